Context: an optimization exercise on an open-source flow, tuned for small area. The choices shown serve that exercise and are no tape-out recipe.
RTL that was checked went through simulation tests only; none was proved equivalent to the original.
Order is by start time. A run may have started before the one above it ended, and the first run may already hold edits.
Some runs may be left out. An edit can pass the tests and still lose a function that they never use.
Function not checked in runs 3 to 7 and 20: the RTL went through the layout flow alone.

==> flow/design.v <==
`timescale 1ns / 1ps
module iic_driver #
	(
		parameter	CLKIN_MHz = 100,  	 
		parameter 	IIC_KHz = 1000,  	 
		parameter	TIMEOUT_us = 1,		 
		parameter	RESTART_DELAY_us = 0  
	)
	(
	input 				clk_in,
	input 				rst_n,
	input 				sda_in,
	output	reg			sda_out,
	output	reg			sda_en,  	 
	output	reg			scl,	 	 
	input				cmd_en,  	 
	input	[7:0]		addr, 	 	 
	input	[31:0]		cmd,	 	 
	input	[2:0]		cmd_len,	 
	input				wdata_vld, 	 
	input	[7:0]		wdata,		 
	input	[7:0]		rd_len,  	 
	output	reg [7:0]	rdata, 		 
	output	reg			rdata_vld,	 
	output	reg			cmd_done,	 
	output	reg 		opt_err		 
    );
localparam  DATA_POS 	= CLKIN_MHz*1000 / (4*IIC_KHz) - 1,
    		CLK_POS 	= CLKIN_MHz*1000 / (2*IIC_KHz) - 1,
    		DATA_NEG 	= 3*CLKIN_MHz*1000 / (4*IIC_KHz) - 1,
			CLK_NEG 	= CLKIN_MHz*1000 / (IIC_KHz) - 1;
localparam  TIMEOUT = CLKIN_MHz * TIMEOUT_us + CLK_POS;
localparam	RESTART_DELAY = CLKIN_MHz * RESTART_DELAY_us;			
localparam  MAX_WR_LEN = 32;
localparam	IDLE 		= 4'd0,
			START 		= 4'd1,
			WRITE 		= 4'd2,
			WAIT_ASK	= 4'd3,
			DELAY		= 4'd4,
			READ		= 4'd5,
			ASK			= 4'd6,
			STOP		= 4'd7,
			FINISH		= 4'd8,
			ERR			= 4'd9;
localparam  DIR_READ	= 1'b1,
			DIR_WRITE	= 1'b0;
localparam 	OPT_IDLE	= 3'd0,
			ADDR1_DONE 	= 3'd1,
			CMD_DONE	= 3'd2,
			ADDR2_DONE	= 3'd3,
			WDATA_DONE	= 3'd4,
			RDATA_DONE	= 3'd5;
reg			cnt_flag;
reg 		dir_flag;
reg 		cmd_en_z; 
reg [2:0] 	opt_sta;
reg [2:0] 	opt_sta_z;		
reg [3:0] 	cur_sta,nxt_sta;
reg [31:0] 	timeout_cnt;
reg [31:0] 	delay_cnt;
reg [3:0] 	bit_cnt;       
reg [31:0] 	clk_cnt;
reg [7:0] 	byte_cnt;
reg [7:0]	byte_len;
reg [31:0]	dly_cnt;
reg [7:0]	wr_len;
reg [7:0] 	wdata_z;
reg [7:0]   wr_mem[MAX_WR_LEN - 1:0];
always@(posedge clk_in or negedge rst_n)
begin
	if(~rst_n)
		clk_cnt <= 0;
	else if(cur_sta == IDLE || clk_cnt == CLK_NEG)
		clk_cnt <= 0;
	else
	begin
		if(cnt_flag)
			clk_cnt <= clk_cnt + 1'b1;
		else
			clk_cnt <= clk_cnt;
	end
end
always@(posedge clk_in or negedge rst_n)
begin
	if(~rst_n)
		timeout_cnt <= 0;
	else
	begin
		if(nxt_sta == WAIT_ASK) 
			timeout_cnt <= timeout_cnt + 1'b1;
		else
			timeout_cnt <= 0;
	end
end
always@(posedge clk_in or negedge rst_n)
begin
	if(~rst_n)
		delay_cnt <= 0;
	else
	begin
		if(nxt_sta == DELAY) 
			delay_cnt <= delay_cnt + 1'b1;
		else
			delay_cnt <= 0;
	end
end
always@(posedge clk_in or negedge rst_n)
begin
	if(~rst_n)
		cnt_flag <= 1'b1;
	else if((nxt_sta == WAIT_ASK) && (clk_cnt >= DATA_NEG))
	begin
		if(timeout_cnt >= TIMEOUT)
			cnt_flag <= 1'b1;
		else if(sda_in == 1'b1)
			cnt_flag <= 1'b0;
		else
			cnt_flag <= 1'b1;
	end
	else if(nxt_sta == DELAY)
	begin
		if(delay_cnt > RESTART_DELAY)
			cnt_flag <= 1'b1;
		else
			cnt_flag <= 1'b0;
	end
	else
	begin
		cnt_flag <= 1'b1;
	end
end
always@(posedge clk_in or negedge rst_n)
begin
	if(~rst_n)
		cmd_en_z <= 8'h0;
	else
		cmd_en_z <= cmd_en;
end
always@(posedge clk_in or negedge rst_n)
begin
	if(~rst_n)
		dir_flag <= 1'h0;
	else if(cmd_en && ~cmd_en_z) 
		dir_flag <= addr[0];
	else
		dir_flag <= dir_flag;
end
always@(posedge clk_in or negedge rst_n)
begin
	if(~rst_n)
		wr_len <= 8'h0;
	else if(wdata_vld && wr_len < MAX_WR_LEN) 
		wr_len <= wr_len + 1'b1;
	else if(nxt_sta == IDLE)
		wr_len <= 8'h0;
	else
		wr_len <= wr_len;
end
integer i;
always@(posedge clk_in or negedge rst_n)
begin
	if(~rst_n)
	begin
		for(i = 0; i < MAX_WR_LEN; i = i+1)
			wr_mem[i] <= 8'h0;
	end
	else if(wdata_vld) 
		wr_mem[wr_len] <= wdata;
	else
		wr_mem[wr_len] <= wr_mem[wr_len];
end
always@(posedge clk_in or negedge rst_n)
begin
	if(~rst_n)
		bit_cnt <= 4'b0;
	else
	begin
		if(nxt_sta == WRITE || nxt_sta == READ)
		begin
			if(clk_cnt == DATA_POS)
				bit_cnt <= bit_cnt + 1'b1;
			else
				bit_cnt <= bit_cnt;
		end
		else
			bit_cnt <= 4'b0;
	end
end
always@(posedge clk_in or negedge rst_n)
begin
	if(~rst_n)
		opt_sta <= OPT_IDLE;
	else if(cur_sta == IDLE)
		opt_sta <= OPT_IDLE;
	else if(opt_sta == OPT_IDLE && cur_sta == WRITE && nxt_sta == WAIT_ASK)  
	begin
		if(cmd_len == 0)  
			opt_sta <= (dir_flag == DIR_READ)?ADDR2_DONE:CMD_DONE;
		else
			opt_sta <= ADDR1_DONE;
	end
	else if(opt_sta == ADDR1_DONE && cur_sta == WRITE && nxt_sta == WAIT_ASK && byte_len == byte_cnt) 
	begin
		if(dir_flag == DIR_WRITE && wr_len == 0)
			opt_sta <= WDATA_DONE;
		else
			opt_sta <= CMD_DONE;
	end
	else if(opt_sta == CMD_DONE && cur_sta == WRITE && nxt_sta == WAIT_ASK && dir_flag == DIR_READ)
		opt_sta <= ADDR2_DONE;
	else if(opt_sta == CMD_DONE && cur_sta == WRITE && nxt_sta == WAIT_ASK && byte_len == byte_cnt)
		opt_sta <= WDATA_DONE;
	else if(opt_sta == ADDR2_DONE && cur_sta == READ && nxt_sta == ASK && byte_len == byte_cnt)
		opt_sta <= RDATA_DONE;
	else
		opt_sta <= opt_sta;
end
always@(posedge clk_in or negedge rst_n)
begin
	if(~rst_n)
		opt_sta_z <= 3'b0;
	else
		opt_sta_z <= opt_sta;
end
always@(posedge clk_in or negedge rst_n)
begin
	if(~rst_n)
		byte_cnt <= 8'b0;
	else if(opt_sta_z != opt_sta)
		byte_cnt <= 8'b0;
	else
	begin
		if((nxt_sta == WRITE || nxt_sta == READ ) && (clk_cnt == CLK_POS) && (bit_cnt == 8))
			byte_cnt <= byte_cnt + 1'b1;
		else
			byte_cnt <= byte_cnt;
	end
end
always@(posedge clk_in or negedge rst_n)
begin
	if(~rst_n)
		byte_len <= 8'b0;
	else if(nxt_sta == START || nxt_sta == STOP)
		byte_len <= 8'd0;
	else if(cur_sta == START && nxt_sta == WRITE)  
		byte_len <= 8'd1;
	else if(opt_sta == ADDR1_DONE && nxt_sta == WAIT_ASK )
		byte_len <= cmd_len;
	else if(opt_sta == CMD_DONE && nxt_sta == WAIT_ASK)
		byte_len <= wr_len;
	else if(opt_sta == ADDR2_DONE && nxt_sta == WAIT_ASK )
		byte_len <= rd_len;
	else
		byte_len <= byte_len;
end
always@(posedge clk_in or negedge rst_n)
begin
	if(~rst_n)
		wdata_z <= 8'b0;
	else if(opt_sta == IDLE)
		wdata_z <= {addr[7:1],(cmd_len == 0) ? dir_flag : DIR_WRITE};
	else if(cur_sta == DELAY && nxt_sta == START)
		wdata_z <= {addr[7:1],DIR_READ};
	else if(opt_sta == ADDR1_DONE) 
	begin
		case(byte_cnt)
		0:wdata_z <= cmd[7:0];
		1:wdata_z <= cmd[15:8];
		2:wdata_z <= cmd[23:16];
		default:wdata_z <= cmd[31:24];
		endcase
	end
	else if(opt_sta == CMD_DONE && dir_flag == DIR_WRITE)
		wdata_z <= wr_mem[byte_cnt];
	else
		wdata_z <= wdata_z;
end
always@(posedge clk_in or negedge rst_n)
begin
	if(~rst_n)
		scl <= 1'b1;
	else if(nxt_sta == IDLE || (cur_sta == WAIT_ASK && nxt_sta == START))
		scl <= 1'b1;
	else if(nxt_sta == STOP || nxt_sta == DELAY)
	begin
		if(clk_cnt == CLK_POS)
			scl <= 1'b1;
		else
			scl <= scl;
	end
	else
	begin
		if(clk_cnt == CLK_POS)
			scl <= 1'b1;
		else if(clk_cnt == CLK_NEG)
			scl <= 1'b0;
	end
end
always@(posedge clk_in or negedge rst_n)
begin
	if(~rst_n)
	begin
		sda_out <= 1'b1;
	end
	else
	begin
		if(nxt_sta == IDLE)
		begin
			sda_out <= 1'b1;
		end
		else if(nxt_sta == START) 	
		begin
			if(clk_cnt == CLK_POS)
				sda_out <= 1'b0;
			else
				sda_out <= sda_out;
		end
		else if(nxt_sta == WRITE)
		begin
			if(clk_cnt == DATA_POS)
				sda_out <= wdata_z[7- bit_cnt];
			else
				sda_out <= sda_out;
		end
		else if(nxt_sta == DELAY)
		begin
			sda_out <= 1'b1;
		end
		else if(nxt_sta == ASK)
		begin
			if(clk_cnt == DATA_POS)
			begin
				if(byte_len == byte_cnt)
					sda_out <= 1'b1;
				else
					sda_out <= 1'b0;
			end
		end
		else if(nxt_sta == READ || nxt_sta == WAIT_ASK)
		begin
			sda_out <= 1'b1;
		end
		else if(nxt_sta == STOP)
		begin
			if(clk_cnt == DATA_POS)
				sda_out <= 1'b0;
			else if(clk_cnt == CLK_NEG)
				sda_out <= 1'b1;
		end
		else
		begin
			sda_out <= sda_out;
		end
	end
end
always@(posedge clk_in or negedge rst_n)
begin
	if(~rst_n)
	begin
		sda_en <= 1'b1;
	end
	else
	begin
		if(nxt_sta == READ || nxt_sta == WAIT_ASK)
			sda_en <= 1'b0;
		else
			sda_en <= 1'b1;
	end
end
always@(posedge clk_in or negedge rst_n)
begin
	if(~rst_n)
		rdata <= 8'b0;
	else if(nxt_sta == READ)
	begin
		if(clk_cnt == CLK_NEG)
			rdata <= {rdata[6:0],sda_in};
		else
			rdata <= rdata;
	end
	else if(nxt_sta != ASK)
		rdata <= 8'b0;
end
always@(posedge clk_in or negedge rst_n)
begin
	if(~rst_n)
		rdata_vld <= 1'b0;
	else if((cur_sta == READ) && (nxt_sta == ASK))
		rdata_vld <= 1'b1;
	else
		rdata_vld <= 1'b0;
end
always@(posedge clk_in or negedge rst_n)
begin
	if(~rst_n)
		cmd_done <= 1'b0;
	else if(cmd_en && !cmd_en_z)
		cmd_done <= 1'b0;
	else if(nxt_sta == FINISH)
		cmd_done <= 1'b1;
	else
		cmd_done <= cmd_done;
end
always@(posedge clk_in or negedge rst_n)
begin
	if(~rst_n)
		opt_err <= 1'b0;
	else if(cmd_en && !cmd_en_z)
		opt_err <= 1'b0;
	else if(timeout_cnt >= TIMEOUT)  
		opt_err <= 1'b1;
	else
		opt_err <= opt_err;
end
always@(posedge clk_in or negedge rst_n)
begin
	if(~rst_n)
		cur_sta <= IDLE;
	else
		cur_sta <= nxt_sta;
end
always@(*)
begin
	nxt_sta = cur_sta;
	case(cur_sta)
		IDLE:
			begin
				if(cmd_en && !cmd_en_z)    
					nxt_sta = START;
			end			
		START: 	if(clk_cnt == CLK_NEG) 	 
					nxt_sta = WRITE;	
		WRITE:	if((clk_cnt == DATA_POS) && (bit_cnt == 8))  
					nxt_sta = WAIT_ASK;
		WAIT_ASK:
			begin
				if(clk_cnt == DATA_POS)  
				begin
					if(timeout_cnt < TIMEOUT)
					begin
						if(opt_sta == CMD_DONE && dir_flag == DIR_READ)
							nxt_sta = DELAY;
						else if(opt_sta == ADDR2_DONE)
							nxt_sta = READ;
						else if(opt_sta == WDATA_DONE)
							nxt_sta = STOP;
						else
							nxt_sta = WRITE;
					end
					else
					nxt_sta = STOP; 
				end
			end
		DELAY:	if(clk_cnt == DATA_POS)  
					nxt_sta = START;
		READ:	if( (clk_cnt == DATA_POS) && (bit_cnt == 8))  
					nxt_sta = ASK;
		ASK:
			begin
				if(clk_cnt == DATA_POS)	 
				begin
					if(opt_sta == RDATA_DONE)
						nxt_sta = STOP;
					else
						nxt_sta = READ;
				end
			end
		STOP:	if(clk_cnt == DATA_POS)  
					nxt_sta = FINISH;	
		FINISH: nxt_sta = IDLE;
		default:nxt_sta = IDLE;
		endcase
end    
endmodule
==> flow/run.sh <==
#!/bin/bash
# synth_recipe.tcl (not shown) runs the flow's synth.tcl, then flattens the netlist and writes it again
# the make line also repeats each setting of config.mk as NAME=value (left out here)
make -C /OpenROAD-flow-scripts/flow DESIGN_CONFIG=/design/flow/config.mk WORK_HOME=/design/flow/orfs CLKGATE_MAP_FILE= SYNTH_SCRIPT=/design/flow/synth_recipe.tcl finish
==> flow/config.mk <==
export PLATFORM = sky130hd
export DESIGN_NAME = iic_driver
export DESIGN_NICKNAME = iic_driver
export VERILOG_FILES = /design/flow/design.v
export SDC_FILE = /design/flow/constraint.sdc
export NUM_CORES = 4
export LEC_CHECK = 0
export CAP_MARGIN = 20
export CORE_MARGIN = 2
export CORE_UTILIZATION = 40
export SLEW_MARGIN = 20
==> flow/constraint.sdc <==
create_clock -name core_clock -period 10.0 [get_ports {clk_in}]
set_input_delay 2.0000 -clock core_clock [delete_from_list [all_inputs] [get_ports {clk_in}]]
set_output_delay 2.0000 -clock core_clock [all_outputs]
set_load 0.01 [all_outputs]
==> reports/metrics.yaml, run 1 <==
global_route:
  grt_pass1_wl_um: 116300
  grt_pass1_vias: 18250
  grt_antenna_before_repair: 3
  grt_start_max_net_pins: 157
  global_route.overflow_total: 0
  grt_usage: 0.2763
worst_setup_path:
  worst_setup_path_end_kind: "flip-flop"
  crit_slowest_cell: "sky130_fd_sc_hd__nor3b_2"
  kind_of_critical_path: "primary input to flip-flop"
  worst_path_most_repeated_cell: "sky130_fd_sc_hd__nand3_1"
  timing.critical_path.fanout_max: 41
  cp_data_required_time_ns: 10.46
  slowest_delay_ns: 0.93
  element_type_at_the_critical_path_start: "primary input"
  worstPathCellList: "clkdlybuf4s50_1 > nor2b_1 > nand2_1 > o221a_2 > nand3_1 > nand3_2 > nor3b_2 > nand3_1 > a32o_1"
  worst_ep_arrival_time_ns: 5.53
status:
  status: "no timing/DRC/antenna violations"
floorplanning:
  floorplan.die_area_um2: 55090
  initial_core_util: 0.4052
  die_h_um: 234.7
  chipWidth_um: 234.7
  design.core.area_um2: 52550
  rows: 84
  design.portCount: 78
timing:
  worst_clock_skew_ns: 0.03596
  worst_pin_slew_ns: 1.310
  final-setup-viol-count: 0
  final.period_utilization: 0.5071
  finalWorstPathRequiredPeriod_ns: 5.071
  worst_hold_slack_ns: 0.4885
  final_hold_violation_count: 0
  unrepaired_setup_endpoints_after_global_routing: "false"
  worst_slew_margin_rel: 0.1237
  fmaxAchievable_ghz: 0.1972
  slew_viol_final: 0
  setup_total_negative_slack_ns: 0
clocking:
  clockRootBuffer: "sky130_fd_sc_hd__clkbuf_16"
  clock_sink_count: 415
  worstSkewPairLatency_ns: 0.60
  post_cts_buffers: 0
  cts_tree: "done"
  cts-hold-fix-buffers: 0
  cts_buffer_depth: 3
  cts-buffers-inserted: 45
  cts.htree.levels: 2
  cts-resized-gates: 0
  path_clk_slew_ns: 0.06
synthesis:
  ys_seq_area_frac: 0.4880
  post_synth_main_area_contributors: "sky130_fd_sc_hd__dfrtp_1 48%, sky130_fd_sc_hd__nor2_1 6.0%, sky130_fd_sc_hd__nand2_1 4.2%"
  synth_edf_count: 0
  leading_cell_types_by_count_after_synthesis: "411 x sky130_fd_sc_hd__dfrtp_1, 340 x sky130_fd_sc_hd__nor2_1, 240 x sky130_fd_sc_hd__nand2_1"
  yosys.area.top_type_share: 0.4830
  yosys_register_bits: 415
  dominantRegCellSynth: "sky130_fd_sc_hd__dfrtp_1"
  synth.net_count: 2403
  post_synth_instance_area_um2: 21290
  postSynthAreaPerCell_um2: 9.194
  yosys.cell_types.count: 74
  synthesis.yosys.warnings: 2
  synth_async_sr_flop_share: 1.000
  yosys.cell_count.top_type: "sky130_fd_sc_hd__dfrtp_1"
  synthesis.instances: 2316
  yosys.area.top_type: "sky130_fd_sc_hd__dfrtp_1"
placement:
  dp_cells: 2980
  finalWeightedCongestion: 1.020
  buffer_ports.inserted: 77
  dp.final_hpwl_um: 50600
route:
  vias_after_detailed_routing: 19400
  drt_wl_total_um: 78040
  dr.pass1.iters: 9
  route.antenna.remaining_nets: 0
  detail_route.iter0.violations: 2725
  detail_route.wl_per_cell_um: 25.49
  drcViolationCount: 0
  post_drt_via_cell_ratio: 6.335
worst_hold_path:
  holdCritPathClass: "flip-flop to flip-flop"
finish:
  nFillCells: 4988
  final_cell_count_no_fill: 3062
  diodes: 0
  final_layout_size_suffix_gt1_frac: 0.09688
  layout.nets: 2428
  final_core_util: 0.4662
  area_growth_pct: 15.05
job:
  timing.max_cap.violations: 0
-- path summary, 6_finish.rpt --
check / slack, ns / depth (start not counted) / to / startpoint
max in group asynchronous: 6.70 / 3 / wr_mem[3][3] / rst_n
worst max register to register: 5.57 / 10 / byte_len[1] / clk_cnt[20]
worst min-delay path: 0.49 / 1 / delay_cnt[0] / delay_cnt[0]
min in group asynchronous: 1.30 / 1 / clk_cnt[29] / rst_n
worst max-delay path: 4.93 / 9 / byte_len[1] / cmd_en
worst min register to register: 0.49 / 1 / delay_cnt[0] / delay_cnt[0]
-- metrics by stage --
| stage | instance area (um2) | setup WS, ns |
|---|---|---|
| 2_1_floorplan | 21290 | 6.391 |
| 3_3_place_gp | 22890 | 4.441 |
| 3_5_place_dp | 22890 | 4.377 |
| 4_1_cts | 24450 | 4.961 |
| 5_1_grt | 24500 | 4.654 |
| 6_report | 24500 | 4.929 |
-- logic make-up after synthesis --
group,share of synthesized area
flops,0.4880
mux,0.02039
simple gates,0.2023
buf+inv,0.03485
fa+ha+maj,0.01352
xor+xnor,0.04113
compound gates,0.1999
-- layer usage --
| layer | GRT usage | wire [um] |
|---|---|---|
| met5 | 0 | 39 |
| met3 | 0.08635 | 9105 |
| met2 | 0.4121 | 33620 |
| met4 | 0.1398 | 4557 |
| met1 | 0.3620 | 30720 |
-- flip-flops by register name (all words and copies together) (netlist names), 4 cells and up --
signal / count
byte_cnt: 8
wdata_z: 8
rdata: 8
bit_cnt: 4
timeout_cnt: 32
clk_cnt: 32
cur_sta: 4
delay_cnt: 32
wr_len: 8
byte_len: 8
wr_mem: 256
-- area by class of cell --
class,instances,area [um2],area share
flip-flops and latches,415,10390,0.4241
multi-input cells,1712,10340,0.4221
clock buffers,61,1316,0.05373
repair buffers,134,1227,0.05010
well taps,688,860.8,0.03514
clock inverters,19,239.0,0.009755
inverters,33,123.9,0.005056
-- critical path: cells and delay by family --
family	cells	cell delay, ns
buf+inv	1	0.47
compound gates	2	0.42
simple gates	6	2.64
-- placed cells by master, fill, tap and decap left out, types with 7 or more instances in the layout --
master / instances
sky130_fd_sc_hd__and3_1: 26
sky130_fd_sc_hd__nand2_1: 240
sky130_fd_sc_hd__nor2_1: 326
sky130_fd_sc_hd__and2_1: 9
sky130_fd_sc_hd__a22oi_1: 101
sky130_fd_sc_hd__nor4b_1: 8
sky130_fd_sc_hd__nand4_1: 36
sky130_fd_sc_hd__a221oi_1: 52
sky130_fd_sc_hd__xnor2_1: 45
sky130_fd_sc_hd__or4_1: 8
sky130_fd_sc_hd__nor2_2: 13
sky130_fd_sc_hd__and4_1: 11
sky130_fd_sc_hd__mux2i_1: 11
sky130_fd_sc_hd__clkbuf_8: 13
sky130_fd_sc_hd__dfrtp_1: 411
sky130_fd_sc_hd__nand2b_1: 9
sky130_fd_sc_hd__clkinv_2: 8
sky130_fd_sc_hd__nor3_1: 22
sky130_fd_sc_hd__a22o_1: 60
sky130_fd_sc_hd__or3_1: 13
sky130_fd_sc_hd__a211oi_1: 7
sky130_fd_sc_hd__or2_2: 7
sky130_fd_sc_hd__o21ai_0: 159
sky130_fd_sc_hd__nor2b_1: 13
sky130_fd_sc_hd__clkdlybuf4s50_1: 76
sky130_fd_sc_hd__ha_1: 23
sky130_fd_sc_hd__inv_1: 31
sky130_fd_sc_hd__buf_4: 54
sky130_fd_sc_hd__a21oi_1: 172
sky130_fd_sc_hd__mux2_2: 23
sky130_fd_sc_hd__o31a_2: 7
sky130_fd_sc_hd__o2111ai_1: 10
sky130_fd_sc_hd__clkbuf_16: 45
sky130_fd_sc_hd__xor2_1: 55
sky130_fd_sc_hd__a222oi_1: 30
sky130_fd_sc_hd__nand3_1: 95
sky130_fd_sc_hd__nor4_1: 25
sky130_fd_sc_hd__and4b_1: 7
Power of run 1 is not shown: the default activity estimate is doubtful for this run.
==> inputs of run 2 (changes only) <==
==> flow/design.v (replaced) <==
`timescale 1ns / 1ps
module iic_driver #
	(
		parameter	CLKIN_MHz = 100,
		parameter 	IIC_KHz = 1000,
		parameter	TIMEOUT_us = 1,
		parameter	RESTART_DELAY_us = 0
	)
	(
	input 				clk_in,
	input 				rst_n,
	input 				sda_in,
	output				sda_out,
	output				sda_en,
	output				scl,
	input				cmd_en,
	input	[7:0]		addr,
	input	[31:0]		cmd,
	input	[2:0]		cmd_len,
	input				wdata_vld,
	input	[7:0]		wdata,
	input	[7:0]		rd_len,
	output	reg [7:0]	rdata,
	output				rdata_vld,
	output				cmd_done,
	output	reg 		opt_err
    );
localparam	S_IDLE0   = 4'b0000,	 
			S_IDLE1   = 4'b0001,	 
			S_STARTA  = 4'b0010,	 
			S_STARTR  = 4'b0011,	 
			S_W_ADDR  = 4'b0100,
			S_W_CMD   = 4'b0101,
			S_W_WR    = 4'b0110,
			S_W_RADDR = 4'b0111,
			S_A_ADDR  = 4'b1000,
			S_A_CMD   = 4'b1001,
			S_A_WR    = 4'b1010,
			S_A_RADDR = 4'b1011,
			S_DELAY   = 4'b1100,
			S_READ    = 4'b1101,
			S_ASK     = 4'b1110,
			S_STOP    = 4'b1111;
reg [3:0]	st, nst;
reg [6:0]	clk_cnt;	 
reg			cnt_flag;
reg [7:0]	tcnt;		 
reg [7:0]	bc;			 
reg [5:0]	wn;			 
reg			cmd_en_z;
reg [7:0]	fifo [0:31];
wire rise   = cmd_en & ~cmd_en_z;
wire c24    = (clk_cnt == 7'd24);
wire c99    = (clk_cnt == 7'd99);
wire ge74   = (clk_cnt >= 7'd74);
wire ge50   = (clk_cnt >= 7'd50);
wire lt25   = (clk_cnt < 7'd25);
wire is_idle  = (st[3:1] == 3'b000);
wire is_start = (st[3:1] == 3'b001);
wire is_w     = (st[3:2] == 2'b01);
wire is_a     = (st[3:2] == 2'b10);
wire tmo      = tcnt >= 8'd156;
wire last_bit = (tcnt[3:0] == 4'd7);
wire last_cmd = (bc[1:0] == cmd_len[1:0]);
wire last_wr  = (bc[5:0] == wn);
wire last_rd  = (bc == rd_len);
wire wn_zero  = (wn == 6'd0);
wire align    = (st == S_W_ADDR) & ~bc[5];
wire consume  = (st == S_W_WR) & c24 & last_bit;
wire shift    = wdata_vld | align | consume;
always @(*) begin
	nst = st;
	case (st)
	S_IDLE0, S_IDLE1:
		if (rise) nst = S_STARTA;
	S_STARTA:
		if (c99) nst = S_W_ADDR;
	S_STARTR:
		if (c99) nst = S_W_RADDR;
	S_W_ADDR, S_W_CMD, S_W_WR, S_W_RADDR:
		if (c24 & last_bit) nst = {2'b10, st[1:0]};
	S_A_ADDR:
		if (c24) begin
			if (tmo) nst = S_STOP;
			else if (cmd_len != 3'd0) nst = S_W_CMD;
			else if (addr[0]) nst = S_READ;
			else nst = S_W_WR;
		end
	S_A_CMD:
		if (c24) begin
			if (tmo) nst = S_STOP;
			else if (!last_cmd) nst = S_W_CMD;
			else if (addr[0]) nst = S_DELAY;
			else if (wn_zero) nst = S_STOP;
			else nst = S_W_WR;
		end
	S_A_WR:
		if (c24) begin
			if (tmo | last_wr) nst = S_STOP;
			else nst = S_W_WR;
		end
	S_A_RADDR:
		if (c24) nst = tmo ? S_STOP : S_READ;
	S_DELAY:
		if (c24) nst = S_STARTR;
	S_READ:
		if (c24 & last_bit) nst = S_ASK;
	S_ASK:
		if (c24) nst = last_rd ? S_STOP : S_READ;
	S_STOP:
		if (c24) nst = S_IDLE1;
	endcase
end
always @(posedge clk_in or negedge rst_n)
	if (~rst_n) st <= S_IDLE0;
	else st <= nst;
always @(posedge clk_in) begin
	cmd_en_z <= cmd_en;
	if (is_idle | c99) clk_cnt <= 7'd0;
	else if (cnt_flag) clk_cnt <= clk_cnt + 7'd1;
	cnt_flag <= ~((is_a & ge74 & ~tmo & sda_in) | ((nst == S_DELAY) & (st != S_DELAY)));
	if (is_a) tcnt <= c24 ? 8'd0 : tcnt + 8'd1;
	else if (is_w | (st == S_READ)) begin
		if (c24) tcnt <= tcnt + 8'd1;
	end
	else if (st == S_ASK) tcnt <= 8'd0;
	else tcnt <= 8'hff;
	if (is_idle) bc <= {7'd0, wdata_vld};
	else if (st == S_STARTA) begin
		if (wdata_vld) bc <= bc + 8'd1;
		if (c99) wn <= bc[5:0];
	end
	else if (align) bc <= bc + 8'd1;
	else if ((st == S_A_ADDR) | (st == S_A_RADDR) | (st == S_DELAY) | ((st == S_A_CMD) & c24 & last_cmd))
		bc <= 8'd0;
	else if (((st == S_W_CMD) | (st == S_W_WR) | (st == S_READ)) & c24 & last_bit)
		bc <= bc + 8'd1;
	if (c99) rdata <= {rdata[6:0], sda_in};
end
integer i;
always @(posedge clk_in)
	if (shift) begin
		fifo[0] <= wdata;
		for (i = 1; i < 32; i = i + 1)
			fifo[i] <= fifo[i-1];
	end
always @(posedge clk_in or negedge rst_n)
	if (~rst_n) opt_err <= 1'b0;
	else if (rise) opt_err <= 1'b0;
	else if (is_a & tmo) opt_err <= 1'b1;
reg [7:0] txb;
always @(*) begin
	case (st[1:0])
	2'b00: txb = {addr[7:1], (cmd_len == 3'd0) ? addr[0] : 1'b0};
	2'b01: case (bc[1:0])
			2'd0: txb = cmd[7:0];
			2'd1: txb = cmd[15:8];
			2'd2: txb = cmd[23:16];
			default: txb = cmd[31:24];
			endcase
	2'b10: txb = fifo[31];
	default: txb = {addr[7:1], 1'b1};
	endcase
end
reg sda_o;
always @(*) begin
	case (st)
	S_STARTA, S_STARTR: sda_o = ~ge50;
	S_W_ADDR, S_W_CMD, S_W_WR, S_W_RADDR: sda_o = tcnt[3] ? 1'b0 : txb[~tcnt[2:0]];
	S_ASK:  sda_o = last_rd;
	S_STOP: sda_o = lt25;
	default: sda_o = 1'b1;
	endcase
end
assign sda_out = sda_o;
assign sda_en = ~(is_a | (st == S_READ));
assign scl = is_idle | is_start | ge50 | (((st == S_DELAY) | (st == S_STOP)) & lt25);
assign rdata_vld = (st == S_ASK) & (clk_cnt == 7'd25);
assign cmd_done  = (st == S_IDLE1);
endmodule
==> reports/metrics.yaml, run 2 <==
status:
  status: "no timing/DRC/antenna violations"
worst_hold_path:
  worst_hold_startpoint: "fifo[21][2]"
  holdCritPathClass: "flip-flop to flip-flop"
floorplanning:
  chipWidth_um: 169.5
  initial_core_util: 0.4064
  die_h_um: 169.5
  design.core.area_um2: 26950
  rows: 60
  design.portCount: 78
  floorplan.die_area_um2: 28720
timing:
  final-setup-viol-count: 0
  unrepaired_setup_endpoints_after_global_routing: "false"
  setup_total_negative_slack_ns: 0
  worst_slew_margin_rel: 0.3098
  final.period_utilization: 0.6316
  worst_clock_skew_ns: 0.02799
  final_hold_violation_count: 0
  slew_viol_final: 0
  finalWorstPathRequiredPeriod_ns: 6.316
  fmaxAchievable_ghz: 0.1583
  worst_pin_slew_ns: 1.035
worst_setup_path:
  cp_data_required_time_ns: 8.00
  element_type_at_the_critical_path_start: "primary input"
  worstPathCellList: "clkdlybuf4s50_1 > nor3_1 > nand3b_1 > o2111ai_1 > a21oi_1 > a2111oi_0 > a2111o_1 > clkdlybuf4s50_1"
  slowest_delay_ns: 0.53
  cpLargestDelayFamily: "buffers and inverters"
  crit_path_start: "cmd_len[1]"
  critical_path_buf_inv_count: 2
  worst_ep_arrival_time_ns: 4.32
  timing.critical_path.fanout_max: 3
  kind_of_critical_path: "primary input to output port"
  worst_path_most_repeated_cell: "sky130_fd_sc_hd__clkdlybuf4s50_1"
  crit-reg2reg-launch: "clk_cnt[1]"
  crit_slowest_cell: "sky130_fd_sc_hd__clkdlybuf4s50_1"
  worst_setup_path_end_kind: "output port"
synthesis:
  yosys.area.top_type_share: 0.7649
  postSynthAreaPerCell_um2: 17.61
  post_synth_instance_area_um2: 10950
  yosys.cell_count.top_type: "sky130_fd_sc_hd__edfxtp_1"
  yosys.area.top_type: "sky130_fd_sc_hd__edfxtp_1"
  ys_seq_area_frac: 0.8056
  post_synth_main_area_contributors: "sky130_fd_sc_hd__edfxtp_1 76%, sky130_fd_sc_hd__dfxtp_1 2.9%, sky130_fd_sc_hd__xor2_1 1.7%"
  synth_edf_count: 279
  yosys.cell_types.count: 66
  synthesis.yosys.warnings: 2
  leading_cell_types_by_count_after_synthesis: "279 x sky130_fd_sc_hd__edfxtp_1, 33 x sky130_fd_sc_hd__nand2_1, 25 x sky130_fd_sc_hd__nor2_1, 25 x sky130_fd_sc_hd__o21ai_0, 21 x sky130_fd_sc_hd__xor2_1"
  synthesis.instances: 622
  synth.net_count: 696
  yosys_register_bits: 300
  synth_async_sr_flop_share: 0.01667
  dominantRegCellSynth: "sky130_fd_sc_hd__edfxtp_1"
finish:
  area_growth_pct: 20.00
  final_layout_size_suffix_gt1_frac: 0.09128
  diodes: 0
  layout.nets: 784
  nFillCells: 2216
  most-common-layout-cells: "279 x sky130_fd_sc_hd__edfxtp_1, 77 x sky130_fd_sc_hd__clkdlybuf4s50_1, 33 x sky130_fd_sc_hd__nand2_1"
  largest_register_ffs: 256
  layout.cells.most_common: "sky130_fd_sc_hd__edfxtp_1"
  largest_register: "fifo"
  layout.area.seq_um2: 8823
  multi_input_combinational_cell_area_um2: 1958
route:
  detail_route.iter0.violations: 506
  vias_after_detailed_routing: 5631
  detail_route.wl_per_cell_um: 17.53
  route.antenna.remaining_nets: 0
  drt_wl_total_um: 18850
  drcViolationCount: 0
  post_drt_via_cell_ratio: 5.238
  dr.pass1.iters: 5
global_route:
  grt_pass1_wl_um: 29780
  grt_antenna_before_repair: 0
  grt_usage: 0.1306
  grt_start_max_net_pins: 90
  global_route.overflow_total: 0
  grt_pass1_vias: 5597
placement:
  buffer_ports.inserted: 77
  dp.final_hpwl_um: 11480
  finalWeightedCongestion: 0.9003
clocking:
  cts-buffers-inserted: 30
  path_clk_slew_ns: 0.07
  worstSkewPairLatency_ns: 0.57
  clock_sink_count: 300
  cts_buffer_depth: 3
  cts-resized-gates: 0
  cts-hold-fix-buffers: 0
  cts_tree: "done"
  cts.htree.levels: 1
  post_cts_buffers: 0
  clockRootBuffer: "sky130_fd_sc_hd__clkbuf_16"
job:
  timing.max_cap.violations: 0
[run 2: changes by cell type after synthesis, sizes merged, moves of 34 or more]
cell    previous run  this run
xor2              55        21
nand3             97        15
o21ai            162        26
clkbuf           105         8
nor2             341        25
a22oi            101         1
xnor2             45         9
a221oi            52         0
a22o              60         0
dfrtp            411         5
edfxtp             0       279
a21oi            174        13
nand2            240        33
[run 2: cells by family (layout without fill, tap and decap cells)]
family | count (synthesis) | after routing | synth area share
DFF | 300 | 300 | 0.8056
muxes | 7 | 7 | 0.007539
and+or+nand+nor | 132 | 132 | 0.06351
xor gates and xnor gates | 30 | 30 | 0.02399
AOI/OAI and AO/OA | 105 | 105 | 0.07026
buffers and inverters | 38 | 150 | 0.01771
adders and majority gates | 10 | 10 | 0.01142
[run 2: worst paths after layout]
check | slack [ns] | endpoint | depth (start not counted)
max in group asynchronous | 8.12 | st[0] | 1
min reg2reg | 0.40 | fifo[22][2] | 0
min | 0.40 | fifo[22][2] | 0
max | 3.68 | sda_out | 8
max reg2reg | 5.85 | fifo[26][2] | 9
min in group asynchronous | 1.68 | st[3] | 1
[run 2: metal layers]
| layer | global-route usage | share of wire | wire length [um] | up-vias |
|---|---|---|---|---|
| met1 | 0.1826 | 0.46 | 8638 | 2763 |
| met4 | 0.04831 | 0.027 | 504 | 0 |
| li1 | - | - | - | 2611 |
| met2 | 0.2020 | 0.44 | 8342 | 211 |
| met3 | 0.02892 | 0.072 | 1362 | 46 |
| met5 | 0 | 0 | 0 | - |
[run 2: area by class of cell]
| cell class | instances | share of cell area |
|---|---|---|
| Sequential cell | 300 | 0.6713 |
| Clock inverter | 26 | 0.02523 |
| Inverter | 12 | 0.003427 |
| Multi-Input combinational cell | 284 | 0.1490 |
| Tap cell | 341 | 0.03246 |
| Clock buffer | 30 | 0.05712 |
| Timing Repair Buffer | 82 | 0.06149 |
[run 2: per-stage QoR]
| step | cell area [um2] | util | setup WS (ns) | std cells | hold WS [ns] |
|---|---|---|---|---|---|
| 2_1_floorplan | 10950 | - | 2.252 | 622 | 0.4003 |
| 3_3_place_gp | 12050 | 0.4472 | 3.811 | 1019 | 0.4003 |
| 3_5_place_dp | 12050 | 0.4472 | 3.766 | 1019 | 0.4045 |
| 4_1_cts | 13140 | 0.4874 | 3.739 | 1075 | 0.4020 |
| 5_1_grt | 13140 | 0.4877 | 3.511 | 1075 | 0.4024 |
| 6_report | 13140 | 0.4877 | 3.684 | 1075 | 0.4048 |
[run 2: worst register-to-register path: cells and delay by family, from the launching register on]
kind,cells,cell delay [ns]
buffers and inverters,3,1.50
AND/OR/NAND/NOR,3,0.89
AO/OA/AOI/OAI,1,0.63
flip-flops,1,0.38
multiplexers,1,0.20
adder cells (fa/ha/maj),1,0.16
Power of run 2 is not shown: the default activity estimate is doubtful for this run.
==> inputs of run 3 (changes only) <==
--- a/flow/design.v
+++ b/flow/design.v
@@ -20,7 +20,7 @@
 	input				wdata_vld,
 	input	[7:0]		wdata,
 	input	[7:0]		rd_len,
-	output	reg [7:0]	rdata,
+	output	[7:0]	rdata,
 	output				rdata_vld,
 	output				cmd_done,
 	output	reg 		opt_err
@@ -46,7 +46,6 @@
 reg			cnt_flag;
 reg [7:0]	tcnt;		 
 reg [7:0]	bc;			 
-reg [5:0]	wn;			 
 reg			cmd_en_z;
 reg [7:0]	fifo [0:31];
 wire rise   = cmd_en & ~cmd_en_z;
@@ -61,13 +60,13 @@
 wire is_a     = (st[3:2] == 2'b10);
 wire tmo      = tcnt >= 8'd156;
 wire last_bit = (tcnt[3:0] == 4'd7);
-wire last_cmd = (bc[1:0] == cmd_len[1:0]);
-wire last_wr  = (bc[5:0] == wn);
+wire last_cmd = (bc[7:6] == cmd_len[1:0]);
+wire last_wr  = bc[5];
 wire last_rd  = (bc == rd_len);
-wire wn_zero  = (wn == 6'd0);
-wire align    = (st == S_W_ADDR) & ~bc[5];
+wire align    = (st == S_STARTA) & clk_cnt[6] & ~tcnt[5];
 wire consume  = (st == S_W_WR) & c24 & last_bit;
-wire shift    = wdata_vld | align | consume;
+wire rd_shift = (st == S_READ) & c99;
+wire shift    = wdata_vld | align | consume | rd_shift;
 always @(*) begin
 	nst = st;
 	case (st)
@@ -91,7 +90,7 @@
 			if (tmo) nst = S_STOP;
 			else if (!last_cmd) nst = S_W_CMD;
 			else if (addr[0]) nst = S_DELAY;
-			else if (wn_zero) nst = S_STOP;
+			else if (last_wr) nst = S_STOP;
 			else nst = S_W_WR;
 		end
 	S_A_WR:
@@ -124,23 +123,21 @@
 		if (c24) tcnt <= tcnt + 8'd1;
 	end
 	else if (st == S_ASK) tcnt <= 8'd0;
+	else if (is_idle) tcnt <= {7'd0, wdata_vld};
+	else if ((st == S_STARTA) & ~c99) begin
+		if (wdata_vld | align) tcnt <= tcnt + 8'd1;
+	end
 	else tcnt <= 8'hff;
-	if (is_idle) bc <= {7'd0, wdata_vld};
-	else if (st == S_STARTA) begin
-		if (wdata_vld) bc <= bc + 8'd1;
-		if (c99) wn <= bc[5:0];
-	end
-	else if (align) bc <= bc + 8'd1;
-	else if ((st == S_A_ADDR) | (st == S_A_RADDR) | (st == S_DELAY) | ((st == S_A_CMD) & c24 & last_cmd))
+	if (is_idle) bc <= 8'd0;
+	else if (align | consume | (((st == S_W_CMD) | (st == S_READ)) & c24 & last_bit))
+		bc <= bc + ((st == S_W_CMD) ? 8'd64 : 8'd1);
+	else if ((st == S_A_RADDR) | ((st == S_A_ADDR) & addr[0]))
 		bc <= 8'd0;
-	else if (((st == S_W_CMD) | (st == S_W_WR) | (st == S_READ)) & c24 & last_bit)
-		bc <= bc + 8'd1;
-	if (c99) rdata <= {rdata[6:0], sda_in};
 end
 integer i;
 always @(posedge clk_in)
 	if (shift) begin
-		fifo[0] <= wdata;
+		fifo[0] <= st[3] ? {fifo[0][6:0], sda_in} : wdata;
 		for (i = 1; i < 32; i = i + 1)
 			fifo[i] <= fifo[i-1];
 	end
@@ -152,7 +149,7 @@
 always @(*) begin
 	case (st[1:0])
 	2'b00: txb = {addr[7:1], (cmd_len == 3'd0) ? addr[0] : 1'b0};
-	2'b01: case (bc[1:0])
+	2'b01: case (bc[7:6])
 			2'd0: txb = cmd[7:0];
 			2'd1: txb = cmd[15:8];
 			2'd2: txb = cmd[23:16];
@@ -175,6 +172,7 @@
 assign sda_out = sda_o;
 assign sda_en = ~(is_a | (st == S_READ));
 assign scl = is_idle | is_start | ge50 | (((st == S_DELAY) | (st == S_STOP)) & lt25);
+assign rdata     = fifo[0];
 assign rdata_vld = (st == S_ASK) & (clk_cnt == 7'd25);
 assign cmd_done  = (st == S_IDLE1);
 endmodule
==> flow/flow/run.sh (new file) <==
#!/bin/bash
set -euo pipefail
export BUFFER_PORTS_ARGS="-buffer_cell sky130_fd_sc_hd__buf_1"
export CTS_ARGS="-sink_clustering_enable -repair_clock_nets -dont_use_dummy_load"
bash standard.sh > flow_make.log 2>&1
==> flow/standard.sh (new file) <==
#!/bin/bash
# synth_recipe.tcl (not shown) runs the flow's synth.tcl, then flattens the netlist and writes it again
# the make line also repeats each setting of config.mk as NAME=value (left out here)
make -C /OpenROAD-flow-scripts/flow DESIGN_CONFIG=/design/flow/config.mk WORK_HOME=/design/flow/orfs CLKGATE_MAP_FILE= SYNTH_SCRIPT=/design/flow/synth_recipe.tcl "${@:-finish}"
removed: flow/run.sh
==> reports/metrics.yaml, run 3 <==
floorplanning:
  design.portCount: 78
  initial_core_util: 0.4060
  design.core.area_um2: 25910
  floorplan.die_area_um2: 27610
  chipWidth_um: 166.2
  die_h_um: 166.2
  rows: 59
clocking:
  cts-buffers-inserted: 28
  worstSkewPairLatency_ns: 0.54
  cts.htree.levels: 1
  cts-resized-gates: 0
  cts_tree: "done"
  post_cts_buffers: 0
  cts_buffer_depth: 3
  cts-hold-fix-buffers: 0
  clockRootBuffer: "sky130_fd_sc_hd__clkbuf_16"
  clock_sink_count: 286
  path_clk_slew_ns: 0.06
finish:
  reg.largest.list: "fifo x256, bc x8, tcnt x8"
  layout.nets: 766
  most-common-layout-cells: "264 x sky130_fd_sc_hd__edfxtp_1, 77 x sky130_fd_sc_hd__buf_1, 35 x sky130_fd_sc_hd__nor2_1"
  layout.area.seq_um2: 8393
  nFillCells: 2208
  area_growth_pct: 13.18
  largest_register: "fifo"
  diodes: 0
  largest_register_ffs: 256
  multi_input_combinational_cell_area_um2: 1967
  final_core_util: 0.4595
  final_layout_size_suffix_gt1_frac: 0.07959
  layout.cells.most_common: "sky130_fd_sc_hd__edfxtp_1"
worst_setup_path:
  critical_path_buf_inv_count: 2
  crit_slowest_cell: "sky130_fd_sc_hd__o41ai_1"
  slowest_delay_ns: 0.38
  cpLargestDelayFamily: "compound AO/OA/AOI/OAI gates"
  kind_of_critical_path: "primary input to output port"
  cp_data_required_time_ns: 8.00
  timing.critical_path.fanout_max: 3
  element_type_at_the_critical_path_start: "primary input"
  worst_setup_path_end_kind: "output port"
  worst_ep_arrival_time_ns: 3.60
  worstPathCellList: "buf_1 > nor3_1 > a311oi_1 > o41ai_1 > a211oi_1 > o41ai_1 > buf_1"
timing:
  worst_clock_skew_ns: 0.06188
  fmaxAchievable_ghz: 0.1787
  final-setup-viol-count: 0
  final.period_utilization: 0.5595
  worst_slew_margin_rel: 0.3237
  worst_pin_slew_ns: 1.007
  final_hold_violation_count: 0
  slew_viol_final: 0
  setup_total_negative_slack_ns: 0
  finalWorstPathRequiredPeriod_ns: 5.595
  unrepaired_setup_endpoints_after_global_routing: "false"
placement:
  finalWeightedCongestion: 0.9233
  dp.final_hpwl_um: 10730
  buffer_ports.inserted: 77
route:
  drcViolationCount: 0
  dr.pass1.iters: 5
  vias_after_detailed_routing: 5405
  detail_route.wl_per_cell_um: 17.15
  drt_wl_total_um: 17590
  detail_route.iter0.violations: 447
  route.antenna.remaining_nets: 0
  post_drt_via_cell_ratio: 5.268
synthesis:
  yosys.cell_count.top_type: "sky130_fd_sc_hd__edfxtp_1"
  post_synth_main_area_contributors: "sky130_fd_sc_hd__edfxtp_1 75%, sky130_fd_sc_hd__dfxtp_1 3.2%, sky130_fd_sc_hd__nor2_1 1.2%"
  postSynthAreaPerCell_um2: 17.42
  post_synth_instance_area_um2: 10520
  yosys.area.top_type_share: 0.7536
  synthesis.yosys.warnings: 2
  dominantRegCellSynth: "sky130_fd_sc_hd__edfxtp_1"
  synth_edf_count: 264
  synthesis.instances: 604
  synth.net_count: 677
  ys_seq_area_frac: 0.7978
  synth_async_sr_flop_share: 0.01748
  yosys.cell_types.count: 62
  yosys.area.top_type: "sky130_fd_sc_hd__edfxtp_1"
  leading_cell_types_by_count_after_synthesis: "264 x sky130_fd_sc_hd__edfxtp_1, 35 x sky130_fd_sc_hd__nor2_1, 25 x sky130_fd_sc_hd__a21oi_1"
  yosys_register_bits: 286
global_route:
  global_route.overflow_total: 0
  grt_pass1_wl_um: 28800
  grt_antenna_before_repair: 0
  grt_pass1_vias: 5525
  grt_usage: 0.1267
  grt_start_max_net_pins: 232
worst_hold_path:
  holdCritPathClass: "flip-flop to flip-flop"
job:
  timing.max_cap.violations: 0
status:
  status: "no timing/DRC/antenna violations"
==> run 3: layer usage <==
metal,vias up,track usage,part of all wire,routed length [um]
met3,36,0.02669,0.062,1090
met5,-,0,0,0
met1,2674,0.1764,0.45,7948
met2,185,0.2001,0.46,8047
li1,2510,-,-,-
met4,0,0.04197,0.029,506
==> run 3: cells by family after synthesis <==
| kind of cell | after synthesis | synth area share |
|---|---|---|
| adders and majority gates | 9 | 0.01070 |
| AOI/OAI and AO/OA | 97 | 0.06137 |
| muxes | 24 | 0.02973 |
| xor gates and xnor gates | 25 | 0.02081 |
| and+or+nand+nor | 124 | 0.06304 |
| buffers and inverters | 39 | 0.01653 |
| DFF | 286 | 0.7978 |
==> run 3: path summary, 6_finish.rpt <==
check / from / depth (start not counted) / slack [ns] / endpoint
worst max-delay path: cmd_len[0] / 7 / 4.40 / sda_out
worst min-delay path: fifo[22][1] / 0 / 0.39 / fifo[23][1]
worst max register to register: clk_cnt[1] / 8 / 6.03 / fifo[26][1]
worst min register to register: fifo[22][1] / 0 / 0.39 / fifo[23][1]
max in group asynchronous: rst_n / 1 / 8.42 / st[3]
min in group asynchronous: rst_n / 1 / 1.36 / opt_err
==> run 3: final cells by class <==
type / instances / share of cell area
Multi-Input combinational cell: 279 / 0.1652
Inverter: 14 / 0.004414
Timing Repair Buffer: 84 / 0.03142
Sequential cell: 286 / 0.7049
Tap cell: 335 / 0.03520
Clock buffer: 28 / 0.05885
==> run 3: per-stage QoR <==
step / hold slack [ns] / std cells / area (um2) / setup WS [ns]
6_report: 0.3898 / 1026 / 11910 / 4.405
3_5_place_dp: 0.4045 / 997 / 11180 / 4.424
4_1_cts: 0.3894 / 1025 / 11880 / 4.407
3_3_place_gp: 0.4042 / 997 / 11180 / 4.499
2_1_floorplan: 0.4003 / 604 / 10530 / 1.409
5_1_grt: 0.3983 / 1026 / 11910 / 4.241
Power of run 3 is not shown: the default activity estimate is doubtful for this run.
==> inputs of run 4 (changes only) <==
==> flow/run.sh (new file) <==
#!/bin/bash
# synth_recipe.tcl (not shown) runs the flow's synth.tcl, then flattens the netlist and writes it again
# the make line also repeats each setting of config.mk as NAME=value (left out here)
make -C /OpenROAD-flow-scripts/flow DESIGN_CONFIG=/design/flow/config.mk WORK_HOME=/design/flow/orfs CLKGATE_MAP_FILE= SYNTH_SCRIPT=/design/flow/synth_recipe.tcl finish
--- a/flow/config.mk
+++ b/flow/config.mk
@@ -8,4 +8,5 @@
 export CAP_MARGIN = 20
 export CORE_MARGIN = 2
 export CORE_UTILIZATION = 40
+export CTS_BUF_LIST = sky130_fd_sc_hd__clkbuf_8
 export SLEW_MARGIN = 20
removed: flow/flow/run.sh
removed: flow/standard.sh
==> reports/metrics.yaml, run 4 <==
clocking:
  worstSkewPairLatency_ns: 0.56
  cts_buffer_depth: 3
  cts-buffers-inserted: 46
  path_clk_slew_ns: 0.06
  clock_sink_count: 286
  cts_tree: "done"
  clockRootBuffer: "sky130_fd_sc_hd__clkbuf_8"
  post_cts_buffers: 0
  cts-hold-fix-buffers: 0
  cts-resized-gates: 0
  cts.htree.levels: 2
placement:
  finalWeightedCongestion: 0.8894
  dp.final_hpwl_um: 10990
  dp_cells: 998
  buffer_ports.inserted: 77
synthesis:
  yosys_register_bits: 286
  leading_cell_types_by_count_after_synthesis: "264 x sky130_fd_sc_hd__edfxtp_1, 35 x sky130_fd_sc_hd__nor2_1, 25 x sky130_fd_sc_hd__a21oi_1"
  synthesis.instances: 604
  yosys.area.top_type_share: 0.7536
  post_synth_main_area_contributors: "sky130_fd_sc_hd__edfxtp_1 75%, sky130_fd_sc_hd__dfxtp_1 3.2%, sky130_fd_sc_hd__nor2_1 1.2%"
  yosys.area.top_type: "sky130_fd_sc_hd__edfxtp_1"
  yosys.cell_count.top_type: "sky130_fd_sc_hd__edfxtp_1"
  synth_edf_count: 264
  synthesis.yosys.warnings: 2
  post_synth_instance_area_um2: 10520
  yosys.cell_types.count: 62
  ys_seq_area_frac: 0.7978
  postSynthAreaPerCell_um2: 17.42
  synth.net_count: 677
  dominantRegCellSynth: "sky130_fd_sc_hd__edfxtp_1"
  synth_async_sr_flop_share: 0.01748
worst_setup_path:
  worst_ep_arrival_time_ns: 4.39
  timing.critical_path.fanout_max: 3
  cp_data_required_time_ns: 8.00
  kind_of_critical_path: "primary input to output port"
  element_type_at_the_critical_path_start: "primary input"
  worst_setup_path_end_kind: "output port"
timing:
  final-setup-viol-count: 0
  worst_clock_skew_ns: 0.03185
  worst_slew_margin_rel: 0.3860
  final.period_utilization: 0.6393
  unrepaired_setup_endpoints_after_global_routing: "false"
  finalWorstPathRequiredPeriod_ns: 6.393
  worst_pin_slew_ns: 0.9210
  final_hold_violation_count: 0
  setup_total_negative_slack_ns: 0
  fmaxAchievable_ghz: 0.1564
  slew_viol_final: 0
route:
  detail_route.wl_per_cell_um: 17.37
  drcViolationCount: 0
  drt_wl_total_um: 18710
  dr.pass1.iters: 4
  route.antenna.remaining_nets: 0
  post_drt_via_cell_ratio: 5.136
  detail_route.iter0.violations: 506
  vias_after_detailed_routing: 5532
floorplanning:
  floorplan.die_area_um2: 27610
  initial_core_util: 0.4060
  design.core.area_um2: 25910
  rows: 59
  die_h_um: 166.2
  design.portCount: 78
  chipWidth_um: 166.2
global_route:
  grt_pass1_vias: 5678
  grt_antenna_before_repair: 0
  grt_usage: 0.1362
  grt_pass1_wl_um: 30360
  global_route.overflow_total: 0
  grt_start_max_net_pins: 96
finish:
  diodes: 0
  most-common-layout-cells: "264 x sky130_fd_sc_hd__edfxtp_1, 77 x sky130_fd_sc_hd__clkdlybuf4s50_1, 47 x sky130_fd_sc_hd__clkbuf_8"
  largest_register: "fifo"
  final_layout_size_suffix_gt1_frac: 0.1078
  largest_register_ffs: 256
  layout.nets: 784
  reg.largest.list: "fifo x256, bc x8, tcnt x8"
  layout.cells.most_common: "sky130_fd_sc_hd__edfxtp_1"
  final_cell_count_no_fill: 1077
  area_growth_pct: 18.86
job:
  timing.max_cap.violations: 0
worst_hold_path:
  holdCritPathClass: "flip-flop to flip-flop"
status:
  status: "no timing/DRC/antenna violations"
==> run 4: cell counts after synthesis <==
Identical to the previous run, type by type.
==> run 4: through the flow <==
| step | utilization | hold slack [ns] | worst slack (ns) | instance area [um2] |
|---|---|---|---|---|
| after CTS | 0.4823 | 0.3928 | 3.620 | 12500 |
| after global routing | 0.4826 | 0.4085 | 3.393 | 12500 |
| final | 0.4826 | 0.3954 | 3.607 | 12500 |
| after detailed placement | 0.4498 | 0.4045 | 3.652 | 11650 |
| after floorplan | - | 0.4003 | 1.409 | 10530 |
| after global placement | 0.4498 | 0.4008 | 3.713 | 11650 |
==> run 4: layout make-up <==
type | count | area [um2]
tap | 335 | 419.2
clock inverter | 32 | 195.2
clock buffer | 47 | 646.9
inverter | 14 | 52.55
multi-input combinational | 279 | 1967
timing repair buffer | 84 | 830.8
fill | 2221 | 13410
sequential | 286 | 8393
==> run 4: worst paths after layout <==
check | start | endpoint | slack, ns | cells past startpoint
worst max-delay path | cmd_len[0] | sda_out | 3.61 | 7
worst min-delay path | fifo[26][1] | fifo[27][1] | 0.40 | 0
worst max register to register | clk_cnt[1] | fifo[22][7] | 5.91 | 7
worst min register to register | fifo[26][1] | fifo[27][1] | 0.40 | 0
max in group asynchronous | rst_n | st[1] | 8.13 | 1
min in group asynchronous | rst_n | st[0] | 1.67 | 1
==> run 4: per-layer routing <==
| metal | GRT usage | up-vias | share of wire |
|---|---|---|---|
| met5 | 0 | - | 0 |
| met4 | 0.04877 | 0 | 0.021 |
| met3 | 0.03932 | 32 | 0.064 |
| met2 | 0.2084 | 174 | 0.45 |
| met1 | 0.1869 | 2748 | 0.46 |
| li1 | - | 2578 | - |
==> run 4: kinds of logic (layout without fill, tap and decap cells) <==
logic type                 count (synthesis)  after routing  synth area share
DFF                                      286            286            0.7978
and+or+nand+nor                          124            124           0.06304
AOI/OAI and AO/OA                         97             97           0.06137
buffers and inverters                     39            177           0.01653
xor gates and xnor gates                  25             25           0.02081
muxes                                     24             24           0.02973
adders and majority gates                  9              9           0.01070
==> run 4: critical path: stages <==
cell,delay (ns)
sky130_fd_sc_hd__clkdlybuf4s50_1,0.45
sky130_fd_sc_hd__nor3_1,0.35
sky130_fd_sc_hd__a311oi_1,0.15
sky130_fd_sc_hd__o41ai_1,0.36
sky130_fd_sc_hd__a211oi_1,0.09
sky130_fd_sc_hd__o41ai_1,0.39
sky130_fd_sc_hd__clkdlybuf4s50_1,0.61
Power of run 4 is not shown: the default activity estimate is doubtful for this run.
==> inputs of run 5 (changes only) <==
==> flow/flow/run.sh (new file) <==
#!/bin/bash
set -euo pipefail
export BUFFER_PORTS_ARGS="-buffer_cell sky130_fd_sc_hd__buf_1"
export CTS_ARGS="-sink_clustering_enable -repair_clock_nets -dont_use_dummy_load -buf_list sky130_fd_sc_hd__clkbuf_8 -sink_clustering_size 16 -sink_clustering_max_diameter 80"
bash standard.sh > flow_make.log 2>&1
==> flow/standard.sh (new file) <==
#!/bin/bash
# synth_recipe.tcl (not shown) runs the flow's synth.tcl, then flattens the netlist and writes it again
# the make line also repeats each setting of config.mk as NAME=value (left out here)
make -C /OpenROAD-flow-scripts/flow DESIGN_CONFIG=/design/flow/config.mk WORK_HOME=/design/flow/orfs CLKGATE_MAP_FILE= SYNTH_SCRIPT=/design/flow/synth_recipe.tcl "${@:-finish}"
--- a/flow/config.mk
+++ b/flow/config.mk
@@ -8,5 +8,4 @@
 export CAP_MARGIN = 20
 export CORE_MARGIN = 2
 export CORE_UTILIZATION = 40
-export CTS_BUF_LIST = sky130_fd_sc_hd__clkbuf_8
 export SLEW_MARGIN = 20
removed: flow/run.sh
==> reports/metrics.yaml, run 5 <==
synthesis:
  synthesis.instances: 604
  yosys.area.top_type_share: 0.7536
  leading_cell_types_by_count_after_synthesis: "264 x sky130_fd_sc_hd__edfxtp_1, 35 x sky130_fd_sc_hd__nor2_1, 25 x sky130_fd_sc_hd__a21oi_1"
  synth.net_count: 677
  post_synth_main_area_contributors: "sky130_fd_sc_hd__edfxtp_1 75%, sky130_fd_sc_hd__dfxtp_1 3.2%, sky130_fd_sc_hd__nor2_1 1.2%"
  dominantRegCellSynth: "sky130_fd_sc_hd__edfxtp_1"
  synth_edf_count: 264
  yosys_register_bits: 286
  synth_async_sr_flop_share: 0.01748
  yosys.area.top_type: "sky130_fd_sc_hd__edfxtp_1"
  yosys.cell_types.count: 62
  postSynthAreaPerCell_um2: 17.42
  post_synth_instance_area_um2: 10520
  yosys.cell_count.top_type: "sky130_fd_sc_hd__edfxtp_1"
  synthesis.yosys.warnings: 2
  ys_seq_area_frac: 0.7978
clocking:
  clock_sink_count: 286
  cts_buffer_depth: 3
  clockRootBuffer: "sky130_fd_sc_hd__clkbuf_8"
  cts-hold-fix-buffers: 0
  cts-resized-gates: 0
  path_clk_slew_ns: 0.09
  cts.htree.levels: 1
  cts-buffers-inserted: 22
  worstSkewPairLatency_ns: 0.53
  post_cts_buffers: 0
  cts_tree: "done"
timing:
  worst_clock_skew_ns: 0.07698
  fmaxAchievable_ghz: 0.1764
  final-setup-viol-count: 0
  final.period_utilization: 0.5669
  final_hold_violation_count: 0
  final_critical_path_setup_slack_ns: 4.331
  unrepaired_setup_endpoints_after_global_routing: "false"
  setup_total_negative_slack_ns: 0
  finalWorstPathRequiredPeriod_ns: 5.669
  slew_viol_final: 0
  worst_pin_slew_ns: 1.015
  worst_slew_margin_rel: 0.3181
finish:
  reg.largest.list: "fifo x256, bc x8, tcnt x8"
  most-common-layout-cells: "264 x sky130_fd_sc_hd__edfxtp_1, 77 x sky130_fd_sc_hd__buf_1, 35 x sky130_fd_sc_hd__nor2_1"
  largest_register_ffs: 256
  largest_register: "fifo"
  nFillCells: 2253
  layout.area.seq_um2: 8393
  layout.cells.most_common: "sky130_fd_sc_hd__edfxtp_1"
  area_growth_pct: 9.395
  final_layout_size_suffix_gt1_frac: 0.07153
  diodes: 0
  layout.nets: 760
  multi_input_combinational_cell_area_um2: 1967
floorplanning:
  design.portCount: 78
  chipWidth_um: 166.2
  initial_core_util: 0.4060
  die_h_um: 166.2
  rows: 59
  floorplan.die_area_um2: 27610
  design.core.area_um2: 25910
route:
  route.antenna.remaining_nets: 0
  drcViolationCount: 0
  dr.pass1.iters: 5
  met2_length_um: 7852
  vias_after_detailed_routing: 5345
  detail_route.wl_per_cell_um: 17.08
  post_drt_via_cell_ratio: 5.240
  wl_met3_um: 896
  detail_route.iter0.violations: 412
  drt_wl_total_um: 17420
  drt-met1-wl_um: 8239
  dr.max_layer_used: "met4"
worst_setup_path:
  kind_of_critical_path: "primary input to output port"
  element_type_at_the_critical_path_start: "primary input"
  critical_path_buf_inv_count: 2
  slowest_delay_ns: 0.43
  timing.critical_path.fanout_max: 3
  worst_setup_path_end_kind: "output port"
  cp.depth: 7
  worstPathCellList: "buf_1 > nor3_1 > a311oi_1 > o41ai_1 > a211oi_1 > o41ai_1 > buf_1"
  worst_ep_arrival_time_ns: 3.67
  crit_slowest_cell: "sky130_fd_sc_hd__o41ai_1"
  reg2reg_depth: 8
  cp_data_required_time_ns: 8.00
  cpLargestDelayFamily: "compound AO/OA/AOI/OAI gates"
global_route:
  grt_usage: 0.1252
  grt_antenna_before_repair: 0
  grt_pass1_vias: 5442
  grt_pass1_wl_um: 28500
  global_route.overflow_total: 0
  grt_start_max_net_pins: 232
placement:
  dp.final_hpwl_um: 10730
  place_ws_ns: 4.424
  buffer_ports.inserted: 77
  finalWeightedCongestion: 0.9233
worst_hold_path:
  worstHoldPathCells: 0
  holdCritPathClass: "flip-flop to flip-flop"
status:
  status: "no timing/DRC/antenna violations"
job:
  timing.max_cap.violations: 0
run 5: cell types whose count changed in the layout (fill, tap and decap cells not counted), moves of 9 or more:
cell	previous run	this run
sky130_fd_sc_hd__clkinv_1	10	1
sky130_fd_sc_hd__clkdlybuf4s50_1	77	0
sky130_fd_sc_hd__inv_1	30	13
sky130_fd_sc_hd__buf_1	0	77
sky130_fd_sc_hd__clkbuf_8	47	22
run 5: through the flow:
stage / utilization / area [um2] / instances / hold slack (ns)
final: 0.4442 / 11510 / 1020 / 0.3964
after global routing: 0.4442 / 11510 / 1020 / 0.3822
after CTS: 0.4431 / 11480 / 1019 / 0.3907
after detailed placement: 0.4314 / 11180 / 997 / 0.4045
after global placement: 0.4314 / 11180 / 997 / 0.4042
after floorplan: - / 10530 / 604 / 0.4003
run 5: per-layer routing:
metal | vias to the layer above | global-route usage
li1 | 2484 | -
met1 | 2663 | 0.1791
met2 | 168 | 0.1983
met3 | 30 | 0.02288
met4 | 0 | 0.03478
met5 | - | 0
run 5: area by class of cell:
class                           count  area share
Inverter                           14    0.004566
Tap cell                          335     0.03642
Clock buffer                       22     0.02631
Sequential cell                   286      0.7293
Timing Repair Buffer               84     0.03251
Multi-Input combinational cell    279      0.1709
run 5: cell families after synthesis:
family / count (synthesis) / synth area share
adder cells (fa/ha/maj): 9 / 0.01070
flip-flops: 286 / 0.7978
AO/OA/AOI/OAI: 97 / 0.06137
buffers and inverters: 39 / 0.01653
XOR/XNOR: 25 / 0.02081
multiplexers: 24 / 0.02973
AND/OR/NAND/NOR: 124 / 0.06304
run 5: path summary, 6_finish.rpt:
kind | startpoint | end | slack (ns)
max in group asynchronous | rst_n | st[2] | 8.44
worst min-delay path | fifo[21][3] | fifo[22][3] | 0.40
min in group asynchronous | rst_n | st[3] | 1.30
worst max-delay path | cmd_len[0] | sda_out | 4.33
worst min register to register | fifo[21][3] | fifo[22][3] | 0.40
worst max register to register | clk_cnt[1] | fifo[4][7] | 6.01
Power of run 5 is not shown: the default activity estimate is doubtful for this run.
==> inputs of run 6 (changes only) <==
==> flow/flow/run.sh (replaced) <==
#!/bin/bash
set -euo pipefail
export BUFFER_PORTS_ARGS="-buffer_cell sky130_fd_sc_hd__buf_1"
export CTS_ARGS="-sink_clustering_enable -repair_clock_nets -dont_use_dummy_load -buf_list sky130_fd_sc_hd__clkbuf_16 -sink_clustering_size 30 -sink_clustering_max_diameter 100"
bash standard.sh > flow_make.log 2>&1
==> reports/metrics.yaml, run 6 <==
global_route:
  grt_usage: 0.1237
  grt_antenna_before_repair: 0
  grt_start_max_net_pins: 232
  global_route.overflow_total: 0
  grt_pass1_vias: 5358
  grt_pass1_wl_um: 28280
timing:
  unrepaired_setup_endpoints_after_global_routing: "false"
  worst_clock_skew_ns: 0.04541
  final-setup-viol-count: 0
  slew_viol_final: 0
  worst_pin_slew_ns: 1.005
  final.period_utilization: 0.5655
  fmaxAchievable_ghz: 0.1768
  setup_total_negative_slack_ns: 0
  worst_hold_slack_ns: 0.3810
  final_hold_violation_count: 0
  worst_slew_margin_rel: 0.3250
  finalWorstPathRequiredPeriod_ns: 5.655
worst_setup_path:
  kind_of_critical_path: "primary input to output port"
  cp_data_required_time_ns: 8.00
  worst_ep_arrival_time_ns: 3.66
  element_type_at_the_critical_path_start: "primary input"
  worst_setup_path_end_kind: "output port"
  timing.critical_path.fanout_max: 3
  r2r_slack_ns: 5.97
synthesis:
  yosys.area.top_type_share: 0.7536
  synth_async_sr_flop_share: 0.01748
  dominantRegCellSynth: "sky130_fd_sc_hd__edfxtp_1"
  yosys_register_bits: 286
  post_synth_main_area_contributors: "sky130_fd_sc_hd__edfxtp_1 75%, sky130_fd_sc_hd__dfxtp_1 3.2%, sky130_fd_sc_hd__nor2_1 1.2%"
  yosys.area.top_type: "sky130_fd_sc_hd__edfxtp_1"
  ys_seq_area_frac: 0.7978
  post_synth_instance_area_um2: 10520
  synthesis.yosys.warnings: 2
  yosys.cell_count.top_type: "sky130_fd_sc_hd__edfxtp_1"
  leading_cell_types_by_count_after_synthesis: "264 x sky130_fd_sc_hd__edfxtp_1, 35 x sky130_fd_sc_hd__nor2_1, 25 x sky130_fd_sc_hd__a21oi_1"
  yosys.cell_types.count: 62
  synthesis.instances: 604
  synth_edf_count: 264
  postSynthAreaPerCell_um2: 17.42
  synth.net_count: 677
finish:
  diodes: 0
  layout.nets: 752
  reg.largest.list: "fifo x256, bc x8, tcnt x8"
  nFillCells: 2246
  largest_register: "fifo"
  largest_register_ffs: 256
  most-common-layout-cells: "264 x sky130_fd_sc_hd__edfxtp_1, 77 x sky130_fd_sc_hd__buf_1, 35 x sky130_fd_sc_hd__nor2_1"
  final_cell_count_no_fill: 1012
  layout.cells.most_common: "sky130_fd_sc_hd__edfxtp_1"
  area_growth_pct: 9.848
  final_core_util: 0.4460
  final_layout_size_suffix_gt1_frac: 0.06056
route:
  post_drt_via_cell_ratio: 5.237
  dr.pass1.iters: 5
  drt_wl_total_um: 17270
  detail_route.wl_per_cell_um: 17.06
  met2_length_um: 7858
  wl_met3_um: 832
  dr.max_layer_used: "met4"
  detail_route.iter0.violations: 478
  drcViolationCount: 0
  route.antenna.remaining_nets: 0
  drt-met1-wl_um: 8162
  vias_after_detailed_routing: 5300
floorplanning:
  initial_core_util: 0.4060
  design.core.area_um2: 25910
  chipWidth_um: 166.2
  rows: 59
  design.portCount: 78
  die_h_um: 166.2
  floorplan.die_area_um2: 27610
clocking:
  worstSkewPairLatency_ns: 0.48
  clockRootBuffer: "sky130_fd_sc_hd__clkbuf_16"
  cts.htree.levels: 1
  clock_sink_count: 286
  path_clk_slew_ns: 0.10
  cts-resized-gates: 0
  cts-hold-fix-buffers: 0
  post_cts_buffers: 0
  cts-buffers-inserted: 14
  cts_tree: "done"
  cts_buffer_depth: 3
placement:
  dp.final_hpwl_um: 10730
  finalWeightedCongestion: 0.9233
  buffer_ports.inserted: 77
  dp_cells: 997
status:
  status: "no timing/DRC/antenna violations"
worst_hold_path:
  holdCritPathClass: "flip-flop to flip-flop"
job:
  timing.max_cap.violations: 0
## run 6: final cells by class
cell class	count	area, um2	share of cell area
repair buffers	84	374.1	0.03237
clock buffers	14	350.3	0.03032
flip-flops and latches	286	8393	0.7263
inverters	14	52.55	0.004547
well taps	335	419.2	0.03627
multi-input cells	279	1967	0.1702
## run 6: path summary, 6_finish.rpt
kind | start | to | cells after the start
max | cmd_len[0] | sda_out | 7
min | fifo[29][3] | fifo[30][3] | 0
max reg2reg | clk_cnt[1] | fifo[13][0] | 8
min reg2reg | fifo[29][3] | fifo[30][3] | 0
max in group asynchronous | rst_n | st[2] | 1
min in group asynchronous | rst_n | opt_err | 1
## run 6: metal layers
layer	global-route usage	up-vias
met5	0	-
met4	0.03214	0
li1	-	2472
met1	0.1752	2643
met3	0.02169	31
met2	0.1995	154
## run 6: logic make-up (layout without fill, tap and decap cells)
group	Yosys count	after routing	share of synthesized area
flip-flops	286	286	0.7978
buffers and inverters	39	112	0.01653
XOR/XNOR	25	25	0.02081
AO/OA/AOI/OAI	97	97	0.06137
multiplexers	24	24	0.02973
AND/OR/NAND/NOR	124	124	0.06304
adder cells (fa/ha/maj)	9	9	0.01070
## run 6: metrics by stage
stage                     worst slack, ns  instance area [um2]
after floorplan                     1.409                10530
after global placement              4.499                11180
after detailed placement            4.424                11180
after CTS                           4.407                11530
after global routing                4.241                11560
final                               4.345                11560
## run 6: worst max-delay path, cell delays in order
cell and delay (ns):
sky130_fd_sc_hd__buf_1 0.11, sky130_fd_sc_hd__nor3_1 0.33, sky130_fd_sc_hd__a311oi_1 0.15, sky130_fd_sc_hd__o41ai_1 0.42
sky130_fd_sc_hd__a211oi_1 0.09, sky130_fd_sc_hd__o41ai_1 0.36, sky130_fd_sc_hd__buf_1 0.20
Power of run 6 is not shown: the default activity estimate is doubtful for this run.
==> inputs of run 7 (changes only) <==
--- a/flow/design.v
+++ b/flow/design.v
@@ -145,25 +145,16 @@
 	if (~rst_n) opt_err <= 1'b0;
 	else if (rise) opt_err <= 1'b0;
 	else if (is_a & tmo) opt_err <= 1'b1;
-reg [7:0] txb;
-always @(*) begin
-	case (st[1:0])
-	2'b00: txb = {addr[7:1], (cmd_len == 3'd0) ? addr[0] : 1'b0};
-	2'b01: case (bc[7:6])
-			2'd0: txb = cmd[7:0];
-			2'd1: txb = cmd[15:8];
-			2'd2: txb = cmd[23:16];
-			default: txb = cmd[31:24];
-			endcase
-	2'b10: txb = fifo[31];
-	default: txb = {addr[7:1], 1'b1};
-	endcase
-end
+wire [2:0] bidx = ~tcnt[2:0];
+wire cmd_bit  = cmd[{bc[7:6], bidx}];
+wire addr_bit = (bidx == 3'd0) ? (st[0] | ((cmd_len == 3'd0) & addr[0])) : addr[bidx];
+wire wr_bit   = fifo[31][bidx];
+wire txbit    = (st[1:0] == 2'b01) ? cmd_bit : (st[1:0] == 2'b10) ? wr_bit : addr_bit;
 reg sda_o;
 always @(*) begin
 	case (st)
 	S_STARTA, S_STARTR: sda_o = ~ge50;
-	S_W_ADDR, S_W_CMD, S_W_WR, S_W_RADDR: sda_o = tcnt[3] ? 1'b0 : txb[~tcnt[2:0]];
+	S_W_ADDR, S_W_CMD, S_W_WR, S_W_RADDR: sda_o = ~tcnt[3] & txbit;
 	S_ASK:  sda_o = last_rd;
 	S_STOP: sda_o = lt25;
 	default: sda_o = 1'b1;
==> flow/flow/run.sh (replaced) <==
#!/bin/bash
set -euo pipefail
export BUFFER_PORTS_ARGS="-buffer_cell sky130_fd_sc_hd__buf_1"
export CTS_ARGS="-sink_clustering_enable -repair_clock_nets -dont_use_dummy_load -buf_list sky130_fd_sc_hd__clkbuf_8 -sink_clustering_size 16 -sink_clustering_max_diameter 80"
bash standard.sh > flow_make.log 2>&1
==> reports/metrics.yaml, run 7 <==
status:
  status: "no timing/DRC/antenna violations"
finish:
  diodes: 0
  area_growth_pct: 9.651
  final_layout_size_suffix_gt1_frac: 0.08882
  largest_register: "fifo"
  final_core_util: 0.4429
  nFillCells: 2270
  largest_register_ffs: 256
  layout.area.seq_um2: 8393
  layout.cells.most_common: "sky130_fd_sc_hd__edfxtp_1"
  reg.largest.list: "fifo x256, bc x8, tcnt x8"
  most-common-layout-cells: "264 x sky130_fd_sc_hd__edfxtp_1, 77 x sky130_fd_sc_hd__buf_1, 28 x sky130_fd_sc_hd__nor2_1"
  layout.nets: 729
  multi_input_combinational_cell_area_um2: 1901
clocking:
  cts-resized-gates: 0
  cts-buffers-inserted: 22
  clock_sink_count: 286
  clockRootBuffer: "sky130_fd_sc_hd__clkbuf_8"
  cts.htree.levels: 1
  cts_buffer_depth: 3
  path_clk_slew_ns: 0.10
  worstSkewPairLatency_ns: 0.51
  post_cts_buffers: 0
  cts-hold-fix-buffers: 0
  cts_tree: "done"
floorplanning:
  initial_core_util: 0.4039
  die_h_um: 165.5
  design.core.area_um2: 25840
  floorplan.die_area_um2: 27400
  chipWidth_um: 165.5
  design.portCount: 78
  rows: 59
route:
  dr.pass1.iters: 5
  detail_route.iter0.violations: 431
  drcViolationCount: 0
  vias_after_detailed_routing: 5051
  dr.max_layer_used: "met4"
  route.antenna.remaining_nets: 0
  wl_met3_um: 955
  drt_wl_total_um: 15600
  post_drt_via_cell_ratio: 5.112
  met2_length_um: 7061
  drt-met1-wl_um: 7284
  detail_route.wl_per_cell_um: 15.79
worst_setup_path:
  cpLargestDelayFamily: "multiplexers"
  worst_setup_path_end_kind: "output port"
  worstPathCellList: "buf_1 > mux4_2 > mux4_2 > mux2i_1 > nand2_1 > o311ai_1 > o311ai_1 > buf_1"
  slowest_delay_ns: 0.48
  crit_slowest_cell: "sky130_fd_sc_hd__mux4_2"
  kind_of_critical_path: "primary input to output port"
  worst_ep_arrival_time_ns: 3.79
  critical_path_buf_inv_count: 2
  cp_data_required_time_ns: 8.00
  element_type_at_the_critical_path_start: "primary input"
  timing.critical_path.fanout_max: 1
synthesis:
  postSynthAreaPerCell_um2: 18.34
  leading_cell_types_by_count_after_synthesis: "264 x sky130_fd_sc_hd__edfxtp_1, 28 x sky130_fd_sc_hd__nor2_1, 24 x sky130_fd_sc_hd__a21oi_1"
  synth_edf_count: 264
  yosys.cell_count.top_type: "sky130_fd_sc_hd__edfxtp_1"
  synth.net_count: 643
  dominantRegCellSynth: "sky130_fd_sc_hd__edfxtp_1"
  yosys.area.top_type: "sky130_fd_sc_hd__edfxtp_1"
  synth_async_sr_flop_share: 0.01748
  yosys_register_bits: 286
  yosys.cell_types.count: 60
  post_synth_main_area_contributors: "sky130_fd_sc_hd__edfxtp_1 76%, sky130_fd_sc_hd__dfxtp_1 3.3%, sky130_fd_sc_hd__mux4_2 3.0%"
  post_synth_instance_area_um2: 10440
  synthesis.yosys.warnings: 2
  yosys.area.top_type_share: 0.7596
  ys_seq_area_frac: 0.8042
  synthesis.instances: 569
timing:
  worst_pin_slew_ns: 0.7996
  slew_viol_final: 0
  finalWorstPathRequiredPeriod_ns: 5.789
  final_hold_violation_count: 0
  unrepaired_setup_endpoints_after_global_routing: "false"
  worst_clock_skew_ns: 0.06466
  final.period_utilization: 0.5789
  worst_slew_margin_rel: 0.4650
  final-setup-viol-count: 0
  final_critical_path_setup_slack_ns: 4.211
  setup_total_negative_slack_ns: 0
  fmaxAchievable_ghz: 0.1728
global_route:
  grt_antenna_before_repair: 0
  grt_usage: 0.1104
  global_route.overflow_total: 0
  grt_pass1_wl_um: 24150
  grt_start_max_net_pins: 240
  grt_pass1_vias: 4721
placement:
  buffer_ports.inserted: 77
  finalWeightedCongestion: 0.8137
  dp.final_hpwl_um: 9475
  place_ws_ns: 4.215
worst_hold_path:
  holdCritPathClass: "flip-flop to flip-flop"
job:
  timing.max_cap.violations: 0
## run 7: logic make-up after synthesis
logic type	synth area share
buffers and inverters	0.01535
adders and majority gates	0.01199
DFF	0.8042
xor gates and xnor gates	0.01846
muxes	0.04256
and+or+nand+nor	0.05647
AOI/OAI and AO/OA	0.05096
## run 7: layout make-up
type,instances,share of cell area
multi-input cells,246,0.1661
repair buffers,82,0.03182
flip-flops and latches,286,0.7334
clock buffers,22,0.02646
well taps,335,0.03663
inverters,17,0.005576
## run 7: routing by layer
metal,track usage,vias to the layer above
li1,-,2367
met1,0.1619,2511
met2,0.1682,149
met3,0.02298,24
met4,0.03017,0
met5,0,-
## run 7: path summary, 6_finish.rpt
path / end / cells past startpoint / slack [ns] / from
min in group asynchronous: st[0] / 1 / 1.31 / rst_n
worst max register to register: fifo[21][2] / 6 / 5.97 / st[1]
worst max-delay path: sda_out / 8 / 4.21 / cmd[24]
worst min register to register: fifo[22][6] / 0 / 0.37 / fifo[21][6]
worst min-delay path: fifo[22][6] / 0 / 0.37 / fifo[21][6]
max in group asynchronous: st[2] / 1 / 8.49 / rst_n
## run 7: through the flow
stage	instances	hold WS (ns)	instance area, um2
6_report	988	0.3720	11440
5_1_grt	988	0.3799	11440
4_1_cts	986	0.3754	11390
3_5_place_dp	964	0.4045	11090
3_3_place_gp	963	0.4014	11090
2_1_floorplan	569	0.4003	10440
Power of run 7 is not shown: the default activity estimate is doubtful for this run.
==> inputs of run 8 (changes only) <==
--- a/flow/design.v
+++ b/flow/design.v
@@ -59,10 +59,11 @@
 wire is_w     = (st[3:2] == 2'b01);
 wire is_a     = (st[3:2] == 2'b10);
 wire tmo      = tcnt >= 8'd156;
-wire last_bit = (tcnt[3:0] == 4'd7);
+wire last_bit = &tcnt[2:0];
+wire post     = lt25 & tcnt[5];	 
 wire last_cmd = (bc[7:6] == cmd_len[1:0]);
 wire last_wr  = bc[5];
-wire last_rd  = (bc == rd_len);
+wire last_rd  = &bc;	 
 wire align    = (st == S_STARTA) & clk_cnt[6] & ~tcnt[5];
 wire consume  = (st == S_W_WR) & c24 & last_bit;
 wire rd_shift = (st == S_READ) & c99;
@@ -72,10 +73,8 @@
 	case (st)
 	S_IDLE0, S_IDLE1:
 		if (rise) nst = S_STARTA;
-	S_STARTA:
-		if (c99) nst = S_W_ADDR;
-	S_STARTR:
-		if (c99) nst = S_W_RADDR;
+	S_STARTA, S_STARTR:
+		if (c24 & tcnt[5]) nst = {2'b01, st[0], st[0]};
 	S_W_ADDR, S_W_CMD, S_W_WR, S_W_RADDR:
 		if (c24 & last_bit) nst = {2'b10, st[1:0]};
 	S_A_ADDR:
@@ -119,20 +118,19 @@
 	else if (cnt_flag) clk_cnt <= clk_cnt + 7'd1;
 	cnt_flag <= ~((is_a & ge74 & ~tmo & sda_in) | ((nst == S_DELAY) & (st != S_DELAY)));
 	if (is_a) tcnt <= c24 ? 8'd0 : tcnt + 8'd1;
-	else if (is_w | (st == S_READ)) begin
-		if (c24) tcnt <= tcnt + 8'd1;
+	else if (st == S_DELAY) tcnt <= tcnt + 8'd1;
+	else if (st == S_ASK) tcnt <= 8'd0;
+	else if (is_idle) tcnt <= wdata_vld ? tcnt + 8'd1 : 8'd0;
+	else if (is_start) begin
+		if (c24 & tcnt[5]) tcnt <= 8'd0;
+		else if (wdata_vld | align) tcnt <= tcnt + 8'd1;
 	end
-	else if (st == S_ASK) tcnt <= 8'd0;
-	else if (is_idle) tcnt <= {7'd0, wdata_vld};
-	else if ((st == S_STARTA) & ~c99) begin
-		if (wdata_vld | align) tcnt <= tcnt + 8'd1;
-	end
-	else tcnt <= 8'hff;
+	else if (c24) tcnt <= tcnt + 8'd1;
 	if (is_idle) bc <= 8'd0;
 	else if (align | consume | (((st == S_W_CMD) | (st == S_READ)) & c24 & last_bit))
 		bc <= bc + ((st == S_W_CMD) ? 8'd64 : 8'd1);
-	else if ((st == S_A_RADDR) | ((st == S_A_ADDR) & addr[0]))
-		bc <= 8'd0;
+	else if ((st == S_A_RADDR) | ((st == S_A_ADDR) & addr[0] & (cmd_len == 3'd0)))
+		bc <= ~rd_len;
 end
 integer i;
 always @(posedge clk_in)
@@ -153,8 +151,8 @@
 reg sda_o;
 always @(*) begin
 	case (st)
-	S_STARTA, S_STARTR: sda_o = ~ge50;
-	S_W_ADDR, S_W_CMD, S_W_WR, S_W_RADDR: sda_o = ~tcnt[3] & txbit;
+	S_STARTA, S_STARTR: sda_o = ~ge50 & ~post;
+	S_W_ADDR, S_W_CMD, S_W_WR, S_W_RADDR: sda_o = txbit;
 	S_ASK:  sda_o = last_rd;
 	S_STOP: sda_o = lt25;
 	default: sda_o = 1'b1;
@@ -162,7 +160,7 @@
 end
 assign sda_out = sda_o;
 assign sda_en = ~(is_a | (st == S_READ));
-assign scl = is_idle | is_start | ge50 | (((st == S_DELAY) | (st == S_STOP)) & lt25);
+assign scl = is_idle | ge50 | (is_start & ~post) | (((st == S_DELAY) | (st == S_STOP)) & lt25);
 assign rdata     = fifo[0];
 assign rdata_vld = (st == S_ASK) & (clk_cnt == 7'd25);
 assign cmd_done  = (st == S_IDLE1);
==> reports/metrics.yaml, run 8 <==
status:
  status: "no timing/DRC/antenna violations"
synthesis:
  yosys.cell_types.count: 62
  yosys.cell_count.top_type: "sky130_fd_sc_hd__edfxtp_1"
  dominantRegCellSynth: "sky130_fd_sc_hd__edfxtp_1"
  synth_edf_count: 264
  synth.net_count: 654
  ys_seq_area_frac: 0.8089
  leading_cell_types_by_count_after_synthesis: "264 x sky130_fd_sc_hd__edfxtp_1, 38 x sky130_fd_sc_hd__nor2_1, 24 x sky130_fd_sc_hd__nand2_1"
  synthesis.instances: 580
  yosys.area.top_type_share: 0.7640
  yosys.area.top_type: "sky130_fd_sc_hd__edfxtp_1"
  yosys_register_bits: 286
  post_synth_instance_area_um2: 10380
  postSynthAreaPerCell_um2: 17.89
  synthesis.yosys.warnings: 2
  post_synth_main_area_contributors: "sky130_fd_sc_hd__edfxtp_1 76%, sky130_fd_sc_hd__dfxtp_1 3.3%, sky130_fd_sc_hd__mux4_2 2.4%"
  synth_async_sr_flop_share: 0.01748
route:
  drcViolationCount: 0
  route.antenna.remaining_nets: 0
  detail_route.iter0.violations: 481
  detail_route.wl_per_cell_um: 16.54
  post_drt_via_cell_ratio: 5.119
  drt_wl_total_um: 16360
  dr.pass1.iters: 4
  vias_after_detailed_routing: 5063
clocking:
  cts-hold-fix-buffers: 0
  post_cts_buffers: 0
  cts_tree: "done"
  clockRootBuffer: "sky130_fd_sc_hd__clkbuf_8"
  cts-resized-gates: 0
  cts-buffers-inserted: 22
  cts.htree.levels: 1
  cts_buffer_depth: 3
  worstSkewPairLatency_ns: 0.54
  path_clk_slew_ns: 0.10
  clock_sink_count: 286
finish:
  most-common-layout-cells: "264 x sky130_fd_sc_hd__edfxtp_1, 77 x sky130_fd_sc_hd__buf_1, 38 x sky130_fd_sc_hd__nor2_1"
  layout.area.seq_um2: 8393
  layout.nets: 735
  multi_input_combinational_cell_area_um2: 1844
  largest_register_ffs: 256
  diodes: 0
  area_growth_pct: 9.333
  layout.cells.most_common: "sky130_fd_sc_hd__edfxtp_1"
  reg.largest.list: "fifo x256, bc x8, tcnt x8"
  nFillCells: 2198
  largest_register: "fifo"
  final_layout_size_suffix_gt1_frac: 0.08498
global_route:
  grt_antenna_before_repair: 0
  grt_start_max_net_pins: 157
  global_route.overflow_total: 0
  grt_pass1_vias: 4979
  grt_pass1_wl_um: 25810
  grt_usage: 0.1193
worst_setup_path:
  worstPathCellList: "buf_1 > mux2_2 > o311ai_0 > a311oi_1 > or4_1 > nand3_1 > nand4_1 > buf_1"
  cp.depth: 8
  worst_path_most_repeated_cell: "sky130_fd_sc_hd__buf_1"
  cp-endpoint: "sda_out"
  kind_of_critical_path: "primary input to output port"
  crit-reg2reg-launch: "tcnt[0]"
  worst_ep_arrival_time_ns: 3.76
  r2r_slack_ns: 5.63
  reg2reg_depth: 8
  crit_path_start: "cmd[12]"
  crit_slowest_cell: "sky130_fd_sc_hd__or4_1"
  element_type_at_the_critical_path_start: "primary input"
  cp_data_required_time_ns: 8.00
  r2r_end: "fifo[2][3]"
  worst_setup_path_end_kind: "output port"
  slowest_delay_ns: 0.55
  critical_path_buf_inv_count: 2
  cpLargestDelayFamily: "simple AND/OR/NAND/NOR gates"
  timing.critical_path.fanout_max: 1
timing:
  worst_clock_skew_ns: 0.05216
  worst_pin_slew_ns: 0.9167
  setup_total_negative_slack_ns: 0
  fmaxAchievable_ghz: 0.1737
  final.period_utilization: 0.5756
  finalWorstPathRequiredPeriod_ns: 5.756
  final-setup-viol-count: 0
  worst_slew_margin_rel: 0.3889
  slew_viol_final: 0
  unrepaired_setup_endpoints_after_global_routing: "false"
  final_hold_violation_count: 0
floorplanning:
  die_h_um: 165.1
  floorplan.die_area_um2: 27240
  chipWidth_um: 165.1
  design.portCount: 78
  design.core.area_um2: 25330
  initial_core_util: 0.4097
  rows: 58
job:
  timing.max_cap.violations: 0
worst_hold_path:
  holdCritPathClass: "flip-flop to flip-flop"
placement:
  finalWeightedCongestion: 0.7673
  buffer_ports.inserted: 77
  dp.final_hpwl_um: 10110
[run 8: kinds of logic (layout without fill, tap and decap cells)]
kind of cell               Yosys count  after routing  share of synthesized area
adders and majority gates           10             10                    0.01206
buffers and inverters               39            118                    0.01507
muxes                               27             27                    0.04040
AOI/OAI and AO/OA                   80             80                    0.05234
DFF                                286            286                     0.8089
and+or+nand+nor                    126            126                    0.06114
xor gates and xnor gates            12             12                    0.01013
[run 8: cell type report]
cell class / count / share of cell area
Inverter: 15 / 0.004963
Tap cell: 330 / 0.03640
Timing Repair Buffer: 81 / 0.02956
Multi-Input combinational cell: 255 / 0.1626
Sequential cell: 286 / 0.7398
Clock buffer: 22 / 0.02669
[run 8: how the worst min path moves through the flow]
stage | start | end | slack [ns] | cells past startpoint
detailed placement | fifo[11][2] | fifo[12][2] | 0.40 | 0
floorplan | fifo[9][0] | fifo[10][0] | 0.40 | 0
global placement | fifo[30][0] | fifo[31][0] | 0.40 | 0
CTS | fifo[25][7] | fifo[26][7] | 0.40 | 0
global route | fifo[25][7] | fifo[26][7] | 0.41 | 0
finish | fifo[6][2] | fifo[7][2] | 0.40 | 0
[run 8: stage by stage]
| stage | util | setup slack (ns) | instance area [um2] | hold WS, ns | cells |
|---|---|---|---|---|---|
| CTS | 0.4476 | 4.255 | 11340 | 0.3960 | 989 |
| floorplan | - | 1.796 | 10390 | 0.4003 | 580 |
| finish | 0.4479 | 4.244 | 11340 | 0.3965 | 989 |
| global placement | 0.4357 | 4.319 | 11030 | 0.4009 | 967 |
| detailed placement | 0.4357 | 4.276 | 11030 | 0.4045 | 967 |
| global route | 0.4479 | 4.086 | 11340 | 0.4099 | 989 |
[run 8: layer usage]
| layer | global-route usage | part of all wire | up-vias | wire [um] |
|---|---|---|---|---|
| li1 | - | - | 2398 | - |
| met5 | 0 | 0 | - | 0 |
| met4 | 0.03676 | 0.027 | 0 | 442 |
| met2 | 0.1828 | 0.45 | 125 | 7365 |
| met3 | 0.02098 | 0.044 | 30 | 714 |
| met1 | 0.1752 | 0.48 | 2510 | 7837 |
Power of run 8 is not shown: the default activity estimate is doubtful for this run.
==> inputs of run 9 (changes only) <==
--- a/flow/design.v
+++ b/flow/design.v
@@ -59,8 +59,7 @@
 wire is_w     = (st[3:2] == 2'b01);
 wire is_a     = (st[3:2] == 2'b10);
 wire tmo      = tcnt >= 8'd156;
-wire last_bit = &tcnt[2:0];
-wire post     = lt25 & tcnt[5];	 
+wire last_bit = (tcnt[3:0] == 4'd7);
 wire last_cmd = (bc[7:6] == cmd_len[1:0]);
 wire last_wr  = bc[5];
 wire last_rd  = &bc;	 
@@ -73,8 +72,10 @@
 	case (st)
 	S_IDLE0, S_IDLE1:
 		if (rise) nst = S_STARTA;
-	S_STARTA, S_STARTR:
-		if (c24 & tcnt[5]) nst = {2'b01, st[0], st[0]};
+	S_STARTA:
+		if (c99) nst = S_W_ADDR;
+	S_STARTR:
+		if (c99) nst = S_W_RADDR;
 	S_W_ADDR, S_W_CMD, S_W_WR, S_W_RADDR:
 		if (c24 & last_bit) nst = {2'b10, st[1:0]};
 	S_A_ADDR:
@@ -118,14 +119,15 @@
 	else if (cnt_flag) clk_cnt <= clk_cnt + 7'd1;
 	cnt_flag <= ~((is_a & ge74 & ~tmo & sda_in) | ((nst == S_DELAY) & (st != S_DELAY)));
 	if (is_a) tcnt <= c24 ? 8'd0 : tcnt + 8'd1;
-	else if (st == S_DELAY) tcnt <= tcnt + 8'd1;
+	else if (is_w | (st == S_READ)) begin
+		if (c24) tcnt <= tcnt + 8'd1;
+	end
 	else if (st == S_ASK) tcnt <= 8'd0;
-	else if (is_idle) tcnt <= wdata_vld ? tcnt + 8'd1 : 8'd0;
-	else if (is_start) begin
-		if (c24 & tcnt[5]) tcnt <= 8'd0;
-		else if (wdata_vld | align) tcnt <= tcnt + 8'd1;
+	else if (is_idle) tcnt <= {7'd0, wdata_vld};
+	else if ((st == S_STARTA) & ~c99) begin
+		if (wdata_vld | align) tcnt <= tcnt + 8'd1;
 	end
-	else if (c24) tcnt <= tcnt + 8'd1;
+	else tcnt <= 8'hff;
 	if (is_idle) bc <= 8'd0;
 	else if (align | consume | (((st == S_W_CMD) | (st == S_READ)) & c24 & last_bit))
 		bc <= bc + ((st == S_W_CMD) ? 8'd64 : 8'd1);
@@ -151,8 +153,8 @@
 reg sda_o;
 always @(*) begin
 	case (st)
-	S_STARTA, S_STARTR: sda_o = ~ge50 & ~post;
-	S_W_ADDR, S_W_CMD, S_W_WR, S_W_RADDR: sda_o = txbit;
+	S_STARTA, S_STARTR: sda_o = ~ge50;
+	S_W_ADDR, S_W_CMD, S_W_WR, S_W_RADDR: sda_o = ~tcnt[3] & txbit;
 	S_ASK:  sda_o = last_rd;
 	S_STOP: sda_o = lt25;
 	default: sda_o = 1'b1;
@@ -160,7 +162,7 @@
 end
 assign sda_out = sda_o;
 assign sda_en = ~(is_a | (st == S_READ));
-assign scl = is_idle | ge50 | (is_start & ~post) | (((st == S_DELAY) | (st == S_STOP)) & lt25);
+assign scl = is_idle | is_start | ge50 | (((st == S_DELAY) | (st == S_STOP)) & lt25);
 assign rdata     = fifo[0];
 assign rdata_vld = (st == S_ASK) & (clk_cnt == 7'd25);
 assign cmd_done  = (st == S_IDLE1);
==> reports/metrics.yaml, run 9 <==
placement:
  buffer_ports.inserted: 77
  dp_cells: 985
  dp.final_hpwl_um: 10180
  finalWeightedCongestion: 0.8372
timing:
  fmaxAchievable_ghz: 0.1753
  final-setup-viol-count: 0
  worst_pin_slew_ns: 1.017
  worst_clock_skew_ns: 0.04534
  slew_viol_final: 0
  finalWorstPathRequiredPeriod_ns: 5.705
  setup_total_negative_slack_ns: 0
  unrepaired_setup_endpoints_after_global_routing: "false"
  final_hold_violation_count: 0
  final.period_utilization: 0.5705
  worst_slew_margin_rel: 0.3222
floorplanning:
  die_h_um: 166.0
  design.portCount: 78
  chipWidth_um: 166.0
  floorplan.die_area_um2: 27560
  design.core.area_um2: 25910
  initial_core_util: 0.4052
  rows: 59
synthesis:
  yosys.cell_types.count: 61
  synth-compound-area-share: 0.05995
  yosys_register_bits: 286
  yosys.cell_count.top_type: "sky130_fd_sc_hd__edfxtp_1"
  synth_simple_gate_area_frac: 0.06245
  synth_async_sr_flop_share: 0.01748
  synth_edf_count: 264
  postSynthAreaPerCell_um2: 17.70
  synth_top_family_by_area: "simple AND/OR/NAND/NOR gates"
  post_synth_instance_area_um2: 10500
  dominantRegCellSynth: "sky130_fd_sc_hd__edfxtp_1"
  arithmetic_cell_share_of_the_synthesized_area_counting_full_adders_half_adders_and_majority_gates: 0.01192
  ys_seq_area_frac: 0.7994
  post_synth_mux_area_share: 0.03814
  yosys.area.top_type_share: 0.7551
  synthesis.instances: 593
  synth-xor-area-share: 0.01251
  post_synth_main_area_contributors: "sky130_fd_sc_hd__edfxtp_1 76%, sky130_fd_sc_hd__dfxtp_1 3.2%, sky130_fd_sc_hd__mux4_2 2.6%"
  synth.net_count: 667
  leading_cell_types_by_count_after_synthesis: "264 x sky130_fd_sc_hd__edfxtp_1, 32 x sky130_fd_sc_hd__nor2_1, 26 x sky130_fd_sc_hd__a21oi_1"
  yosys.area.top_type: "sky130_fd_sc_hd__edfxtp_1"
  synthesis.yosys.warnings: 2
finish:
  layout.nets: 748
  layout.area.seq_um2: 8393
  nFillCells: 2218
  final_layout_size_suffix_gt1_frac: 0.07887
  multi_input_combinational_cell_area_um2: 1954
  largest_register: "fifo"
  reg.largest.list: "fifo x256, bc x8, tcnt x8"
  area_growth_pct: 9.046
  layout.cells.most_common: "sky130_fd_sc_hd__edfxtp_1"
  final_cell_count_no_fill: 1007
  diodes: 0
  most-common-layout-cells: "264 x sky130_fd_sc_hd__edfxtp_1, 77 x sky130_fd_sc_hd__buf_1, 32 x sky130_fd_sc_hd__nor2_1"
  largest_register_ffs: 256
worst_setup_path:
  element_type_at_the_critical_path_start: "primary input"
  worst_ep_arrival_time_ns: 3.71
  timing.critical_path.fanout_max: 1
  worst_setup_path_end_kind: "output port"
  kind_of_critical_path: "primary input to output port"
  cp_data_required_time_ns: 8.00
route:
  detail_route.iter0.violations: 483
  drcViolationCount: 0
  route.antenna.remaining_nets: 0
  vias_after_detailed_routing: 5269
  detail_route.wl_per_cell_um: 16.51
  drt_wl_total_um: 16630
  dr.pass1.iters: 5
  post_drt_via_cell_ratio: 5.232
clocking:
  path_clk_slew_ns: 0.09
  clockRootBuffer: "sky130_fd_sc_hd__clkbuf_8"
  cts-hold-fix-buffers: 0
  cts-resized-gates: 0
  worstSkewPairLatency_ns: 0.53
  cts-buffers-inserted: 22
  cts_tree: "done"
  post_cts_buffers: 0
  cts_buffer_depth: 3
  clock_sink_count: 286
  cts.htree.levels: 1
global_route:
  grt_pass1_wl_um: 26810
  grt_pass1_vias: 5183
  grt_antenna_before_repair: 0
  global_route.overflow_total: 0
  grt_start_max_net_pins: 87
  grt_usage: 0.1175
status:
  status: "no timing/DRC/antenna violations"
worst_hold_path:
  holdCritPathClass: "flip-flop to flip-flop"
job:
  timing.max_cap.violations: 0
==> run 9: through the flow <==
step | hold WS, ns | util | cell area (um2) | worst slack (ns)
3_5_place_dp | 0.4045 | 0.4302 | 11150 | 4.301
4_1_cts | 0.4019 | 0.4418 | 11450 | 4.272
3_3_place_gp | 0.4018 | 0.4302 | 11150 | 4.335
6_report | 0.4015 | 0.4418 | 11450 | 4.295
5_1_grt | 0.3920 | 0.4418 | 11450 | 4.079
2_1_floorplan | 0.4003 | - | 10500 | 2.935
==> run 9: final timing paths <==
path,end,slack (ns),startpoint,depth (start not counted)
setup / recovery,sda_out,4.29,cmd[4],8
hold / removal,fifo[21][6],0.40,fifo[20][6],0
setup reg to reg,fifo[26][1],5.43,tcnt[0],7
hold reg to reg,fifo[21][6],0.40,fifo[20][6],0
max in group asynchronous,st[1],8.44,rst_n,1
min in group asynchronous,st[3],1.31,rst_n,1
==> run 9: area by class of cell <==
type / instances / area share
clock buffer: 22 / 0.02645
inverter: 14 / 0.004590
multi-input combinational: 268 / 0.1707
sequential: 286 / 0.7331
tap: 335 / 0.03661
timing repair buffer: 82 / 0.02852
==> run 9: logic make-up after synthesis <==
group | after synthesis
multiplexers | 24
adder cells (fa/ha/maj) | 10
buffers and inverters | 39
XOR/XNOR | 15
AO/OA/AOI/OAI | 92
AND/OR/NAND/NOR | 127
flip-flops | 286
==> run 9: metal layers <==
metal	up-vias	global-route usage	share of wire
met5	-	0	0
met4	0	0.03214	0.023
met3	35	0.02479	0.053
met2	159	0.1822	0.45
met1	2624	0.1700	0.48
li1	2451	-	-
==> run 9: critical path: stages <==
cell and delay, ns:
sky130_fd_sc_hd__buf_1 0.08, sky130_fd_sc_hd__mux4_2 0.45, sky130_fd_sc_hd__nor2b_1 0.14, sky130_fd_sc_hd__a2111oi_0 0.45, sky130_fd_sc_hd__a31oi_1 0.08, sky130_fd_sc_hd__a31oi_1 0.19
sky130_fd_sc_hd__o311ai_0 0.14, sky130_fd_sc_hd__buf_1 0.17
Power of run 9 is not shown: the default activity estimate is doubtful for this run.
==> inputs of run 10 (changes only) <==
--- a/flow/design.v
+++ b/flow/design.v
@@ -59,7 +59,8 @@
 wire is_w     = (st[3:2] == 2'b01);
 wire is_a     = (st[3:2] == 2'b10);
 wire tmo      = tcnt >= 8'd156;
-wire last_bit = (tcnt[3:0] == 4'd7);
+wire last_bit = &tcnt[2:0];
+wire post     = lt25 & tcnt[5];	 
 wire last_cmd = (bc[7:6] == cmd_len[1:0]);
 wire last_wr  = bc[5];
 wire last_rd  = &bc;	 
@@ -72,10 +73,8 @@
 	case (st)
 	S_IDLE0, S_IDLE1:
 		if (rise) nst = S_STARTA;
-	S_STARTA:
-		if (c99) nst = S_W_ADDR;
-	S_STARTR:
-		if (c99) nst = S_W_RADDR;
+	S_STARTA, S_STARTR:
+		if (c24 & tcnt[5]) nst = {2'b01, st[0], st[0]};
 	S_W_ADDR, S_W_CMD, S_W_WR, S_W_RADDR:
 		if (c24 & last_bit) nst = {2'b10, st[1:0]};
 	S_A_ADDR:
@@ -119,15 +118,14 @@
 	else if (cnt_flag) clk_cnt <= clk_cnt + 7'd1;
 	cnt_flag <= ~((is_a & ge74 & ~tmo & sda_in) | ((nst == S_DELAY) & (st != S_DELAY)));
 	if (is_a) tcnt <= c24 ? 8'd0 : tcnt + 8'd1;
-	else if (is_w | (st == S_READ)) begin
-		if (c24) tcnt <= tcnt + 8'd1;
+	else if (st == S_DELAY) tcnt <= tcnt + 8'd1;
+	else if (st == S_ASK) tcnt <= 8'd0;
+	else if (is_idle) tcnt <= wdata_vld ? tcnt + 8'd1 : 8'd0;
+	else if (is_start) begin
+		if (c24 & tcnt[5]) tcnt <= 8'd0;
+		else if (wdata_vld | align) tcnt <= tcnt + 8'd1;
 	end
-	else if (st == S_ASK) tcnt <= 8'd0;
-	else if (is_idle) tcnt <= {7'd0, wdata_vld};
-	else if ((st == S_STARTA) & ~c99) begin
-		if (wdata_vld | align) tcnt <= tcnt + 8'd1;
-	end
-	else tcnt <= 8'hff;
+	else if (c24) tcnt <= tcnt + 8'd1;
 	if (is_idle) bc <= 8'd0;
 	else if (align | consume | (((st == S_W_CMD) | (st == S_READ)) & c24 & last_bit))
 		bc <= bc + ((st == S_W_CMD) ? 8'd64 : 8'd1);
@@ -153,8 +151,8 @@
 reg sda_o;
 always @(*) begin
 	case (st)
-	S_STARTA, S_STARTR: sda_o = ~ge50;
-	S_W_ADDR, S_W_CMD, S_W_WR, S_W_RADDR: sda_o = ~tcnt[3] & txbit;
+	S_STARTA, S_STARTR: sda_o = ~ge50 & ~post;
+	S_W_ADDR, S_W_CMD, S_W_WR, S_W_RADDR: sda_o = txbit;
 	S_ASK:  sda_o = last_rd;
 	S_STOP: sda_o = lt25;
 	default: sda_o = 1'b1;
@@ -162,7 +160,7 @@
 end
 assign sda_out = sda_o;
 assign sda_en = ~(is_a | (st == S_READ));
-assign scl = is_idle | is_start | ge50 | (((st == S_DELAY) | (st == S_STOP)) & lt25);
+assign scl = is_idle | ge50 | (is_start & ~post) | (((st == S_DELAY) | (st == S_STOP)) & lt25);
 assign rdata     = fifo[0];
 assign rdata_vld = (st == S_ASK) & (clk_cnt == 7'd25);
 assign cmd_done  = (st == S_IDLE1);
==> flow/flow/run.sh (replaced) <==
#!/bin/bash
# The standard layout with these changes:
# - synthesis maps the logic with an area-oriented ABC script (flow/synth.tcl)
# - ports are buffered with the smallest buffer
# - CTS uses clkbuf_8 in clusters of at most 16 sinks and inserts no dummy loads
set -euo pipefail
here=$(pwd)
export FLOW_WORK=$here
export MY_ABC_SCRIPT=$here/flow/abc_area.script
export BUFFER_PORTS_ARGS="-buffer_cell sky130_fd_sc_hd__buf_1"
export CTS_ARGS="-sink_clustering_enable -repair_clock_nets -dont_use_dummy_load -buf_list sky130_fd_sc_hd__clkbuf_8 -sink_clustering_size 16 -sink_clustering_max_diameter 80"
sed "s|SYNTH_SCRIPT=[^ ]*|SYNTH_SCRIPT=$here/flow/synth.tcl|" standard.sh > synth_area.sh
bash synth_area.sh synth > synth_make.log 2>&1
bash standard.sh > flow_make.log 2>&1
==> flow/flow/abc_area.script (new file) <==
strash
dc2
dch -f
amap
strash
dc2
dch -f
amap
topo
==> flow/flow/synth.tcl (new file) <==
# The standard synthesis (synth_recipe.tcl), with one change: the final
# technology mapping uses the area-oriented ABC script in MY_ABC_SCRIPT
# instead of ORFS's speed script. Registers are mapped before ABC runs, so
# they are the same as in the standard synthesis.
proc abc {args} {
  set i [lsearch -exact $args -script]
  if {$i >= 0} { lset args [expr {$i + 1}] $::env(MY_ABC_SCRIPT) }
  yosys abc {*}$args
}
source $::env(FLOW_WORK)/synth_recipe.tcl
==> reports/metrics.yaml, run 10 <==
synthesis:
  yosys.area.top_type: "sky130_fd_sc_hd__edfxtp_1"
  synth_async_sr_flop_share: 0.01748
  synthesis.instances: 596
  synth.net_count: 670
  arithmetic_cell_share_of_the_synthesized_area_counting_full_adders_half_adders_and_majority_gates: 0.01244
  synthesis.yosys.warnings: 2
  ys_seq_area_frac: 0.8347
  yosys.cell_count.top_type: "sky130_fd_sc_hd__edfxtp_1"
  post_synth_mux_area_share: 0
  leading_cell_types_by_count_after_synthesis: "264 x sky130_fd_sc_hd__edfxtp_1, 83 x sky130_fd_sc_hd__nor2_1, 43 x sky130_fd_sc_hd__clkinv_1"
  yosys.area.top_type_share: 0.7885
  post_synth_main_area_contributors: "sky130_fd_sc_hd__edfxtp_1 79%, sky130_fd_sc_hd__dfxtp_1 3.4%, sky130_fd_sc_hd__nor2_1 3.1%"
  yosys.cell_types.count: 36
  post_synth_instance_area_um2: 10050
  synth_edf_count: 264
  synth_simple_gate_area_frac: 0.06894
  yosys_register_bits: 286
  dominantRegCellSynth: "sky130_fd_sc_hd__edfxtp_1"
  postSynthAreaPerCell_um2: 16.87
  synth-xor-area-share: 0
  synth-compound-area-share: 0.06782
  synth_top_family_by_area: "simple AND/OR/NAND/NOR gates"
floorplanning:
  design.core.area_um2: 24960
  rows: 58
  floorplan.die_area_um2: 26420
  design.portCount: 78
  die_h_um: 162.5
  initial_core_util: 0.4028
  chipWidth_um: 162.5
worst_setup_path:
  reg2reg_depth: 9
  kind_of_critical_path: "flip-flop to output port"
  cpLargestDelayFamily: "compound AO/OA/AOI/OAI gates"
  worstPathCellList: "clkinv_1 > nand2_1 > nor2_1 > a2111oi_0 > nor3_1 > o31ai_1 > a21oi_1 > o41ai_1 > buf_1"
  timing.critical_path.fanout_max: 18
  crit-reg2reg-launch: "st[1]"
  crit_slowest_cell: "sky130_fd_sc_hd__edfxtp_1"
  cp_data_required_time_ns: 8.00
  worst_ep_arrival_time_ns: 3.52
  r2r_slack_ns: 5.61
  worst_setup_path_end_kind: "output port"
  slowest_delay_ns: 0.76
  critical_path_buf_inv_count: 2
  r2r_end: "fifo[20][7]"
  element_type_at_the_critical_path_start: "flip-flop"
worst_hold_path:
  hold-path-endpoint: "fifo[28][0]"
  worst_hold_startpoint: "fifo[27][0]"
  holdCritPathClass: "flip-flop to flip-flop"
  worstHoldPathCells: 0
route:
  detail_route.iter0.violations: 550
  dr.pass1.iters: 4
  route.antenna.remaining_nets: 0
  detail_route.wl_per_cell_um: 16.32
  drt_wl_total_um: 16760
  drcViolationCount: 0
  post_drt_via_cell_ratio: 5.175
  vias_after_detailed_routing: 5315
placement:
  placedInstanceArea_um2: 10800
  dp_cells: 1005
  buffer_ports.inserted: 77
  finalWeightedCongestion: 0.8927
  dp.final_hpwl_um: 10510
finish:
  most-common-layout-cells: "264 x sky130_fd_sc_hd__edfxtp_1, 83 x sky130_fd_sc_hd__nor2_1, 77 x sky130_fd_sc_hd__buf_1"
  layout.nets: 773
  final_cell_count_no_fill: 1027
  largest_register: "fifo"
  layout.area.seq_um2: 8393
  diodes: 0
  reg.largest.list: "fifo x256, bc x8, tcnt x8"
  multi_input_combinational_cell_area_um2: 1511
  layout.cells.most_common: "sky130_fd_sc_hd__edfxtp_1"
  finalInstanceArea_um2: 11100
  final_layout_size_suffix_gt1_frac: 0.03587
  largest_register_ffs: 256
  nFillCells: 2198
  area_growth_pct: 10.38
timing:
  worst_slew_margin_rel: 0.3315
  final-setup-viol-count: 0
  final.period_utilization: 0.5522
  slew_viol_final: 0
  unrepaired_setup_endpoints_after_global_routing: "false"
  final_hold_violation_count: 0
  worst_pin_slew_ns: 1.003
  setup_total_negative_slack_ns: 0
  worst_clock_skew_ns: 0.07382
  finalWorstPathRequiredPeriod_ns: 5.522
  fmaxAchievable_ghz: 0.1811
clocking:
  post_cts_buffers: 0
  cts-hold-fix-buffers: 0
  cts_buffer_depth: 3
  path_clk_slew_ns: 0.09
  worstSkewPairLatency_ns: 0.54
  cts-buffers-inserted: 22
  cts.htree.levels: 1
  cts_tree: "done"
  clockRootBuffer: "sky130_fd_sc_hd__clkbuf_8"
  cts-resized-gates: 0
  clock_sink_count: 286
global_route:
  grt_usage: 0.1262
  grt_start_max_net_pins: 190
  grt_antenna_before_repair: 0
  global_route.overflow_total: 0
  grt_pass1_vias: 5195
  grt_pass1_wl_um: 26710
job:
  timing.max_cap.violations: 0
status:
  status: "no timing/DRC/antenna violations"
## run 10: cell families after synthesis
kind of cell,after synthesis
flops,286
buf+inv,43
fa+ha+maj,10
simple gates,159
compound gates,98
## run 10: routing by layer
layer | part of all wire | global-route usage | vias to the layer above
met1 | 0.48 | 0.1777 | 2619
met5 | 0 | 0 | -
li1 | - | - | 2489
met4 | 0.025 | 0.03781 | 0
met2 | 0.44 | 0.1994 | 171
met3 | 0.059 | 0.02648 | 36
## run 10: how the worst max path moves through the flow
| stage | startpoint | slack, ns | cells after the start | to |
|---|---|---|---|---|
| final | tcnt[2] | 4.48 | 9 | sda_out |
| after global placement | cmd_len[0] | 4.57 | 8 | sda_out |
| after global routing | tcnt[2] | 4.16 | 9 | sda_out |
| after floorplan | st[0] | 1.59 | 6 | fifo[0][0] |
| after CTS | cmd_len[0] | 4.49 | 8 | sda_out |
| after detailed placement | cmd_len[0] | 4.51 | 8 | sda_out |
## run 10: through the flow
stage            util  setup WS, ns  hold slack, ns
6_report       0.4446         4.478          0.3921
5_1_grt        0.4446         4.158          0.4026
3_5_place_dp   0.4324         4.512          0.4045
4_1_cts        0.4446         4.495          0.3932
3_3_place_gp   0.4324         4.570          0.4015
2_1_floorplan       -         1.587          0.4003
## run 10: area by class of cell
cell class	count	share of cell area
Clock buffer	22	0.02728
Inverter	43	0.01454
Multi-Input combinational cell	267	0.1362
Sequential cell	286	0.7563
Tap cell	330	0.03720
Timing Repair Buffer	79	0.02852
Power of run 10 is not shown: the default activity estimate is doubtful for this run.
==> inputs of run 11 (changes only) <==
--- a/flow/flow/run.sh
+++ b/flow/flow/run.sh
@@ -8,7 +8,7 @@
 export FLOW_WORK=$here
 export MY_ABC_SCRIPT=$here/flow/abc_area.script
 export BUFFER_PORTS_ARGS="-buffer_cell sky130_fd_sc_hd__buf_1"
-export CTS_ARGS="-sink_clustering_enable -repair_clock_nets -dont_use_dummy_load -buf_list sky130_fd_sc_hd__clkbuf_8 -sink_clustering_size 16 -sink_clustering_max_diameter 80"
+export CTS_ARGS='-sink_clustering_enable -repair_clock_nets -dont_use_dummy_load -buf_list {sky130_fd_sc_hd__clkbuf_4 sky130_fd_sc_hd__clkbuf_8} -root_buf sky130_fd_sc_hd__clkbuf_4 -tree_buf sky130_fd_sc_hd__clkbuf_4 -sink_clustering_buffer sky130_fd_sc_hd__clkbuf_8 -sink_clustering_size 16 -sink_clustering_max_diameter 80'
 sed "s|SYNTH_SCRIPT=[^ ]*|SYNTH_SCRIPT=$here/flow/synth.tcl|" standard.sh > synth_area.sh
 bash synth_area.sh synth > synth_make.log 2>&1
 bash standard.sh > flow_make.log 2>&1
==> reports/metrics.yaml, run 11 <==
status:
  status: "no timing/DRC/antenna violations"
floorplanning:
  die_h_um: 162.5
  design.core.area_um2: 24960
  initial_core_util: 0.4028
  floorplan.die_area_um2: 26420
  design.portCount: 78
  rows: 58
  chipWidth_um: 162.5
route:
  drt_wl_total_um: 16790
  drcViolationCount: 0
  detail_route.iter0.violations: 498
  route.antenna.remaining_nets: 0
  post_drt_via_cell_ratio: 5.152
  dr.pass1.iters: 4
  vias_after_detailed_routing: 5296
  detail_route.wl_per_cell_um: 16.33
synthesis:
  yosys.area.top_type_share: 0.7885
  synthesis.yosys.warnings: 2
  post_synth_instance_area_um2: 10050
  synth_edf_count: 264
  synthesis.instances: 596
  yosys_register_bits: 286
  leading_cell_types_by_count_after_synthesis: "264 x sky130_fd_sc_hd__edfxtp_1, 83 x sky130_fd_sc_hd__nor2_1, 43 x sky130_fd_sc_hd__clkinv_1"
  ys_seq_area_frac: 0.8347
  post_synth_main_area_contributors: "sky130_fd_sc_hd__edfxtp_1 79%, sky130_fd_sc_hd__dfxtp_1 3.4%, sky130_fd_sc_hd__nor2_1 3.1%"
  yosys.cell_count.top_type: "sky130_fd_sc_hd__edfxtp_1"
  dominantRegCellSynth: "sky130_fd_sc_hd__edfxtp_1"
  synth_async_sr_flop_share: 0.01748
  yosys.area.top_type: "sky130_fd_sc_hd__edfxtp_1"
  synth.net_count: 670
  postSynthAreaPerCell_um2: 16.87
  yosys.cell_types.count: 36
timing:
  slew_viol_final: 0
  worst_pin_slew_ns: 1.024
  finalWorstPathRequiredPeriod_ns: 5.599
  final_hold_violation_count: 0
  fmaxAchievable_ghz: 0.1786
  worst_slew_margin_rel: 0.3172
  final-setup-viol-count: 0
  final.period_utilization: 0.5599
  setup_total_negative_slack_ns: 0
  worst_clock_skew_ns: 0.1097
  unrepaired_setup_endpoints_after_global_routing: "false"
worst_setup_path:
  r2r_slack_ns: 5.52
  cp-endpoint: "sda_out"
  cpLargestDelayFamily: "compound AO/OA/AOI/OAI gates"
  timing.critical_path.fanout_max: 18
  worst_ep_arrival_time_ns: 3.60
  worst_setup_path_end_kind: "output port"
  cp.depth: 9
  reg2reg_depth: 9
  crit_path_start: "tcnt[2]"
  critical_path_buf_inv_count: 2
  kind_of_critical_path: "flip-flop to output port"
  r2r_end: "fifo[20][7]"
  element_type_at_the_critical_path_start: "flip-flop"
  cp_data_required_time_ns: 8.00
  crit-reg2reg-launch: "st[1]"
  slowest_delay_ns: 0.75
  worstPathCellList: "clkinv_1 > nand2_1 > nor2_1 > a2111oi_0 > nor3_1 > o31ai_1 > a21oi_1 > o41ai_1 > buf_1"
  crit_slowest_cell: "sky130_fd_sc_hd__edfxtp_1"
placement:
  dp.final_hpwl_um: 10510
  buffer_ports.inserted: 77
  finalWeightedCongestion: 0.8927
finish:
  nFillCells: 2204
  multi_input_combinational_cell_area_um2: 1511
  reg.largest.list: "fifo x256, bc x8, tcnt x8"
  layout.cells.most_common: "sky130_fd_sc_hd__edfxtp_1"
  layout.area.seq_um2: 8393
  layout.nets: 773
  most-common-layout-cells: "264 x sky130_fd_sc_hd__edfxtp_1, 83 x sky130_fd_sc_hd__nor2_1, 77 x sky130_fd_sc_hd__buf_1"
  final_layout_size_suffix_gt1_frac: 0.03587
  area_growth_pct: 10.22
  largest_register_ffs: 256
  largest_register: "fifo"
global_route:
  groute.layer.met1.usage: 0.1777
  grt_antenna_before_repair: 1
  grt_pass1_vias: 5205
  grt_pass1_wl_um: 26710
  global_route.overflow_total: 0
  globalRoute.busiestLayer: "met2"
  grt.met3_usage: 0.02597
  globalRouteMet2Util: 0.1994
  grt_start_max_net_pins: 190
  grt_usage: 0.1261
clocking:
  cts-buffers-inserted: 22
  path_clk_slew_ns: 0.10
  cts_tree: "done"
  cts-hold-fix-buffers: 0
  clock_sink_count: 286
  cts_buffer_depth: 3
  clockRootBuffer: "sky130_fd_sc_hd__clkbuf_4"
  post_cts_buffers: 0
  worstSkewPairLatency_ns: 0.68
  cts.htree.levels: 1
  cts-resized-gates: 0
job:
  timing.max_cap.violations: 0
worst_hold_path:
  holdCritPathClass: "flip-flop to flip-flop"
-- run 11: cell type report --
class | instances | area share
diodes | 1 | 0.0002258
clock buffers | 22 | 0.02563
inverters | 43 | 0.01456
multi-input cells | 267 | 0.1364
flip-flops and latches | 286 | 0.7574
well taps | 330 | 0.03726
repair buffers | 79 | 0.02856
-- run 11: cell families after synthesis --
logic type / after synthesis / synth area share
DFF: 286 / 0.8347
and+or+nand+nor: 159 / 0.06894
AOI/OAI and AO/OA: 98 / 0.06782
buffers and inverters: 43 / 0.01605
adders and majority gates: 10 / 0.01244
-- run 11: metal layers --
layer	vias up	share of wire
li1	2492	-
met1	2615	0.47
met2	156	0.45
met3	33	0.055
met4	0	0.026
met5	-	0
-- run 11: how the worst min path moves through the flow --
| stage | end | startpoint | slack (ns) | depth (start not counted) |
|---|---|---|---|---|
| after floorplan | fifo[10][0] | fifo[9][0] | 0.40 | 0 |
| after CTS | fifo[22][3] | fifo[21][3] | 0.38 | 0 |
| after global placement | fifo[31][0] | fifo[30][0] | 0.40 | 0 |
| after global routing | fifo[18][4] | fifo[17][4] | 0.39 | 0 |
| after detailed placement | fifo[13][5] | fifo[12][5] | 0.40 | 0 |
| final | fifo[19][2] | fifo[18][2] | 0.37 | 0 |
-- run 11: through the flow --
stage	utilization	instances	instance area, um2	hold WS, ns	setup WS, ns
after floorplan	-	596	10060	0.4003	1.587
after global placement	0.4324	1005	10800	0.4015	4.570
after detailed placement	0.4324	1005	10800	0.4045	4.512
after CTS	0.4438	1027	11080	0.3753	4.374
after global routing	0.4439	1028	11080	0.3917	4.035
final	0.4439	1028	11080	0.3665	4.401
Power of run 11 is not shown: the default activity estimate is doubtful for this run.
==> inputs of run 12 (changes only) <==
==> flow/flow/run.sh (replaced) <==
#!/bin/bash
# The standard layout with these changes:
# - synthesis maps the logic with an area-oriented ABC script (flow/synth.tcl)
# - ports are buffered with the smallest buffer
# - CTS uses clkbuf_8 in clusters of at most 16 sinks and inserts no dummy loads
set -euo pipefail
here=$(pwd)
export FLOW_WORK=$here
export MY_ABC_SCRIPT=$here/flow/abc_area.script
export BUFFER_PORTS_ARGS="-buffer_cell sky130_fd_sc_hd__buf_1"
export CTS_ARGS='-sink_clustering_enable -repair_clock_nets -dont_use_dummy_load -buf_list {sky130_fd_sc_hd__clkbuf_4 sky130_fd_sc_hd__clkbuf_16} -root_buf sky130_fd_sc_hd__clkbuf_4 -tree_buf sky130_fd_sc_hd__clkbuf_4 -sink_clustering_buffer sky130_fd_sc_hd__clkbuf_16 -sink_clustering_size 34 -sink_clustering_max_diameter 100'
sed "s|SYNTH_SCRIPT=[^ ]*|SYNTH_SCRIPT=$here/flow/synth.tcl|" standard.sh > synth_area.sh
bash synth_area.sh synth > synth_make.log 2>&1
bash standard.sh > flow_make.log 2>&1
==> reports/metrics.yaml, run 12 <==
status:
  status: "no timing/DRC/antenna violations"
worst_hold_path:
  holdCritPathClass: "flip-flop to flip-flop"
floorplanning:
  design.portCount: 78
  floorplan.die_area_um2: 26420
  rows: 58
  design.core.area_um2: 24960
  chipWidth_um: 162.5
  die_h_um: 162.5
  initial_core_util: 0.4028
synthesis:
  yosys.cell_count.top_type: "sky130_fd_sc_hd__edfxtp_1"
  post_synth_main_area_contributors: "sky130_fd_sc_hd__edfxtp_1 79%, sky130_fd_sc_hd__dfxtp_1 3.4%, sky130_fd_sc_hd__nor2_1 3.1%"
  synth.net_count: 670
  dominantRegCellSynth: "sky130_fd_sc_hd__edfxtp_1"
  postSynthAreaPerCell_um2: 16.87
  yosys.area.top_type_share: 0.7885
  synth_async_sr_flop_share: 0.01748
  yosys.area.top_type: "sky130_fd_sc_hd__edfxtp_1"
  synthesis.instances: 596
  leading_cell_types_by_count_after_synthesis: "264 x sky130_fd_sc_hd__edfxtp_1, 83 x sky130_fd_sc_hd__nor2_1, 43 x sky130_fd_sc_hd__clkinv_1"
  ys_seq_area_frac: 0.8347
  post_synth_instance_area_um2: 10050
  yosys.cell_types.count: 36
  synthesis.yosys.warnings: 2
  yosys_register_bits: 286
  synth_edf_count: 264
clocking:
  clockRootBuffer: "sky130_fd_sc_hd__clkbuf_4"
  post_cts_buffers: 0
  cts.htree.levels: 1
  path_clk_slew_ns: 0.12
  cts_tree: "done"
  cts-hold-fix-buffers: 0
  worstSkewPairLatency_ns: 0.66
  cts_buffer_depth: 3
  clock_sink_count: 286
  cts-buffers-inserted: 13
  cts-resized-gates: 0
worst_setup_path:
  crit-reg2reg-launch: "st[1]"
  timing.critical_path.fanout_max: 18
  reg2reg_depth: 9
  cp_data_required_time_ns: 8.00
  kind_of_critical_path: "flip-flop to output port"
  r2r_end: "fifo[29][3]"
  worst_ep_arrival_time_ns: 3.67
  r2r_slack_ns: 5.77
  cp-endpoint: "sda_out"
  worst_setup_path_end_kind: "output port"
  element_type_at_the_critical_path_start: "flip-flop"
  crit_path_start: "tcnt[2]"
global_route:
  grt_usage: 0.1245
  grt_pass1_vias: 5143
  global_route.overflow_total: 0
  grt_start_max_net_pins: 190
  grt_pass1_wl_um: 26430
  grt_antenna_before_repair: 1
placement:
  place_ws_ns: 4.512
  finalWeightedCongestion: 0.8927
  dp.final_hpwl_um: 10510
  buffer_ports.inserted: 77
finish:
  reg.largest.list: "fifo x256, bc x8, tcnt x8"
  layout.cells.most_common: "sky130_fd_sc_hd__edfxtp_1"
  final_layout_size_suffix_gt1_frac: 0.02326
  largest_register: "fifo"
  layout.nets: 764
  most-common-layout-cells: "264 x sky130_fd_sc_hd__edfxtp_1, 83 x sky130_fd_sc_hd__nor2_1, 77 x sky130_fd_sc_hd__buf_1"
  area_growth_pct: 10.10
  nFillCells: 2200
  largest_register_ffs: 256
timing:
  final_critical_path_setup_slack_ns: 4.332
  setup_total_negative_slack_ns: 0
  final.period_utilization: 0.5668
  final_hold_violation_count: 0
  slew_viol_final: 0
  fmaxAchievable_ghz: 0.1764
  final-setup-viol-count: 0
  worst_slew_margin_rel: 0.2849
  unrepaired_setup_endpoints_after_global_routing: "false"
  worst_pin_slew_ns: 1.073
  worst_clock_skew_ns: 0.1076
  finalWorstPathRequiredPeriod_ns: 5.668
route:
  route.antenna.remaining_nets: 0
  dr.pass1.iters: 5
  detail_route.wl_per_cell_um: 16.22
  vias_after_detailed_routing: 5223
  post_drt_via_cell_ratio: 5.126
  drt_wl_total_um: 16530
  detail_route.iter0.violations: 516
  drcViolationCount: 0
job:
  timing.max_cap.violations: 0
## run 12: cell counts after synthesis
Identical to the previous run, type by type.
## run 12: cells by family after synthesis
| logic type | Yosys count | share of synthesized area |
|---|---|---|
| adders and majority gates | 10 | 0.01244 |
| and+or+nand+nor | 159 | 0.06894 |
| AOI/OAI and AO/OA | 98 | 0.06782 |
| buffers and inverters | 43 | 0.01605 |
| DFF | 286 | 0.8347 |
## run 12: area by class of cell
class | instances | area [um2] | area share
timing repair buffer | 79 | 316.6 | 0.02859
inverter | 43 | 161.4 | 0.01458
sequential | 286 | 8393 | 0.7581
tap | 330 | 412.9 | 0.03730
antenna | 1 | 2.502 | 0.0002260
clock buffer | 13 | 272.8 | 0.02464
multi-input combinational | 267 | 1511 | 0.1365
## run 12: how the worst min path moves through the flow
stage / from / to / slack, ns / cells after the start
2_1_floorplan: fifo[9][0] / fifo[10][0] / 0.40 / 0
3_3_place_gp: fifo[30][0] / fifo[31][0] / 0.40 / 0
3_5_place_dp: fifo[12][5] / fifo[13][5] / 0.40 / 0
4_1_cts: fifo[21][1] / fifo[22][1] / 0.32 / 0
5_1_grt: fifo[21][1] / fifo[22][1] / 0.33 / 0
6_report: fifo[21][1] / fifo[22][1] / 0.33 / 0
## run 12: metrics by stage
stage	cell area, um2	instances	hold slack, ns	util
floorplan	10060	596	0.4003	-
global placement	10800	1005	0.4015	0.4324
detailed placement	10800	1005	0.4045	0.4324
CTS	11070	1018	0.3217	0.4434
global route	11070	1019	0.3330	0.4435
finish	11070	1019	0.3320	0.4435
## run 12: worst max-delay path, cell delays in order (launching register included)
cell	delay, ns
sky130_fd_sc_hd__edfxtp_1	0.77
sky130_fd_sc_hd__clkinv_1	0.55
sky130_fd_sc_hd__nand2_1	0.43
sky130_fd_sc_hd__nor2_1	0.07
sky130_fd_sc_hd__a2111oi_0	0.38
sky130_fd_sc_hd__nor3_1	0.12
sky130_fd_sc_hd__o31ai_1	0.23
sky130_fd_sc_hd__a21oi_1	0.06
sky130_fd_sc_hd__o41ai_1	0.24
sky130_fd_sc_hd__buf_1	0.20
## run 12: layer usage
metal | vias to the layer above | wire length [um] | GRT usage
met3 | 25 | 1010 | 0.02496
li1 | 2473 | - | -
met1 | 2564 | 7746 | 0.1772
met5 | - | 0 | 0
met2 | 161 | 7497 | 0.1979
met4 | 0 | 278 | 0.03258
Power of run 12 is not shown: the default activity estimate is doubtful for this run.
==> inputs of run 13 (changes only) <==
==> flow/flow/run.sh (replaced) <==
#!/bin/bash
# The standard layout with these changes:
# - synthesis maps the logic with an area-oriented ABC script (flow/synth.tcl,
#   flow/abc_area.script)
# - ports are buffered with the smallest buffer
# - CTS uses clkbuf_8 leaf buffers for clusters of at most 16 sinks, clkbuf_4
#   above them, and inserts no dummy loads
set -euo pipefail
here=$(pwd)
export FLOW_WORK=$here
export MY_ABC_SCRIPT=$here/flow/abc_area.script
export BUFFER_PORTS_ARGS="-buffer_cell sky130_fd_sc_hd__buf_1"
export CTS_ARGS='-sink_clustering_enable -repair_clock_nets -dont_use_dummy_load -buf_list {sky130_fd_sc_hd__clkbuf_4 sky130_fd_sc_hd__clkbuf_8} -root_buf sky130_fd_sc_hd__clkbuf_4 -tree_buf sky130_fd_sc_hd__clkbuf_4 -sink_clustering_buffer sky130_fd_sc_hd__clkbuf_8 -sink_clustering_size 16 -sink_clustering_max_diameter 80'
sed "s|SYNTH_SCRIPT=[^ ]*|SYNTH_SCRIPT=$here/flow/synth.tcl|" standard.sh > synth_area.sh
bash synth_area.sh synth > synth_make.log 2>&1
bash standard.sh > flow_make.log 2>&1
==> flow/flow/abc_area.script (replaced) <==
strash
&get -n
&deepsyn -J 50 -T 100
&put
dc2
dch -f
amap
strash
dc2
dch -f
amap
topo
==> reports/metrics.yaml, run 13 <==
synthesis:
  synth.net_count: 646
  yosys.area.top_type_share: 0.7945
  leading_cell_types_by_count_after_synthesis: "264 x sky130_fd_sc_hd__edfxtp_1, 72 x sky130_fd_sc_hd__nor2_1, 49 x sky130_fd_sc_hd__clkinv_1"
  dominantRegCellSynth: "sky130_fd_sc_hd__edfxtp_1"
  synth_async_sr_flop_share: 0.01748
  synthesis.yosys.warnings: 2
  synth_edf_count: 264
  post_synth_instance_area_um2: 9978
  synthesis.instances: 572
  postSynthAreaPerCell_um2: 17.44
  ys_seq_area_frac: 0.8411
  yosys_register_bits: 286
  yosys.area.top_type: "sky130_fd_sc_hd__edfxtp_1"
  yosys.cell_count.top_type: "sky130_fd_sc_hd__edfxtp_1"
  post_synth_main_area_contributors: "sky130_fd_sc_hd__edfxtp_1 79%, sky130_fd_sc_hd__dfxtp_1 3.4%, sky130_fd_sc_hd__nor2_1 2.7%"
  yosys.cell_types.count: 41
floorplanning:
  chipWidth_um: 161.9
  design.portCount: 78
  rows: 57
  initial_core_util: 0.4091
  floorplan.die_area_um2: 26220
  design.core.area_um2: 24390
  die_h_um: 161.9
timing:
  fmaxAchievable_ghz: 0.1818
  final_hold_violation_count: 0
  setup_total_negative_slack_ns: 0
  final.period_utilization: 0.5501
  worst_pin_slew_ns: 0.9388
  final-setup-viol-count: 0
  worst_clock_skew_ns: 0.02587
  unrepaired_setup_endpoints_after_global_routing: "false"
  finalWorstPathRequiredPeriod_ns: 5.501
  worst_slew_margin_rel: 0.3741
  slew_viol_final: 0
worst_setup_path:
  timing.critical_path.fanout_max: 1
  crit_slowest_cell: "sky130_fd_sc_hd__a221oi_1"
  slowest_delay_ns: 0.26
  kind_of_critical_path: "primary input to output port"
  worst_setup_path_end_kind: "output port"
  element_type_at_the_critical_path_start: "primary input"
  cpLargestDelayFamily: "compound AO/OA/AOI/OAI gates"
  worstPathCellList: "buf_1 > and3_1 > a21oi_1 > clkinv_1 > a221oi_1 > o221ai_1 > and3_1 > a311oi_1 > o41ai_1 > buf_1"
  worst_ep_arrival_time_ns: 3.50
  cp_data_required_time_ns: 8.00
  critical_path_buf_inv_count: 3
global_route:
  globalRouteMet2Util: 0.1859
  grt_pass1_wl_um: 25450
  globalRoute.busiestLayer: "met2"
  groute.layer.met1.usage: 0.1732
  grt_pass1_vias: 4905
  grt.met3_usage: 0.02349
  global_route.overflow_total: 0
  grt_start_max_net_pins: 83
  grt_antenna_before_repair: 0
  grt_usage: 0.1203
clocking:
  path_clk_slew_ns: 0.09
  clock_sink_count: 286
  cts-resized-gates: 0
  cts-buffers-inserted: 21
  cts-hold-fix-buffers: 0
  cts_tree: "done"
  clockRootBuffer: "sky130_fd_sc_hd__clkbuf_4"
  post_cts_buffers: 0
  cts.htree.levels: 1
  worstSkewPairLatency_ns: 0.63
  cts_buffer_depth: 3
route:
  dr.pass1.iters: 5
  post_drt_via_cell_ratio: 5.035
  drcViolationCount: 0
  vias_after_detailed_routing: 5020
  drt_wl_total_um: 15860
  detail_route.iter0.violations: 477
  route.antenna.remaining_nets: 0
  detail_route.wl_per_cell_um: 15.91
finish:
  area_growth_pct: 9.981
  final_layout_size_suffix_gt1_frac: 0.03715
  largest_register_ffs: 256
  largest_register: "fifo"
  reg.largest.list: "fifo x256, bc x8, tcnt x8"
  layout.nets: 749
  layout.cells.most_common: "sky130_fd_sc_hd__edfxtp_1"
  nFillCells: 2192
  most-common-layout-cells: "264 x sky130_fd_sc_hd__edfxtp_1, 77 x sky130_fd_sc_hd__buf_1, 72 x sky130_fd_sc_hd__nor2_1"
  diodes: 0
worst_hold_path:
  holdCritPathClass: "flip-flop to flip-flop"
job:
  timing.max_cap.violations: 0
placement:
  dp.final_hpwl_um: 10220
  buffer_ports.inserted: 77
  finalWeightedCongestion: 0.9745
status:
  status: "no timing/DRC/antenna violations"
-- run 13: cell count changes after synthesis, moves of 5 or more --
cell,previous run,this run
sky130_fd_sc_hd__a221oi_1,9,4
sky130_fd_sc_hd__a222oi_1,0,6
sky130_fd_sc_hd__clkinv_1,43,49
sky130_fd_sc_hd__nor2_1,83,72
sky130_fd_sc_hd__nor3_1,19,11
sky130_fd_sc_hd__o21ai_0,24,10
sky130_fd_sc_hd__o22a_1,1,8
-- run 13: path summary, 6_finish.rpt --
path | start | endpoint | slack (ns) | cells after the start
max | cmd[18] | sda_out | 4.50 | 10
min | fifo[4][5] | fifo[5][5] | 0.42 | 0
max reg2reg | st[3] | fifo[6][6] | 5.39 | 7
min reg2reg | fifo[4][5] | fifo[5][5] | 0.42 | 0
max in group asynchronous | rst_n | st[1] | 8.58 | 1
min in group asynchronous | rst_n | opt_err | 1.21 | 1
-- run 13: layer usage --
layer,part of all wire,vias to the layer above
met2,0.44,160
met1,0.47,2422
met3,0.062,35
li1,-,2403
met4,0.028,0
met5,0,-
-- run 13: cells by family after synthesis --
logic type                 count (synthesis)  share of synthesized area
adders and majority gates                 10                    0.01254
and+or+nand+nor                          132                    0.05680
AOI/OAI and AO/OA                         95                    0.07110
buffers and inverters                     49                    0.01843
DFF                                      286                     0.8411
-- run 13: worst register-to-register path, stage by stage, from the launching register on --
cell and delay (ns):
sky130_fd_sc_hd__dfrtp_1 0.73, sky130_fd_sc_hd__clkinv_1 0.63, sky130_fd_sc_hd__nor2_1 0.37, sky130_fd_sc_hd__clkinv_1 0.20, sky130_fd_sc_hd__nor2_1 0.26, sky130_fd_sc_hd__a211o_4 0.55, sky130_fd_sc_hd__buf_4 0.67, sky130_fd_sc_hd__buf_4 0.81
-- run 13: layout make-up --
type / instances / area, um2 / share of cell area
clock buffers: 21 / 270.3 / 0.02463
inverters: 49 / 183.9 / 0.01676
multi-input cells: 237 / 1410 / 0.1285
flip-flops and latches: 286 / 8393 / 0.7648
well taps: 324 / 405.4 / 0.03694
repair buffers: 80 / 311.5 / 0.02839
-- run 13: metrics by stage --
| step | cell area, um2 | util | hold slack (ns) | std cells | worst slack (ns) |
|---|---|---|---|---|---|
| 2_1_floorplan | 9978 | - | 0.4003 | 572 | 2.122 |
| 3_3_place_gp | 10700 | 0.4389 | 0.4017 | 976 | 4.561 |
| 3_5_place_dp | 10700 | 0.4389 | 0.4045 | 976 | 4.515 |
| 4_1_cts | 10970 | 0.4499 | 0.4161 | 997 | 4.505 |
| 5_1_grt | 10970 | 0.4499 | 0.4214 | 997 | 4.392 |
| 6_report | 10970 | 0.4499 | 0.4172 | 997 | 4.499 |
Power of run 13 is not shown: the default activity estimate is doubtful for this run.
==> inputs of run 14 (changes only) <==
--- a/flow/design.v
+++ b/flow/design.v
@@ -58,13 +58,17 @@
 wire is_start = (st[3:1] == 3'b001);
 wire is_w     = (st[3:2] == 2'b01);
 wire is_a     = (st[3:2] == 2'b10);
-wire tmo      = tcnt >= 8'd156;
-wire last_bit = &tcnt[2:0];
-wire post     = lt25 & tcnt[5];	 
+localparam [7:0] T_S0 = 8'h97;
+wire [7:0] tnext  = {tcnt[6:0], ~(tcnt[7] ^ tcnt[6] ^ tcnt[1] ^ tcnt[0])};
+wire last_bit = ~tcnt[2] & tcnt[1];
+wire t32      = tcnt[6] & tcnt[2] & tcnt[0];
+wire tmo      = (tcnt[7] & ~tcnt[6] & tcnt[5] & ~tcnt[3] & ~tcnt[2] & tcnt[1]) | opt_err;
+wire sec      = t32 | st[0];	 
+wire post     = lt25 & sec;		 
 wire last_cmd = (bc[7:6] == cmd_len[1:0]);
 wire last_wr  = bc[5];
 wire last_rd  = &bc;	 
-wire align    = (st == S_STARTA) & clk_cnt[6] & ~tcnt[5];
+wire align    = (st == S_STARTA) & clk_cnt[6] & ~t32;
 wire consume  = (st == S_W_WR) & c24 & last_bit;
 wire rd_shift = (st == S_READ) & c99;
 wire shift    = wdata_vld | align | consume | rd_shift;
@@ -74,7 +78,7 @@
 	S_IDLE0, S_IDLE1:
 		if (rise) nst = S_STARTA;
 	S_STARTA, S_STARTR:
-		if (c24 & tcnt[5]) nst = {2'b01, st[0], st[0]};
+		if (c24 & sec) nst = {2'b01, st[0], st[0]};
 	S_W_ADDR, S_W_CMD, S_W_WR, S_W_RADDR:
 		if (c24 & last_bit) nst = {2'b10, st[1:0]};
 	S_A_ADDR:
@@ -117,15 +121,13 @@
 	if (is_idle | c99) clk_cnt <= 7'd0;
 	else if (cnt_flag) clk_cnt <= clk_cnt + 7'd1;
 	cnt_flag <= ~((is_a & ge74 & ~tmo & sda_in) | ((nst == S_DELAY) & (st != S_DELAY)));
-	if (is_a) tcnt <= c24 ? 8'd0 : tcnt + 8'd1;
-	else if (st == S_DELAY) tcnt <= tcnt + 8'd1;
-	else if (st == S_ASK) tcnt <= 8'd0;
-	else if (is_idle) tcnt <= wdata_vld ? tcnt + 8'd1 : 8'd0;
+	if (st[3] & (st != S_READ)) tcnt <= c24 ? T_S0 : tnext;
+	else if (is_idle) tcnt <= wdata_vld ? tnext : T_S0;
 	else if (is_start) begin
-		if (c24 & tcnt[5]) tcnt <= 8'd0;
-		else if (wdata_vld | align) tcnt <= tcnt + 8'd1;
+		if (c24 & sec) tcnt <= T_S0;
+		else if (wdata_vld | align) tcnt <= tnext;
 	end
-	else if (c24) tcnt <= tcnt + 8'd1;
+	else if (c24) tcnt <= tnext;
 	if (is_idle) bc <= 8'd0;
 	else if (align | consume | (((st == S_W_CMD) | (st == S_READ)) & c24 & last_bit))
 		bc <= bc + ((st == S_W_CMD) ? 8'd64 : 8'd1);
@@ -143,7 +145,18 @@
 	if (~rst_n) opt_err <= 1'b0;
 	else if (rise) opt_err <= 1'b0;
 	else if (is_a & tmo) opt_err <= 1'b1;
-wire [2:0] bidx = ~tcnt[2:0];
+reg [2:0] bidx;
+always @(*)
+	case (tcnt[6:4])
+	3'd1: bidx = 3'd7;
+	3'd2: bidx = 3'd6;
+	3'd5: bidx = 3'd5;
+	3'd3: bidx = 3'd4;
+	3'd7: bidx = 3'd3;
+	3'd6: bidx = 3'd2;
+	3'd4: bidx = 3'd1;
+	default: bidx = 3'd0;
+	endcase
 wire cmd_bit  = cmd[{bc[7:6], bidx}];
 wire addr_bit = (bidx == 3'd0) ? (st[0] | ((cmd_len == 3'd0) & addr[0])) : addr[bidx];
 wire wr_bit   = fifo[31][bidx];
==> reports/metrics.yaml, run 14 <==
finish:
  finalInstanceArea_um2: 10850
  final_layout_size_suffix_gt1_frac: 0.04128
  diodes: 0
  layout.nets: 728
  largest_register_ffs: 256
  nFillCells: 2146
  multi_input_combinational_cell_area_um2: 1318
  final_cell_count_no_fill: 978
  most-common-layout-cells: "264 x sky130_fd_sc_hd__edfxtp_1, 77 x sky130_fd_sc_hd__buf_1, 76 x sky130_fd_sc_hd__nor2_1"
  layout.cells.most_common: "sky130_fd_sc_hd__edfxtp_1"
  area_growth_pct: 10.38
  layout.area.seq_um2: 8393
  largest_register: "fifo"
  reg.largest.list: "fifo x256, bc x8, tcnt x8"
synthesis:
  yosys.area.top_type_share: 0.8062
  postSynthAreaPerCell_um2: 17.81
  synthesis.instances: 552
  synthesis.yosys.warnings: 2
  synth_async_sr_flop_share: 0.01748
  yosys.area.top_type: "sky130_fd_sc_hd__edfxtp_1"
  synth.net_count: 624
  yosys.cell_count.top_type: "sky130_fd_sc_hd__edfxtp_1"
  yosys_register_bits: 286
  ys_seq_area_frac: 0.8535
  yosys.cell_types.count: 40
  post_synth_main_area_contributors: "sky130_fd_sc_hd__edfxtp_1 81%, sky130_fd_sc_hd__dfxtp_1 3.5%, sky130_fd_sc_hd__nor2_1 2.9%"
  post_synth_instance_area_um2: 9833
  synth_edf_count: 264
  leading_cell_types_by_count_after_synthesis: "264 x sky130_fd_sc_hd__edfxtp_1, 76 x sky130_fd_sc_hd__nor2_1, 37 x sky130_fd_sc_hd__clkinv_1"
  dominantRegCellSynth: "sky130_fd_sc_hd__edfxtp_1"
timing:
  final_hold_violation_count: 0
  slew_viol_final: 0
  worst_clock_skew_ns: 0.1379
  fmaxAchievable_ghz: 0.1805
  final-setup-viol-count: 0
  final.period_utilization: 0.5541
  unrepaired_setup_endpoints_after_global_routing: "false"
  worst_slew_margin_rel: 0.4397
  finalWorstPathRequiredPeriod_ns: 5.541
  worst_pin_slew_ns: 0.8405
  setup_total_negative_slack_ns: 0
worst_setup_path:
  timing.critical_path.fanout_max: 3
  element_type_at_the_critical_path_start: "primary input"
  worst_setup_path_end_kind: "output port"
  crit-reg2reg-launch: "clk_cnt[6]"
  crit_path_start: "cmd_len[0]"
  worst_path_most_repeated_cell: "sky130_fd_sc_hd__buf_1"
  crit_slowest_cell: "sky130_fd_sc_hd__nor4_1"
  kind_of_critical_path: "primary input to output port"
  r2r_end: "fifo[30][6]"
  worstPathCellList: "buf_1 > nor4_1 > a21oi_1 > o32a_1 > o2111ai_1 > o311ai_0 > o211ai_1 > buf_1"
  slowest_delay_ns: 0.39
  r2r_slack_ns: 5.90
  reg2reg_depth: 7
  worst_ep_arrival_time_ns: 3.54
  cp_data_required_time_ns: 8.00
global_route:
  grt_antenna_before_repair: 0
  globalRouteMet2Util: 0.1818
  grt_pass1_wl_um: 25300
  grt_pass1_vias: 4706
  grt_start_max_net_pins: 94
  grt.met3_usage: 0.02454
  globalRoute.busiestLayer: "met1"
  grt_usage: 0.1217
  global_route.overflow_total: 0
  groute.layer.met1.usage: 0.1828
clocking:
  cts-hold-fix-buffers: 0
  post_cts_buffers: 0
  clockRootBuffer: "sky130_fd_sc_hd__clkbuf_4"
  path_clk_slew_ns: 0.09
  clock_sink_count: 286
  cts_buffer_depth: 3
  cts_tree: "done"
  worstSkewPairLatency_ns: 0.69
  cts.htree.levels: 1
  cts-resized-gates: 0
  cts-buffers-inserted: 22
placement:
  dp.final_hpwl_um: 9998
  buffer_ports.inserted: 77
  placedInstanceArea_um2: 10560
  finalWeightedCongestion: 0.8029
  dp_cells: 956
route:
  post_drt_via_cell_ratio: 4.956
  vias_after_detailed_routing: 4847
  detail_route.wl_per_cell_um: 16.13
  drt_wl_total_um: 15770
  route.antenna.remaining_nets: 0
  dr.pass1.iters: 5
  drcViolationCount: 0
  detail_route.iter0.violations: 495
worst_hold_path:
  worstHoldPathCells: 0
  hold-path-endpoint: "fifo[25][7]"
  holdCritPathClass: "flip-flop to flip-flop"
  worst_hold_startpoint: "fifo[24][7]"
status:
  status: "no timing/DRC/antenna violations"
floorplanning:
  design.portCount: 78
  chipWidth_um: 160.8
  design.core.area_um2: 24250
  die_h_um: 160.8
  floorplan.die_area_um2: 25850
  initial_core_util: 0.4055
  rows: 57
job:
  timing.max_cap.violations: 0
## run 14: how the worst max path moves through the flow
| stage | end | cells past startpoint |
|---|---|---|
| global route | sda_out | 8 |
| global placement | sda_out | 8 |
| floorplan | fifo[0][0] | 1 |
| CTS | sda_out | 8 |
| detailed placement | sda_out | 8 |
| finish | sda_out | 8 |
## run 14: worst max-delay path, delay by kind of cell
kind,cells,cell delay [ns]
AND/OR/NAND/NOR,1,0.39
AO/OA/AOI/OAI,5,0.87
buffers and inverters,2,0.28
## run 14: cells by family (layout without fill, tap and decap cells)
logic type,after synthesis,count (layout),synth area share
AO/OA/AOI/OAI,81,81,0.05879
buffers and inverters,37,139,0.01412
flip-flops,286,286,0.8535
AND/OR/NAND/NOR,139,139,0.06248
XOR/XNOR,1,1,0.0008909
adder cells (fa/ha/maj),8,8,0.01018
## run 14: layout make-up
cell class,instances,share of cell area
clock buffer,22,0.02617
inverter,37,0.01280
multi-input combinational,229,0.1214
sequential,286,0.7733
tap,324,0.03735
timing repair buffer,80,0.02905
## run 14: stage by stage
step,hold slack (ns),setup WS [ns],util
after CTS,0.3247,4.430,0.4473
final,0.3398,4.459,0.4476
after global routing,0.3419,4.338,0.4476
after floorplan,0.4003,1.507,-
after global placement,0.4039,4.531,0.4356
after detailed placement,0.4045,4.438,0.4356
## run 14: per-layer routing
layer / wire length, um / part of all wire
met4: 390 / 0.025
met1: 7644 / 0.48
met5: 0 / 0
met3: 831 / 0.053
met2: 6906 / 0.44
Power of run 14 is not shown: the default activity estimate is doubtful for this run.
==> inputs of run 15 (changes only) <==
--- a/flow/design.v
+++ b/flow/design.v
@@ -72,6 +72,8 @@
 wire consume  = (st == S_W_WR) & c24 & last_bit;
 wire rd_shift = (st == S_READ) & c99;
 wire shift    = wdata_vld | align | consume | rd_shift;
+wire lo_inc   = align | consume | ((st == S_READ) & c24 & last_bit);
+wire hi_inc   = ((st == S_W_CMD) & c24 & last_bit) | (lo_inc & (&bc[5:0]));
 always @(*) begin
 	nst = st;
 	case (st)
@@ -129,10 +131,12 @@
 	end
 	else if (c24) tcnt <= tnext;
 	if (is_idle) bc <= 8'd0;
-	else if (align | consume | (((st == S_W_CMD) | (st == S_READ)) & c24 & last_bit))
-		bc <= bc + ((st == S_W_CMD) ? 8'd64 : 8'd1);
 	else if ((st == S_A_RADDR) | ((st == S_A_ADDR) & addr[0] & (cmd_len == 3'd0)))
 		bc <= ~rd_len;
+	else begin
+		if (lo_inc) bc[5:0] <= bc[5:0] + 6'd1;
+		if (hi_inc) bc[7:6] <= bc[7:6] + 2'd1;
+	end
 end
 integer i;
 always @(posedge clk_in)
==> reports/metrics.yaml, run 15 <==
status:
  status: "no timing/DRC/antenna violations"
global_route:
  global_route.overflow_total: 0
  grt_antenna_before_repair: 0
  grt_pass1_vias: 4876
  grt_usage: 0.1254
  grt_pass1_wl_um: 26040
  grt_start_max_net_pins: 208
worst_setup_path:
  crit-reg2reg-launch: "st[0]"
  cpLargestDelayFamily: "compound AO/OA/AOI/OAI gates"
  slowest_delay_ns: 0.25
  cp.depth: 13
  reg2reg_depth: 10
  element_type_at_the_critical_path_start: "primary input"
  crit_slowest_cell: "sky130_fd_sc_hd__o2111a_1"
  cp_data_required_time_ns: 8.00
  timing.critical_path.fanout_max: 1
  worst_setup_path_end_kind: "output port"
  worstPathCellList: "buf_1 > nor2_1 > nor3_1 > o221ai_1 > o221ai_1 > clkinv_1 > o41ai_1 > a32oi_1 > o2111a_1 > a31oi_1 > a21oi_1 > o21ai_0 > buf_1"
  critical_path_buf_inv_count: 3
  r2r_end: "fifo[29][6]"
  worst_ep_arrival_time_ns: 3.63
  crit_path_start: "cmd[3]"
  cp-endpoint: "sda_out"
  r2r_slack_ns: 5.58
  kind_of_critical_path: "primary input to output port"
floorplanning:
  design.core.area_um2: 24250
  initial_core_util: 0.4051
  design.portCount: 78
  floorplan.die_area_um2: 25820
  rows: 57
  die_h_um: 160.7
  chipWidth_um: 160.7
synthesis:
  yosys.area.top_type_share: 0.8071
  synthesis.yosys.warnings: 2
  yosys.area.top_type: "sky130_fd_sc_hd__edfxtp_1"
  synth_async_sr_flop_share: 0.01748
  yosys.cell_types.count: 43
  synthesis.instances: 543
  synth_edf_count: 264
  dominantRegCellSynth: "sky130_fd_sc_hd__edfxtp_1"
  post_synth_main_area_contributors: "sky130_fd_sc_hd__edfxtp_1 81%, sky130_fd_sc_hd__dfxtp_1 3.5%, sky130_fd_sc_hd__nor2_1 2.4%"
  leading_cell_types_by_count_after_synthesis: "264 x sky130_fd_sc_hd__edfxtp_1, 62 x sky130_fd_sc_hd__nor2_1, 48 x sky130_fd_sc_hd__clkinv_1"
  yosys.cell_count.top_type: "sky130_fd_sc_hd__edfxtp_1"
  synth.net_count: 614
  ys_seq_area_frac: 0.8545
  postSynthAreaPerCell_um2: 18.09
  post_synth_instance_area_um2: 9822
  yosys_register_bits: 286
timing:
  unrepaired_setup_endpoints_after_global_routing: "false"
  slew_viol_final: 0
  final.period_utilization: 0.5628
  worst_pin_slew_ns: 1.017
  worst_slew_margin_rel: 0.3218
  final-setup-viol-count: 0
  fmaxAchievable_ghz: 0.1777
  worst_clock_skew_ns: 0.1121
  finalWorstPathRequiredPeriod_ns: 5.628
  setup_total_negative_slack_ns: 0
  final_hold_violation_count: 0
placement:
  placedInstanceArea_um2: 10570
  dp_cells: 947
  dp.final_hpwl_um: 10250
  finalWeightedCongestion: 0.8309
  buffer_ports.inserted: 77
clocking:
  clock_sink_count: 286
  cts-buffers-inserted: 22
  cts-resized-gates: 0
  post_cts_buffers: 0
  cts-hold-fix-buffers: 0
  cts.htree.levels: 1
  clockRootBuffer: "sky130_fd_sc_hd__clkbuf_4"
  path_clk_slew_ns: 0.09
  cts_tree: "done"
  worstSkewPairLatency_ns: 0.68
  cts_buffer_depth: 3
finish:
  diodes: 0
  layout.cells.most_common: "sky130_fd_sc_hd__edfxtp_1"
  final_core_util: 0.4476
  most-common-layout-cells: "264 x sky130_fd_sc_hd__edfxtp_1, 77 x sky130_fd_sc_hd__buf_1, 62 x sky130_fd_sc_hd__nor2_1"
  reg.largest.list: "fifo x256, bc x8, tcnt x8"
  area_growth_pct: 10.50
  layout.nets: 718
  final_layout_size_suffix_gt1_frac: 0.04031
  largest_register: "fifo"
  final_cell_count_no_fill: 969
  largest_register_ffs: 256
  finalInstanceArea_um2: 10850
route:
  dr.pass1.iters: 5
  detail_route.iter0.violations: 557
  vias_after_detailed_routing: 4905
  drt_wl_total_um: 16360
  post_drt_via_cell_ratio: 5.062
  detail_route.wl_per_cell_um: 16.88
  drcViolationCount: 0
  route.antenna.remaining_nets: 0
worst_hold_path:
  holdCritPathClass: "flip-flop to flip-flop"
  worstHoldPathCells: 0
job:
  timing.max_cap.violations: 0
[run 15: changes by cell type after synthesis, moves of 5 or more]
cell | previous run | this run
sky130_fd_sc_hd__or2_0 | 8 | 2
sky130_fd_sc_hd__nor4_1 | 9 | 0
sky130_fd_sc_hd__o21ai_0 | 18 | 13
sky130_fd_sc_hd__nand3_1 | 2 | 9
sky130_fd_sc_hd__nor2_1 | 76 | 62
sky130_fd_sc_hd__clkinv_1 | 37 | 48
[run 15: final cells by class]
cell class,count,area [um2]
inverter,48,180.2
multi-input combinational,209,1266
fill,2186,13400
sequential,286,8393
timing repair buffer,80,324.1
tap,324,405.4
clock buffer,22,284.0
[run 15: cell families (layout without fill, tap and decap cells)]
logic type,Yosys count,count (layout),synth area share
buffers and inverters,48,150,0.01834
DFF,286,286,0.8545
xor gates and xnor gates,1,1,0.0008919
adders and majority gates,7,7,0.008917
and+or+nand+nor,113,113,0.04968
AOI/OAI and AO/OA,88,88,0.06765
[run 15: stage by stage]
| step | hold slack, ns | setup WS [ns] |
|---|---|---|
| finish | 0.3531 | 4.372 |
| floorplan | 0.4003 | 0.9724 |
| global route | 0.3503 | 4.166 |
| detailed placement | 0.4045 | 4.362 |
| global placement | 0.4048 | 4.381 |
| CTS | 0.3339 | 4.355 |
[run 15: worst reg2reg max path: stages, from the launching register on]
cell,delay [ns]
sky130_fd_sc_hd__dfrtp_1,0.51
sky130_fd_sc_hd__clkinv_1,0.24
sky130_fd_sc_hd__nor2_1,0.36
sky130_fd_sc_hd__clkinv_1,0.16
sky130_fd_sc_hd__nor2_1,0.28
sky130_fd_sc_hd__clkinv_1,0.21
sky130_fd_sc_hd__a211oi_1,0.35
sky130_fd_sc_hd__nor2_1,0.21
sky130_fd_sc_hd__o221ai_4,0.20
sky130_fd_sc_hd__buf_4,0.54
sky130_fd_sc_hd__buf_12,0.87
[run 15: worst min path at each step]
stage | slack [ns] | start | endpoint
floorplan | 0.40 | fifo[9][0] | fifo[10][0]
global placement | 0.40 | fifo[16][7] | fifo[17][7]
detailed placement | 0.40 | fifo[15][1] | fifo[16][1]
CTS | 0.33 | fifo[20][6] | fifo[21][6]
global route | 0.35 | fifo[14][1] | fifo[15][1]
finish | 0.35 | fifo[20][6] | fifo[21][6]
[run 15: layer usage]
metal  GRT usage  vias up  share of wire
met2      0.1879      147           0.43
met1      0.1835     2421           0.48
met5           0        -              0
met4     0.03977        0          0.027
li1            -     2305              -
met3     0.02944       32          0.058
Power of run 15 is not shown: the default activity estimate is doubtful for this run.
==> inputs of run 16 (changes only) <==
--- a/flow/design.v
+++ b/flow/design.v
@@ -72,8 +72,6 @@
 wire consume  = (st == S_W_WR) & c24 & last_bit;
 wire rd_shift = (st == S_READ) & c99;
 wire shift    = wdata_vld | align | consume | rd_shift;
-wire lo_inc   = align | consume | ((st == S_READ) & c24 & last_bit);
-wire hi_inc   = ((st == S_W_CMD) & c24 & last_bit) | (lo_inc & (&bc[5:0]));
 always @(*) begin
 	nst = st;
 	case (st)
@@ -131,12 +129,10 @@
 	end
 	else if (c24) tcnt <= tnext;
 	if (is_idle) bc <= 8'd0;
+	else if (align | consume | (((st == S_W_CMD) | (st == S_READ)) & c24 & last_bit))
+		bc <= bc + ((st == S_W_CMD) ? 8'd64 : 8'd1);
 	else if ((st == S_A_RADDR) | ((st == S_A_ADDR) & addr[0] & (cmd_len == 3'd0)))
 		bc <= ~rd_len;
-	else begin
-		if (lo_inc) bc[5:0] <= bc[5:0] + 6'd1;
-		if (hi_inc) bc[7:6] <= bc[7:6] + 2'd1;
-	end
 end
 integer i;
 always @(posedge clk_in)
==> flow/flow/run.sh (replaced) <==
#!/bin/bash
# The standard layout with these changes:
# - synthesis maps the logic with an area-oriented ABC script (flow/synth.tcl,
#   flow/abc_area.script)
# - ports are buffered with the smallest buffer
# - CTS uses clkbuf_8 leaf buffers for clusters of at most 16 sinks, clkbuf_4
#   above them, and inserts no dummy loads
set -euo pipefail
here=$(pwd)
export FLOW_WORK=$here
export MY_ABC_SCRIPT=$here/flow/abc_area.script
export BUFFER_PORTS_ARGS="-buffer_cell sky130_fd_sc_hd__buf_1"
export CTS_ARGS='-sink_clustering_enable -repair_clock_nets -dont_use_dummy_load -buf_list {sky130_fd_sc_hd__clkbuf_4 sky130_fd_sc_hd__clkbuf_16} -root_buf sky130_fd_sc_hd__clkbuf_4 -tree_buf sky130_fd_sc_hd__clkbuf_4 -sink_clustering_buffer sky130_fd_sc_hd__clkbuf_16 -sink_clustering_size 30 -sink_clustering_max_diameter 100'
sed "s|SYNTH_SCRIPT=[^ ]*|SYNTH_SCRIPT=$here/flow/synth.tcl|" standard.sh > synth_area.sh
bash synth_area.sh synth > synth_make.log 2>&1
bash standard.sh > flow_make.log 2>&1
==> reports/metrics.yaml, run 16 <==
status:
  status: "no timing/DRC/antenna violations"
route:
  post_drt_via_cell_ratio: 4.965
  drcViolationCount: 0
  vias_after_detailed_routing: 4821
  detail_route.wl_per_cell_um: 16.13
  dr.pass1.iters: 6
  route.antenna.remaining_nets: 0
  detail_route.iter0.violations: 575
  drt_wl_total_um: 15670
clocking:
  cts.htree.levels: 1
  post_cts_buffers: 0
  cts_buffer_depth: 3
  path_clk_slew_ns: 0.11
  cts-buffers-inserted: 14
  clockRootBuffer: "sky130_fd_sc_hd__clkbuf_4"
  cts-resized-gates: 0
  worstSkewPairLatency_ns: 0.67
  clock_sink_count: 286
  cts_tree: "done"
  cts-hold-fix-buffers: 0
timing:
  worst_slew_margin_rel: 0.4363
  fmaxAchievable_ghz: 0.1805
  slew_viol_final: 0
  worst_clock_skew_ns: 0.1061
  unrepaired_setup_endpoints_after_global_routing: "false"
  final.period_utilization: 0.5539
  finalWorstPathRequiredPeriod_ns: 5.539
  setup_total_negative_slack_ns: 0
  worst_pin_slew_ns: 0.8456
  final-setup-viol-count: 0
  final_hold_violation_count: 0
finish:
  final_cell_count_no_fill: 971
  most-common-layout-cells: "264 x sky130_fd_sc_hd__edfxtp_1, 77 x sky130_fd_sc_hd__buf_1, 76 x sky130_fd_sc_hd__nor2_1"
  layout.nets: 720
  area_growth_pct: 10.55
  nFillCells: 2138
  final_core_util: 0.4483
  final_layout_size_suffix_gt1_frac: 0.02941
  largest_register_ffs: 256
  finalInstanceArea_um2: 10870
  reg.largest.list: "fifo x256, bc x8, tcnt x8"
  largest_register: "fifo"
  layout.cells.most_common: "sky130_fd_sc_hd__edfxtp_1"
worst_setup_path:
  worst_path_most_repeated_cell: "sky130_fd_sc_hd__buf_1"
  crit_slowest_cell: "sky130_fd_sc_hd__nor4_1"
  worst_setup_path_end_kind: "output port"
  cp_data_required_time_ns: 8.00
  worstPathCellList: "buf_1 > nor4_1 > a21oi_1 > o32a_1 > o2111ai_1 > o311ai_0 > o211ai_1 > buf_1"
  timing.critical_path.fanout_max: 3
  kind_of_critical_path: "primary input to output port"
  element_type_at_the_critical_path_start: "primary input"
  worst_ep_arrival_time_ns: 3.54
  slowest_delay_ns: 0.39
placement:
  buffer_ports.inserted: 77
  placedInstanceArea_um2: 10560
  dp.final_hpwl_um: 9998
  dp_cells: 956
  finalWeightedCongestion: 0.8029
synthesis:
  yosys.area.top_type_share: 0.8062
  ys_seq_area_frac: 0.8535
  dominantRegCellSynth: "sky130_fd_sc_hd__edfxtp_1"
  post_synth_main_area_contributors: "sky130_fd_sc_hd__edfxtp_1 81%, sky130_fd_sc_hd__dfxtp_1 3.5%, sky130_fd_sc_hd__nor2_1 2.9%"
  synthesis.instances: 552
  post_synth_instance_area_um2: 9833
  postSynthAreaPerCell_um2: 17.81
  synth.net_count: 624
  synth_async_sr_flop_share: 0.01748
  yosys.cell_count.top_type: "sky130_fd_sc_hd__edfxtp_1"
  yosys.cell_types.count: 40
  yosys_register_bits: 286
  synth_edf_count: 264
  leading_cell_types_by_count_after_synthesis: "264 x sky130_fd_sc_hd__edfxtp_1, 76 x sky130_fd_sc_hd__nor2_1, 37 x sky130_fd_sc_hd__clkinv_1"
  synthesis.yosys.warnings: 2
  yosys.area.top_type: "sky130_fd_sc_hd__edfxtp_1"
global_route:
  grt_start_max_net_pins: 94
  grt_usage: 0.1200
  grt_antenna_before_repair: 1
  grt_pass1_wl_um: 24990
  global_route.overflow_total: 0
  grt_pass1_vias: 4690
floorplanning:
  floorplan.die_area_um2: 25850
  rows: 57
  chipWidth_um: 160.8
  design.core.area_um2: 24250
  die_h_um: 160.8
  initial_core_util: 0.4055
  design.portCount: 78
worst_hold_path:
  holdCritPathClass: "flip-flop to flip-flop"
job:
  timing.max_cap.violations: 0
-- run 16: through the flow --
stage | setup slack (ns) | hold WS [ns]
after CTS | 4.430 | 0.3445
final | 4.461 | 0.3519
after global routing | 4.338 | 0.3549
after global placement | 4.531 | 0.4039
after detailed placement | 4.438 | 0.4045
after floorplan | 1.507 | 0.4003
-- run 16: cell families (layout without fill, tap and decap cells) --
kind of cell,count (synthesis),in the layout,synth area share
flops,286,286,0.8535
other cells,0,1,0
buf+inv,37,131,0.01412
simple gates,139,139,0.06248
xor+xnor,1,1,0.0008909
fa+ha+maj,8,8,0.01018
compound gates,81,81,0.05879
-- run 16: critical path: cells and delay by family --
family / cells / cell delay (ns)
and+or+nand+nor: 1 / 0.39
AOI/OAI and AO/OA: 5 / 0.87
buffers and inverters: 2 / 0.28
-- run 16: layout make-up --
cell class                 instances  area, um2  area share
clock buffer                      14      297.8     0.02739
antenna                            1      2.502   0.0002302
inverter                          37      138.9     0.01278
tap                              324      405.4     0.03729
sequential                       286       8393      0.7721
multi-input combinational        229       1318      0.1212
timing repair buffer              80      315.3     0.02901
-- run 16: routing by layer --
layer / vias to the layer above / global-route usage / part of all wire
li1: 2319 / - / -
met1: 2337 / 0.1797 / 0.48
met2: 142 / 0.1836 / 0.44
met3: 23 / 0.01756 / 0.051
met4: 0 / 0.03653 / 0.022
met5: - / 0 / 0
-- run 16: final timing paths --
kind / start / to / slack, ns / cells after the start
hold reg to reg: fifo[9][6] / fifo[10][6] / 0.35 / 0
setup reg to reg: clk_cnt[6] / fifo[15][4] / 5.94 / 7
min in group asynchronous: rst_n / st[0] / 1.28 / 1
hold / removal: fifo[9][6] / fifo[10][6] / 0.35 / 0
setup / recovery: cmd_len[0] / sda_out / 4.46 / 8
max in group asynchronous: rst_n / opt_err / 8.46 / 1
Power of run 16 is not shown: the default activity estimate is doubtful for this run.
==> inputs of run 17 (changes only) <==
==> flow/flow/run.sh (replaced) <==
#!/bin/bash
# The standard layout with these changes:
# - synthesis maps the logic with an area-oriented ABC script (flow/synth.tcl,
#   flow/abc_area.script) and leaves adders to ABC (no ADDER_MAP_FILE)
# - ports are buffered with the smallest buffer
# - CTS uses clkbuf_8 leaf buffers for clusters of at most 16 sinks, clkbuf_4
#   above them, and inserts no dummy loads
set -euo pipefail
here=$(pwd)
export FLOW_WORK=$here
export MY_ABC_SCRIPT=$here/flow/abc_area.script
export BUFFER_PORTS_ARGS="-buffer_cell sky130_fd_sc_hd__buf_1"
export CTS_ARGS='-sink_clustering_enable -repair_clock_nets -dont_use_dummy_load -buf_list {sky130_fd_sc_hd__clkbuf_4 sky130_fd_sc_hd__clkbuf_8} -root_buf sky130_fd_sc_hd__clkbuf_4 -tree_buf sky130_fd_sc_hd__clkbuf_4 -sink_clustering_buffer sky130_fd_sc_hd__clkbuf_8 -sink_clustering_size 16 -sink_clustering_max_diameter 80'
sed "s|SYNTH_SCRIPT=[^ ]*|SYNTH_SCRIPT=$here/flow/synth.tcl|" standard.sh > synth_area.sh
ADDER_MAP_FILE= bash synth_area.sh synth > synth_make.log 2>&1
bash standard.sh > flow_make.log 2>&1
==> reports/metrics.yaml, run 17 <==
finish:
  final_core_util: 0.4454
  diodes: 0
  final_layout_size_suffix_gt1_frac: 0.04088
  layout.cells.most_common: "sky130_fd_sc_hd__edfxtp_1"
  reg.largest.list: "fifo x256, bc x8, tcnt x8"
  largest_register: "fifo"
  layout.area.seq_um2: 8393
  area_growth_pct: 10.55
  multi_input_combinational_cell_area_um2: 1184
  nFillCells: 2197
  most-common-layout-cells: "264 x sky130_fd_sc_hd__edfxtp_1, 77 x sky130_fd_sc_hd__buf_1, 53 x sky130_fd_sc_hd__nor2_1"
  layout.nets: 702
  largest_register_ffs: 256
worst_setup_path:
  worstPathCellList: "buf_1 > or3_1 > nor2_1 > nor2_1 > nor2_1 > a2111oi_0 > o311a_1 > o221ai_1 > buf_1"
  kind_of_critical_path: "primary input to output port"
  worst_path_most_repeated_cell: "sky130_fd_sc_hd__nor2_1"
  cp_data_required_time_ns: 8.00
  worst_setup_path_end_kind: "output port"
  crit_slowest_cell: "sky130_fd_sc_hd__or3_1"
  element_type_at_the_critical_path_start: "primary input"
  r2r_slack_ns: 5.57
  slowest_delay_ns: 0.41
  timing.critical_path.fanout_max: 3
  worst_ep_arrival_time_ns: 3.62
placement:
  finalWeightedCongestion: 0.8716
  place_ws_ns: 4.387
  buffer_ports.inserted: 77
  dp.final_hpwl_um: 9787
clocking:
  path_clk_slew_ns: 0.09
  cts-resized-gates: 0
  cts-hold-fix-buffers: 0
  cts_tree: "done"
  cts.htree.levels: 1
  post_cts_buffers: 0
  clock_sink_count: 286
  worstSkewPairLatency_ns: 0.66
  cts_buffer_depth: 3
  cts-buffers-inserted: 22
  clockRootBuffer: "sky130_fd_sc_hd__clkbuf_4"
timing:
  finalWorstPathRequiredPeriod_ns: 5.620
  worst_clock_skew_ns: 0.06962
  fmaxAchievable_ghz: 0.1779
  slew_viol_final: 0
  final.period_utilization: 0.5620
  worst_hold_slack_ns: 0.3582
  worst_slew_margin_rel: 0.2694
  final-setup-viol-count: 0
  worst_pin_slew_ns: 1.084
  final_hold_violation_count: 0
  final_critical_path_setup_slack_ns: 4.380
  setup_total_negative_slack_ns: 0
  unrepaired_setup_endpoints_after_global_routing: "false"
route:
  detail_route.iter0.violations: 525
  drcViolationCount: 0
  wl_met3_um: 864
  drt_wl_total_um: 15500
  dr.pass1.iters: 5
  met2_length_um: 6889
  post_drt_via_cell_ratio: 4.923
  drt-met1-wl_um: 7428
  route.antenna.remaining_nets: 0
  detail_route.wl_per_cell_um: 16.15
  dr.max_layer_used: "met4"
  vias_after_detailed_routing: 4726
synthesis:
  yosys.area.top_type: "sky130_fd_sc_hd__edfxtp_1"
  ys_seq_area_frac: 0.8642
  yosys.cell_count.top_type: "sky130_fd_sc_hd__edfxtp_1"
  synth_edf_count: 264
  post_synth_instance_area_um2: 9712
  dominantRegCellSynth: "sky130_fd_sc_hd__edfxtp_1"
  synthesis.instances: 534
  leading_cell_types_by_count_after_synthesis: "264 x sky130_fd_sc_hd__edfxtp_1, 53 x sky130_fd_sc_hd__nor2_1, 39 x sky130_fd_sc_hd__clkinv_1"
  synthesis.yosys.warnings: 2
  synth.net_count: 598
  yosys_register_bits: 286
  yosys.area.top_type_share: 0.8163
  yosys.cell_types.count: 38
  post_synth_main_area_contributors: "sky130_fd_sc_hd__edfxtp_1 82%, sky130_fd_sc_hd__dfxtp_1 3.5%, sky130_fd_sc_hd__nor2_1 2.0%"
  postSynthAreaPerCell_um2: 18.19
  synth_async_sr_flop_share: 0.01748
floorplanning:
  initial_core_util: 0.4029
  rows: 57
  die_h_um: 159.8
  design.portCount: 78
  floorplan.die_area_um2: 25540
  chipWidth_um: 159.8
  design.core.area_um2: 24110
global_route:
  grt_antenna_before_repair: 0
  grt_pass1_vias: 4659
  grt_start_max_net_pins: 177
  global_route.overflow_total: 0
  grt_pass1_wl_um: 24740
  grt_usage: 0.1203
status:
  status: "no timing/DRC/antenna violations"
job:
  timing.max_cap.violations: 0
worst_hold_path:
  holdCritPathClass: "flip-flop to flip-flop"
==> run 17: changes by cell type in the layout (fill, tap and decap cells not counted), moves of 4 or more <==
cell	change
sky130_fd_sc_hd__clkbuf_8	+19
sky130_fd_sc_hd__o31ai_1	-4
sky130_fd_sc_hd__nor4_1	-6
sky130_fd_sc_hd__nand3_1	+4
sky130_fd_sc_hd__clkbuf_16	-11
sky130_fd_sc_hd__a21oi_1	+10
sky130_fd_sc_hd__o21ai_0	-6
sky130_fd_sc_hd__and3_1	+4
sky130_fd_sc_hd__a2111oi_0	+5
sky130_fd_sc_hd__nor2_1	-23
sky130_fd_sc_hd__ha_1	-8
==> run 17: layer usage <==
layer | global-route usage | vias up
met3 | 0.02338 | 24
met1 | 0.1743 | 2305
met5 | 0 | -
li1 | - | 2272
met2 | 0.1854 | 125
met4 | 0.03849 | 0
==> run 17: kinds of logic (layout without fill, tap and decap cells) <==
group                     count (synthesis)  after routing  share of synthesized area
buffers and inverters                    39            141                    0.01507
and+or+nand+nor                         120            120                    0.05527
AOI/OAI and AO/OA                        88             88                    0.06455
DFF                                     286            286                     0.8642
xor gates and xnor gates                  1              1                  0.0009020
==> run 17: worst max-delay path: cells and delay by family <==
kind	cells	cell delay [ns]
AND/OR/NAND/NOR	4	0.69
buffers and inverters	2	0.29
AO/OA/AOI/OAI	3	0.66
==> run 17: through the flow <==
stage               std cells  cell area [um2]
CTS                       960            10740
floorplan                 534             9716
global route              960            10740
global placement          938            10450
finish                    960            10740
detailed placement        938            10450
==> run 17: final cells by class <==
type,instances,area share
Inverter,39,0.01363
Timing Repair Buffer,80,0.03018
Multi-Input combinational cell,209,0.1102
Tap cell,324,0.03776
Clock buffer,22,0.02645
Sequential cell,286,0.7817
==> run 17: path summary, 6_finish.rpt <==
path | start | endpoint | cells past startpoint
min reg2reg | fifo[9][7] | fifo[10][7] | 0
max in group asynchronous | rst_n | st[3] | 1
max reg2reg | st[3] | fifo[18][7] | 8
min in group asynchronous | rst_n | st[2] | 1
min | fifo[9][7] | fifo[10][7] | 0
max | cmd_len[0] | sda_out | 9
Power of run 17 is not shown: the default activity estimate is doubtful for this run.
==> inputs of run 18 (changes only) <==
--- a/flow/design.v
+++ b/flow/design.v
@@ -72,6 +72,8 @@
 wire consume  = (st == S_W_WR) & c24 & last_bit;
 wire rd_shift = (st == S_READ) & c99;
 wire shift    = wdata_vld | align | consume | rd_shift;
+wire lo_inc   = align | consume | ((st == S_READ) & c24 & last_bit);
+wire hi_inc   = ((st == S_W_CMD) & c24 & last_bit) | (lo_inc & (&bc[5:0]));
 always @(*) begin
 	nst = st;
 	case (st)
@@ -129,10 +131,12 @@
 	end
 	else if (c24) tcnt <= tnext;
 	if (is_idle) bc <= 8'd0;
-	else if (align | consume | (((st == S_W_CMD) | (st == S_READ)) & c24 & last_bit))
-		bc <= bc + ((st == S_W_CMD) ? 8'd64 : 8'd1);
 	else if ((st == S_A_RADDR) | ((st == S_A_ADDR) & addr[0] & (cmd_len == 3'd0)))
 		bc <= ~rd_len;
+	else begin
+		if (lo_inc) bc[5:0] <= bc[5:0] + 6'd1;
+		if (hi_inc) bc[7:6] <= bc[7:6] + 2'd1;
+	end
 end
 integer i;
 always @(posedge clk_in)
==> reports/metrics.yaml, run 18 <==
timing:
  finalWorstPathRequiredPeriod_ns: 5.650
  worst_clock_skew_ns: 0.1181
  unrepaired_setup_endpoints_after_global_routing: "false"
  final_hold_violation_count: 0
  worst_slew_margin_rel: 0.3487
  final.period_utilization: 0.5650
  setup_total_negative_slack_ns: 0
  worst_pin_slew_ns: 0.9770
  slew_viol_final: 0
  final-setup-viol-count: 0
  fmaxAchievable_ghz: 0.1770
synthesis:
  yosys.area.top_type: "sky130_fd_sc_hd__edfxtp_1"
  yosys.area.top_type_share: 0.8152
  leading_cell_types_by_count_after_synthesis: "264 x sky130_fd_sc_hd__edfxtp_1, 71 x sky130_fd_sc_hd__nor2_1, 39 x sky130_fd_sc_hd__clkinv_1"
  postSynthAreaPerCell_um2: 17.97
  yosys_register_bits: 286
  ys_seq_area_frac: 0.8631
  yosys.cell_count.top_type: "sky130_fd_sc_hd__edfxtp_1"
  synth_edf_count: 264
  synthesis.yosys.warnings: 2
  synth.net_count: 605
  post_synth_instance_area_um2: 9724
  yosys.cell_types.count: 33
  dominantRegCellSynth: "sky130_fd_sc_hd__edfxtp_1"
  synth_async_sr_flop_share: 0.01748
  synthesis.instances: 541
  post_synth_main_area_contributors: "sky130_fd_sc_hd__edfxtp_1 82%, sky130_fd_sc_hd__dfxtp_1 3.5%, sky130_fd_sc_hd__nor2_1 2.7%"
finish:
  largest_register: "fifo"
  final_layout_size_suffix_gt1_frac: 0.03744
  reg.largest.list: "fifo x256, bc x8, tcnt x8"
  most-common-layout-cells: "264 x sky130_fd_sc_hd__edfxtp_1, 77 x sky130_fd_sc_hd__buf_1, 71 x sky130_fd_sc_hd__nor2_1"
  area_growth_pct: 10.40
  diodes: 0
  nFillCells: 2169
  layout.nets: 707
  layout.cells.most_common: "sky130_fd_sc_hd__edfxtp_1"
  largest_register_ffs: 256
route:
  post_drt_via_cell_ratio: 4.954
  drt_wl_total_um: 15910
  dr.pass1.iters: 4
  detail_route.iter0.violations: 391
  drcViolationCount: 0
  vias_after_detailed_routing: 4781
  route.antenna.remaining_nets: 0
  detail_route.wl_per_cell_um: 16.49
worst_setup_path:
  worst_setup_path_end_kind: "output port"
  kind_of_critical_path: "primary input to output port"
  r2r_slack_ns: 5.09
  crit-reg2reg-launch: "clk_cnt[1]"
  cp_data_required_time_ns: 8.00
  timing.critical_path.fanout_max: 3
  reg2reg_depth: 9
  element_type_at_the_critical_path_start: "primary input"
  worst_ep_arrival_time_ns: 3.65
  r2r_end: "fifo[15][1]"
clocking:
  path_clk_slew_ns: 0.09
  worstSkewPairLatency_ns: 0.69
  cts_buffer_depth: 3
  clock_sink_count: 286
  post_cts_buffers: 0
  cts_tree: "done"
  cts-buffers-inserted: 22
  clockRootBuffer: "sky130_fd_sc_hd__clkbuf_4"
  cts-resized-gates: 0
  cts.htree.levels: 1
  cts-hold-fix-buffers: 0
floorplanning:
  rows: 57
  die_h_um: 159.9
  design.core.area_um2: 24110
  initial_core_util: 0.4034
  floorplan.die_area_um2: 25570
  design.portCount: 78
  chipWidth_um: 159.9
global_route:
  grt_pass1_wl_um: 25690
  grt_antenna_before_repair: 0
  grt_pass1_vias: 4729
  global_route.overflow_total: 0
  grt_start_max_net_pins: 187
  grt_usage: 0.1244
worst_hold_path:
  hold-path-endpoint: "fifo[20][0]"
  worstHoldPathCells: 0
  worst_hold_startpoint: "fifo[19][0]"
  holdCritPathClass: "flip-flop to flip-flop"
placement:
  finalWeightedCongestion: 0.8952
  dp.final_hpwl_um: 9981
  buffer_ports.inserted: 77
status:
  status: "no timing/DRC/antenna violations"
job:
  timing.max_cap.violations: 0
-- run 18: through the flow --
stage | setup WS [ns] | util | std cells | hold slack (ns) | instance area (um2)
after detailed placement | 4.363 | 0.4335 | 943 | 0.4045 | 10450
after global placement | 4.442 | 0.4335 | 943 | 0.4016 | 10450
after CTS | 4.350 | 0.4453 | 965 | 0.3318 | 10730
final | 4.350 | 0.4453 | 965 | 0.3444 | 10740
after global routing | 4.149 | 0.4453 | 965 | 0.3624 | 10740
after floorplan | 1.462 | - | 541 | 0.4003 | 9724
-- run 18: layout make-up --
class / count / area [um2] / share of cell area
Sequential cell: 286 / 8393 / 0.7818
Multi-Input combinational cell: 216 / 1197 / 0.1115
Tap cell: 324 / 405.4 / 0.03776
Timing Repair Buffer: 78 / 309.0 / 0.02879
Clock buffer: 22 / 284.0 / 0.02646
Inverter: 39 / 146.4 / 0.01364
-- run 18: critical path, cell delays in order --
cell and delay [ns]:
sky130_fd_sc_hd__buf_1 0.09, sky130_fd_sc_hd__or3_1 0.40, sky130_fd_sc_hd__o21ai_0 0.22, sky130_fd_sc_hd__nand2_1 0.12, sky130_fd_sc_hd__a211oi_1 0.27, sky130_fd_sc_hd__o21ai_0 0.13, sky130_fd_sc_hd__nand3_1 0.08, sky130_fd_sc_hd__a21oi_1 0.06
sky130_fd_sc_hd__o21ai_0 0.11, sky130_fd_sc_hd__buf_1 0.18
-- run 18: per-layer routing --
| metal | up-vias | global-route usage | wire length, um |
|---|---|---|---|
| met1 | 2342 | 0.1841 | 7699 |
| met2 | 139 | 0.1867 | 6918 |
| li1 | 2272 | - | - |
| met3 | 28 | 0.03169 | 962 |
| met5 | - | 0 | 0 |
| met4 | 0 | 0.02948 | 331 |
-- run 18: cells by family (layout without fill, tap and decap cells) --
kind of cell,after synthesis,count (layout),share of synthesized area
DFF,286,286,0.8631
and+or+nand+nor,128,128,0.05816
AOI/OAI and AO/OA,87,87,0.06279
buffers and inverters,39,139,0.01505
xor gates and xnor gates,1,1,0.0009008
-- run 18: worst max path at each step --
| stage | start | to | slack (ns) | depth (start not counted) |
|---|---|---|---|---|
| finish | cmd_len[0] | sda_out | 4.35 | 10 |
| global route | tcnt[5] | sda_out | 4.15 | 12 |
| CTS | cmd_len[0] | sda_out | 4.35 | 10 |
| detailed placement | cmd_len[0] | sda_out | 4.36 | 10 |
| global placement | cmd[7] | sda_out | 4.44 | 10 |
| floorplan | wdata_vld | fifo[0][0] | 1.46 | 2 |
Power of run 18 is not shown: the default activity estimate is doubtful for this run.
==> inputs of run 19 (changes only) <==
==> flow/flow/abc_area.script (replaced) <==
strash
&get -n
&deepsyn -J 200 -T 200
&put
dc2
dch -f
amap
strash
dc2
dch -f
amap
topo
==> reports/metrics.yaml, run 19 <==
synthesis:
  synthesis.yosys.warnings: 2
  synth-compound-area-share: 0.06279
  yosys.area.top_type_share: 0.8152
  yosys_register_bits: 286
  synthesis.instances: 541
  yosys.cell_count.top_type: "sky130_fd_sc_hd__edfxtp_1"
  synth.net_count: 605
  dominantRegCellSynth: "sky130_fd_sc_hd__edfxtp_1"
  leading_cell_types_by_count_after_synthesis: "264 x sky130_fd_sc_hd__edfxtp_1, 71 x sky130_fd_sc_hd__nor2_1, 39 x sky130_fd_sc_hd__clkinv_1"
  post_synth_mux_area_share: 0
  post_synth_instance_area_um2: 9724
  synth_async_sr_flop_share: 0.01748
  postSynthAreaPerCell_um2: 17.97
  synth-xor-area-share: 0.0009007
  yosys.area.top_type: "sky130_fd_sc_hd__edfxtp_1"
  yosys.cell_types.count: 33
  synth_top_family_by_area: "compound AO/OA/AOI/OAI gates"
  post_synth_main_area_contributors: "sky130_fd_sc_hd__edfxtp_1 82%, sky130_fd_sc_hd__dfxtp_1 3.5%, sky130_fd_sc_hd__nor2_1 2.7%"
  synth_edf_count: 264
  arithmetic_cell_share_of_the_synthesized_area_counting_full_adders_half_adders_and_majority_gates: 0
  ys_seq_area_frac: 0.8631
  synth_simple_gate_area_frac: 0.05816
global_route:
  grt_pass1_wl_um: 25690
  grt_usage: 0.1244
  grt_antenna_before_repair: 0
  grt_pass1_vias: 4729
  global_route.overflow_total: 0
  grt_start_max_net_pins: 187
route:
  vias_after_detailed_routing: 4781
  dr.pass1.iters: 4
  drt_wl_total_um: 15910
  route.antenna.remaining_nets: 0
  detail_route.iter0.violations: 391
  post_drt_via_cell_ratio: 4.954
  drcViolationCount: 0
  detail_route.wl_per_cell_um: 16.49
finish:
  reg.largest.list: "fifo x256, bc x8, tcnt x8"
  layout.nets: 707
  finalInstanceArea_um2: 10740
  largest_register_ffs: 256
  final_layout_size_suffix_gt1_frac: 0.03744
  diodes: 0
  multi_input_combinational_cell_area_um2: 1197
  area_growth_pct: 10.40
  largest_register: "fifo"
  layout.cells.most_common: "sky130_fd_sc_hd__edfxtp_1"
  final_core_util: 0.4453
  most-common-layout-cells: "264 x sky130_fd_sc_hd__edfxtp_1, 77 x sky130_fd_sc_hd__buf_1, 71 x sky130_fd_sc_hd__nor2_1"
  nFillCells: 2169
  layout.area.seq_um2: 8393
floorplanning:
  initial_core_util: 0.4034
  chipWidth_um: 159.9
  design.portCount: 78
  die_h_um: 159.9
  floorplan.die_area_um2: 25570
  rows: 57
  design.core.area_um2: 24110
worst_setup_path:
  slowest_delay_ns: 0.40
  timing.critical_path.fanout_max: 3
  worst_ep_arrival_time_ns: 3.65
  kind_of_critical_path: "primary input to output port"
  critical_path_buf_inv_count: 2
  cpLargestDelayFamily: "compound AO/OA/AOI/OAI gates"
  worstPathCellList: "buf_1 > or3_1 > o21ai_0 > nand2_1 > a211oi_1 > o21ai_0 > nand3_1 > a21oi_1 > o21ai_0 > buf_1"
  cp_data_required_time_ns: 8.00
  worst_path_most_repeated_cell: "sky130_fd_sc_hd__o21ai_0"
  crit_slowest_cell: "sky130_fd_sc_hd__or3_1"
  worst_setup_path_end_kind: "output port"
  element_type_at_the_critical_path_start: "primary input"
clocking:
  clock_sink_count: 286
  cts_tree: "done"
  path_clk_slew_ns: 0.09
  cts-resized-gates: 0
  cts-buffers-inserted: 22
  cts-hold-fix-buffers: 0
  cts.htree.levels: 1
  worstSkewPairLatency_ns: 0.69
  post_cts_buffers: 0
  cts_buffer_depth: 3
  clockRootBuffer: "sky130_fd_sc_hd__clkbuf_4"
timing:
  finalWorstPathRequiredPeriod_ns: 5.650
  final.period_utilization: 0.5650
  final_hold_violation_count: 0
  setup_total_negative_slack_ns: 0
  fmaxAchievable_ghz: 0.1770
  worst_clock_skew_ns: 0.1181
  worst_slew_margin_rel: 0.3487
  worst_pin_slew_ns: 0.9770
  slew_viol_final: 0
  final-setup-viol-count: 0
  unrepaired_setup_endpoints_after_global_routing: "false"
placement:
  dp.final_hpwl_um: 9981
  placedInstanceArea_um2: 10450
  finalWeightedCongestion: 0.8952
  buffer_ports.inserted: 77
worst_hold_path:
  holdCritPathClass: "flip-flop to flip-flop"
status:
  status: "no timing/DRC/antenna violations"
job:
  timing.max_cap.violations: 0
-- run 19: cell counts in the layout (fill, tap and decap cells not counted) --
Identical to the previous run, type by type.
-- run 19: worst reg2reg max path, cell delays in order (launching register included) --
cell	delay, ns
sky130_fd_sc_hd__dfxtp_1	0.34
sky130_fd_sc_hd__nor2_1	0.19
sky130_fd_sc_hd__clkinv_1	0.13
sky130_fd_sc_hd__o21ai_0	0.32
sky130_fd_sc_hd__nand3_1	0.22
sky130_fd_sc_hd__nor3_1	0.67
sky130_fd_sc_hd__clkinv_1	0.32
sky130_fd_sc_hd__nor3_1	0.46
sky130_fd_sc_hd__a221o_4	0.87
sky130_fd_sc_hd__buf_12	0.72
-- run 19: kinds of logic (layout without fill, tap and decap cells) --
family | after synthesis | after routing
DFF | 286 | 286
and+or+nand+nor | 128 | 128
AOI/OAI and AO/OA | 87 | 87
buffers and inverters | 39 | 139
xor gates and xnor gates | 1 | 1
-- run 19: per-layer routing --
metal | global-route usage | vias up | part of all wire
met5 | 0 | - | 0
met4 | 0.02948 | 0 | 0.021
met3 | 0.03169 | 28 | 0.060
met2 | 0.1867 | 139 | 0.43
met1 | 0.1841 | 2342 | 0.48
li1 | - | 2272 | -
-- run 19: per-stage QoR --
| step | instances | hold slack (ns) | setup WS [ns] |
|---|---|---|---|
| after floorplan | 541 | 0.4003 | 1.462 |
| after global placement | 943 | 0.4016 | 4.442 |
| after detailed placement | 943 | 0.4045 | 4.363 |
| after CTS | 965 | 0.3318 | 4.350 |
| after global routing | 965 | 0.3624 | 4.149 |
| final | 965 | 0.3444 | 4.350 |
-- run 19: layout make-up --
class,count,share of cell area
Sequential cell,286,0.7818
Timing Repair Buffer,78,0.02879
Inverter,39,0.01364
Tap cell,324,0.03776
Clock buffer,22,0.02646
Multi-Input combinational cell,216,0.1115
-- run 19: path summary, 6_finish.rpt --
check,depth (start not counted),to,startpoint,slack [ns]
max in group asynchronous,1,st[3],rst_n,8.42
worst min-delay path,0,fifo[20][0],fifo[19][0],0.34
worst min register to register,0,fifo[20][0],fifo[19][0],0.34
min in group asynchronous,1,st[1],rst_n,1.30
worst max register to register,9,fifo[15][1],clk_cnt[1],5.09
worst max-delay path,10,sda_out,cmd_len[0],4.35
Power of run 19 is not shown: the default activity estimate is doubtful for this run.
==> inputs of run 20 (changes only) <==
--- a/flow/design.v
+++ b/flow/design.v
@@ -30,12 +30,12 @@
 			S_STARTA  = 4'b0010,	 
 			S_STARTR  = 4'b0011,	 
 			S_W_ADDR  = 4'b0100,
-			S_W_CMD   = 4'b0101,
-			S_W_WR    = 4'b0110,
+			S_W_CMD   = 4'b0110,
+			S_W_WR    = 4'b0101,
 			S_W_RADDR = 4'b0111,
 			S_A_ADDR  = 4'b1000,
-			S_A_CMD   = 4'b1001,
-			S_A_WR    = 4'b1010,
+			S_A_CMD   = 4'b1010,
+			S_A_WR    = 4'b1001,
 			S_A_RADDR = 4'b1011,
 			S_DELAY   = 4'b1100,
 			S_READ    = 4'b1101,
@@ -164,7 +164,7 @@
 wire cmd_bit  = cmd[{bc[7:6], bidx}];
 wire addr_bit = (bidx == 3'd0) ? (st[0] | ((cmd_len == 3'd0) & addr[0])) : addr[bidx];
 wire wr_bit   = fifo[31][bidx];
-wire txbit    = (st[1:0] == 2'b01) ? cmd_bit : (st[1:0] == 2'b10) ? wr_bit : addr_bit;
+wire txbit    = (st[1:0] == 2'b10) ? cmd_bit : (st[1:0] == 2'b01) ? wr_bit : addr_bit;
 reg sda_o;
 always @(*) begin
 	case (st)
==> reports/metrics.yaml, run 20 <==
finish:
  layout.nets: 694
  final_layout_size_suffix_gt1_frac: 0.04140
  diodes: 0
  reg.largest.list: "fifo x256, bc x8, tcnt x8"
  area_growth_pct: 10.57
  most-common-layout-cells: "264 x sky130_fd_sc_hd__edfxtp_1, 77 x sky130_fd_sc_hd__buf_1, 56 x sky130_fd_sc_hd__nor2_1"
  largest_register: "fifo"
  largest_register_ffs: 256
  layout.cells.most_common: "sky130_fd_sc_hd__edfxtp_1"
  finalInstanceArea_um2: 10690
synthesis:
  synth.net_count: 590
  synth-compound-area-share: 0.06394
  ys_seq_area_frac: 0.8682
  yosys_register_bits: 286
  synth_edf_count: 264
  yosys.cell_count.top_type: "sky130_fd_sc_hd__edfxtp_1"
  dominantRegCellSynth: "sky130_fd_sc_hd__edfxtp_1"
  yosys.cell_types.count: 38
  yosys.area.top_type: "sky130_fd_sc_hd__edfxtp_1"
  post_synth_instance_area_um2: 9667
  arithmetic_cell_share_of_the_synthesized_area_counting_full_adders_half_adders_and_majority_gates: 0
  synth_async_sr_flop_share: 0.01748
  synth_top_family_by_area: "compound AO/OA/AOI/OAI gates"
  synthesis.instances: 526
  post_synth_main_area_contributors: "sky130_fd_sc_hd__edfxtp_1 82%, sky130_fd_sc_hd__dfxtp_1 3.5%, sky130_fd_sc_hd__nor2_1 2.2%"
  synth_simple_gate_area_frac: 0.05138
  leading_cell_types_by_count_after_synthesis: "264 x sky130_fd_sc_hd__edfxtp_1, 56 x sky130_fd_sc_hd__nor2_1, 40 x sky130_fd_sc_hd__clkinv_1"
  synthesis.yosys.warnings: 2
  yosys.area.top_type_share: 0.8201
  synth-xor-area-share: 0.0009060
  post_synth_mux_area_share: 0
  postSynthAreaPerCell_um2: 18.38
route:
  detail_route.iter0.violations: 372
  vias_after_detailed_routing: 4728
  post_drt_via_cell_ratio: 4.993
  route.antenna.remaining_nets: 0
  drt_wl_total_um: 15250
  dr.pass1.iters: 8
  drcViolationCount: 0
  detail_route.wl_per_cell_um: 16.11
worst_setup_path:
  worstPathCellList: "clkinv_1 > o311ai_0 > o21ai_0 > a311oi_1 > clkinv_1 > a311oi_1 > o21ai_0 > buf_1"
  slowest_delay_ns: 0.79
  worst_ep_arrival_time_ns: 3.83
  worst_setup_path_end_kind: "output port"
  crit-reg2reg-launch: "clk_cnt[2]"
  critical_path_buf_inv_count: 3
  cpLargestDelayFamily: "compound AO/OA/AOI/OAI gates"
  crit_path_start: "st[3]"
  timing.critical_path.fanout_max: 16
  crit_slowest_cell: "sky130_fd_sc_hd__dfrtp_1"
  cp_data_required_time_ns: 8.00
  kind_of_critical_path: "flip-flop to output port"
  element_type_at_the_critical_path_start: "flip-flop"
timing:
  finalWorstPathRequiredPeriod_ns: 5.832
  slew_viol_final: 0
  final_hold_violation_count: 0
  final.period_utilization: 0.5832
  worst_slew_margin_rel: 0.4277
  worst_pin_slew_ns: 0.8584
  setup_total_negative_slack_ns: 0
  fmaxAchievable_ghz: 0.1715
  unrepaired_setup_endpoints_after_global_routing: "false"
  worst_clock_skew_ns: 0.1457
  final-setup-viol-count: 0
floorplanning:
  floorplan.die_area_um2: 25430
  chipWidth_um: 159.5
  design.portCount: 78
  design.core.area_um2: 23610
  die_h_um: 159.5
  initial_core_util: 0.4094
  rows: 56
placement:
  buffer_ports.inserted: 77
  finalWeightedCongestion: 0.9725
  dp.final_hpwl_um: 9487
  placedInstanceArea_um2: 10400
global_route:
  grt_pass1_wl_um: 24610
  global_route.overflow_total: 0
  grt_usage: 0.1183
  grt_antenna_before_repair: 0
  grt_pass1_vias: 4742
  grt_start_max_net_pins: 169
clocking:
  path_clk_slew_ns: 0.09
  cts-resized-gates: 0
  cts.htree.levels: 1
  worstSkewPairLatency_ns: 0.68
  clockRootBuffer: "sky130_fd_sc_hd__clkbuf_4"
  post_cts_buffers: 0
  cts-hold-fix-buffers: 0
  clock_sink_count: 286
  cts_buffer_depth: 3
  cts_tree: "done"
  cts-buffers-inserted: 22
worst_hold_path:
  worst_hold_startpoint: "fifo[21][6]"
  holdCritPathClass: "flip-flop to flip-flop"
job:
  timing.max_cap.violations: 0
status:
  status: "no timing/DRC/antenna violations"
run 20: through the flow:
stage               utilization  hold slack [ns]  cells  setup slack (ns)
finish                   0.4527           0.2767    947             4.168
CTS                      0.4525           0.2747    947             4.187
detailed placement       0.4405           0.4045    925             4.367
global placement         0.4405           0.4015    925             4.483
floorplan                     -           0.4003    526             1.254
global route             0.4527           0.2951    947             3.735
run 20: area by class of cell:
type / count / area [um2]
clock buffer: 22 / 284.0
inverter: 40 / 150.1
tap: 319 / 399.1
multi-input combinational: 200 / 1135
fill: 2077 / 12920
sequential: 286 / 8393
timing repair buffer: 80 / 327.8
run 20: path summary, 6_finish.rpt:
| check | endpoint | slack [ns] | cells after the start |
|---|---|---|---|
| min | fifo[22][6] | 0.28 | 0 |
| max reg2reg | fifo[20][3] | 5.68 | 11 |
| min reg2reg | fifo[22][6] | 0.28 | 0 |
| max | sda_out | 4.17 | 8 |
| min in group asynchronous | st[0] | 1.28 | 1 |
| max in group asynchronous | st[2] | 8.41 | 1 |
run 20: per-layer routing:
metal / wire length, um / vias to the layer above / track usage / share of wire
li1: - / 2242 / - / -
met1: 7193 / 2304 / 0.1669 / 0.47
met2: 6970 / 149 / 0.1870 / 0.46
met3: 692 / 33 / 0.02318 / 0.045
met4: 397 / 0 / 0.03760 / 0.026
met5: 0 / - / 0 / 0
run 20: kinds of logic (layout without fill, tap and decap cells):
kind of cell           Yosys count  in the layout
buffers and inverters           40            142
flip-flops                     286            286
AO/OA/AOI/OAI                   87             87
AND/OR/NAND/NOR                112            112
XOR/XNOR                         1              1
Power of run 20 is not shown: the default activity estimate is doubtful for this run.
==> inputs of run 21 (changes only) <==
--- a/flow/design.v
+++ b/flow/design.v
@@ -141,7 +141,7 @@
 integer i;
 always @(posedge clk_in)
 	if (shift) begin
-		fifo[0] <= st[3] ? {fifo[0][6:0], sda_in} : wdata;
+		fifo[0] <= {wdata[7:1], st[3] ? sda_in : wdata[0]};
 		for (i = 1; i < 32; i = i + 1)
 			fifo[i] <= fifo[i-1];
 	end
@@ -178,7 +178,8 @@
 assign sda_out = sda_o;
 assign sda_en = ~(is_a | (st == S_READ));
 assign scl = is_idle | ge50 | (is_start & ~post) | (((st == S_DELAY) | (st == S_STOP)) & lt25);
-assign rdata     = fifo[0];
+assign rdata     = {fifo[7][0], fifo[6][0], fifo[5][0], fifo[4][0],
+					fifo[3][0], fifo[2][0], fifo[1][0], fifo[0][0]};
 assign rdata_vld = (st == S_ASK) & (clk_cnt == 7'd25);
 assign cmd_done  = (st == S_IDLE1);
 endmodule
==> reports/metrics.yaml, run 21 <==
finish:
  nFillCells: 2102
  layout.cells.most_common: "sky130_fd_sc_hd__edfxtp_1"
  reg.largest.list: "fifo x256, bc x8, tcnt x8"
  most-common-layout-cells: "264 x sky130_fd_sc_hd__edfxtp_1, 77 x sky130_fd_sc_hd__buf_1, 52 x sky130_fd_sc_hd__nor2_1"
  final_layout_size_suffix_gt1_frac: 0.04262
  largest_register_ffs: 256
  layout.nets: 676
  multi_input_combinational_cell_area_um2: 1054
  area_growth_pct: 9.851
  final_cell_count_no_fill: 930
  layout.area.seq_um2: 8393
  largest_register: "fifo"
  finalInstanceArea_um2: 10580
timing:
  final.period_utilization: 0.5594
  finalWorstPathRequiredPeriod_ns: 5.594
  final-setup-viol-count: 0
  worst_slew_margin_rel: 0.2985
  worst_pin_slew_ns: 1.052
  slew_viol_final: 0
  worst_clock_skew_ns: 0.08248
  final_hold_violation_count: 0
  unrepaired_setup_endpoints_after_global_routing: "false"
  fmaxAchievable_ghz: 0.1788
  setup_total_negative_slack_ns: 0
clocking:
  cts_tree: "done"
  post_cts_buffers: 0
  worstSkewPairLatency_ns: 0.66
  cts_buffer_depth: 3
  cts.htree.levels: 1
  cts-hold-fix-buffers: 0
  cts-resized-gates: 0
  clockRootBuffer: "sky130_fd_sc_hd__clkbuf_4"
  cts-buffers-inserted: 22
  path_clk_slew_ns: 0.09
  clock_sink_count: 286
worst_setup_path:
  cpLargestDelayFamily: "compound AO/OA/AOI/OAI gates"
  timing.critical_path.fanout_max: 3
  worst_path_most_repeated_cell: "sky130_fd_sc_hd__buf_1"
  worst_ep_arrival_time_ns: 3.59
  worstPathCellList: "buf_1 > or3_1 > o21ai_0 > o2111ai_1 > o311ai_0 > a41oi_1 > a31oi_1 > buf_1"
  element_type_at_the_critical_path_start: "primary input"
  crit-reg2reg-launch: "clk_cnt[1]"
  critical_path_buf_inv_count: 2
  worst_setup_path_end_kind: "output port"
  r2r_slack_ns: 5.45
  slowest_delay_ns: 0.42
  crit_slowest_cell: "sky130_fd_sc_hd__or3_1"
  reg2reg_depth: 11
  kind_of_critical_path: "primary input to output port"
  cp_data_required_time_ns: 8.00
  r2r_end: "fifo[18][1]"
worst_hold_path:
  worst_hold_startpoint: "fifo[25][3]"
  hold-path-endpoint: "fifo[26][3]"
  holdCritPathClass: "flip-flop to flip-flop"
  worstHoldPathCells: 0
global_route:
  grt_usage: 0.1157
  global_route.overflow_total: 0
  grt_antenna_before_repair: 1
  grt_start_max_net_pins: 90
  grt_pass1_wl_um: 24050
  grt_pass1_vias: 4692
status:
  status: "no timing/DRC/antenna violations"
synthesis:
  synthesis.yosys.warnings: 2
  dominantRegCellSynth: "sky130_fd_sc_hd__edfxtp_1"
  ys_seq_area_frac: 0.8718
  yosys.area.top_type_share: 0.8235
  synth.net_count: 580
  leading_cell_types_by_count_after_synthesis: "264 x sky130_fd_sc_hd__edfxtp_1, 52 x sky130_fd_sc_hd__nor2_1, 35 x sky130_fd_sc_hd__clkinv_1"
  synth_async_sr_flop_share: 0.01748
  postSynthAreaPerCell_um2: 18.66
  yosys.cell_types.count: 39
  post_synth_instance_area_um2: 9627
  synthesis.instances: 516
  yosys_register_bits: 286
  post_synth_main_area_contributors: "sky130_fd_sc_hd__edfxtp_1 82%, sky130_fd_sc_hd__dfxtp_1 3.5%, sky130_fd_sc_hd__nor2_1 2.0%"
  yosys.area.top_type: "sky130_fd_sc_hd__edfxtp_1"
  synth_edf_count: 264
  yosys.cell_count.top_type: "sky130_fd_sc_hd__edfxtp_1"
route:
  dr.pass1.iters: 4
  detail_route.wl_per_cell_um: 15.91
  drcViolationCount: 0
  drt_wl_total_um: 14790
  post_drt_via_cell_ratio: 4.894
  route.antenna.remaining_nets: 0
  vias_after_detailed_routing: 4551
  detail_route.iter0.violations: 383
placement:
  finalWeightedCongestion: 0.9238
  dp_cells: 907
  placedInstanceArea_um2: 10290
  buffer_ports.inserted: 77
  dp.final_hpwl_um: 9071
floorplanning:
  chipWidth_um: 159.1
  die_h_um: 159.1
  design.core.area_um2: 23540
  initial_core_util: 0.4089
  design.portCount: 78
  rows: 56
  floorplan.die_area_um2: 25320
job:
  timing.max_cap.violations: 0
run 21: stage by stage:
stage | hold WS [ns] | utilization | setup WS [ns]
after CTS | 0.3875 | 0.4491 | 4.382
final | 0.3880 | 0.4492 | 4.406
after floorplan | 0.4003 | - | 1.393
after detailed placement | 0.4045 | 0.4370 | 4.391
after global placement | 0.4010 | 0.4370 | 4.523
after global routing | 0.4052 | 0.4492 | 4.242
run 21: cell type report:
cell class                 count  area share
multi-input combinational    187     0.09962
timing repair buffer          80     0.02946
antenna                        1   0.0002366
sequential                   286      0.7937
inverter                      35     0.01242
clock buffer                  22     0.02686
tap                          319     0.03774
run 21: how the worst max path moves through the flow:
stage | start | endpoint | slack (ns) | depth (start not counted)
CTS | cmd_len[0] | sda_out | 4.38 | 8
detailed placement | cmd_len[0] | sda_out | 4.39 | 8
global placement | cmd_len[0] | sda_out | 4.52 | 8
global route | cmd_len[0] | sda_out | 4.24 | 8
floorplan | clk_cnt[1] | fifo[0][0] | 1.39 | 9
finish | cmd_len[0] | sda_out | 4.41 | 8
run 21: per-layer routing:
layer	track usage	vias to the layer above	wire [um]
met5	0	-	0
met4	0.03636	0	355
met3	0.02709	29	717
met2	0.1824	123	6712
met1	0.1609	2223	7006
li1	-	2176	-
run 21: logic make-up (layout without fill, tap and decap cells):
logic type             after synthesis  after routing  share of synthesized area
AO/OA/AOI/OAI                       85             85                    0.06161
flip-flops                         286            286                     0.8718
AND/OR/NAND/NOR                    102            102                    0.04666
buffers and inverters               43            137                    0.01989
other                                0              1                          0
Power of run 21 is not shown: the default activity estimate is doubtful for this run.
==> inputs of run 22 (changes only) <==
==> flow/flow/run.sh (replaced) <==
#!/bin/bash
# The standard layout with these changes:
# - synthesis maps the logic with an area-oriented ABC script (flow/synth.tcl,
#   flow/abc_area.script) and leaves adders to ABC (no ADDER_MAP_FILE)
# - ports are buffered with the smallest buffer
# - CTS uses clkbuf_8 leaf buffers for clusters of at most 18 sinks, clkbuf_4
#   above them, and inserts no dummy loads
set -euo pipefail
here=$(pwd)
export FLOW_WORK=$here
export MY_ABC_SCRIPT=$here/flow/abc_area.script
export BUFFER_PORTS_ARGS="-buffer_cell sky130_fd_sc_hd__buf_1"
export CTS_ARGS='-sink_clustering_enable -repair_clock_nets -dont_use_dummy_load -buf_list {sky130_fd_sc_hd__clkbuf_4 sky130_fd_sc_hd__clkbuf_8} -root_buf sky130_fd_sc_hd__clkbuf_4 -tree_buf sky130_fd_sc_hd__clkbuf_4 -sink_clustering_buffer sky130_fd_sc_hd__clkbuf_8 -sink_clustering_size 18 -sink_clustering_max_diameter 80'
sed "s|SYNTH_SCRIPT=[^ ]*|SYNTH_SCRIPT=$here/flow/synth.tcl|" standard.sh > synth_area.sh
ADDER_MAP_FILE= bash synth_area.sh synth > synth_make.log 2>&1
bash standard.sh > flow_make.log 2>&1
==> reports/metrics.yaml, run 22 <==
global_route:
  grt_pass1_vias: 4670
  grt_usage: 0.1156
  global_route.overflow_total: 0
  grt_antenna_before_repair: 1
  grt_pass1_wl_um: 24070
  grt_start_max_net_pins: 90
synthesis:
  dominantRegCellSynth: "sky130_fd_sc_hd__edfxtp_1"
  synth_edf_count: 264
  yosys.area.top_type_share: 0.8235
  synth.net_count: 580
  postSynthAreaPerCell_um2: 18.66
  synth_async_sr_flop_share: 0.01748
  post_synth_instance_area_um2: 9627
  yosys.cell_types.count: 39
  leading_cell_types_by_count_after_synthesis: "264 x sky130_fd_sc_hd__edfxtp_1, 52 x sky130_fd_sc_hd__nor2_1, 35 x sky130_fd_sc_hd__clkinv_1"
  post_synth_main_area_contributors: "sky130_fd_sc_hd__edfxtp_1 82%, sky130_fd_sc_hd__dfxtp_1 3.5%, sky130_fd_sc_hd__nor2_1 2.0%"
  yosys.area.top_type: "sky130_fd_sc_hd__edfxtp_1"
  synthesis.instances: 516
  yosys_register_bits: 286
  ys_seq_area_frac: 0.8718
  synthesis.yosys.warnings: 2
  yosys.cell_count.top_type: "sky130_fd_sc_hd__edfxtp_1"
placement:
  buffer_ports.inserted: 77
  dp_cells: 907
  finalWeightedCongestion: 0.9238
  dp.final_hpwl_um: 9071
route:
  post_drt_via_cell_ratio: 4.944
  detail_route.wl_per_cell_um: 16.02
  route.antenna.remaining_nets: 0
  vias_after_detailed_routing: 4588
  detail_route.iter0.violations: 337
  drt_wl_total_um: 14870
  dr.pass1.iters: 4
  drcViolationCount: 0
finish:
  largest_register: "fifo"
  final_core_util: 0.4480
  final_cell_count_no_fill: 928
  nFillCells: 2100
  most-common-layout-cells: "264 x sky130_fd_sc_hd__edfxtp_1, 77 x sky130_fd_sc_hd__buf_1, 52 x sky130_fd_sc_hd__nor2_1"
  reg.largest.list: "fifo x256, bc x8, tcnt x8"
  final_layout_size_suffix_gt1_frac: 0.03947
  layout.area.seq_um2: 8393
  layout.cells.most_common: "sky130_fd_sc_hd__edfxtp_1"
  largest_register_ffs: 256
  area_growth_pct: 9.566
  layout.nets: 674
  multi_input_combinational_cell_area_um2: 1054
floorplanning:
  rows: 56
  design.portCount: 78
  chipWidth_um: 159.1
  die_h_um: 159.1
  floorplan.die_area_um2: 25320
  initial_core_util: 0.4089
  design.core.area_um2: 23540
worst_setup_path:
  kind_of_critical_path: "primary input to output port"
  cp_data_required_time_ns: 8.00
  worst_ep_arrival_time_ns: 3.61
  element_type_at_the_critical_path_start: "primary input"
  timing.critical_path.fanout_max: 3
  worst_setup_path_end_kind: "output port"
clocking:
  cts_buffer_depth: 3
  post_cts_buffers: 0
  cts.htree.levels: 1
  worstSkewPairLatency_ns: 0.63
  clockRootBuffer: "sky130_fd_sc_hd__clkbuf_4"
  cts-hold-fix-buffers: 0
  clock_sink_count: 286
  cts-buffers-inserted: 20
  cts_tree: "done"
  cts-resized-gates: 0
  path_clk_slew_ns: 0.10
timing:
  worst_hold_slack_ns: 0.3702
  worst_pin_slew_ns: 1.076
  fmaxAchievable_ghz: 0.1784
  finalWorstPathRequiredPeriod_ns: 5.607
  setup_total_negative_slack_ns: 0
  final.period_utilization: 0.5607
  final-setup-viol-count: 0
  slew_viol_final: 0
  final_hold_violation_count: 0
  worst_slew_margin_rel: 0.2824
  worst_clock_skew_ns: 0.04836
  unrepaired_setup_endpoints_after_global_routing: "false"
status:
  status: "no timing/DRC/antenna violations"
job:
  timing.max_cap.violations: 0
worst_hold_path:
  holdCritPathClass: "flip-flop to flip-flop"
run 22: cell counts after synthesis:
No cell type changed its count.
run 22: per-layer routing:
metal,vias to the layer above,share of wire,global-route usage
li1,2166,-,-
met1,2275,0.47,0.1610
met2,124,0.46,0.1842
met3,23,0.053,0.02527
met4,0,0.019,0.03471
met5,-,0,0
run 22: through the flow:
step	area [um2]	worst slack [ns]
global route	10550	4.242
finish	10550	4.393
CTS	10550	4.382
detailed placement	10290	4.391
global placement	10290	4.523
floorplan	9630	1.393
run 22: final timing paths:
check	start	to	slack (ns)	cells after the start
setup / recovery	cmd_len[0]	sda_out	4.39	8
hold / removal	fifo[6][2]	fifo[7][2]	0.37	0
setup reg to reg	clk_cnt[1]	fifo[1][7]	5.45	11
hold reg to reg	fifo[6][2]	fifo[7][2]	0.37	0
max in group asynchronous	rst_n	st[3]	8.50	1
min in group asynchronous	rst_n	st[2]	1.24	1
run 22: cells by family (layout without fill, tap and decap cells):
kind of cell           Yosys count  in the layout  synth area share
and+or+nand+nor                102            102           0.04666
AOI/OAI and AO/OA               85             85           0.06161
buffers and inverters           43            135           0.01989
other                            0              1                 0
DFF                            286            286            0.8718
run 22: layout make-up:
type,count,area share
Clock buffer,20,0.02432
Sequential cell,286,0.7957
Timing Repair Buffer,80,0.02954
Multi-Input combinational cell,187,0.09988
Tap cell,319,0.03784
Inverter,35,0.01246
Antenna cell,1,0.0002372
run 22: worst max-delay path, stage by stage:
cell,delay [ns]
sky130_fd_sc_hd__buf_1,0.10
sky130_fd_sc_hd__or3_1,0.42
sky130_fd_sc_hd__o21ai_0,0.29
sky130_fd_sc_hd__o2111ai_1,0.16
sky130_fd_sc_hd__o311ai_0,0.10
sky130_fd_sc_hd__a41oi_1,0.17
sky130_fd_sc_hd__a31oi_1,0.17
sky130_fd_sc_hd__buf_1,0.20
Power of run 22 is not shown: the default activity estimate is doubtful for this run.

[what the ideal ports hide]
The results above use ideal ports. As a check the final layouts listed here were re-extracted and re-timed, cells and wires unchanged.
Step 1 (the two cells are an assumption about what drives the block):
set clk [get_ports {clk_in}]
set_driving_cell -lib_cell sky130_fd_sc_hd__clkbuf_16 $clk
set_driving_cell -lib_cell sky130_fd_sc_hd__buf_2 [delete_from_list [all_inputs] $clk]
Step 2 moves the port delays by t, midway between the first and last clock arrival at a register: inputs arrive t later, outputs are due t later. That takes back most of the time a late clock gives input paths.
a / b / c = no drivers / after step 1 / after step 2; a / b = the first two.
run | shift t [ns] | setup slack, ns | latest minus earliest clock arrival (ns) | worst slew at a driven data input, ns | pins driven straight from the clock port
run 1 | 0.647 | 4.929 / 4.966 / 4.320 | 0.039 / 0.039 | 0.06 | 1
run 2 | 0.592 | 3.684 / 3.653 / 3.653 | 0.028 / 0.028 | 0.06 | 1
run 3 | 0.557 | 4.405 / 4.382 / 4.382 | 0.062 / 0.062 | 0.05 | 1
run 4 | 0.579 | 3.607 / 3.577 / 3.577 | 0.033 / 0.033 | 0.05 | 1
run 5 | 0.532 | 4.331 / 4.308 / 4.308 | 0.077 / 0.077 | 0.05 | 1
run 6 | 0.497 | 4.345 / 4.321 / 4.321 | 0.045 / 0.045 | 0.05 | 1
run 7 | 0.522 | 4.211 / 4.183 / 4.183 | 0.065 / 0.066 | 0.06 | 1
run 8 | 0.552 | 4.244 / 4.220 / 4.220 | 0.052 / 0.053 | 0.06 | 1
run 9 | 0.540 | 4.295 / 4.268 / 4.268 | 0.045 / 0.045 | 0.05 | 1
run 10 | 0.547 | 4.478 / 4.439 / 4.479 | 0.073 / 0.074 | 0.04 | 1
run 11 | 0.662 | 4.401 / 4.362 / 4.478 | 0.110 / 0.110 | 0.04 | 1
run 12 | 0.640 | 4.332 / 4.293 / 4.478 | 0.107 / 0.107 | 0.04 | 1
run 13 | 0.655 | 4.499 / 4.474 / 4.474 | 0.027 / 0.028 | 0.04 | 1
run 14 | 0.652 | 4.459 / 4.424 / 4.424 | 0.139 / 0.138 | 0.06 | 1
run 15 | 0.661 | 4.372 / 4.335 / 4.335 | 0.113 / 0.113 | 0.05 | 1
run 16 | 0.648 | 4.461 / 4.425 / 4.425 | 0.108 / 0.108 | 0.06 | 1
run 17 | 0.656 | 4.380 / 4.360 / 4.360 | 0.072 / 0.071 | 0.05 | 1
run 18 | 0.663 | 4.350 / 4.326 / 4.326 | 0.118 / 0.118 | 0.06 | 1
run 19 | 0.663 | 4.350 / 4.326 / 4.326 | 0.118 / 0.118 | 0.06 | 1
run 20 | 0.645 | 4.168 / 4.134 / 4.301 | 0.146 / 0.145 | 0.04 | 1
run 21 | 0.656 | 4.406 / 4.385 / 4.385 | 0.083 / 0.082 | 0.05 | 1
run 22 | 0.644 | 4.393 / 4.371 / 4.371 | 0.054 / 0.054 | 0.05 | 1
After both steps every run listed still meets setup and hold. For run 1, which loses most, drivers alone change the setup slack by +0.037 ns; drivers and shift together by -0.609 ns.
